Context: an optimization exercise on an open-source flow, tuned for small area and few clock cycles per item. The choices shown serve that exercise and are no tape-out recipe.
In this exercise RTL edits were held to simulation tests only and were not proved equivalent to the original.
Order is by start time. A run may have started before the one above it ended, and the first run may already hold edits.
Not every run is shown, and edits may drop behaviour that the tests do not exercise.
Power and IR drop assume default switching activity.

## design/flow/run.sh

```bash
#!/bin/bash
# synth_recipe.tcl (not shown) runs the flow's synth.tcl, then flattens the netlist and writes it again
# the make line also repeats each setting of config.mk as NAME=value (left out here)
make -C /OpenROAD-flow-scripts/flow DESIGN_CONFIG=/design/flow/config.mk WORK_HOME=/design/flow/orfs CLKGATE_MAP_FILE= SYNTH_SCRIPT=/design/flow/synth_recipe.tcl finish
```

## design/flow/config.mk

```make
export PLATFORM = sky130hd
export DESIGN_NAME = SpiFlash
export DESIGN_NICKNAME = SpiFlash
export VERILOG_FILES = /design/flow/design.v
export SDC_FILE = /design/flow/constraint.sdc
export NUM_CORES = 4
export LEC_CHECK = 0
export CAP_MARGIN = 20
export CORE_MARGIN = 2
export CORE_UTILIZATION = 40
export SLEW_MARGIN = 20
```

## design/flow/constraint.sdc

```tcl
create_clock -name core_clock -period 10.0 [get_ports {iClk}]
set_input_delay 2.0000 -clock core_clock [delete_from_list [all_inputs] [get_ports {iClk}]]
set_output_delay 2.0000 -clock core_clock [all_outputs]
set_load 0.01 [all_outputs]
```

## design/flow/design.v

```verilog
module SpiMaster
	#(
	parameter CLK_DIV_COUNT = 10	 
	)
	( 						
		input iClk,
		input iRst,
		input iCpol,
		input iCpha,
		input	[7:0] iDin,
		input	iStart,
		output	[7:0] oDout,
		output	oReady,
		output	oSpiClk,
		output	oSpiMosi,
		input	iSpiMiso
	);					
	logic [$clog2(CLK_DIV_COUNT*2)-1:0] rClkCnt;
	logic [$clog2(CLK_DIV_COUNT*2)-1:0] wClkCnt;
	typedef	enum
	{			 
		S_IDLE,
		S_WAIT,
		S_PHASE0,
		S_PHASE1
	}SPI_M_STATE;
	SPI_M_STATE  rState;
	SPI_M_STATE wStateNext;
	logic [7:0] rDataMosi; 
	logic [7:0] rDataMiso;	 
	logic [7:0] wDataMosi;
	logic [7:0] wDataMiso;
	logic rSpiClk;
	logic [2:0] rBitCnt;
	logic rDone;
	logic wSpiClk;
	logic [2:0]	wBitCnt;
	logic wDone;
	wire wClk; 
	always_ff@(posedge iClk or posedge iRst)
	begin
		if(iRst) begin
			rState <= S_IDLE;
			rClkCnt <= 0; 
			rSpiClk <= 1'b1;  
			rBitCnt <= 3'h0;	
			rDone <= 1'b0;
			rDataMosi <= 8'h0;
			rDataMiso <= 8'h0;
		end						   
		else begin
			rState <= wStateNext;
			rClkCnt <= wClkCnt;
			rSpiClk <= wSpiClk;
			rBitCnt <= wBitCnt;
			rDone <= wDone;	
			rDataMosi <= wDataMosi;
			rDataMiso <= wDataMiso;
		end
	end
	always_comb
	begin
		wStateNext = rState;
		wClkCnt = rClkCnt;	
		wBitCnt = rBitCnt;	
		wDone = rDone;	 
		wDataMosi = rDataMosi;
		wDataMiso = rDataMiso;
		case (rState)
			S_IDLE:			
			begin		 
				wClkCnt = 0;
				wDone = 1'b0;
				if(iStart)
					begin	 
						wDataMosi = iDin;
						wBitCnt = 3'h0;	
						if(iCpha)  
							begin
								wStateNext = S_WAIT;
							end	
						else
							wStateNext = S_PHASE0;
					end
			end		 
			S_WAIT:
			begin	 
				if(rClkCnt == CLK_DIV_COUNT-1 ) begin
					wStateNext = S_PHASE0;
					wClkCnt = 0;
				end
				else begin
					wClkCnt = rClkCnt +1;
				end
			end
			S_PHASE0:
			begin				
				if(rClkCnt == CLK_DIV_COUNT-1) begin	 
					wDataMiso = {rDataMiso[6:0], iSpiMiso};
					wStateNext = S_PHASE1;
					wClkCnt = 0;
				end
				else begin		
					wClkCnt = rClkCnt + 1;
				end
			end
			S_PHASE1:
			begin					   
				if(rClkCnt == CLK_DIV_COUNT-1) begin
					wDataMosi = {rDataMosi[6:0], 1'b1};
					if(rBitCnt == 7) begin  
						wStateNext = S_IDLE;
						wDone = 1'b1;  
						wBitCnt = 0;	
					end	
					else begin
						wStateNext = S_PHASE0;  
						wBitCnt = rBitCnt + 1;
					end
					wClkCnt = 0;
				end
				else begin
					wClkCnt = rClkCnt + 1;
				end
			end
		endcase
	end	
	assign wClk = (rState==S_PHASE0 && iCpha) || (rState==S_PHASE1 && ~iCpha);  
	assign wSpiClk = (iCpol)?~wClk:wClk; 
	assign oDout  = (rDone)?rDataMiso:8'h0;
	assign oReady = rDone;
	assign oSpiClk = rSpiClk;
	assign oSpiMosi = rDataMosi[7];	
endmodule
module SpiFlash
	#(
	parameter CLK_COUNT_HALF_PERIOD = 4
	)						 
	(
		input logic			iClk,
		input logic			iRst,
		input logic			iWr,
		input logic 		iRd,
		input logic [31:0]	iAddr,  
		input logic [7:0] 	iDataIn,   
		output logic [7:0]	oDataOut,  
		output logic 		oDone,
		output	logic 		oSpiCs,
		output	logic		oSpiClk,
		output	logic		oSpiMosi,
		input	logic		iSpiMiso
	);
	localparam [7:0] 
		NOP			= 8'hFF,		 
		WR_EN		= 8'h06,		 
		WR_DI		= 8'h04,		 
		RD_SR		= 8'h05,		 
		WR_SR		= 8'h01,		 
		RD_CMD		= 8'h03,		 
		FAST_RD		= 8'h0B,		 
		PAGE_PRO	= 8'h02,		 
		SEC_ERASE 	= 8'hD8,		 
		BLOCK_ERASE	= 8'hC7,		 
		DEEP_DOWN 	= 8'hB9,		 
		READ_SIG 	= 8'hAB; 		 
	typedef	enum
	{			 
		S_IDLE,
		S_CMD,
		S_ADDR_3,
		S_ADDR_2,
		S_ADDR_1,
		S_ADDR_0,
		S_READ,
		S_WRITE,
		S_DONE
	}FLASH_STATE;
	FLASH_STATE	rState;
	FLASH_STATE	wStateNext;
	logic [31:0] rAddress, wAddress;
	logic [7:0] rWrData, wWrData;
	logic [7:0] rDataToFlash;
	logic [7:0] wDataToFlash;
	logic rIsRead;
	logic wIsRead;
	logic [7:0]	rRdData, wRdData;
	logic rSpiStart;
	logic wSpiStart;
	logic rSpiCs, wSpiCs;
	logic [7:0]	wDataFromFlash;
	logic wSpiDone;	 
	SpiMaster
	#(
	.CLK_DIV_COUNT(CLK_COUNT_HALF_PERIOD)
	)
	spi_minst
	( 
		.iClk(iClk),
		.iRst(iRst),
		.iCpol(1'b1),
		.iCpha(1'b1),
		.iDin(rDataToFlash),
		.iStart(rSpiStart),
		.oDout(wDataFromFlash),
		.oReady(wSpiDone),
		.oSpiClk(oSpiClk),
		.oSpiMosi(oSpiMosi),
		.iSpiMiso(iSpiMiso)
	);
	always_ff@(posedge iClk or posedge iRst)
	begin
		if(iRst) begin
			rState <= S_IDLE;		
			rAddress <= 0;
			rDataToFlash <= 8'h0;
			rIsRead <= 1'b0;	 
			rSpiStart <= 1'b0;
			rWrData <= 8'h0;  
			rRdData <= 8'h0;
			rSpiCs <= 1'b1;
		end
		else begin
			rState <= wStateNext;
			rAddress <= wAddress;
			rDataToFlash <= wDataToFlash;
			rIsRead <= wIsRead;
			rSpiStart <= wSpiStart;
			rWrData <= wWrData;	   
			rRdData <= wRdData;
			rSpiCs <= wSpiCs;
		end
	end
	always_comb
	begin		
		wStateNext = rState;	
		wAddress = rAddress;
		wDataToFlash = rDataToFlash;		 
		wIsRead = rIsRead;	  
		wSpiStart = rSpiStart;
		wWrData = rWrData;
		wRdData = rRdData;	
		wSpiCs = rSpiCs;
		case (rState)
			S_IDLE: begin 
				wSpiCs = 1'b1;  
				if(iWr || iRd) begin 
					wSpiCs = 1'b0;
					wStateNext = S_CMD;
					wAddress = iAddr;
					wSpiStart = 1'b1;	 
					if(iRd) begin
						wIsRead = 1'b1;
						wDataToFlash = RD_CMD;
					end	
					else begin
						wIsRead = 1'b0;
						wDataToFlash = PAGE_PRO;
						wWrData = iDataIn;
 					end	
				end
			end
			S_CMD: begin
				wSpiStart = 1'b0;
				if(wSpiDone) begin
					wSpiStart = 1'b1;  
					wStateNext = S_ADDR_2;
					wDataToFlash = rAddress[23:16];
				end
			end
			S_ADDR_3: begin
				wSpiStart = 1'b0;  
				if(wSpiDone) begin
					wStateNext = S_ADDR_2;
					wSpiStart = 1'b1;
					wDataToFlash = rAddress[23:16];
				end	
			end
			S_ADDR_2: begin		
				wSpiStart = 1'b0;  
				if(wSpiDone) begin
					wStateNext = S_ADDR_1;
					wSpiStart = 1'b1;
					wDataToFlash = rAddress[15:8];
				end	
			end
			S_ADDR_1: begin
				wSpiStart = 1'b0;  
				if(wSpiDone) begin
					wStateNext = S_ADDR_0;
					wSpiStart = 1'b1;
					wDataToFlash = rAddress[7:0];
				end	
			end
			S_ADDR_0: begin
				wSpiStart = 1'b0;  
				if(wSpiDone) begin  
					wSpiStart = 1'b1;   
					if(rIsRead) begin   
						wStateNext = S_READ;
					end	
					else begin
						wStateNext = S_WRITE;
						wDataToFlash = rWrData;  
					end	
				end	
			end
			S_READ: begin
				wSpiStart = 1'b0;  
				if(wSpiDone) begin
					wStateNext = S_DONE;
					wRdData = wDataFromFlash; 
				end	
			end
			S_WRITE: begin
				wSpiStart = 1'b0; 
				if(wSpiDone) begin 
					wStateNext = S_DONE;
				end	
			end
			S_DONE: begin
				wSpiStart = 1'b0;	   
				wSpiCs = 1'b1;  
				wStateNext = S_IDLE;
			end
		endcase
	end
	assign oDataOut = (rState==S_DONE)?rRdData:8'h0;  
	assign oDone = (rState==S_DONE)?1'b1:1'b0;
	assign oSpiCs = rSpiCs;
endmodule
```

==> out/metrics.cfg, run 1 <==
[power]
maximum_ir_drop_on_the_vdd_rail_mv=0.0782
power.density_cell_area_nw_per_um2=219
static-leakage-power_nw=1.98

[timing]
report.final.slew_viol_count=0
setup_tns_ps=0
max_freq_ghz=0.222
finalHoldViolations=0
worst_slew_margin_rel_pct=43.2
post-route-min-period_ps=4500
setup_repair_after_global_routing_missed_its_margin=no
final.setup_skew_ps=6.73
transition_time_at_the_pin_with_the_least_slew_margin_ps=853
timing.final.crit_share_pct=45.0
report.final.setup_viol=0
hold_ws_ps=456

[grt]
global_route.overflow_total=0
global_route_wire_length_before_repair_um=12700
first_global_vias=2536
antenna_found_initial=0
largest_net_degree_at_the_start_of_global_routing=82
groute.usage.overall_pct=15.7

[worst_setup_path]
regToRegEndpoint=rAddress[11]$_DFFE_PP0P_
crit_path_max_fanout=31
timing.critical_path.from_type=register
critical_path_required_ps=8000
worst-setup-path-type=reg -> out
endpoint_kind=output pin
rr_worst_depth=4
cp_data_arrival_time_ps=2500
setup.reg_to_reg.worst_slack_ps=7460
crit-reg2reg-launch=rState[1]$_DFFE_PP0P_

[synthesis]
asyncSetResetFlopFracSynth_pct=100
synth-seq-cells=81
postSynthCellCount=320
seq_area_frac_synth_pct=52.7
synth_ff_type=sky130_fd_sc_hd__dfrtp_1
synth.avg_cell_area_um2=12.0
ys.warnings.count=2
synth.cell_area_um2=3850
synth_enable_flop_cells=0
netlist-cell-type-count=43
syn-num-nets=372

[floorplan]
initial_util_pct=41.5
std_cell_rows=35
dieArea_um2=10400
core_area_um2=9280
die_width_um=102
pin_count=57
die-height_um=102

[clock_network]
cts_root_buf=sky130_fd_sc_hd__clkbuf_8
cts-resized-gates=0
clock_sinks=81
post_cts.repair.setup_buffers=0
cts_buffers=9
clk_pin_slew_ps=80
clock_tree.buffer_depth=2
post_cts_hold_buffer_count=0
clock_latency_ps=350
cts_htree_levels=3
clock_tree_from_tritoncts=yes

[cells_and_area]
flow.area_growth_from_synthesis_pct=20.4
multiInputGateArea_um2=1680
mostFrequentLayoutCell=sky130_fd_sc_hd__dfrtp_1
antenna-diode-count=0
layout.cells.most_common_list=79 x sky130_fd_sc_hd__dfrtp_1, 48 x sky130_fd_sc_hd__clkdlybuf4s50_1, 44 x sky130_fd_sc_hd__mux2_2, 18 x sky130_fd_sc_hd__nor2_1, 18 x sky130_fd_sc_hd__a21oi_1
stdcell_area_um2=4640
drive_above_1_share_pct=21.5
num-fill-cells=875
fin_nets=415
register_area_um2=2030

[routing]
first_iter_violations=155
num_vias=2534
drc_errors=0
wire_per_inst_um=14.6
final_antenna_net_count=0
overall_routed_net_length_um=7280
drtPass1Iterations=4
route.detailed.vias_per_inst=5.10

[worst_hold_path]
timing.hold.worst.class=reg -> reg
hold_path_startpoint=spi_minst.rClkCnt[0]$_DFFE_PP0P_
instance_count_along_the_most_critical_hold_path=1
worst_hold_path.endpoint=spi_minst.rClkCnt[0]$_DFFE_PP0P_

[placement]
buffer_ports.inserted=48
dp_hpwl_um=4930
placement.cell_area_um2=4420
gp_congestion=0.778

[job]
drv.max_cap_violation_count=0

[outcome]
outcome=finished clean

worst max-delay path by stage:
stage,start,end,depth (start not counted)
floorplan,iRst,rAddress[0]$_DFFE_PP0P_,1
global placement,rState[1]$_DFFE_PP0P_,oDataOut[6],3
detailed placement,rState[1]$_DFFE_PP0P_,oDataOut[5],3
CTS,rState[1]$_DFFE_PP0P_,oDataOut[5],3
global route,rState[1]$_DFFE_PP0P_,oDataOut[6],4
finish,rState[1]$_DFFE_PP0P_,oDataOut[4],4
through the flow:
step	setup slack, ps	util [%]	total power (W)	std cells
after floorplan	5920	-	0.000683	320
after global placement	5510	47.4	0.000748	479
after detailed placement	5520	47.6	0.000768	480
after CTS	5120	49.9	0.00103	496
after global routing	5340	50.0	0.00108	497
final	5500	50.0	0.00101	497
kinds of logic after synthesis:
kind of cell | count (synthesis) | share of synthesized area (%)
buf+inv | 30 | 3.99
compound gates | 57 | 10.0
fa+ha+maj | 7 | 2.27
simple gates | 81 | 11.9
mux | 64 | 19.2
flops | 81 | 52.7
Yosys cell counts, types with 2 or more instances:
| cell type | number | area [um^2] |
|---|---|---|
| sky130_fd_sc_hd__dfrtp_1 | 79 | 1980 |
| sky130_fd_sc_hd__mux2_2 | 44 | 495 |
| sky130_fd_sc_hd__a21oi_1 | 18 | 90.1 |
| sky130_fd_sc_hd__nor2_1 | 18 | 67.6 |
| sky130_fd_sc_hd__nand3b_1 | 15 | 113 |
| sky130_fd_sc_hd__nand2_1 | 14 | 52.6 |
| sky130_fd_sc_hd__clkbuf_1 | 10 | 37.5 |
| sky130_fd_sc_hd__inv_1 | 10 | 37.5 |
| sky130_fd_sc_hd__mux2i_1 | 10 | 100 |
| sky130_fd_sc_hd__o21ai_0 | 10 | 50.1 |
| sky130_fd_sc_hd__and3_1 | 8 | 50.1 |
| sky130_fd_sc_hd__mux2_4 | 8 | 120 |
| sky130_fd_sc_hd__ha_1 | 7 | 87.6 |
| sky130_fd_sc_hd__a221o_1 | 6 | 60.1 |
| sky130_fd_sc_hd__a21boi_0 | 5 | 37.5 |
| sky130_fd_sc_hd__buf_6 | 5 | 56.3 |
| sky130_fd_sc_hd__nand2b_1 | 5 | 31.3 |
| sky130_fd_sc_hd__nand3_1 | 5 | 25.0 |
| sky130_fd_sc_hd__nor3_1 | 4 | 20.0 |
| sky130_fd_sc_hd__nor3b_1 | 4 | 30.0 |
| sky130_fd_sc_hd__a211oi_1 | 3 | 22.5 |
| sky130_fd_sc_hd__buf_2 | 3 | 15.0 |
| sky130_fd_sc_hd__nor2b_1 | 3 | 18.8 |
| sky130_fd_sc_hd__dfstp_2 | 2 | 52.6 |
| sky130_fd_sc_hd__mux2_1 | 2 | 22.5 |
| sky130_fd_sc_hd__o21bai_1 | 2 | 15.0 |
| sky130_fd_sc_hd__o22ai_1 | 2 | 12.5 |
| sky130_fd_sc_hd__o311ai_0 | 2 | 17.5 |
| sky130_fd_sc_hd__o41ai_1 | 2 | 17.5 |
routing by layer:
layer,global-route usage (%),vias to the layer above,share of wire [%]
li1,-,1243,-
met1,22.6,1238,48
met2,22.6,42,46
met3,3.15,11,3.4
met4,8.00,0,2.3
met5,0,-,0
final cells by class:
type | instances | area share, %
Timing Repair Buffer | 51 | 11.0
Inverter | 11 | 0.917
Sequential cell | 81 | 43.8
Clock inverter | 6 | 1.78
Multi-Input combinational cell | 209 | 36.3
Clock buffer | 10 | 2.75
Tap cell | 129 | 3.48
power by group:
group	internal (W)	leakage, nW	switching, W
Combinational	0.000148	0.875	0.000128
Clock	0.000139	0.106	0.000116
Sequential	0.000426	1.00	0.0000569
worst max-delay path, stage by stage, from the launching register on:
cell	delay, ps
sky130_fd_sc_hd__dfrtp_1	700
sky130_fd_sc_hd__nor3_1	470
sky130_fd_sc_hd__buf_2	260
sky130_fd_sc_hd__and3_1	170
sky130_fd_sc_hd__clkdlybuf4s50_1	530
flip-flops by register name, summed over array words and instances, names as in the netlist, 3 cells and up:
name / flops
rRdData: 8
spi_minst.rDataMosi: 8
rAddress: 24
rState: 4
spi_minst.rDataMiso: 8
rWrData: 8
spi_minst.rClkCnt: 3
spi_minst.rBitCnt: 3
rDataToFlash: 8
Testbench counts, summed over its fixed seeds: cycles 168,948, items 480.
==> run 2, diff against run 1 <==
==> design/flow/design.v (replaced) <==
module SpiFlash
	(
		input logic			iClk,
		input logic			iRst,
		input logic			iWr,
		input logic 		iRd,
		input logic [31:0]	iAddr,
		input logic [7:0] 	iDataIn,
		output logic [7:0]	oDataOut,
		output logic 		oDone,
		output	logic 		oSpiCs,
		output	logic		oSpiClk,
		output	logic		oSpiMosi,
		input	logic		iSpiMiso
	);
	localparam logic [8:0] CNT_START = 9'd188;
	localparam int N = 33;
	logic [8:0]   rCnt;
	logic         rCs;       
	logic         rDone;
	logic         rMosi;
	logic [N-1:0] rRing;
	logic [N-1:0] wLoad;
	wire  [31:0]  wPay = {iAddr[23:0], iDataIn};
	always_comb begin
		wLoad = '0;
		wLoad[27] = iRd;
		for (int q = 0; q < 32; q++)
			wLoad[(8*q + 2) % N] = wPay[31-q];
	end
	wire wLatch = rCnt[2:0] == 3'd0;                
	wire wCapt  = rCnt[8] & (rCnt[2:0] == 3'd3);    
	wire wEnd   = &rCnt[8:2];                       
	always_ff @(posedge iClk or posedge iRst) begin
		if (iRst) begin
			rCs   <= 1'b1;
			rDone <= 1'b0;
		end else begin
			rCs   <= rCs ? ~(iRd | iWr) : wEnd;
			rDone <= ~rCs & wEnd;
		end
	end
	wire wCmdLow = ~rCnt[8] & ~(&rCnt[7:3]);        
	wire wCmd6   = ~rCnt[8] & (&rCnt[7:4]) & ~rCnt[3];
	always_ff @(posedge iClk) begin
		rCnt <= rCs ? CNT_START : rCnt + 9'd1;
		if (rCs)
			rRing <= wLoad;
		else begin
			rRing <= {rRing[0], rRing[N-1:1]};
			if (wCapt)
				rRing[29] <= iSpiMiso;
		end
		if (wLatch)
			rMosi <= wCmdLow ? wCmd6 : rRing[0];
	end
	assign oSpiMosi = rMosi;
	assign oSpiClk  = rCnt[2] | rCs;
	assign oSpiCs   = rCs;
	assign oDone    = rDone;
	assign oDataOut = {rRing[5], rRing[13], rRing[21], rRing[29],
	                   rRing[4], rRing[12], rRing[20], rRing[28]};
endmodule
==> run 2 against run 1 <==
Effect of this change:
- still clean on timing, DRC and antenna
- count of clock-buffer cells in the layout decreased by 4
- global-route usage shrank 2.5 points
- core utilization rose by 5.3 points
- critical path depth shrank 2
- clock power fell by 54%
- die area decreased by 55%
- clock skew decreased by 4.1 ps
- cell count down 54%
- largest cell class unchanged
- largest power group unchanged
==> out/metrics.cfg, run 2 <==
[outcome]
outcome=finished clean  ; unchanged

[routing]
first_iter_violations=22  ; was 155
overall_routed_net_length_um=2710  ; was 7280 um
route.detailed.vias_per_inst=4.67  ; was 5.10
num_vias=1064  ; was 2534
wire_per_inst_um=11.9  ; was 14.6 um
drtPass1Iterations=4  ; unchanged
final_antenna_net_count=0  ; unchanged
drc_errors=0  ; unchanged

[synthesis]
synth-seq-cells=45  ; was 81
ys.warnings.count=1  ; was 2
post-synth-top-area-cell=sky130_fd_sc_hd__dfxtp_1  ; was sky130_fd_sc_hd__dfrtp_1
syn-num-nets=184  ; was 372
synth_ff_type=sky130_fd_sc_hd__dfxtp_1  ; was sky130_fd_sc_hd__dfrtp_1
seq_area_frac_synth_pct=55.7  ; was 52.7%
netlist-cell-type-count=32  ; was 43
synth.top_cells.by_area=sky130_fd_sc_hd__dfxtp_1 51%, sky130_fd_sc_hd__mux2_2 22%, sky130_fd_sc_hd__buf_4 3.6%  ; was sky130_fd_sc_hd__dfrtp_1 51%, sky130_fd_sc_hd__mux2_2 13%, sky130_fd_sc_hd__mux2_4 3.1%
synth.cell_area_um2=1650  ; was 3850 um^2
synth_top_area_share_pct=50.8  ; was 51.3%
asyncSetResetFlopFracSynth_pct=4.44  ; was 100%
synth.most_common_cell=sky130_fd_sc_hd__dfxtp_1  ; was sky130_fd_sc_hd__dfrtp_1
yosys-top-cells-count=42 x sky130_fd_sc_hd__dfxtp_1, 32 x sky130_fd_sc_hd__mux2_2, 8 x sky130_fd_sc_hd__buf_4  ; was 79 x sky130_fd_sc_hd__dfrtp_1, 44 x sky130_fd_sc_hd__mux2_2, 18 x sky130_fd_sc_hd__a21oi_1, 18 x sky130_fd_sc_hd__nor2_1, 15 x sky130_fd_sc_hd__nand3b_1
postSynthCellCount=136  ; was 320
synth_enable_flop_cells=1  ; was 0
synth.avg_cell_area_um2=12.2  ; was 12.0 um^2

[floorplan]
die-height_um=68.3  ; was 102 um
die_width_um=68.3  ; was 102 um
pin_count=57  ; unchanged
core_area_um2=4000  ; was 9280 um^2
std_cell_rows=23  ; was 35
initial_util_pct=41.4  ; was 41.5%
dieArea_um2=4670  ; was 10400 um^2

[worst_hold_path]
timing.hold.worst.class=reg -> reg  ; unchanged

[timing]
finalHoldViolations=0  ; unchanged
final.setup_skew_ps=2.61  ; was 6.73 ps
report.final.slew_viol_count=0  ; unchanged
transition_time_at_the_pin_with_the_least_slew_margin_ps=895  ; was 853 ps
max_freq_ghz=0.239  ; was 0.222 GHz
setup_repair_after_global_routing_missed_its_margin=no  ; unchanged
post-route-min-period_ps=4180  ; was 4500 ps
timing.final.crit_share_pct=41.8  ; was 45.0%
setup_tns_ps=0  ; unchanged
worst_slew_margin_rel_pct=40.3  ; was 43.2%
report.final.setup_viol=0  ; unchanged

[worst_setup_path]
endpoint_kind=output pin  ; unchanged
timing.critical_path.from_type=register  ; unchanged
critical_path_required_ps=8000  ; about the same
crit_path_max_fanout=47  ; was 31
cp_data_arrival_time_ps=2180  ; was 2500 ps
worst-setup-path-type=reg -> out  ; unchanged

[cells_and_area]
num-fill-cells=362  ; was 875
finish.cell_count_without_fillers=228  ; was 497
drive_above_1_share_pct=25.8  ; was 21.5%
mostFrequentLayoutCell=sky130_fd_sc_hd__clkdlybuf4s50_1  ; was sky130_fd_sc_hd__dfrtp_1
fin_nets=226  ; was 415
flow.area_growth_from_synthesis_pct=33.7  ; was 20.4%
registers_with_the_highest_flip_flop_counts=rRing: 33 flops, rCnt: 9 flops
layout.cells.most_common_list=48 x sky130_fd_sc_hd__clkdlybuf4s50_1, 42 x sky130_fd_sc_hd__dfxtp_1, 32 x sky130_fd_sc_hd__mux2_2, 6 x sky130_fd_sc_hd__inv_1, 5 x sky130_fd_sc_hd__clkbuf_8  ; was 79 x sky130_fd_sc_hd__dfrtp_1, 48 x sky130_fd_sc_hd__clkdlybuf4s50_1, 44 x sky130_fd_sc_hd__mux2_2, 18 x sky130_fd_sc_hd__nor2_1, 18 x sky130_fd_sc_hd__a21oi_1
largest_reg_flops=33  ; was 24
antenna-diode-count=0  ; unchanged
max_flop_register=rRing  ; was rAddress

[placement]
buffer_ports.inserted=48  ; unchanged
gp_congestion=0.684  ; was 0.778
post-place-cells=221  ; was 480
dp_hpwl_um=1970  ; was 4930 um

[grt]
first_global_vias=1012  ; was 2536
groute.usage.overall_pct=13.2  ; was 15.7%
global_route.overflow_total=0  ; unchanged
antenna_found_initial=0  ; unchanged
global_route_wire_length_before_repair_um=4370  ; was 12700 um
largest_net_degree_at_the_start_of_global_routing=48  ; was 82

[clock_network]
cts_htree_levels=2  ; was 3
clock_sinks=45  ; was 81
cts_buffers=5  ; was 9
clock_tree_from_tritoncts=yes  ; unchanged
clock_tree.buffer_depth=2  ; unchanged
clk_pin_slew_ps=80  ; about the same
clock_latency_ps=290  ; was 350 ps
cts-resized-gates=0  ; unchanged
post_cts_hold_buffer_count=0  ; unchanged
post_cts.repair.setup_buffers=0  ; unchanged
cts_root_buf=sky130_fd_sc_hd__clkbuf_8  ; unchanged

[power]
report.power.total_w=0.000626  ; was 0.00101 W
static-leakage-power_nw=0.888  ; was 1.98 nW
maximum_ir_drop_on_the_vdd_rail_mv=0.121  ; was 0.0782 mV
power.density_cell_area_nw_per_um2=283  ; was 219 nW/um^2

[job]
drv.max_cap_violation_count=0  ; unchanged

-- run 2: cell types whose count changed after synthesis, moves of 6 or more --
cell	previous run	this run
sky130_fd_sc_hd__dfxtp_1	0	42
sky130_fd_sc_hd__mux2_4	8	0
sky130_fd_sc_hd__dfrtp_1	79	1
sky130_fd_sc_hd__a21oi_1	18	3
sky130_fd_sc_hd__buf_4	0	8
sky130_fd_sc_hd__nand2_1	14	4
sky130_fd_sc_hd__nor2_1	18	4
sky130_fd_sc_hd__o21ai_0	10	3
sky130_fd_sc_hd__nand3b_1	15	0
sky130_fd_sc_hd__and3_1	8	0
sky130_fd_sc_hd__a221o_1	6	0
sky130_fd_sc_hd__mux2_2	44	32
sky130_fd_sc_hd__mux2i_1	10	1
sky130_fd_sc_hd__clkbuf_1	10	1
-- run 2: area by class of cell --
| cell class | instances | area (um^2) | share of cell area (%) |
|---|---|---|---|
| flip-flops and latches | 45 | 922 | 41.7 |
| multi-input cells | 72 | 626 | 28.3 |
| repair buffers | 48 | 480 | 21.7 |
| clock buffers | 6 | 93.8 | 4.24 |
| well taps | 50 | 62.6 | 2.83 |
| inverters | 6 | 22.5 | 1.02 |
| clock inverters | 1 | 5.00 | 0.226 |
-- run 2: final timing paths --
check | startpoint | endpoint | slack [ps] | depth (start not counted)
worst min-delay path | rRing[10]$_DFF_P_ | rRing[9]$_DFF_P_ | 460 | 1
max in group asynchronous | iRst | rCs$_DFF_PP1_ | 7950 | 2
worst max-delay path | rCs$_DFF_PP1_ | oSpiClk | 5820 | 2
worst max register to register | rCs$_DFF_PP1_ | rRing[3]$_DFF_P_ | 8330 | 1
worst min register to register | rRing[10]$_DFF_P_ | rRing[9]$_DFF_P_ | 460 | 1
min in group asynchronous | iRst | rDone$_DFF_PP0_ | 1860 | 2
-- run 2: kinds of logic after synthesis --
| kind of cell | Yosys count | share of synthesized area [%] |
|---|---|---|
| AO/OA/AOI/OAI | 11 | 3.93 |
| flip-flops | 45 | 55.7 |
| adder cells (fa/ha/maj) | 3 | 2.27 |
| multiplexers | 33 | 22.4 |
| buffers and inverters | 19 | 6.43 |
| AND/OR/NAND/NOR | 24 | 8.70 |
| XOR/XNOR | 1 | 0.530 |
-- run 2: where the power goes --
part | total, W | leakage (nW) | internal, W | switching [W]
logic | 0.000190 | 0.448 | 0.000127 | 0.0000630
clock network | 0.000118 | 0.0522 | 0.0000625 | 0.0000556
registers | 0.000318 | 0.388 | 0.000273 | 0.0000449
total | 0.000626 | 0.888 | 0.000462 | 0.000164
-- run 2: critical path: stages, from the launching register on --
cell	delay, ps
sky130_fd_sc_hd__dfstp_2	1130
sky130_fd_sc_hd__or2_2	230
sky130_fd_sc_hd__clkdlybuf4s50_1	520
-- run 2: metal layers --
layer / routed length (um) / track usage [%] / share of wire, % / up-vias
met2: 1300 / 21.2 / 48 / 38
met3: 311 / 8.22 / 11 / 5
met4: 57 / 6.75 / 2.1 / 0
met5: 0 / 0 / 0 / -
li1: - / - / - / 540
met1: 1040 / 13.3 / 38 / 481
-- run 2: per-stage QoR --
step | util [%] | area [um^2] | worst slack [ps] | hold WS [ps]
3_3_place_gp | 52.8 | 2110 | 6130 | 436
2_1_floorplan | - | 1650 | 6870 | 434
6_report | 55.3 | 2210 | 5820 | 458
5_1_grt | 55.3 | 2210 | 5690 | 472
3_5_place_dp | 52.8 | 2110 | 6090 | 442
4_1_cts | 55.3 | 2210 | 5760 | 462
Testbench counts for the RTL of run 2, summed over its fixed seeds: cycles 155,028, items 480.
==> run 3, diff against run 2 <==
--- a/design/flow/design.v
+++ b/design/flow/design.v
@@ -18,5 +18,5 @@
 	logic [8:0]   rCnt;
 	logic         rCs;       
-	logic         rDone;
+	logic         rBusy;     
 	logic         rMosi;
 	logic [N-1:0] rRing;
@@ -32,11 +32,12 @@
 	wire wCapt  = rCnt[8] & (rCnt[2:0] == 3'd3);    
 	wire wEnd   = &rCnt[8:2];                       
+	wire wStart = ~rBusy & (iRd | iWr);             
 	always_ff @(posedge iClk or posedge iRst) begin
 		if (iRst) begin
 			rCs   <= 1'b1;
-			rDone <= 1'b0;
+			rBusy <= 1'b0;
 		end else begin
-			rCs   <= rCs ? ~(iRd | iWr) : wEnd;
-			rDone <= ~rCs & wEnd;
+			rCs   <= rCs ? ~wStart : wEnd;
+			rBusy <= ~rCs | wStart;
 		end
 	end
@@ -45,18 +46,14 @@
 	always_ff @(posedge iClk) begin
 		rCnt <= rCs ? CNT_START : rCnt + 9'd1;
-		if (rCs)
-			rRing <= wLoad;
-		else begin
-			rRing <= {rRing[0], rRing[N-1:1]};
-			if (wCapt)
-				rRing[29] <= iSpiMiso;
-		end
+		rRing <= ~((wLoad | {N{rBusy}}) & ({rRing[0], rRing[N-1:1]} | {N{rCs}}));
+		if (rBusy & wCapt)
+			rRing[29] <= ~iSpiMiso;
 		if (wLatch)
-			rMosi <= wCmdLow ? wCmd6 : rRing[0];
+			rMosi <= wCmdLow ? wCmd6 : ~rRing[0];
 	end
 	assign oSpiMosi = rMosi;
 	assign oSpiClk  = rCnt[2] | rCs;
 	assign oSpiCs   = rCs;
-	assign oDone    = rDone;
+	assign oDone    = rCs & rBusy;
 	assign oDataOut = {rRing[5], rRing[13], rRing[21], rRing[29],
 	                   rRing[4], rRing[12], rRing[20], rRing[28]};
==> run 3 against run 2 <==
Effect of this change:
- still clean
- fmax rose by 1.6%
- count of clock-buffer cells in the layout is 1 higher
- sequential power up 9.1%
- combinational power grew 15%
- via count is 9.9% higher
- power increased by 11%
- clock skew rose by 5.8 ps
- core utilization rose by 1.5 points
- first-iteration DRC count grew to 4.3 times the previous value
- die area shrank 8.1%
- non-clock buffer count rose by 1
- synthesized cell count rose by 5.1%
- critical endpoint is now oDone
- largest power group unchanged
==> out/metrics.cfg, run 3 <==
[grt]
antenna_found_initial=0  ; unchanged
largest_net_degree_at_the_start_of_global_routing=49  ; was 48
first_global_vias=1167  ; was 1012
global_route.overflow_total=0  ; unchanged
global_route_wire_length_before_repair_um=5260  ; was 4370 um
groute.usage.overall_pct=16.3  ; was 13.2%

[timing]
finalHoldViolations=0  ; unchanged
transition_time_at_the_pin_with_the_least_slew_margin_ps=794  ; was 895 ps
post-route-min-period_ps=4110  ; was 4180 ps
setup_tns_ps=0  ; unchanged
worst_slew_margin_rel_pct=47.1  ; was 40.3%
report.final.slew_viol_count=0  ; unchanged
setup_repair_after_global_routing_missed_its_margin=no  ; unchanged
final.setup_skew_ps=8.40  ; was 2.61 ps
timing.final.crit_share_pct=41.1  ; was 41.8%
max_freq_ghz=0.243  ; was 0.239 GHz
hold_ws_ps=408  ; was 458 ps
report.final.setup_viol=0  ; unchanged

[floorplan]
std_cell_rows=22  ; was 23
dieArea_um2=4290  ; was 4670 um^2
initial_util_pct=41.3  ; was 41.4%
die_width_um=65.5  ; was 68.3 um
core_area_um2=3660  ; was 4000 um^2
die-height_um=65.5  ; was 68.3 um
pin_count=57  ; unchanged

[routing]
overall_routed_net_length_um=3070  ; was 2710 um
first_iter_violations=94  ; was 22
wire_per_inst_um=13.3  ; was 11.9 um
num_vias=1169  ; was 1064
drc_errors=0  ; unchanged
final_antenna_net_count=0  ; unchanged
drtPass1Iterations=5  ; was 4
route.detailed.vias_per_inst=5.06  ; was 4.67

[cells_and_area]
fin_nets=230  ; was 226
antenna-diode-count=0  ; unchanged
registers_with_the_highest_flip_flop_counts=rRing: 33 flops, rCnt: 9 flops  ; unchanged
max_flop_register=rRing  ; unchanged
layout.cells.most_common_list=48 x sky130_fd_sc_hd__clkdlybuf4s50_1, 42 x sky130_fd_sc_hd__dfxtp_1, 32 x sky130_fd_sc_hd__o22ai_1, 7 x sky130_fd_sc_hd__inv_1  ; was 48 x sky130_fd_sc_hd__clkdlybuf4s50_1, 42 x sky130_fd_sc_hd__dfxtp_1, 32 x sky130_fd_sc_hd__mux2_2, 6 x sky130_fd_sc_hd__inv_1, 5 x sky130_fd_sc_hd__clkbuf_8
drive_above_1_share_pct=7.10  ; was 25.8%
mostFrequentLayoutCell=sky130_fd_sc_hd__clkdlybuf4s50_1  ; unchanged
largest_reg_flops=33  ; unchanged
flow.area_growth_from_synthesis_pct=37.5  ; was 33.7%

[clock_network]
clock_tree_from_tritoncts=yes  ; unchanged
clock_latency_ps=290  ; about the same
clk_pin_slew_ps=80  ; about the same
cts_root_buf=sky130_fd_sc_hd__clkbuf_8  ; unchanged
cts_buffers=5  ; unchanged
post_cts_hold_buffer_count=0  ; unchanged
clock_tree.buffer_depth=2  ; unchanged
cts_htree_levels=2  ; unchanged
clock_sinks=45  ; unchanged
cts-resized-gates=0  ; unchanged
post_cts.repair.setup_buffers=0  ; unchanged

[worst_setup_path]
worst-setup-path-type=reg -> out  ; unchanged
critical_path_required_ps=8000  ; about the same
endpoint_kind=output pin  ; unchanged
cp_data_arrival_time_ps=2110  ; was 2180 ps
crit_path_max_fanout=48  ; was 47
timing.critical_path.from_type=register  ; unchanged

[job]
drv.max_cap_violation_count=0  ; unchanged

[synthesis]
netlist-cell-type-count=29  ; was 32
post-synth-top-area-cell=sky130_fd_sc_hd__dfxtp_1  ; unchanged
syn-num-nets=191  ; was 184
synth.top_cells.by_area=sky130_fd_sc_hd__dfxtp_1 56%, sky130_fd_sc_hd__o22ai_1 13%, sky130_fd_sc_hd__buf_4 4.0%  ; was sky130_fd_sc_hd__dfxtp_1 51%, sky130_fd_sc_hd__mux2_2 22%, sky130_fd_sc_hd__buf_4 3.6%
synth.avg_cell_area_um2=10.6  ; was 12.2 um^2
postSynthCellCount=143  ; was 136
yosys-top-cells-count=42 x sky130_fd_sc_hd__dfxtp_1, 32 x sky130_fd_sc_hd__o22ai_1, 8 x sky130_fd_sc_hd__buf_4  ; was 42 x sky130_fd_sc_hd__dfxtp_1, 32 x sky130_fd_sc_hd__mux2_2, 8 x sky130_fd_sc_hd__buf_4
synth_top_area_share_pct=55.6  ; was 50.8%
synth_ff_type=sky130_fd_sc_hd__dfxtp_1  ; unchanged
synth_enable_flop_cells=1  ; unchanged
asyncSetResetFlopFracSynth_pct=4.44  ; unchanged
seq_area_frac_synth_pct=61.0  ; was 55.7%
synth.most_common_cell=sky130_fd_sc_hd__dfxtp_1  ; unchanged
synth.cell_area_um2=1510  ; was 1650 um^2
synth-seq-cells=45  ; unchanged
ys.warnings.count=1  ; unchanged

[placement]
dp_hpwl_um=2110  ; was 1970 um
buffer_ports.inserted=48  ; unchanged
gp_congestion=0.723  ; was 0.684

[worst_hold_path]
timing.hold.worst.class=reg -> reg  ; unchanged

[power]
power.density_cell_area_nw_per_um2=335  ; was 283 nW/um^2
static-leakage-power_nw=0.811  ; was 0.888 nW
maximum_ir_drop_on_the_vdd_rail_mv=0.154  ; was 0.121 mV

[outcome]
outcome=finished clean  ; unchanged

==> run 3: worst max-delay path: stages (launching register included) <==
cell	delay [ps]
sky130_fd_sc_hd__dfstp_2	1060
sky130_fd_sc_hd__and2_1	220
sky130_fd_sc_hd__clkdlybuf4s50_1	530
==> run 3: final timing paths <==
path / start / to / slack [ps] / depth (start not counted)
worst max-delay path: rCs$_DFF_PP1_ / oDone / 5890 / 2
worst min-delay path: rRing[1]$_DFF_P_ / rRing[0]$_DFF_P_ / 410 / 1
worst max register to register: rCs$_DFF_PP1_ / rCs$_DFF_PP1_ / 8380 / 2
worst min register to register: rRing[1]$_DFF_P_ / rRing[0]$_DFF_P_ / 410 / 1
max in group asynchronous: iRst / rCs$_DFF_PP1_ / 7940 / 2
min in group asynchronous: iRst / rBusy$_DFF_PP0_ / 1860 / 2
==> run 3: where the power goes <==
part / leakage (nW) / internal (W) / switching (W) / total, W
clock network: 0.0556 / 0.0000712 / 0.0000592 / 0.000130
registers: 0.383 / 0.000281 / 0.0000658 / 0.000347
logic: 0.373 / 0.000129 / 0.0000907 / 0.000219
total: 0.811 / 0.000481 / 0.000216 / 0.000697
==> run 3: routing by layer <==
layer / up-vias / wire, um / GRT usage (%)
met4: 0 / 30 / 5.47
met2: 36 / 1480 / 25.1
met1: 545 / 1350 / 20.3
met3: 4 / 207 / 7.02
met5: - / 0 / 0
li1: 584 / - / -
==> run 3: area by class of cell <==
class / instances / area [um^2]
fill: 325 / 1580
multi-input combinational: 74 / 468
clock buffer: 7 / 108
timing repair buffer: 49 / 488
clock inverter: 1 / 7.51
inverter: 7 / 26.3
sequential: 45 / 922
tap: 48 / 60.1
==> run 3: cell families after synthesis <==
kind of cell	after synthesis	share of synthesized area, %
AOI/OAI and AO/OA	46	18.5
xor gates and xnor gates	2	1.16
adders and majority gates	3	2.48
buffers and inverters	24	8.11
DFF	45	61.0
and+or+nand+nor	23	8.77
==> run 3: through the flow <==
step	instance area (um^2)	cells	setup slack (ps)	util [%]	power [W]
after floorplan	1510	143	7020	-	0.000495
final	2080	231	5890	56.8	0.000697
after CTS	2080	231	5890	56.8	0.000705
after detailed placement	1960	223	6220	53.7	0.000572
after global routing	2080	231	5770	56.8	0.000751
after global placement	1960	223	6240	53.7	0.000560
Testbench counts for the RTL of run 3, summed over its fixed seeds: cycles 155,028, items 480.
==> run 4, diff against run 3 <==
==> design/flow/flow/run.sh (new file) <==
#!/bin/bash
# Standard synthesis, then the standard ORFS layout with two changes:
# the port buffers are the smallest buffer cell, and CTS adds no dummy loads.
set -euo pipefail
bash standard.sh synth > synth.log 2>&1
bash standard.sh \
  "BUFFER_PORTS_ARGS=-buffer_cell sky130_fd_sc_hd__buf_1" \
  "CTS_ARGS=-sink_clustering_enable -repair_clock_nets -dont_use_dummy_load" \
  finish > layout.log 2>&1
==> design/flow/standard.sh (new file) <==
#!/bin/bash
# synth_recipe.tcl (not shown) runs the flow's synth.tcl, then flattens the netlist and writes it again
# the make line also repeats each setting of config.mk as NAME=value (left out here)
make -C /OpenROAD-flow-scripts/flow DESIGN_CONFIG=/design/flow/config.mk WORK_HOME=/design/flow/orfs CLKGATE_MAP_FILE= SYNTH_SCRIPT=/design/flow/synth_recipe.tcl "${@:-finish}"
removed: design/flow/run.sh
==> run 4 against run 3 <==
Effect of this change:
- still clean
- die area unchanged
- core utilization down 9.5 points
- register-to-register slack better by 20 ps
- critical path type unchanged
==> out/metrics.cfg, run 4 <==
[worst_hold_path]
timing.hold.worst.class=reg -> reg  ; unchanged

[floorplan]
core_area_um2=3660  ; unchanged
std_cell_rows=22  ; unchanged
pin_count=57  ; unchanged
die-height_um=65.5  ; unchanged
initial_util_pct=41.3  ; unchanged
die_width_um=65.5  ; unchanged
dieArea_um2=4290  ; unchanged

[synthesis]
post-synth-top-area-cell=sky130_fd_sc_hd__dfxtp_1  ; unchanged
synth_enable_flop_cells=1  ; unchanged
ys.warnings.count=1  ; unchanged
synth.avg_cell_area_um2=10.6  ; unchanged
asyncSetResetFlopFracSynth_pct=4.44  ; unchanged
synth_top_area_share_pct=55.6  ; unchanged
synth.top_cells.by_area=sky130_fd_sc_hd__dfxtp_1 56%, sky130_fd_sc_hd__o22ai_1 13%, sky130_fd_sc_hd__buf_4 4.0%  ; unchanged
synth.most_common_cell=sky130_fd_sc_hd__dfxtp_1  ; unchanged
synth-seq-cells=45  ; unchanged
netlist-cell-type-count=29  ; unchanged
syn-num-nets=191  ; unchanged
yosys-top-cells-count=42 x sky130_fd_sc_hd__dfxtp_1, 32 x sky130_fd_sc_hd__o22ai_1, 8 x sky130_fd_sc_hd__buf_4  ; unchanged
seq_area_frac_synth_pct=61.0  ; unchanged
postSynthCellCount=143  ; unchanged
synth.cell_area_um2=1510  ; unchanged
synth_ff_type=sky130_fd_sc_hd__dfxtp_1  ; unchanged

[clock_network]
cts_root_buf=sky130_fd_sc_hd__clkbuf_8  ; unchanged
clock_sinks=45  ; unchanged
clock_latency_ps=290  ; about the same
post_cts_hold_buffer_count=0  ; unchanged
cts_buffers=5  ; unchanged
clock_tree.buffer_depth=2  ; unchanged
post_cts.repair.setup_buffers=0  ; unchanged
cts_htree_levels=2  ; unchanged
clk_pin_slew_ps=70  ; was 80 ps
clock_tree_from_tritoncts=yes  ; unchanged
cts-resized-gates=0  ; unchanged

[grt]
met1_usage_in_global_routing_pct=17.4  ; was 20.3%
largest_net_degree_at_the_start_of_global_routing=49  ; unchanged
grt_most_used_layer=met2  ; unchanged
antenna_found_initial=0  ; unchanged
global_route.overflow_total=0  ; unchanged
grtUsageMet2_pct=21.6  ; was 25.1%
global_route_wire_length_before_repair_um=4490  ; was 5260 um
first_global_vias=1033  ; was 1167
groute.usage.overall_pct=14.0  ; was 16.3%
use_met3_pct=5.82  ; was 7.02%

[placement]
buffer_ports.inserted=48  ; unchanged
dp_hpwl_um=1850  ; was 2110 um
post-place-cells=223  ; unchanged
gp_congestion=0.721  ; was 0.723

[routing]
overall_routed_net_length_um=2720  ; was 3070 um
first_iter_violations=32  ; was 94
route.detailed.vias_per_inst=4.96  ; was 5.06
num_vias=1132  ; was 1169
wire_per_inst_um=11.9  ; was 13.3 um
final_antenna_net_count=0  ; unchanged
drc_errors=0  ; unchanged
drtPass1Iterations=4  ; was 5

[power]
power_frac_clock_pct=15.4  ; was 18.7%
share_seq_of_total_power_pct=56.0  ; was 49.8%
power_switching_share_pct=32.8  ; was 30.9%
switching_power_w=0.000203  ; was 0.000216 W
internal-power_w=0.000417  ; was 0.000481 W
report.power.total_w=0.000620  ; was 0.000697 W
power.density_cell_area_nw_per_um2=358  ; was 335 nW/um^2
maximum_ir_drop_on_the_vdd_rail_mv=0.172  ; was 0.154 mV
p_comb_share_pct=28.7  ; was 31.5%
static-leakage-power_nw=0.661  ; was 0.811 nW

[cells_and_area]
antenna-diode-count=0  ; unchanged
registers_with_the_highest_flip_flop_counts=rRing: 33 flops, rCnt: 9 flops  ; unchanged
fin_nets=230  ; unchanged
flow.area_growth_from_synthesis_pct=14.6  ; was 37.5%
max_flop_register=rRing  ; unchanged
largest_reg_flops=33  ; unchanged
finish.cell_count_without_fillers=228  ; was 231
num-fill-cells=366  ; was 325
mostFrequentLayoutCell=sky130_fd_sc_hd__buf_1  ; was sky130_fd_sc_hd__clkdlybuf4s50_1
layout.cells.most_common_list=48 x sky130_fd_sc_hd__buf_1, 42 x sky130_fd_sc_hd__dfxtp_1, 32 x sky130_fd_sc_hd__o22ai_1, 7 x sky130_fd_sc_hd__inv_1, 6 x sky130_fd_sc_hd__o21ai_0  ; was 48 x sky130_fd_sc_hd__clkdlybuf4s50_1, 42 x sky130_fd_sc_hd__dfxtp_1, 32 x sky130_fd_sc_hd__o22ai_1, 7 x sky130_fd_sc_hd__inv_1
drive_above_1_share_pct=5.56  ; was 7.10%

[worst_setup_path]
worst_path_largest_cell_delay_ps=1040  ; was 1060 ps
timing.critical_path.from_type=register  ; unchanged
crit_path_max_fanout=48  ; unchanged
cp_data_arrival_time_ps=1690  ; was 2110 ps
critical_path_required_ps=8000  ; about the same
cp_slowest_cell=sky130_fd_sc_hd__dfstp_2  ; unchanged
worst-setup-path-type=reg -> out  ; unchanged
endpoint_kind=output pin  ; unchanged
timing.critical_path.cells=or2_2 > buf_1  ; was and2_1 > clkdlybuf4s50_1

[timing]
setup_repair_after_global_routing_missed_its_margin=no  ; unchanged
setup_tns_ps=0  ; unchanged
worst_slew_margin_rel_pct=48.4  ; was 47.1%
timing.final.crit_share_pct=36.9  ; was 41.1%
final.setup_skew_ps=12.5  ; was 8.40 ps
max_freq_ghz=0.271  ; was 0.243 GHz
finalHoldViolations=0  ; unchanged
report.final.slew_viol_count=0  ; unchanged
post-route-min-period_ps=3690  ; was 4110 ps
report.final.setup_viol=0  ; unchanged
transition_time_at_the_pin_with_the_least_slew_margin_ps=774  ; was 794 ps

[outcome]
outcome=finished clean  ; unchanged

[job]
drv.max_cap_violation_count=0  ; unchanged

[run 4: cell counts after synthesis]
Identical to the previous run, type by type.
[run 4: layer usage]
metal | part of all wire (%) | vias up
li1 | - | 577
met1 | 47 | 523
met2 | 46 | 27
met3 | 5.7 | 5
met4 | 1.5 | 0
met5 | 0 | -
[run 4: logic make-up (layout without fill, tap and decap cells)]
| group | Yosys count | count (layout) | synth area share, % |
|---|---|---|---|
| AO/OA/AOI/OAI | 46 | 46 | 18.5 |
| flip-flops | 45 | 45 | 61.0 |
| buffers and inverters | 24 | 61 | 8.11 |
| AND/OR/NAND/NOR | 23 | 23 | 8.77 |
| adder cells (fa/ha/maj) | 3 | 3 | 2.48 |
| XOR/XNOR | 2 | 2 | 1.16 |
[run 4: power groups by stage]
stage / sequential (W) / combinational (W) / clock [W]
6_report: 0.000347 / 0.000178 / 0.0000954
5_1_grt: 0.000361 / 0.000204 / 0.000107
4_1_cts: 0.000347 / 0.000181 / 0.0000993
3_5_place_dp: 0.000348 / 0.000182 / 0
3_3_place_gp: 0.000347 / 0.000172 / 0
2_1_floorplan: 0.000319 / 0.000176 / 0
[run 4: final timing paths]
path | startpoint | end | slack [ps] | cells past startpoint
worst min register to register | rRing[31]$_DFF_P_ | rRing[30]$_DFF_P_ | 420 | 1
max in group asynchronous | iRst | rCs$_DFF_PP1_ | 8280 | 2
worst max register to register | rCs$_DFF_PP1_ | rCs$_DFF_PP1_ | 8400 | 2
min in group asynchronous | iRst | rBusy$_DFF_PP0_ | 1530 | 2
worst max-delay path | rCs$_DFF_PP1_ | oSpiClk | 6310 | 2
worst min-delay path | rRing[31]$_DFF_P_ | rRing[30]$_DFF_P_ | 420 | 1
[run 4: critical path: cells and delay by family, from the launching register on]
family                 cells  cell delay, ps
and+or+nand+nor            1             220
DFF                        1            1040
buffers and inverters      1             140
[run 4: cell type report]
class	count	area, um^2	share of cell area (%)
clock buffers	5	68.8	3.97
flip-flops and latches	45	922	53.2
inverters	7	26.3	1.52
well taps	48	60.1	3.47
repair buffers	49	188	10.8
multi-input cells	74	468	27.0
[run 4: per-stage QoR]
stage | area (um^2) | utilization (%) | hold WS (ps) | setup slack, ps
final | 1730 | 47.3 | 415 | 6310
after CTS | 1730 | 47.3 | 417 | 6280
after floorplan | 1510 | - | 388 | 7020
after global routing | 1730 | 47.3 | 427 | 6180
after global placement | 1660 | 45.5 | 403 | 6620
after detailed placement | 1660 | 45.5 | 404 | 6590
==> run 5, diff against run 4 <==
==> design/flow/flow/run.sh (replaced) <==
#!/bin/bash
# Standard synthesis, then the standard ORFS layout with these changes:
# the port buffers are the smallest buffer cell, and CTS adds no dummy loads
# and builds the tree from small clock buffers.
set -euo pipefail
bash standard.sh synth > synth.log 2>&1
bash standard.sh \
  "BUFFER_PORTS_ARGS=-buffer_cell sky130_fd_sc_hd__buf_1" \
  "CTS_ARGS=-sink_clustering_enable -repair_clock_nets -dont_use_dummy_load -buf_list {sky130_fd_sc_hd__clkbuf_2 sky130_fd_sc_hd__clkbuf_4} -root_buf sky130_fd_sc_hd__clkbuf_4" \
  finish > layout.log 2>&1
==> run 5 against run 4 <==
Effect of this change:
- core utilization fell by 0.85 points
- largest cell class unchanged
- clock skew rose by 9.5 ps
- cell count did not move
- critical path depth did not move
- register-to-register slack barely moved
- critical path type unchanged
- fmax fell by 1.6%
- critical endpoint unchanged
- flip-flop and latch count did not move
==> out/metrics.cfg, run 5 <==
[synthesis]
synth.cell_area_um2=1510  ; unchanged
synth_top_area_share_pct=55.6  ; unchanged
post-synth-top-area-cell=sky130_fd_sc_hd__dfxtp_1  ; unchanged
netlist-cell-type-count=29  ; unchanged
synth-seq-cells=45  ; unchanged
postSynthCellCount=143  ; unchanged
ys.warnings.count=1  ; unchanged
synth.avg_cell_area_um2=10.6  ; unchanged
seq_area_frac_synth_pct=61.0  ; unchanged
synth_ff_type=sky130_fd_sc_hd__dfxtp_1  ; unchanged
synth.most_common_cell=sky130_fd_sc_hd__dfxtp_1  ; unchanged
syn-num-nets=191  ; unchanged
yosys-top-cells-count=42 x sky130_fd_sc_hd__dfxtp_1, 32 x sky130_fd_sc_hd__o22ai_1, 8 x sky130_fd_sc_hd__buf_4  ; unchanged
synth.top_cells.by_area=sky130_fd_sc_hd__dfxtp_1 56%, sky130_fd_sc_hd__o22ai_1 13%, sky130_fd_sc_hd__buf_4 4.0%  ; unchanged
asyncSetResetFlopFracSynth_pct=4.44  ; unchanged
synth_enable_flop_cells=1  ; unchanged

[power]
maximum_ir_drop_on_the_vdd_rail_mv=0.163  ; was 0.172 mV
power.density_cell_area_nw_per_um2=350  ; was 358 nW/um^2
static-leakage-power_nw=0.648  ; was 0.661 nW

[timing]
timing.final.crit_share_pct=37.5  ; was 36.9%
worst_slack_ps=6250  ; was 6310 ps
report.final.slew_viol_count=0  ; unchanged
post-route-min-period_ps=3750  ; was 3690 ps
setup_repair_after_global_routing_missed_its_margin=no  ; unchanged
report.final.setup_viol=0  ; unchanged
transition_time_at_the_pin_with_the_least_slew_margin_ps=772  ; was 774 ps
setup_tns_ps=0  ; unchanged
finalHoldViolations=0  ; unchanged
worst_slew_margin_rel_pct=48.6  ; was 48.4%
max_freq_ghz=0.266  ; was 0.271 GHz
final.setup_skew_ps=22.1  ; was 12.5 ps

[floorplan]
initial_util_pct=41.3  ; unchanged
std_cell_rows=22  ; unchanged
die_width_um=65.5  ; unchanged
core_area_um2=3660  ; unchanged
pin_count=57  ; unchanged
die-height_um=65.5  ; unchanged
dieArea_um2=4290  ; unchanged

[clock_network]
clock_sinks=45  ; unchanged
post_cts_hold_buffer_count=0  ; unchanged
post_cts.repair.setup_buffers=0  ; unchanged
clock_latency_ps=340  ; was 290 ps
clock_tree_from_tritoncts=yes  ; unchanged
clk_pin_slew_ps=110  ; was 70 ps
clock_tree.buffer_depth=2  ; unchanged
cts_root_buf=sky130_fd_sc_hd__clkbuf_4  ; was sky130_fd_sc_hd__clkbuf_8
cts_buffers=5  ; unchanged
cts_htree_levels=2  ; unchanged
cts-resized-gates=0  ; unchanged

[placement]
dp_hpwl_um=1850  ; unchanged
post-place-cells=223  ; unchanged
gp_congestion=0.721  ; unchanged
buffer_ports.inserted=48  ; unchanged
dp_worst_setup_slack_ps=6590  ; unchanged

[worst_setup_path]
crit_path_max_fanout=48  ; unchanged
critical_path_required_ps=8000  ; about the same
crit-reg2reg-launch=rCs$_DFF_PP1_  ; unchanged
cp_data_arrival_time_ps=1750  ; was 1690 ps
timing.critical_path.from_type=register  ; unchanged
endpoint_kind=output pin  ; unchanged
critPathLaunch=rCs$_DFF_PP1_  ; unchanged
worst-setup-path-type=reg -> out  ; unchanged

[routing]
num_vias=1130  ; was 1132
drtPass1Iterations=4  ; unchanged
first_iter_violations=36  ; was 32
overall_routed_net_length_um=2730  ; was 2720 um
drc_errors=0  ; unchanged
wire_per_inst_um=12.0  ; was 11.9 um
route.detailed.vias_per_inst=4.96  ; about the same
final_antenna_net_count=0  ; unchanged

[grt]
global_route.overflow_total=0  ; unchanged
global_route_wire_length_before_repair_um=4500  ; was 4490 um
largest_net_degree_at_the_start_of_global_routing=49  ; unchanged
antenna_found_initial=0  ; unchanged
grtUsageMet2_pct=21.6  ; unchanged
groute.usage.overall_pct=14.0  ; about the same
met1_usage_in_global_routing_pct=17.5  ; was 17.4%
first_global_vias=1033  ; unchanged
grt_most_used_layer=met2  ; unchanged
use_met3_pct=5.82  ; unchanged

[cells_and_area]
largest_reg_flops=33  ; unchanged
drive_above_1_share_pct=5.56  ; unchanged
layout.cells.most_common_list=48 x sky130_fd_sc_hd__buf_1, 42 x sky130_fd_sc_hd__dfxtp_1, 32 x sky130_fd_sc_hd__o22ai_1, 7 x sky130_fd_sc_hd__inv_1, 6 x sky130_fd_sc_hd__o21ai_0  ; unchanged
finish.cell_count_without_fillers=228  ; unchanged
num-fill-cells=373  ; was 366
mostFrequentLayoutCell=sky130_fd_sc_hd__buf_1  ; unchanged
flow.area_growth_from_synthesis_pct=12.5  ; was 14.6%
fin_nets=230  ; unchanged
max_flop_register=rRing  ; unchanged
registers_with_the_highest_flip_flop_counts=rRing: 33 flops, rCnt: 9 flops  ; unchanged
antenna-diode-count=0  ; unchanged

[job]
drv.max_cap_violation_count=0  ; unchanged

[outcome]
outcome=finished clean  ; unchanged

[worst_hold_path]
hold_path_startpoint=rRing[31]$_DFF_P_  ; unchanged
timing.hold.worst.class=reg -> reg  ; unchanged

-- run 5: cell counts after synthesis --
Identical to the previous run, type by type.
-- run 5: kinds of logic after synthesis --
kind of cell	count (synthesis)	synth area share [%]
and+or+nand+nor	23	8.77
adders and majority gates	3	2.48
buffers and inverters	24	8.11
DFF	45	61.0
xor gates and xnor gates	2	1.16
AOI/OAI and AO/OA	46	18.5
-- run 5: layer usage --
| metal | vias to the layer above | routed length (um) |
|---|---|---|
| li1 | 579 | - |
| met1 | 517 | 1260 |
| met2 | 29 | 1260 |
| met3 | 5 | 160 |
| met4 | 0 | 42 |
| met5 | - | 0 |
-- run 5: worst max-delay path: stages (launching register included) --
cell and delay [ps]:
sky130_fd_sc_hd__dfstp_2 1050, sky130_fd_sc_hd__or2_2 220, sky130_fd_sc_hd__buf_1 140
-- run 5: final timing paths --
path / depth (start not counted) / end / slack, ps
setup reg to reg: 2 / rCs$_DFF_PP1_ / 8400
hold / removal: 1 / rRing[30]$_DFF_P_ / 420
setup / recovery: 2 / oSpiClk / 6250
hold reg to reg: 1 / rRing[30]$_DFF_P_ / 420
min in group asynchronous: 2 / rBusy$_DFF_PP0_ / 1470
max in group asynchronous: 2 / rCs$_DFF_PP1_ / 8340
-- run 5: power breakdown --
part / internal, W / switching, W
Combinational: 0.0000904 / 0.0000869
Clock: 0.0000236 / 0.0000486
Sequential: 0.000281 / 0.0000658
-- run 5: through the flow --
step	hold slack [ps]	area [um^2]	total power (W)	utilization [%]
floorplan	388	1510	0.000495	-
global placement	403	1660	0.000519	45.5
detailed placement	404	1660	0.000530	45.5
CTS	416	1700	0.000604	46.5
global route	430	1700	0.000647	46.5
finish	421	1700	0.000596	46.5
-- run 5: area by class of cell --
class	count	area [um^2]	area share, %
multi-input combinational	74	468	27.5
timing repair buffer	49	188	11.0
clock buffer	5	37.5	2.21
tap	48	60.1	3.53
sequential	45	922	54.2
inverter	7	26.3	1.54
==> run 6, diff against run 5 <==
--- a/design/flow/config.mk
+++ b/design/flow/config.mk
@@ -8,4 +8,4 @@
 export CAP_MARGIN = 20
 export CORE_MARGIN = 2
-export CORE_UTILIZATION = 40
+export CORE_UTILIZATION = 70
 export SLEW_MARGIN = 20
==> run 6 against run 5 <==
Effect of this change:
- synthesized cell count did not move
- register-to-register slack improved by 30 ps
- final area fell by 2.0%
- worst hold slack got worse by 8.4 ps
- die area fell by 41%
- clock power fell by 2%
- area after synthesis did not move
==> out/metrics.cfg, run 6 <==
[outcome]
outcome=finished clean  ; unchanged

[placement]
dp_hpwl_um=1920  ; was 1850 um
gp_congestion=0.725  ; was 0.721
dp_worst_setup_slack_ps=6580  ; was 6590 ps
buffer_ports.inserted=48  ; unchanged
placement.cell_area_um2=1630  ; was 1660 um^2

[worst_hold_path]
timing.hold.worst.class=reg -> reg  ; unchanged

[routing]
route.detailed.vias_per_inst=5.72  ; was 4.96
final_antenna_net_count=0  ; unchanged
first_iter_violations=29  ; was 36
overall_routed_net_length_um=2890  ; was 2730 um
drc_errors=0  ; unchanged
wire_per_inst_um=14.0  ; was 12.0 um
num_vias=1179  ; was 1130
drtPass1Iterations=4  ; unchanged

[synthesis]
synth.most_common_cell=sky130_fd_sc_hd__dfxtp_1  ; unchanged
yosys-top-cells-count=42 x sky130_fd_sc_hd__dfxtp_1, 32 x sky130_fd_sc_hd__o22ai_1, 8 x sky130_fd_sc_hd__buf_4  ; unchanged
synth_adder_area_share_pct=2.48  ; unchanged
synth.cell_area_um2=1510  ; unchanged
synth_ff_type=sky130_fd_sc_hd__dfxtp_1  ; unchanged
synth-seq-cells=45  ; unchanged
synth.top_cells.by_area=sky130_fd_sc_hd__dfxtp_1 56%, sky130_fd_sc_hd__o22ai_1 13%, sky130_fd_sc_hd__buf_4 4.0%  ; unchanged
ys.warnings.count=1  ; unchanged
synth_top_area_share_pct=55.6  ; unchanged
post_synth_mux_area_share_pct=0  ; unchanged
asyncSetResetFlopFracSynth_pct=4.44  ; unchanged
seq_area_frac_synth_pct=61.0  ; unchanged
post-synth-top-area-cell=sky130_fd_sc_hd__dfxtp_1  ; unchanged
synth_xor_area_share_pct=1.16  ; unchanged
compound_cell_area_share_of_the_yosys_netlist_pct=18.5  ; unchanged
syn-num-nets=191  ; unchanged
dominant_combinational_cell_family_by_area_after_synthesis=compound AO/OA/AOI/OAI gates  ; unchanged
synth_enable_flop_cells=1  ; unchanged
synth.avg_cell_area_um2=10.6  ; unchanged
postSynthCellCount=143  ; unchanged
yosys.area_share.simple_pct=8.77  ; unchanged
netlist-cell-type-count=29  ; unchanged

[worst_setup_path]
endpoint_kind=output pin  ; unchanged
critical_path_required_ps=8000  ; about the same
worst-setup-path-type=reg -> out  ; unchanged
worst_path_largest_cell_delay_ps=1060  ; was 1050 ps
timing.critical_path.cells=and2_1 > buf_1  ; was or2_2 > buf_1
timing.critical_path.from_type=register  ; unchanged
cp_data_arrival_time_ps=1810  ; was 1750 ps
crit_path_max_fanout=36  ; was 48
cp_slowest_cell=sky130_fd_sc_hd__dfrtp_1  ; was sky130_fd_sc_hd__dfstp_2

[cells_and_area]
fin_nets=229  ; was 230
flow.area_growth_from_synthesis_pct=10.3  ; was 12.5%
antenna-diode-count=0  ; unchanged
registers_with_the_highest_flip_flop_counts=rRing: 33 flops, rCnt: 9 flops  ; unchanged
drive_above_1_share_pct=5.03  ; was 5.56%
layout.cells.most_common_list=48 x sky130_fd_sc_hd__buf_1, 42 x sky130_fd_sc_hd__dfxtp_1, 32 x sky130_fd_sc_hd__o22ai_1, 7 x sky130_fd_sc_hd__inv_1, 6 x sky130_fd_sc_hd__o21ai_0  ; unchanged
multiInputGateArea_um2=468  ; unchanged
register_area_um2=922  ; unchanged
largest_reg_flops=33  ; unchanged
mostFrequentLayoutCell=sky130_fd_sc_hd__buf_1  ; unchanged
max_flop_register=rRing  ; unchanged
stdcell_area_um2=1670  ; was 1700 um^2
num-fill-cells=129  ; was 373

[clock_network]
post_cts.repair.setup_buffers=0  ; unchanged
clock_tree_from_tritoncts=yes  ; unchanged
cts-resized-gates=0  ; unchanged
post_cts_hold_buffer_count=0  ; unchanged
cts_root_buf=sky130_fd_sc_hd__clkbuf_4  ; unchanged
clock_sinks=45  ; unchanged
clk_pin_slew_ps=120  ; was 110 ps
clock_latency_ps=330  ; was 340 ps
cts_buffers=5  ; unchanged
cts_htree_levels=2  ; unchanged
clock_tree.buffer_depth=2  ; unchanged

[floorplan]
die_width_um=50.5  ; was 65.5 um
die-height_um=50.5  ; was 65.5 um
initial_util_pct=75.6  ; was 41.3%
std_cell_rows=16  ; was 22
dieArea_um2=2550  ; was 4290 um^2
core_area_um2=2000  ; was 3660 um^2
pin_count=57  ; unchanged

[grt]
antenna_found_initial=0  ; unchanged
largest_net_degree_at_the_start_of_global_routing=49  ; unchanged
first_global_vias=1128  ; was 1033
groute.usage.overall_pct=24.8  ; was 14.0%
global_route_wire_length_before_repair_um=4730  ; was 4500 um
global_route.overflow_total=0  ; unchanged

[timing]
worst_slack_ps=6190  ; was 6250 ps
hold_ws_ps=413  ; was 421 ps
setup_repair_after_global_routing_missed_its_margin=no  ; unchanged
final.setup_skew_ps=16.5  ; was 22.1 ps
report.final.setup_viol=0  ; unchanged
setup_tns_ps=0  ; unchanged
report.final.slew_viol_count=0  ; unchanged
post-route-min-period_ps=3810  ; was 3750 ps
timing.final.crit_share_pct=38.1  ; was 37.5%
max_freq_ghz=0.263  ; was 0.266 GHz
finalHoldViolations=0  ; unchanged
worst_slew_margin_rel_pct=29.1  ; was 48.6%
transition_time_at_the_pin_with_the_least_slew_margin_ps=1060  ; was 772 ps

[job]
drv.max_cap_violation_count=0  ; unchanged

[power]
maximum_ir_drop_on_the_vdd_rail_mv=0.249  ; was 0.163 mV
report.power.total_w=0.000600  ; was 0.000596 W
power.density_cell_area_nw_per_um2=360  ; was 350 nW/um^2
static-leakage-power_nw=0.644  ; was 0.648 nW

## run 6: final cells by class
| type | count | area share (%) |
|---|---|---|
| well taps | 27 | 2.03 |
| clock buffers | 5 | 2.25 |
| multi-input cells | 74 | 28.1 |
| repair buffers | 48 | 10.8 |
| inverters | 7 | 1.58 |
| flip-flops and latches | 45 | 55.3 |
## run 6: worst paths after layout
check	startpoint	end	slack [ps]	cells after the start
setup / recovery	rBusy$_DFF_PP0_	oDone	6190	2
hold / removal	rRing[1]$_DFF_P_	rRing[0]$_DFF_P_	410	1
hold reg to reg	rRing[1]$_DFF_P_	rRing[0]$_DFF_P_	410	1
max in group asynchronous	iRst	rCs$_DFF_PP1_	8340	2
min in group asynchronous	iRst	rBusy$_DFF_PP0_	1460	2
setup reg to reg	rCs$_DFF_PP1_	rRing[29]$_DFF_P_	8430	3
## run 6: layer usage
metal	share of wire [%]	GRT usage (%)	vias up
met5	0	0	-
met4	1.1	6.76	0
met3	6.2	6.25	6
met2	50	45.2	42
met1	43	28.7	548
li1	-	-	583
## run 6: where the power goes
part / leakage (nW) / internal (W) / switching (W) / total [W]
logic: 0.238 / 0.0000890 / 0.0000779 / 0.000167
registers: 0.383 / 0.000281 / 0.0000815 / 0.000362
clock network: 0.0230 / 0.0000236 / 0.0000475 / 0.0000711
total: 0.644 / 0.000393 / 0.000207 / 0.000600
## run 6: logic make-up after synthesis
| kind of cell | count (synthesis) |
|---|---|
| XOR/XNOR | 2 |
| buffers and inverters | 24 |
| flip-flops | 45 |
| AO/OA/AOI/OAI | 46 |
| adder cells (fa/ha/maj) | 3 |
| AND/OR/NAND/NOR | 23 |
## run 6: through the flow
step / util (%) / std cells
finish: 83.3 / 206
CTS: 83.3 / 206
floorplan: - / 143
detailed placement: 81.4 / 201
global route: 83.3 / 206
global placement: 81.4 / 201
## run 6: worst max-delay path: cells and delay by family (launching register included)
family                 cells  cell delay, ps
DFF                        1            1060
and+or+nand+nor            1             250
buffers and inverters      1             150
==> run 7, diff against run 6 <==
==> design/flow/flow/run.sh (replaced) <==
#!/bin/bash
# Standard synthesis, then the standard ORFS layout with these changes:
# the port buffers are the smallest buffer cell, and CTS adds no dummy loads
# and clusters all sinks under few clock buffers.
set -euo pipefail
bash standard.sh synth > synth.log 2>&1
bash standard.sh \
  "BUFFER_PORTS_ARGS=-buffer_cell sky130_fd_sc_hd__buf_1" \
  "CTS_ARGS=-sink_clustering_enable -repair_clock_nets -dont_use_dummy_load -sink_clustering_size 50 -sink_clustering_max_diameter 300 -buf_list {sky130_fd_sc_hd__clkbuf_4 sky130_fd_sc_hd__clkbuf_8 sky130_fd_sc_hd__clkbuf_16} -root_buf sky130_fd_sc_hd__clkbuf_4" \
  finish > layout.log 2>&1
==> run 7 against run 6 <==
Effect of this change:
- still clean
- sequential share of layout area unchanged
- power unchanged
- cell count unchanged
- register-to-register slack about the same
- critical path depth unchanged
- critical path type unchanged
- critical endpoint unchanged
==> out/metrics.cfg, run 7 <==
[power]
power.density_cell_area_nw_per_um2=360  ; unchanged
maximum_ir_drop_on_the_vdd_rail_mv=0.249  ; unchanged
static-leakage-power_nw=0.644  ; unchanged
report.power.total_w=0.000600  ; unchanged

[routing]
num_vias=1179  ; unchanged
final_antenna_net_count=0  ; unchanged
first_iter_violations=29  ; unchanged
wire_per_inst_um=14.0  ; unchanged
drtPass1Iterations=4  ; unchanged
drc_errors=0  ; unchanged
route.detailed.vias_per_inst=5.72  ; unchanged
overall_routed_net_length_um=2890  ; unchanged

[grt]
first_global_vias=1128  ; unchanged
largest_net_degree_at_the_start_of_global_routing=49  ; unchanged
antenna_found_initial=0  ; unchanged
global_route.overflow_total=0  ; unchanged
groute.usage.overall_pct=24.8  ; unchanged
global_route_wire_length_before_repair_um=4730  ; unchanged

[clock_network]
post_cts.repair.setup_buffers=0  ; unchanged
clock_sinks=45  ; unchanged
cts_root_buf=sky130_fd_sc_hd__clkbuf_4  ; unchanged
post_cts_hold_buffer_count=0  ; unchanged
clock_latency_ps=330  ; about the same
cts-resized-gates=0  ; unchanged
cts_buffers=5  ; unchanged
clk_pin_slew_ps=120  ; about the same
clock_tree.buffer_depth=2  ; unchanged
cts_htree_levels=2  ; unchanged
clock_tree_from_tritoncts=yes  ; unchanged

[synthesis]
postSynthCellCount=143  ; unchanged
synth.top_cells.by_area=sky130_fd_sc_hd__dfxtp_1 56%, sky130_fd_sc_hd__o22ai_1 13%, sky130_fd_sc_hd__buf_4 4.0%  ; unchanged
syn-num-nets=191  ; unchanged
synth_top_area_share_pct=55.6  ; unchanged
ys.warnings.count=1  ; unchanged
netlist-cell-type-count=29  ; unchanged
asyncSetResetFlopFracSynth_pct=4.44  ; unchanged
synth_enable_flop_cells=1  ; unchanged
synth-seq-cells=45  ; unchanged
yosys-top-cells-count=42 x sky130_fd_sc_hd__dfxtp_1, 32 x sky130_fd_sc_hd__o22ai_1, 8 x sky130_fd_sc_hd__buf_4  ; unchanged
synth.cell_area_um2=1510  ; unchanged
post-synth-top-area-cell=sky130_fd_sc_hd__dfxtp_1  ; unchanged
synth.avg_cell_area_um2=10.6  ; unchanged
seq_area_frac_synth_pct=61.0  ; unchanged
synth.most_common_cell=sky130_fd_sc_hd__dfxtp_1  ; unchanged
synth_ff_type=sky130_fd_sc_hd__dfxtp_1  ; unchanged

[placement]
buffer_ports.inserted=48  ; unchanged
gp_congestion=0.725  ; unchanged
dp_hpwl_um=1920  ; unchanged

[cells_and_area]
fin_nets=229  ; unchanged
mostFrequentLayoutCell=sky130_fd_sc_hd__buf_1  ; unchanged
layout.cells.most_common_list=48 x sky130_fd_sc_hd__buf_1, 42 x sky130_fd_sc_hd__dfxtp_1, 32 x sky130_fd_sc_hd__o22ai_1, 7 x sky130_fd_sc_hd__inv_1, 6 x sky130_fd_sc_hd__o21ai_0  ; unchanged
max_flop_register=rRing  ; unchanged
flow.area_growth_from_synthesis_pct=10.3  ; unchanged
drive_above_1_share_pct=5.03  ; unchanged
largest_reg_flops=33  ; unchanged
antenna-diode-count=0  ; unchanged
num-fill-cells=129  ; unchanged
registers_with_the_highest_flip_flop_counts=rRing: 33 flops, rCnt: 9 flops  ; unchanged

[worst_setup_path]
path_buf_inv=1  ; unchanged
cp_slowest_cell=sky130_fd_sc_hd__dfrtp_1  ; unchanged
timing.critical_path.cells=and2_1 > buf_1  ; unchanged
crit_path_max_fanout=36  ; unchanged
worst_path_largest_cell_delay_ps=1060  ; about the same
crit-reg2reg-launch=rCs$_DFF_PP1_  ; unchanged
endpoint_kind=output pin  ; unchanged
setup.reg_to_reg.worst_slack_ps=8430  ; about the same
worst-setup-path-type=reg -> out  ; unchanged
cp_data_arrival_time_ps=1810  ; about the same
rr_worst_depth=3  ; unchanged
timing.critical_path.from_type=register  ; unchanged
worst_path_dominant_cell_family=flip-flops  ; unchanged
critical_path_depth=2  ; unchanged
regToRegEndpoint=rRing[29]$_DFF_P_  ; unchanged
critical_path_required_ps=8000  ; about the same

[floorplan]
initial_util_pct=75.6  ; unchanged
std_cell_rows=16  ; unchanged
die_width_um=50.5  ; unchanged
dieArea_um2=2550  ; unchanged
pin_count=57  ; unchanged
core_area_um2=2000  ; unchanged
die-height_um=50.5  ; unchanged

[timing]
report.final.slew_viol_count=0  ; unchanged
max_freq_ghz=0.263  ; unchanged
transition_time_at_the_pin_with_the_least_slew_margin_ps=1060  ; unchanged
setup_tns_ps=0  ; unchanged
timing.final.crit_share_pct=38.1  ; unchanged
report.final.setup_viol=0  ; unchanged
post-route-min-period_ps=3810  ; unchanged
setup_repair_after_global_routing_missed_its_margin=no  ; unchanged
finalHoldViolations=0  ; unchanged
final.setup_skew_ps=16.5  ; unchanged
worst_slew_margin_rel_pct=29.1  ; unchanged
hold_ws_ps=413  ; unchanged

[outcome]
outcome=finished clean  ; unchanged

[worst_hold_path]
hold_path_startpoint=rRing[1]$_DFF_P_  ; unchanged
instance_count_along_the_most_critical_hold_path=1  ; unchanged
worst_hold_path.endpoint=rRing[0]$_DFF_P_  ; unchanged
timing.hold.worst.class=reg -> reg  ; unchanged

[job]
drv.max_cap_violation_count=0  ; unchanged

[run 7: cell counts after synthesis]
Identical to the previous run, type by type.
[run 7: metrics by stage]
step           setup slack (ps)  cells  area [um^2]  utilization (%)
2_1_floorplan              7020    143         1510                -
3_3_place_gp               6650    201         1630             81.4
3_5_place_dp               6580    201         1630             81.4
4_1_cts                    6210    206         1670             83.3
5_1_grt                    6050    206         1670             83.3
6_report                   6190    206         1670             83.3
[run 7: cell families (layout without fill, tap and decap cells)]
group | after synthesis | in the layout | synth area share [%]
compound gates | 46 | 46 | 18.5
flops | 45 | 45 | 61.0
buf+inv | 24 | 60 | 8.11
simple gates | 23 | 23 | 8.77
fa+ha+maj | 3 | 3 | 2.48
xor+xnor | 2 | 2 | 1.16
[run 7: layer usage]
| metal | vias to the layer above | share of wire [%] | wire length [um] | track usage (%) |
|---|---|---|---|---|
| met5 | - | 0 | 0 | 0 |
| met4 | 0 | 1.1 | 32 | 6.76 |
| met1 | 548 | 43 | 1230 | 28.7 |
| met3 | 6 | 6.2 | 180 | 6.25 |
| li1 | 583 | - | - | - |
| met2 | 42 | 50 | 1450 | 45.2 |
[run 7: layout make-up]
type	count	area [um^2]	share of cell area [%]
clock buffers	5	37.5	2.25
multi-input cells	74	468	28.1
repair buffers	48	180	10.8
inverters	7	26.3	1.58
well taps	27	33.8	2.03
flip-flops and latches	45	922	55.3
[run 7: where the power goes]
| group | total, W | switching, W | internal (W) |
|---|---|---|---|
| Clock | 0.0000711 | 0.0000475 | 0.0000236 |
| Combinational | 0.000167 | 0.0000779 | 0.0000890 |
| Sequential | 0.000362 | 0.0000815 | 0.000281 |
| Total | 0.000600 | 0.000207 | 0.000393 |
[run 7: how the worst max path moves through the flow]
| stage | startpoint | end |
|---|---|---|
| finish | rBusy$_DFF_PP0_ | oDone |
| global route | rBusy$_DFF_PP0_ | oDone |
| CTS | rBusy$_DFF_PP0_ | oDone |
| detailed placement | rBusy$_DFF_PP0_ | oDone |
| global placement | rCs$_DFF_PP1_ | oDone |
| floorplan | rCs$_DFF_PP1_ | oDone |
[run 7: worst register-to-register path, delay by kind of cell, from the launching register on]
family / cells / cell delay, ps
AOI/OAI and AO/OA: 3 / 390
DFF: 1 / 1050
==> run 8, diff against run 7 <==
==> design/flow/flow/run.sh (replaced) <==
#!/bin/bash
# Standard synthesis, then the standard ORFS layout with these changes:
# the port buffers are the smallest buffer cell, and CTS adds no dummy loads
# and builds a small clock tree.
set -euo pipefail
bash standard.sh synth > synth.log 2>&1
bash standard.sh \
  "BUFFER_PORTS_ARGS=-buffer_cell sky130_fd_sc_hd__buf_1" \
  "CTS_ARGS=-repair_clock_nets -dont_use_dummy_load -sink_clustering_enable -sink_clustering_size 50 -sink_clustering_max_diameter 500 -buf_list {sky130_fd_sc_hd__clkbuf_16} -root_buf sky130_fd_sc_hd__clkbuf_16" \
  finish > layout.log 2>&1
==> run 8 against run 7 <==
Effect of this change:
- still clean on timing, DRC and antenna
- via count up 2.5%
- power rose by 14%
- critical path depth is the same
- first-iteration DRC count is 6.9% lower
- combinational power increased by 4%
- core utilization is 4.4 points higher
- count of clock-buffer cells in the layout is the same
- synthesized cell count unchanged
- area after synthesis unchanged
- worst hold slack got worse by 0.91 ps
- worst setup slack improved by 84 ps
- non-clock buffer count is the same
- critical path type unchanged
==> out/metrics.cfg, run 8 <==
[worst_setup_path]
worst_path_dominant_cell_family=flip-flops  ; unchanged
endpoint_kind=output pin  ; unchanged
regToRegEndpoint=rCs$_DFF_PP1_  ; was rRing[29]$_DFF_P_
setup.reg_to_reg.worst_slack_ps=8420  ; was 8430 ps
critical_path_required_ps=8000  ; about the same
path_buf_inv=1  ; unchanged
crit_path_max_fanout=36  ; unchanged
timing.critical_path.from_type=register  ; unchanged
cp_slowest_cell=sky130_fd_sc_hd__dfrtp_1  ; unchanged
worst_path_largest_cell_delay_ps=1040  ; was 1060 ps
cp_data_arrival_time_ps=1720  ; was 1810 ps
rr_worst_depth=2  ; was 3
timing.critical_path.cells=and2_1 > buf_1  ; unchanged
worst-setup-path-type=reg -> out  ; unchanged
crit-reg2reg-launch=rBusy$_DFF_PP0_  ; was rCs$_DFF_PP1_

[timing]
report.final.slew_viol_count=0  ; unchanged
timing.final.crit_share_pct=37.2  ; was 38.1%
final.setup_skew_ps=6.58  ; was 16.5 ps
finalHoldViolations=0  ; unchanged
post-route-min-period_ps=3720  ; was 3810 ps
transition_time_at_the_pin_with_the_least_slew_margin_ps=1060  ; about the same
setup_tns_ps=0  ; unchanged
report.final.setup_viol=0  ; unchanged
worst_slew_margin_rel_pct=29.5  ; was 29.1%
max_freq_ghz=0.269  ; was 0.263 GHz
setup_repair_after_global_routing_missed_its_margin=no  ; unchanged

[synthesis]
netlist-cell-type-count=29  ; unchanged
synth_top_area_share_pct=55.6  ; unchanged
post-synth-top-area-cell=sky130_fd_sc_hd__dfxtp_1  ; unchanged
synth-seq-cells=45  ; unchanged
synth_ff_type=sky130_fd_sc_hd__dfxtp_1  ; unchanged
postSynthCellCount=143  ; unchanged
synth_enable_flop_cells=1  ; unchanged
synth.top_cells.by_area=sky130_fd_sc_hd__dfxtp_1 56%, sky130_fd_sc_hd__o22ai_1 13%, sky130_fd_sc_hd__buf_4 4.0%  ; unchanged
seq_area_frac_synth_pct=61.0  ; unchanged
synth.cell_area_um2=1510  ; unchanged
ys.warnings.count=1  ; unchanged
syn-num-nets=191  ; unchanged
asyncSetResetFlopFracSynth_pct=4.44  ; unchanged
synth.most_common_cell=sky130_fd_sc_hd__dfxtp_1  ; unchanged
synth.avg_cell_area_um2=10.6  ; unchanged
yosys-top-cells-count=42 x sky130_fd_sc_hd__dfxtp_1, 32 x sky130_fd_sc_hd__o22ai_1, 8 x sky130_fd_sc_hd__buf_4  ; unchanged

[grt]
global_route_wire_length_before_repair_um=5400  ; was 4730 um
antenna_found_initial=0  ; unchanged
global_route.overflow_total=0  ; unchanged
first_global_vias=1167  ; was 1128
largest_net_degree_at_the_start_of_global_routing=49  ; unchanged
groute.usage.overall_pct=30.3  ; was 24.8%

[clock_network]
post_cts.repair.setup_buffers=0  ; unchanged
cts_buffers=5  ; unchanged
cts_root_buf=sky130_fd_sc_hd__clkbuf_16  ; was sky130_fd_sc_hd__clkbuf_4
clock_latency_ps=280  ; was 330 ps
post_cts_hold_buffer_count=0  ; unchanged
clock_tree.buffer_depth=2  ; unchanged
cts-resized-gates=0  ; unchanged
clock_tree_from_tritoncts=yes  ; unchanged
clk_pin_slew_ps=60  ; was 120 ps
cts_htree_levels=2  ; unchanged
clock_sinks=45  ; unchanged

[routing]
overall_routed_net_length_um=3300  ; was 2890 um
final_antenna_net_count=0  ; unchanged
num_vias=1209  ; was 1179
drtPass1Iterations=4  ; unchanged
first_iter_violations=27  ; was 29
drc_errors=0  ; unchanged
wire_per_inst_um=16.0  ; was 14.0 um
route.detailed.vias_per_inst=5.87  ; was 5.72

[power]
maximum_ir_drop_on_the_vdd_rail_mv=0.292  ; was 0.249 mV
power.density_cell_area_nw_per_um2=390  ; was 360 nW/um^2
static-leakage-power_nw=0.683  ; was 0.644 nW

[cells_and_area]
drive_above_1_share_pct=5.03  ; unchanged
fin_nets=229  ; unchanged
antenna-diode-count=0  ; unchanged
max_flop_register=rRing  ; unchanged
largest_reg_flops=33  ; unchanged
flow.area_growth_from_synthesis_pct=16.0  ; was 10.3%
layout.cells.most_common_list=48 x sky130_fd_sc_hd__buf_1, 42 x sky130_fd_sc_hd__dfxtp_1, 32 x sky130_fd_sc_hd__o22ai_1, 7 x sky130_fd_sc_hd__inv_1, 6 x sky130_fd_sc_hd__o21ai_0  ; unchanged
share_of_the_core_filled_with_cells_pct=87.7  ; was 83.3%
registers_with_the_highest_flip_flop_counts=rRing: 33 flops, rCnt: 9 flops  ; unchanged
mostFrequentLayoutCell=sky130_fd_sc_hd__buf_1  ; unchanged

[floorplan]
initial_util_pct=75.6  ; unchanged
std_cell_rows=16  ; unchanged
dieArea_um2=2550  ; unchanged
pin_count=57  ; unchanged
die_width_um=50.5  ; unchanged
die-height_um=50.5  ; unchanged
core_area_um2=2000  ; unchanged

[worst_hold_path]
timing.hold.worst.class=reg -> reg  ; unchanged
hold_path_startpoint=rRing[32]$_DFF_P_  ; was rRing[1]$_DFF_P_
instance_count_along_the_most_critical_hold_path=1  ; unchanged
worst_hold_path.endpoint=rRing[31]$_DFF_P_  ; was rRing[0]$_DFF_P_

[outcome]
outcome=finished clean  ; unchanged

[placement]
buffer_ports.inserted=48  ; unchanged
gp_congestion=0.725  ; unchanged
dp_hpwl_um=1920  ; unchanged

[job]
drv.max_cap_violation_count=0  ; unchanged

## run 8: worst max path at each step
stage | to | slack (ps) | from | cells after the start
finish | oDone | 6280 | rBusy$_DFF_PP0_ | 2
global route | oDone | 6140 | rBusy$_DFF_PP0_ | 2
CTS | oDone | 6290 | rBusy$_DFF_PP0_ | 2
detailed placement | oDone | 6580 | rBusy$_DFF_PP0_ | 2
global placement | oDone | 6650 | rCs$_DFF_PP1_ | 2
floorplan | oDone | 7020 | rCs$_DFF_PP1_ | 2
## run 8: worst reg2reg max path: stages, from the launching register on
cell and delay, ps:
sky130_fd_sc_hd__dfrtp_1 1040, sky130_fd_sc_hd__o21ai_0 310, sky130_fd_sc_hd__o41ai_1 130
## run 8: through the flow
stage	area (um^2)	power (W)	std cells	worst slack [ps]	hold slack (ps)
global route	1760	0.000729	206	6140	420
finish	1760	0.000685	206	6280	412
floorplan	1510	0.000495	143	7020	388
CTS	1760	0.000684	206	6290	415
global placement	1630	0.000511	201	6650	393
detailed placement	1630	0.000530	201	6580	404
## run 8: layer usage
layer	up-vias	track usage, %	routed length [um]
met3	10	11.3	260
li1	582	-	-
met1	558	33.7	1310
met5	-	0	0
met2	59	49.6	1620
met4	0	17.6	111
## run 8: final cells by class
type / instances / area [um^2]
tap: 27 / 33.8
clock buffer: 5 / 125
multi-input combinational: 74 / 468
fill: 104 / 246
inverter: 7 / 26.3
sequential: 45 / 922
timing repair buffer: 48 / 180
## run 8: kinds of logic after synthesis
logic type	Yosys count	synth area share [%]
compound gates	46	18.5
xor+xnor	2	1.16
fa+ha+maj	3	2.48
buf+inv	24	8.11
flops	45	61.0
simple gates	23	8.77
## run 8: power by group
part	switching (W)	total (W)	internal, W
Sequential	0.0000854	0.000367	0.000282
Combinational	0.0000839	0.000173	0.0000890
Clock	0.0000573	0.000145	0.0000880
Total	0.000227	0.000685	0.000459
==> run 9, diff against run 8 <==
--- a/design/flow/design.v
+++ b/design/flow/design.v
@@ -14,7 +14,7 @@
 		input	logic		iSpiMiso
 	);
-	localparam logic [8:0] CNT_START = 9'd188;
 	localparam int N = 33;
-	logic [8:0]   rCnt;
+	logic [3:0]   rPh;
+	logic [5:0]   rBit;
 	logic         rCs;       
 	logic         rBusy;     
@@ -29,7 +29,8 @@
 			wLoad[(8*q + 2) % N] = wPay[31-q];
 	end
-	wire wLatch = rCnt[2:0] == 3'd0;                
-	wire wCapt  = rCnt[8] & (rCnt[2:0] == 3'd3);    
-	wire wEnd   = &rCnt[8:2];                       
+	wire wFall  = rPh[3] & ~rPh[2];                 
+	wire wLatch = ~rPh[3] & ~rPh[0];                
+	wire wCapt  = rBit[5] & ~rPh[3] & rPh[2];       
+	wire wEnd   = (&rBit) & rPh[3] & rPh[0];        
 	wire wStart = ~rBusy & (iRd | iWr);             
 	always_ff @(posedge iClk or posedge iRst) begin
@@ -42,8 +43,9 @@
 		end
 	end
-	wire wCmdLow = ~rCnt[8] & ~(&rCnt[7:3]);        
-	wire wCmd6   = ~rCnt[8] & (&rCnt[7:4]) & ~rCnt[3];
+	wire wCmdLow = ~rBit[5] & ~(&rBit[4:0]);        
+	wire wCmd6   = ~rBit[5] & (&rBit[4:1]) & ~rBit[0];
 	always_ff @(posedge iClk) begin
-		rCnt <= rCs ? CNT_START : rCnt + 9'd1;
+		rPh  <= rCs ? 4'b1111 : {rPh[2:0], ~rPh[3]};
+		rBit <= rCs ? 6'd23 : rBit + {5'd0, wFall};
 		rRing <= ~((wLoad | {N{rBusy}}) & ({rRing[0], rRing[N-1:1]} | {N{rCs}}));
 		if (rBusy & wCapt)
@@ -53,5 +55,5 @@
 	end
 	assign oSpiMosi = rMosi;
-	assign oSpiClk  = rCnt[2] | rCs;
+	assign oSpiClk  = rPh[3] | rCs;
 	assign oSpiCs   = rCs;
 	assign oDone    = rCs & rBusy;
==> design/flow/flow/run.sh (replaced) <==
#!/bin/bash
# Standard synthesis, then the standard ORFS layout with two changes:
# the port buffers are the smallest buffer cell, and CTS adds no dummy loads.
set -euo pipefail
bash standard.sh synth > synth.log 2>&1
bash standard.sh \
  "BUFFER_PORTS_ARGS=-buffer_cell sky130_fd_sc_hd__buf_1" \
  "CTS_ARGS=-sink_clustering_enable -repair_clock_nets -dont_use_dummy_load" \
  finish > layout.log 2>&1
--- a/design/flow/config.mk
+++ b/design/flow/config.mk
@@ -7,5 +7,5 @@
 export LEC_CHECK = 0
 export CAP_MARGIN = 20
-export CORE_MARGIN = 2
-export CORE_UTILIZATION = 70
+export CORE_AREA = 2.2 2.2 57.8 57.8
+export DIE_AREA = 0 0 60 60
 export SLEW_MARGIN = 20
==> run 9 against run 8 <==
Effect of this change:
- global-route usage is 14 points lower
- fmax is 0.80% lower
- clock skew is 11 ps higher
- die area is 41% higher
- register-to-register slack hardly changed
- critical path depth stayed put
- non-clock buffer count is 1 higher
- sequential power is 7.9% lower
- core utilization is 33 points lower
- routed wire length is 21% lower
- critical path type unchanged
- highest routed layer unchanged
==> out/metrics.cfg, run 9 <==
[worst_setup_path]
crit_path_max_fanout=49  ; was 36
timing.critical_path.from_type=register  ; unchanged
path_buf_inv=1  ; unchanged
timing.critical_path.cells=or2_2 > buf_1  ; was and2_1 > buf_1
rr_worst_depth=3  ; was 2
endpoint_kind=output pin  ; unchanged
setup.reg_to_reg.worst_slack_ps=8430  ; was 8420 ps
crit-reg2reg-launch=rCs$_DFF_PP1_  ; was rBusy$_DFF_PP0_
critical_path_required_ps=8000  ; about the same
worst_path_dominant_cell_family=flip-flops  ; unchanged
regToRegEndpoint=rBit[5]$_SDFF_PP0_  ; was rCs$_DFF_PP1_
cp_data_arrival_time_ps=1750  ; was 1720 ps
cp_slowest_cell=sky130_fd_sc_hd__dfstp_2  ; was sky130_fd_sc_hd__dfrtp_1
worst_path_largest_cell_delay_ps=1050  ; was 1040 ps
worst-setup-path-type=reg -> out  ; unchanged

[cells_and_area]
largest_reg_flops=33  ; unchanged
flow.area_growth_from_synthesis_pct=10.8  ; was 16.0%
finish.cell_count_without_fillers=202  ; was 206
antenna-diode-count=0  ; unchanged
drive_above_1_share_pct=8.28  ; was 5.03%
max_flop_register=rRing  ; unchanged
registers_with_the_highest_flip_flop_counts=rRing: 33 flops, rBit: 6 flops, rPh: 4 flops  ; was rRing: 33 flops, rCnt: 9 flops
num-fill-cells=298  ; was 104
fin_nets=218  ; was 229
multiInputGateArea_um2=438  ; was 468 um^2
register_area_um2=942  ; was 922 um^2
layout.cells.most_common_list=48 x sky130_fd_sc_hd__buf_1, 43 x sky130_fd_sc_hd__dfxtp_1, 33 x sky130_fd_sc_hd__o22ai_1, 6 x sky130_fd_sc_hd__or2_2  ; was 48 x sky130_fd_sc_hd__buf_1, 42 x sky130_fd_sc_hd__dfxtp_1, 32 x sky130_fd_sc_hd__o22ai_1, 7 x sky130_fd_sc_hd__inv_1, 6 x sky130_fd_sc_hd__o21ai_0
mostFrequentLayoutCell=sky130_fd_sc_hd__buf_1  ; unchanged

[timing]
max_freq_ghz=0.267  ; was 0.269 GHz
setup_repair_after_global_routing_missed_its_margin=no  ; unchanged
report.final.slew_viol_count=0  ; unchanged
report.final.setup_viol=0  ; unchanged
finalHoldViolations=0  ; unchanged
worst_slew_margin_rel_pct=48.9  ; was 29.5%
transition_time_at_the_pin_with_the_least_slew_margin_ps=767  ; was 1060 ps
post-route-min-period_ps=3750  ; was 3720 ps
timing.final.crit_share_pct=37.5  ; was 37.2%
setup_tns_ps=0  ; unchanged
final.setup_skew_ps=18.0  ; was 6.58 ps

[worst_hold_path]
instance_count_along_the_most_critical_hold_path=1  ; unchanged
worst_hold_path.endpoint=rRing[8]$_DFF_P_  ; was rRing[31]$_DFF_P_
timing.hold.worst.class=reg -> reg  ; unchanged
hold_path_startpoint=rRing[9]$_DFF_P_  ; was rRing[32]$_DFF_P_

[clock_network]
clock_tree.buffer_depth=2  ; unchanged
post_cts.repair.setup_buffers=0  ; unchanged
cts-resized-gates=0  ; unchanged
clock_sinks=46  ; was 45
clock_latency_ps=340  ; was 280 ps
clock_tree_from_tritoncts=yes  ; unchanged
clk_pin_slew_ps=120  ; was 60 ps
cts_buffers=5  ; unchanged
post_cts_hold_buffer_count=0  ; unchanged
cts_root_buf=sky130_fd_sc_hd__clkbuf_4  ; was sky130_fd_sc_hd__clkbuf_16
cts_htree_levels=2  ; unchanged

[routing]
drtPass1Iterations=4  ; unchanged
wire_per_inst_um=12.9  ; was 16.0 um
overall_routed_net_length_um=2610  ; was 3300 um
final_antenna_net_count=0  ; unchanged
drc_errors=0  ; unchanged
route.detailed.vias_per_inst=5.27  ; was 5.87
num_vias=1065  ; was 1209
first_iter_violations=23  ; was 27

[grt]
antenna_found_initial=0  ; unchanged
largest_net_degree_at_the_start_of_global_routing=50  ; was 49
global_route_wire_length_before_repair_um=4420  ; was 5400 um
global_route.overflow_total=0  ; unchanged
groute.usage.overall_pct=16.7  ; was 30.3%
first_global_vias=1059  ; was 1167

[synthesis]
synth_ff_type=sky130_fd_sc_hd__dfxtp_1  ; unchanged
synth_top_area_share_pct=57.8  ; was 55.6%
synth-seq-cells=46  ; was 45
netlist-cell-type-count=25  ; was 29
syn-num-nets=179  ; was 191
synth.most_common_cell=sky130_fd_sc_hd__dfxtp_1  ; unchanged
post-synth-top-area-cell=sky130_fd_sc_hd__dfxtp_1  ; unchanged
yosys-top-cells-count=43 x sky130_fd_sc_hd__dfxtp_1, 33 x sky130_fd_sc_hd__o22ai_1, 8 x sky130_fd_sc_hd__buf_2, 8 x sky130_fd_sc_hd__buf_4, 6 x sky130_fd_sc_hd__or2_2  ; was 42 x sky130_fd_sc_hd__dfxtp_1, 32 x sky130_fd_sc_hd__o22ai_1, 8 x sky130_fd_sc_hd__buf_4
synth.avg_cell_area_um2=11.3  ; was 10.6 um^2
synth.cell_area_um2=1490  ; was 1510 um^2
ys.warnings.count=1  ; unchanged
synth_enable_flop_cells=1  ; unchanged
post_synth_mux_area_share_pct=0  ; unchanged
synth.top_cells.by_area=sky130_fd_sc_hd__dfxtp_1 58%, sky130_fd_sc_hd__o22ai_1 14%, sky130_fd_sc_hd__buf_4 4.0%  ; was sky130_fd_sc_hd__dfxtp_1 56%, sky130_fd_sc_hd__o22ai_1 13%, sky130_fd_sc_hd__buf_4 4.0%
yosys.area_share.simple_pct=9.66  ; was 8.77%
compound_cell_area_share_of_the_yosys_netlist_pct=16.3  ; was 18.5%
seq_area_frac_synth_pct=63.3  ; was 61.0%
postSynthCellCount=132  ; was 143
dominant_combinational_cell_family_by_area_after_synthesis=compound AO/OA/AOI/OAI gates  ; unchanged
synth_xor_area_share_pct=1.76  ; was 1.16%
synth_adder_area_share_pct=1.68  ; was 2.48%
asyncSetResetFlopFracSynth_pct=4.35  ; was 4.44%

[outcome]
outcome=finished clean  ; unchanged

[floorplan]
std_cell_rows=20  ; was 16
pin_count=57  ; unchanged
dieArea_um2=3600  ; was 2550 um^2
core_area_um2=3000  ; was 2000 um^2
die_width_um=60  ; was 50.5 um
die-height_um=60  ; was 50.5 um
initial_util_pct=49.6  ; was 75.6%

[power]
static-leakage-power_nw=0.638  ; was 0.683 nW
maximum_ir_drop_on_the_vdd_rail_mv=0.133  ; was 0.292 mV
power.density_cell_area_nw_per_um2=342  ; was 390 nW/um^2

[job]
drv.max_cap_violation_count=0  ; unchanged

[placement]
post-place-cells=197  ; was 201
buffer_ports.inserted=48  ; unchanged
gp_congestion=0.722  ; was 0.725
dp_hpwl_um=1700  ; was 1920 um

[run 9: through the flow]
stage          power [W]  util [%]  cell area (um^2)  hold WS (ps)  setup slack, ps
2_1_floorplan   0.000471         -              1490           389             7110
3_3_place_gp    0.000487      53.7              1610           395             6620
3_5_place_dp    0.000497      53.7              1610           393             6590
4_1_cts         0.000573      55.0              1650           427             6220
5_1_grt         0.000613      55.0              1650           440             6090
6_report        0.000565      55.0              1650           424             6250
[run 9: metal layers]
metal,GRT usage [%],up-vias,wire [um]
met1,19.8,495,1130
li1,-,538,-
met3,4.98,4,138
met2,27.2,28,1300
met4,8.25,0,38
met5,0,-,0
[run 9: logic make-up (layout without fill, tap and decap cells)]
family | after synthesis | in the layout
flops | 46 | 46
compound gates | 39 | 39
simple gates | 24 | 24
buf+inv | 18 | 55
xor+xnor | 3 | 3
fa+ha+maj | 2 | 2
[run 9: how the worst max path moves through the flow]
stage / startpoint / to / slack, ps / cells after the start
floorplan: rCs$_DFF_PP1_ / oDone / 7110 / 2
global placement: rCs$_DFF_PP1_ / oSpiClk / 6620 / 2
detailed placement: rCs$_DFF_PP1_ / oSpiClk / 6590 / 2
CTS: rCs$_DFF_PP1_ / oSpiClk / 6220 / 2
global route: rCs$_DFF_PP1_ / oSpiClk / 6090 / 2
finish: rCs$_DFF_PP1_ / oSpiClk / 6250 / 2
[run 9: layout make-up]
| class | instances | share of cell area (%) |
|---|---|---|
| clock buffers | 5 | 2.27 |
| multi-input cells | 68 | 26.5 |
| repair buffers | 49 | 11.4 |
| flip-flops and latches | 46 | 57.1 |
| well taps | 33 | 2.50 |
| inverters | 1 | 0.227 |
[run 9: worst register-to-register path: stages (launching register included)]
cell                       delay, ps
sky130_fd_sc_hd__dfstp_2        1050
sky130_fd_sc_hd__nand2b_1        200
sky130_fd_sc_hd__a21oi_1          40
sky130_fd_sc_hd__a31o_1          180
[run 9: power by group]
| group | total, W | internal, W | switching (W) |
|---|---|---|---|
| registers | 0.000338 | 0.000285 | 0.0000535 |
| clock network | 0.0000735 | 0.0000236 | 0.0000499 |
| logic | 0.000153 | 0.0000821 | 0.0000713 |
| total | 0.000565 | 0.000390 | 0.000175 |
Testbench counts for the RTL of run 9, summed over its fixed seeds: cycles 155,028, items 480.
==> run 10, diff against run 9 <==
--- a/design/flow/config.mk
+++ b/design/flow/config.mk
@@ -7,5 +7,5 @@
 export LEC_CHECK = 0
 export CAP_MARGIN = 20
-export CORE_AREA = 2.2 2.2 57.8 57.8
-export DIE_AREA = 0 0 60 60
+export CORE_AREA = 2.5 2.5 59.5 59.5
+export DIE_AREA = 0 0 62 62
 export SLEW_MARGIN = 20
==> run 10 against run 9 <==
Effect of this change:
- area after synthesis unchanged
- combinational power about the same
- worst hold slack worse by 9.5 ps
- global-route usage down 1.0 points
- first-iteration DRC count down 30%
- count of clock-buffer cells in the layout unchanged
- final area up 0.83%
- core utilization down 0.89 points
- flip-flop and latch count unchanged
- fmax down 0.10%
- via count down 0.85%
- clock power down 1%
- critical path type unchanged
- highest routed layer unchanged
==> out/metrics.cfg, run 10 <==
[worst_hold_path]
instance_count_along_the_most_critical_hold_path=1  ; unchanged
timing.hold.worst.class=reg -> reg  ; unchanged

[synthesis]
synth-seq-cells=46  ; unchanged
syn-num-nets=179  ; unchanged
post-synth-top-area-cell=sky130_fd_sc_hd__dfxtp_1  ; unchanged
ys.warnings.count=1  ; unchanged
synth.avg_cell_area_um2=11.3  ; unchanged
synth_top_area_share_pct=57.8  ; unchanged
seq_area_frac_synth_pct=63.3  ; unchanged
synth.cell_area_um2=1490  ; unchanged
synth.top_cells.by_area=sky130_fd_sc_hd__dfxtp_1 58%, sky130_fd_sc_hd__o22ai_1 14%, sky130_fd_sc_hd__buf_4 4.0%  ; unchanged
postSynthCellCount=132  ; unchanged
netlist-cell-type-count=25  ; unchanged
synth_enable_flop_cells=1  ; unchanged
synth.most_common_cell=sky130_fd_sc_hd__dfxtp_1  ; unchanged
asyncSetResetFlopFracSynth_pct=4.35  ; unchanged
yosys-top-cells-count=43 x sky130_fd_sc_hd__dfxtp_1, 33 x sky130_fd_sc_hd__o22ai_1, 8 x sky130_fd_sc_hd__buf_2, 8 x sky130_fd_sc_hd__buf_4, 6 x sky130_fd_sc_hd__or2_2  ; unchanged
synth_ff_type=sky130_fd_sc_hd__dfxtp_1  ; unchanged

[timing]
transition_time_at_the_pin_with_the_least_slew_margin_ps=765  ; was 767 ps
report.final.setup_viol=0  ; unchanged
setup_repair_after_global_routing_missed_its_margin=no  ; unchanged
finalHoldViolations=0  ; unchanged
final.setup_skew_ps=19.8  ; was 18.0 ps
report.final.slew_viol_count=0  ; unchanged
post-route-min-period_ps=3760  ; was 3750 ps
setup_tns_ps=0  ; unchanged
timing.final.crit_share_pct=37.6  ; was 37.5%
max_freq_ghz=0.266  ; was 0.267 GHz
worst_slew_margin_rel_pct=49.0  ; was 48.9%

[routing]
route.detailed.vias_per_inst=4.96  ; was 5.27
wire_per_inst_um=12.4  ; was 12.9 um
first_iter_violations=16  ; was 23
overall_routed_net_length_um=2630  ; was 2610 um
num_vias=1056  ; was 1065
drtPass1Iterations=4  ; unchanged
drc_errors=0  ; unchanged
final_antenna_net_count=0  ; unchanged

[power]
power_frac_clock_pct=12.9  ; was 13.0%
internal-power_w=0.000391  ; was 0.000390 W
share_seq_of_total_power_pct=59.8  ; about the same
maximum_ir_drop_on_the_vdd_rail_mv=0.186  ; was 0.133 mV
power.density_cell_area_nw_per_um2=340  ; was 342 nW/um^2
power_switching_share_pct=31.0  ; was 30.9%
report.power.total_w=0.000566  ; was 0.000565 W
switching_power_w=0.000176  ; was 0.000175 W
static-leakage-power_nw=0.638  ; unchanged
p_comb_share_pct=27.3  ; was 27.2%

[grt]
antenna_found_initial=0  ; unchanged
first_global_vias=943  ; was 1059
groute.usage.overall_pct=15.7  ; was 16.7%
global_route_wire_length_before_repair_um=4180  ; was 4420 um
largest_net_degree_at_the_start_of_global_routing=50  ; unchanged
global_route.overflow_total=0  ; unchanged

[worst_setup_path]
timing.critical_path.from_type=register  ; unchanged
endpoint_kind=output pin  ; unchanged
crit_path_max_fanout=49  ; unchanged
cp_data_arrival_time_ps=1760  ; was 1750 ps
rr_worst_depth=3  ; unchanged
critical_path_required_ps=8000  ; about the same
worst-setup-path-type=reg -> out  ; unchanged

[clock_network]
clock_sinks=46  ; unchanged
post_cts_hold_buffer_count=0  ; unchanged
cts_root_buf=sky130_fd_sc_hd__clkbuf_4  ; unchanged
cts-resized-gates=0  ; unchanged
clk_pin_slew_ps=120  ; about the same
clock_tree_from_tritoncts=yes  ; unchanged
post_cts.repair.setup_buffers=0  ; unchanged
clock_latency_ps=340  ; about the same
clock_tree.buffer_depth=2  ; unchanged
cts_buffers=5  ; unchanged
cts_htree_levels=2  ; unchanged

[job]
drv.max_cap_violation_count=0  ; unchanged

[cells_and_area]
mostFrequentLayoutCell=sky130_fd_sc_hd__buf_1  ; unchanged
flow.area_growth_from_synthesis_pct=11.8  ; was 10.8%
fin_nets=218  ; unchanged
drive_above_1_share_pct=8.28  ; unchanged
registers_with_the_highest_flip_flop_counts=rRing: 33 flops, rBit: 6 flops, rPh: 4 flops  ; unchanged
max_flop_register=rRing  ; unchanged
largest_reg_flops=33  ; unchanged
layout.cells.most_common_list=48 x sky130_fd_sc_hd__buf_1, 43 x sky130_fd_sc_hd__dfxtp_1, 33 x sky130_fd_sc_hd__o22ai_1, 6 x sky130_fd_sc_hd__or2_2  ; unchanged
antenna-diode-count=0  ; unchanged

[placement]
dp_hpwl_um=1740  ; was 1700 um
buffer_ports.inserted=48  ; unchanged
gp_congestion=0.688  ; was 0.722

[floorplan]
die_width_um=62  ; was 60 um
dieArea_um2=3840  ; was 3600 um^2
initial_util_pct=48.4  ; was 49.6%
pin_count=57  ; unchanged
std_cell_rows=20  ; unchanged
die-height_um=62  ; was 60 um
core_area_um2=3080  ; was 3000 um^2

[outcome]
outcome=finished clean  ; unchanged

==> run 10: worst paths after layout <==
kind                                      end  slack, ps              start
max                                     oDone       6240      rCs$_DFF_PP1_
min                         rRing[17]$_DFF_P_        410  rRing[18]$_DFF_P_
max reg2reg                rBit[5]$_SDFF_PP0_       8440      rCs$_DFF_PP1_
min reg2reg                 rRing[17]$_DFF_P_        410  rRing[18]$_DFF_P_
max in group asynchronous       rCs$_DFF_PP1_       8330               iRst
min in group asynchronous     rBusy$_DFF_PP0_       1470               iRst
==> run 10: per-stage QoR <==
step	hold WS (ps)	setup WS (ps)	instances	util (%)	cell area, um^2
finish	414	6240	213	54.1	1660
global route	435	6080	213	54.1	1660
CTS	420	6210	213	54.1	1660
detailed placement	397	6590	208	52.8	1630
global placement	399	6620	208	52.8	1630
floorplan	389	7110	132	-	1490
==> run 10: per-layer routing <==
layer | track usage [%] | vias to the layer above | wire length (um)
li1 | - | 542 | -
met1 | 17.9 | 481 | 1150
met2 | 25.7 | 27 | 1270
met3 | 6.63 | 6 | 170
met4 | 6.38 | 0 | 41
met5 | 0 | - | 0
==> run 10: final cells by class <==
type                    instances  area (um^2)
inverters                       1         3.75
well taps                      44         55.1
clock buffers                   5         37.5
flip-flops and latches         46          942
multi-input cells              68          438
fillers                       299         1410
repair buffers                 49          188
==> run 10: worst max-delay path, cell delays in order (launching register included) <==
cell and delay [ps]:
sky130_fd_sc_hd__dfstp_2 1040, sky130_fd_sc_hd__and2_1 220, sky130_fd_sc_hd__buf_1 160
==> run 10: kinds of logic (layout without fill, tap and decap cells) <==
kind of cell    Yosys count  after routing  share of synthesized area (%)
buf+inv                  18             55                           7.31
xor+xnor                  3              3                           1.77
flops                    46             46                           63.3
fa+ha+maj                 2              2                           1.68
compound gates           39             39                           16.3
simple gates             24             24                           9.66
==> run 10: power by group through the flow <==
stage	Clock [W]	Combinational, W	Sequential, W
after global routing	0.0000842	0.000179	0.000352
after global placement	0	0.000150	0.000340
after detailed placement	0	0.000157	0.000342
after floorplan	0	0.000151	0.000320
after CTS	0.0000756	0.000158	0.000340
final	0.0000728	0.000155	0.000339
==> run 11, diff against run 10 <==
--- a/design/flow/config.mk
+++ b/design/flow/config.mk
@@ -6,6 +6,7 @@
 export NUM_CORES = 4
 export LEC_CHECK = 0
-export CAP_MARGIN = 20
+export CAP_MARGIN = 5
 export CORE_AREA = 2.5 2.5 59.5 59.5
 export DIE_AREA = 0 0 62 62
-export SLEW_MARGIN = 20
+export GPL_TIMING_DRIVEN = 0
+export SLEW_MARGIN = 5
==> run 11 against run 10 <==
Effect of this change:
- still clean on timing, DRC and antenna
- fmax grew 11%
- flip-flop and latch count is the same
- worst setup slack gained 360 ps
- final area grew 5.9%
- via count grew 5.3%
- sequential power shrank 3%
- first-iteration DRC count grew 110%
- synthesized cell count is the same
- sequential share of layout area shrank 3.1 points
- clock skew shrank 10 ps
- core utilization grew 3.2 points
- critical path type unchanged
- highest routed layer unchanged
==> out/metrics.cfg, run 11 <==
[grt]
global_route.overflow_total=0  ; unchanged
antenna_found_initial=0  ; unchanged
first_global_vias=1126  ; was 943
groute.usage.overall_pct=17.8  ; was 15.7%
global_route_wire_length_before_repair_um=4840  ; was 4180 um
largest_net_degree_at_the_start_of_global_routing=14  ; was 50

[worst_setup_path]
setup.reg_to_reg.worst_slack_ps=8540  ; was 8440 ps
cp_data_arrival_time_ps=1400  ; was 1760 ps
rr_worst_depth=4  ; was 3
timing.critical_path.cells=clkbuf_2 > and2_1 > buf_1  ; was and2_1 > buf_1
crit_path_max_fanout=10  ; was 49
worst-setup-path-type=reg -> out  ; unchanged
critical_path_required_ps=8000  ; about the same
timing.critical_path.from_type=register  ; unchanged
crit-reg2reg-launch=rPh[3]$_SDFF_PP1_  ; was rCs$_DFF_PP1_
path_buf_inv=2  ; was 1
worst_path_dominant_cell_family=flip-flops  ; unchanged
endpoint_kind=output pin  ; unchanged
cp_slowest_cell=sky130_fd_sc_hd__dfstp_2  ; unchanged
regToRegEndpoint=rBit[1]$_SDFF_PP1_  ; was rBit[5]$_SDFF_PP0_
worst_path_largest_cell_delay_ps=560  ; was 1040 ps

[timing]
worst_slack_ps=6600  ; was 6240 ps
final.setup_skew_ps=9.81  ; was 19.8 ps
max_freq_ghz=0.294  ; was 0.266 GHz
hold_ws_ps=424  ; was 414 ps
finalHoldViolations=0  ; unchanged
transition_time_at_the_pin_with_the_least_slew_margin_ps=201  ; was 765 ps
post-route-min-period_ps=3400  ; was 3760 ps
setup_repair_after_global_routing_missed_its_margin=no  ; unchanged
worst_slew_margin_rel_pct=86.5  ; was 49.0%
report.final.slew_viol_count=0  ; unchanged
report.final.setup_viol=0  ; unchanged
timing.final.crit_share_pct=34.0  ; was 37.6%
setup_tns_ps=0  ; unchanged

[routing]
num_vias=1112  ; was 1056
final_antenna_net_count=0  ; unchanged
drtPass1Iterations=3  ; was 4
route.detailed.vias_per_inst=4.86  ; was 4.96
overall_routed_net_length_um=2950  ; was 2630 um
wire_per_inst_um=12.9  ; was 12.4 um
drc_errors=0  ; unchanged
first_iter_violations=33  ; was 16

[synthesis]
netlist-cell-type-count=25  ; unchanged
yosys-top-cells-count=43 x sky130_fd_sc_hd__dfxtp_1, 33 x sky130_fd_sc_hd__o22ai_1, 8 x sky130_fd_sc_hd__buf_2, 8 x sky130_fd_sc_hd__buf_4, 6 x sky130_fd_sc_hd__or2_2  ; unchanged
synth.top_cells.by_area=sky130_fd_sc_hd__dfxtp_1 58%, sky130_fd_sc_hd__o22ai_1 14%, sky130_fd_sc_hd__buf_4 4.0%  ; unchanged
asyncSetResetFlopFracSynth_pct=4.35  ; unchanged
synth_enable_flop_cells=1  ; unchanged
synth.most_common_cell=sky130_fd_sc_hd__dfxtp_1  ; unchanged
synth_top_area_share_pct=57.8  ; unchanged
syn-num-nets=179  ; unchanged
synth.avg_cell_area_um2=11.3  ; unchanged
synth-seq-cells=46  ; unchanged
seq_area_frac_synth_pct=63.3  ; unchanged
postSynthCellCount=132  ; unchanged
synth_ff_type=sky130_fd_sc_hd__dfxtp_1  ; unchanged
ys.warnings.count=1  ; unchanged
synth.cell_area_um2=1490  ; unchanged
post-synth-top-area-cell=sky130_fd_sc_hd__dfxtp_1  ; unchanged

[placement]
dp_worst_setup_slack_ps=6960  ; was 6590 ps
gp_congestion=0.727  ; was 0.688
buffer_ports.inserted=48  ; unchanged
dp_hpwl_um=2150  ; was 1740 um

[clock_network]
cts-resized-gates=0  ; unchanged
post_cts.repair.setup_buffers=0  ; unchanged
clock_tree.buffer_depth=2  ; unchanged
cts_root_buf=sky130_fd_sc_hd__clkbuf_4  ; unchanged
cts_htree_levels=2  ; unchanged
clk_pin_slew_ps=110  ; was 120 ps
clock_sinks=46  ; unchanged
post_cts_hold_buffer_count=0  ; unchanged
clock_latency_ps=350  ; was 340 ps
clock_tree_from_tritoncts=yes  ; unchanged
cts_buffers=5  ; unchanged

[cells_and_area]
share_of_the_core_filled_with_cells_pct=57.2  ; was 54.1%
num-fill-cells=312  ; was 299
largest_reg_flops=33  ; unchanged
max_flop_register=rRing  ; unchanged
mostFrequentLayoutCell=sky130_fd_sc_hd__buf_1  ; unchanged
flow.area_growth_from_synthesis_pct=18.3  ; was 11.8%
antenna-diode-count=0  ; unchanged
registers_with_the_highest_flip_flop_counts=rRing: 33 flops, rBit: 6 flops, rPh: 4 flops  ; unchanged
layout.cells.most_common_list=48 x sky130_fd_sc_hd__buf_1, 43 x sky130_fd_sc_hd__dfxtp_1, 33 x sky130_fd_sc_hd__o22ai_1, 8 x sky130_fd_sc_hd__buf_2, 8 x sky130_fd_sc_hd__buf_4  ; was 48 x sky130_fd_sc_hd__buf_1, 43 x sky130_fd_sc_hd__dfxtp_1, 33 x sky130_fd_sc_hd__o22ai_1, 6 x sky130_fd_sc_hd__or2_2
drive_above_1_share_pct=16.2  ; was 8.28%
fin_nets=234  ; was 218

[floorplan]
pin_count=57  ; unchanged
die-height_um=62  ; unchanged
initial_util_pct=48.4  ; unchanged
dieArea_um2=3840  ; unchanged
die_width_um=62  ; unchanged
core_area_um2=3080  ; unchanged
std_cell_rows=20  ; unchanged

[worst_hold_path]
worst_hold_path.endpoint=rRing[24]$_DFF_P_  ; was rRing[17]$_DFF_P_
timing.hold.worst.class=reg -> reg  ; unchanged
hold_path_startpoint=rRing[25]$_DFF_P_  ; was rRing[18]$_DFF_P_
instance_count_along_the_most_critical_hold_path=1  ; unchanged

[power]
static-leakage-power_nw=0.709  ; was 0.638 nW
power.density_cell_area_nw_per_um2=340  ; about the same
maximum_ir_drop_on_the_vdd_rail_mv=0.158  ; was 0.186 mV

[job]
drv.max_cap_violation_count=0  ; unchanged

[outcome]
outcome=finished clean  ; unchanged

==> run 11: layer usage <==
layer	track usage, %	up-vias	share of wire, %
li1	-	576	-
met1	20.1	503	42
met2	30.2	27	50
met3	7.45	6	6.1
met4	6.38	0	1.6
met5	0	-	0
==> run 11: layout make-up <==
type | instances | area [um^2] | area share, %
Multi-Input combinational cell | 68 | 438 | 24.9
Inverter | 1 | 3.75 | 0.213
Tap cell | 44 | 55.1 | 3.12
Buffer | 17 | 105 | 5.97
Timing Repair Buffer | 48 | 180 | 10.2
Sequential cell | 46 | 942 | 53.5
Clock buffer | 5 | 37.5 | 2.13
==> run 11: logic make-up (layout without fill, tap and decap cells) <==
group,count (synthesis),after routing,synth area share (%)
adders and majority gates,2,2,1.68
DFF,46,46,63.3
and+or+nand+nor,24,24,9.66
AOI/OAI and AO/OA,39,39,16.3
buffers and inverters,18,71,7.31
xor gates and xnor gates,3,3,1.77
==> run 11: power by group <==
part           internal, W  switching [W]  total [W]
Sequential        0.000284      0.0000445   0.000329
Combinational     0.000106      0.0000897   0.000195
Clock            0.0000236      0.0000507  0.0000742
Total             0.000414       0.000185   0.000598
==> run 11: how the worst max path moves through the flow <==
stage / startpoint / to / cells past startpoint
finish: rCs$_DFF_PP1_ / oDone / 3
global route: rCs$_DFF_PP1_ / oDone / 3
CTS: rCs$_DFF_PP1_ / oDone / 3
detailed placement: rCs$_DFF_PP1_ / oDone / 3
global placement: rCs$_DFF_PP1_ / oDone / 3
floorplan: rCs$_DFF_PP1_ / oDone / 2
==> run 11: metrics by stage <==
| stage | total power (W) | instance area, um^2 | instances |
|---|---|---|---|
| after floorplan | 0.000471 | 1490 | 132 |
| after global placement | 0.000520 | 1720 | 224 |
| after detailed placement | 0.000531 | 1720 | 224 |
| after CTS | 0.000607 | 1760 | 229 |
| after global routing | 0.000648 | 1760 | 229 |
| final | 0.000598 | 1760 | 229 |
==> run 12, diff against run 11 <==
--- a/design/flow/config.mk
+++ b/design/flow/config.mk
@@ -6,7 +6,7 @@
 export NUM_CORES = 4
 export LEC_CHECK = 0
-export CAP_MARGIN = 5
+export CAP_MARGIN = 20
 export CORE_AREA = 2.5 2.5 59.5 59.5
 export DIE_AREA = 0 0 62 62
 export GPL_TIMING_DRIVEN = 0
-export SLEW_MARGIN = 5
+export SLEW_MARGIN = 20
==> run 12 against run 11 <==
Effect of this change:
- worst hold slack unchanged
- largest power group unchanged
- area after synthesis unchanged
- fmax did not move
- flip-flop and latch count did not move
- non-clock buffer count did not move
- power stayed put
- largest cell class unchanged
==> out/metrics.cfg, run 12 <==
[synthesis]
synth_top_area_share_pct=57.8  ; unchanged
synth.most_common_cell=sky130_fd_sc_hd__dfxtp_1  ; unchanged
netlist-cell-type-count=25  ; unchanged
synth_adder_area_share_pct=1.68  ; unchanged
post_synth_mux_area_share_pct=0  ; unchanged
synth_xor_area_share_pct=1.76  ; unchanged
asyncSetResetFlopFracSynth_pct=4.35  ; unchanged
compound_cell_area_share_of_the_yosys_netlist_pct=16.3  ; unchanged
synth-seq-cells=46  ; unchanged
ys.warnings.count=1  ; unchanged
synth_ff_type=sky130_fd_sc_hd__dfxtp_1  ; unchanged
yosys.area_share.simple_pct=9.66  ; unchanged
synth.cell_area_um2=1490  ; unchanged
synth.top_cells.by_area=sky130_fd_sc_hd__dfxtp_1 58%, sky130_fd_sc_hd__o22ai_1 14%, sky130_fd_sc_hd__buf_4 4.0%  ; unchanged
syn-num-nets=179  ; unchanged
seq_area_frac_synth_pct=63.3  ; unchanged
dominant_combinational_cell_family_by_area_after_synthesis=compound AO/OA/AOI/OAI gates  ; unchanged
synth.avg_cell_area_um2=11.3  ; unchanged
synth_enable_flop_cells=1  ; unchanged
post-synth-top-area-cell=sky130_fd_sc_hd__dfxtp_1  ; unchanged
yosys-top-cells-count=43 x sky130_fd_sc_hd__dfxtp_1, 33 x sky130_fd_sc_hd__o22ai_1, 8 x sky130_fd_sc_hd__buf_2, 8 x sky130_fd_sc_hd__buf_4, 6 x sky130_fd_sc_hd__or2_2  ; unchanged
postSynthCellCount=132  ; unchanged

[timing]
worst_slew_margin_rel_pct=86.5  ; unchanged
worst_slack_ps=6600  ; unchanged
setup_tns_ps=0  ; unchanged
transition_time_at_the_pin_with_the_least_slew_margin_ps=201  ; unchanged
post-route-min-period_ps=3400  ; unchanged
report.final.setup_viol=0  ; unchanged
timing.final.crit_share_pct=34.0  ; unchanged
setup_repair_after_global_routing_missed_its_margin=no  ; unchanged
report.final.slew_viol_count=0  ; unchanged
finalHoldViolations=0  ; unchanged
max_freq_ghz=0.294  ; unchanged
final.setup_skew_ps=9.81  ; unchanged

[clock_network]
cts-resized-gates=0  ; unchanged
clk_pin_slew_ps=110  ; about the same
post_cts.repair.setup_buffers=0  ; unchanged
post_cts_hold_buffer_count=0  ; unchanged
clock_tree_from_tritoncts=yes  ; unchanged
cts_htree_levels=2  ; unchanged
clock_latency_ps=350  ; about the same
cts_root_buf=sky130_fd_sc_hd__clkbuf_4  ; unchanged
clock_sinks=46  ; unchanged
clock_tree.buffer_depth=2  ; unchanged
cts_buffers=5  ; unchanged

[routing]
final_antenna_net_count=0  ; unchanged
drtPass1Iterations=3  ; unchanged
wire_per_inst_um=12.9  ; unchanged
first_iter_violations=33  ; unchanged
route.detailed.vias_per_inst=4.86  ; unchanged
overall_routed_net_length_um=2950  ; unchanged
drc_errors=0  ; unchanged
num_vias=1112  ; unchanged

[worst_hold_path]
timing.hold.worst.class=reg -> reg  ; unchanged

[floorplan]
std_cell_rows=20  ; unchanged
pin_count=57  ; unchanged
dieArea_um2=3840  ; unchanged
die_width_um=62  ; unchanged
initial_util_pct=48.4  ; unchanged
die-height_um=62  ; unchanged
core_area_um2=3080  ; unchanged

[grt]
antenna_found_initial=0  ; unchanged
first_global_vias=1126  ; unchanged
largest_net_degree_at_the_start_of_global_routing=14  ; unchanged
use_met3_pct=7.45  ; unchanged
met1_usage_in_global_routing_pct=20.1  ; unchanged
groute.usage.overall_pct=17.8  ; unchanged
global_route_wire_length_before_repair_um=4840  ; unchanged
grtUsageMet2_pct=30.2  ; unchanged
grt_most_used_layer=met2  ; unchanged
global_route.overflow_total=0  ; unchanged

[cells_and_area]
flow.area_growth_from_synthesis_pct=18.3  ; unchanged
antenna-diode-count=0  ; unchanged
finish.cell_count_without_fillers=229  ; unchanged
num-fill-cells=312  ; unchanged
mostFrequentLayoutCell=sky130_fd_sc_hd__buf_1  ; unchanged
registers_with_the_highest_flip_flop_counts=rRing: 33 flops, rBit: 6 flops, rPh: 4 flops  ; unchanged
drive_above_1_share_pct=16.2  ; unchanged
max_flop_register=rRing  ; unchanged
stdcell_area_um2=1760  ; unchanged
largest_reg_flops=33  ; unchanged
layout.cells.most_common_list=48 x sky130_fd_sc_hd__buf_1, 43 x sky130_fd_sc_hd__dfxtp_1, 33 x sky130_fd_sc_hd__o22ai_1, 8 x sky130_fd_sc_hd__buf_2, 8 x sky130_fd_sc_hd__buf_4  ; unchanged
fin_nets=234  ; unchanged

[placement]
buffer_ports.inserted=48  ; unchanged
dp_worst_setup_slack_ps=6960  ; unchanged
post-place-cells=224  ; unchanged
placement.cell_area_um2=1720  ; unchanged
dp_hpwl_um=2150  ; unchanged
gp_congestion=0.727  ; unchanged

[worst_setup_path]
timing.critical_path.from_type=register  ; unchanged
worst-setup-path-type=reg -> out  ; unchanged
critical_path_required_ps=8000  ; about the same
endpoint_kind=output pin  ; unchanged
cp_data_arrival_time_ps=1400  ; about the same
crit_path_max_fanout=10  ; unchanged

[job]
drv.max_cap_violation_count=0  ; unchanged

[outcome]
outcome=finished clean  ; unchanged

[power]
power.density_cell_area_nw_per_um2=340  ; unchanged
static-leakage-power_nw=0.709  ; unchanged
maximum_ir_drop_on_the_vdd_rail_mv=0.158  ; unchanged
report.power.total_w=0.000598  ; unchanged

run 12: cell counts after synthesis:
Identical to the previous run, type by type.
run 12: kinds of logic (layout without fill, tap and decap cells):
family / count (synthesis) / count (layout)
simple gates: 24 / 24
fa+ha+maj: 2 / 2
xor+xnor: 3 / 3
compound gates: 39 / 39
buf+inv: 18 / 71
flops: 46 / 46
run 12: worst paths after layout:
kind / from / endpoint / slack, ps / cells past startpoint
min in group asynchronous: iRst / rBusy$_DFF_PP0_ / 1460 / 2
min: rRing[25]$_DFF_P_ / rRing[24]$_DFF_P_ / 420 / 1
max reg2reg: rPh[3]$_SDFF_PP1_ / rBit[1]$_SDFF_PP1_ / 8540 / 4
max: rCs$_DFF_PP1_ / oDone / 6600 / 3
min reg2reg: rRing[25]$_DFF_P_ / rRing[24]$_DFF_P_ / 420 / 1
max in group asynchronous: iRst / rCs$_DFF_PP1_ / 8350 / 2
run 12: per-layer routing:
metal  routed length, um  vias up  share of wire (%)
met5                   0        -                  0
met4                  48        0                1.6
met3                 181        6                6.1
met2                1470       27                 50
met1                1250      503                 42
li1                    -      576                  -
run 12: critical path, stage by stage (launching register included):
cell,delay [ps]
sky130_fd_sc_hd__dfstp_2,560
sky130_fd_sc_hd__clkbuf_2,200
sky130_fd_sc_hd__and2_1,150
sky130_fd_sc_hd__buf_1,150
run 12: where the power goes:
group	switching, W	internal [W]	leakage [nW]	total, W
Sequential	0.0000445	0.000284	0.391	0.000329
Combinational	0.0000897	0.000106	0.294	0.000195
Clock	0.0000507	0.0000236	0.0230	0.0000742
run 12: per-stage QoR:
stage	utilization [%]	hold WS, ps
global route	57.2	440
CTS	57.2	427
global placement	56.0	397
floorplan	-	389
detailed placement	56.0	403
finish	57.2	424
run 12: cell type report:
| class | count | area [um^2] | area share (%) |
|---|---|---|---|
| sequential | 46 | 942 | 53.5 |
| buffer | 17 | 105 | 5.97 |
| inverter | 1 | 3.75 | 0.213 |
| tap | 44 | 55.1 | 3.12 |
| multi-input combinational | 68 | 438 | 24.9 |
| timing repair buffer | 48 | 180 | 10.2 |
| clock buffer | 5 | 37.5 | 2.13 |
==> run 13, diff against run 12 <==
--- a/design/flow/config.mk
+++ b/design/flow/config.mk
@@ -6,7 +6,6 @@
 export NUM_CORES = 4
 export LEC_CHECK = 0
-export CAP_MARGIN = 20
+export CAP_MARGIN = 10
 export CORE_AREA = 2.5 2.5 59.5 59.5
 export DIE_AREA = 0 0 62 62
-export GPL_TIMING_DRIVEN = 0
-export SLEW_MARGIN = 20
+export SLEW_MARGIN = 10
==> run 13 against run 12 <==
Effect of this change:
- clock power down 2%
- clock skew up 10 ps
- routed wire length down 11%
- global-route usage down 2.2 points
- core utilization down 3.2 points
- final area down 5.5%
- first-iteration DRC count down 52%
- largest cell class unchanged
- non-clock buffer count down 16
- still clean
- critical endpoint unchanged
- power down 5.4%
- synthesized cell count unchanged
- flip-flop and latch count unchanged
- critical path depth down 1
==> out/metrics.cfg, run 13 <==
[floorplan]
core_area_um2=3080  ; unchanged
initial_util_pct=48.4  ; unchanged
pin_count=57  ; unchanged
dieArea_um2=3840  ; unchanged
std_cell_rows=20  ; unchanged
die_width_um=62  ; unchanged
die-height_um=62  ; unchanged

[cells_and_area]
multiInputGateArea_um2=438  ; unchanged
drive_above_1_share_pct=8.28  ; was 16.2%
fin_nets=218  ; was 234
flow.area_growth_from_synthesis_pct=11.8  ; was 18.3%
num-fill-cells=299  ; was 312
registers_with_the_highest_flip_flop_counts=rRing: 33 flops, rBit: 6 flops, rPh: 4 flops  ; unchanged
antenna-diode-count=0  ; unchanged
largest_reg_flops=33  ; unchanged
register_area_um2=942  ; unchanged
stdcell_area_um2=1660  ; was 1760 um^2
max_flop_register=rRing  ; unchanged
share_of_the_core_filled_with_cells_pct=54.1  ; was 57.2%
mostFrequentLayoutCell=sky130_fd_sc_hd__buf_1  ; unchanged
layout.cells.most_common_list=48 x sky130_fd_sc_hd__buf_1, 43 x sky130_fd_sc_hd__dfxtp_1, 33 x sky130_fd_sc_hd__o22ai_1, 6 x sky130_fd_sc_hd__or2_2  ; was 48 x sky130_fd_sc_hd__buf_1, 43 x sky130_fd_sc_hd__dfxtp_1, 33 x sky130_fd_sc_hd__o22ai_1, 8 x sky130_fd_sc_hd__buf_2, 8 x sky130_fd_sc_hd__buf_4

[synthesis]
yosys-top-cells-count=43 x sky130_fd_sc_hd__dfxtp_1, 33 x sky130_fd_sc_hd__o22ai_1, 8 x sky130_fd_sc_hd__buf_2, 8 x sky130_fd_sc_hd__buf_4, 6 x sky130_fd_sc_hd__or2_2  ; unchanged
synth.most_common_cell=sky130_fd_sc_hd__dfxtp_1  ; unchanged
postSynthCellCount=132  ; unchanged
synth.avg_cell_area_um2=11.3  ; unchanged
synth_xor_area_share_pct=1.76  ; unchanged
syn-num-nets=179  ; unchanged
synth-seq-cells=46  ; unchanged
dominant_combinational_cell_family_by_area_after_synthesis=compound AO/OA/AOI/OAI gates  ; unchanged
ys.warnings.count=1  ; unchanged
synth_adder_area_share_pct=1.68  ; unchanged
asyncSetResetFlopFracSynth_pct=4.35  ; unchanged
netlist-cell-type-count=25  ; unchanged
synth_enable_flop_cells=1  ; unchanged
synth_top_area_share_pct=57.8  ; unchanged
post_synth_mux_area_share_pct=0  ; unchanged
seq_area_frac_synth_pct=63.3  ; unchanged
compound_cell_area_share_of_the_yosys_netlist_pct=16.3  ; unchanged
post-synth-top-area-cell=sky130_fd_sc_hd__dfxtp_1  ; unchanged
yosys.area_share.simple_pct=9.66  ; unchanged
synth_ff_type=sky130_fd_sc_hd__dfxtp_1  ; unchanged
synth.top_cells.by_area=sky130_fd_sc_hd__dfxtp_1 58%, sky130_fd_sc_hd__o22ai_1 14%, sky130_fd_sc_hd__buf_4 4.0%  ; unchanged
synth.cell_area_um2=1490  ; unchanged

[timing]
setup_repair_after_global_routing_missed_its_margin=no  ; unchanged
transition_time_at_the_pin_with_the_least_slew_margin_ps=765  ; was 201 ps
finalHoldViolations=0  ; unchanged
timing.final.crit_share_pct=37.6  ; was 34.0%
report.final.setup_viol=0  ; unchanged
final.setup_skew_ps=19.8  ; was 9.81 ps
post-route-min-period_ps=3760  ; was 3400 ps
report.final.slew_viol_count=0  ; unchanged
max_freq_ghz=0.266  ; was 0.294 GHz
worst_slew_margin_rel_pct=49.0  ; was 86.5%
setup_tns_ps=0  ; unchanged

[clock_network]
clock_sinks=46  ; unchanged
post_cts.repair.setup_buffers=0  ; unchanged
clock_latency_ps=340  ; was 350 ps
clk_pin_slew_ps=120  ; was 110 ps
post_cts_hold_buffer_count=0  ; unchanged
clock_tree.buffer_depth=2  ; unchanged
clock_tree_from_tritoncts=yes  ; unchanged
cts-resized-gates=0  ; unchanged
cts_htree_levels=2  ; unchanged
cts_root_buf=sky130_fd_sc_hd__clkbuf_4  ; unchanged
cts_buffers=5  ; unchanged

[grt]
largest_net_degree_at_the_start_of_global_routing=50  ; was 14
groute.usage.overall_pct=15.7  ; was 17.8%
first_global_vias=943  ; was 1126
global_route.overflow_total=0  ; unchanged
global_route_wire_length_before_repair_um=4180  ; was 4840 um
antenna_found_initial=0  ; unchanged

[routing]
overall_routed_net_length_um=2630  ; was 2950 um
route.detailed.vias_per_inst=4.96  ; was 4.86
first_iter_violations=16  ; was 33
drc_errors=0  ; unchanged
num_vias=1056  ; was 1112
final_antenna_net_count=0  ; unchanged
drtPass1Iterations=4  ; was 3
wire_per_inst_um=12.4  ; was 12.9 um

[worst_setup_path]
crit-reg2reg-launch=rCs$_DFF_PP1_  ; was rPh[3]$_SDFF_PP1_
timing.critical_path.from_type=register  ; unchanged
rr_worst_depth=3  ; was 4
cp_data_arrival_time_ps=1760  ; was 1400 ps
endpoint_kind=output pin  ; unchanged
crit_path_max_fanout=49  ; was 10
regToRegEndpoint=rBit[5]$_SDFF_PP0_  ; was rBit[1]$_SDFF_PP1_
setup.reg_to_reg.worst_slack_ps=8440  ; was 8540 ps
worst-setup-path-type=reg -> out  ; unchanged
critical_path_required_ps=8000  ; about the same

[placement]
dp_hpwl_um=1740  ; was 2150 um
buffer_ports.inserted=48  ; unchanged
gp_congestion=0.688  ; was 0.727
placement.cell_area_um2=1630  ; was 1720 um^2

[job]
drv.max_cap_violation_count=0  ; unchanged

[power]
maximum_ir_drop_on_the_vdd_rail_mv=0.186  ; was 0.158 mV
static-leakage-power_nw=0.638  ; was 0.709 nW
power.density_cell_area_nw_per_um2=340  ; about the same

[worst_hold_path]
worst_hold_path.endpoint=rRing[17]$_DFF_P_  ; was rRing[24]$_DFF_P_
timing.hold.worst.class=reg -> reg  ; unchanged
instance_count_along_the_most_critical_hold_path=1  ; unchanged
hold_path_startpoint=rRing[18]$_DFF_P_  ; was rRing[25]$_DFF_P_

[outcome]
outcome=finished clean  ; unchanged

run 13: final cells by class:
type	count	area share, %
Timing Repair Buffer	49	11.3
Inverter	1	0.226
Multi-Input combinational cell	68	26.3
Sequential cell	46	56.6
Tap cell	44	3.31
Clock buffer	5	2.26
run 13: stage by stage:
| stage | setup WS, ps | cells | power (W) | hold WS, ps |
|---|---|---|---|---|
| floorplan | 7110 | 132 | 0.000471 | 389 |
| global placement | 6620 | 208 | 0.000490 | 399 |
| detailed placement | 6590 | 208 | 0.000499 | 397 |
| CTS | 6210 | 213 | 0.000573 | 420 |
| global route | 6080 | 213 | 0.000615 | 435 |
| finish | 6240 | 213 | 0.000566 | 414 |
run 13: how the worst max path moves through the flow:
| stage | startpoint | endpoint | slack [ps] |
|---|---|---|---|
| floorplan | rCs$_DFF_PP1_ | oDone | 7110 |
| global placement | rCs$_DFF_PP1_ | oSpiClk | 6620 |
| detailed placement | rCs$_DFF_PP1_ | oDone | 6590 |
| CTS | rCs$_DFF_PP1_ | oDone | 6210 |
| global route | rCs$_DFF_PP1_ | oSpiClk | 6080 |
| finish | rCs$_DFF_PP1_ | oDone | 6240 |
run 13: kinds of logic (layout without fill, tap and decap cells):
group / after synthesis / after routing
flops: 46 / 46
xor+xnor: 3 / 3
compound gates: 39 / 39
fa+ha+maj: 2 / 2
simple gates: 24 / 24
buf+inv: 18 / 55
run 13: critical path, stage by stage, from the launching register on:
cell and delay [ps]:
sky130_fd_sc_hd__dfstp_2 1040, sky130_fd_sc_hd__and2_1 220, sky130_fd_sc_hd__buf_1 160
run 13: routing by layer:
| layer | up-vias | GRT usage (%) | part of all wire (%) |
|---|---|---|---|
| met5 | - | 0 | 0 |
| met4 | 0 | 6.38 | 1.6 |
| met3 | 6 | 6.63 | 6.5 |
| met2 | 27 | 25.7 | 48 |
| met1 | 481 | 17.9 | 44 |
| li1 | 542 | - | - |
run 13: where the power goes:
| part | switching (W) | internal (W) | leakage, nW |
|---|---|---|---|
| logic | 0.0000723 | 0.0000824 | 0.224 |
| clock network | 0.0000493 | 0.0000236 | 0.0230 |
| registers | 0.0000541 | 0.000285 | 0.391 |
==> run 14, diff against run 13 <==
==> design/flow/config.mk (replaced) <==
export PLATFORM = sky130hd
export DESIGN_NAME = SpiFlash
export DESIGN_NICKNAME = SpiFlash
export VERILOG_FILES = /design/flow/design.v
export SDC_FILE = /design/flow/constraint.sdc
export NUM_CORES = 4
export LEC_CHECK = 0
export CAP_MARGIN = 20
export CORE_AREA = 2.5 2.5 65.5 65.5
export DIE_AREA = 0 0 68 68
export SLEW_MARGIN = 20
==> run 14 against run 13 <==
Effect of this change:
- non-clock buffer count did not move
- die area increased by 20%
- largest power group unchanged
- clock skew shrank 7.0 ps
- largest cell class unchanged
==> out/metrics.cfg, run 14 <==
[outcome]
outcome=finished clean  ; unchanged

[synthesis]
asyncSetResetFlopFracSynth_pct=4.35  ; unchanged
synth.avg_cell_area_um2=11.3  ; unchanged
synth.top_cells.by_area=sky130_fd_sc_hd__dfxtp_1 58%, sky130_fd_sc_hd__o22ai_1 14%, sky130_fd_sc_hd__buf_4 4.0%  ; unchanged
synth.cell_area_um2=1490  ; unchanged
seq_area_frac_synth_pct=63.3  ; unchanged
synth_top_area_share_pct=57.8  ; unchanged
postSynthCellCount=132  ; unchanged
syn-num-nets=179  ; unchanged
synth_ff_type=sky130_fd_sc_hd__dfxtp_1  ; unchanged
ys.warnings.count=1  ; unchanged
synth.most_common_cell=sky130_fd_sc_hd__dfxtp_1  ; unchanged
synth-seq-cells=46  ; unchanged
netlist-cell-type-count=25  ; unchanged
yosys-top-cells-count=43 x sky130_fd_sc_hd__dfxtp_1, 33 x sky130_fd_sc_hd__o22ai_1, 8 x sky130_fd_sc_hd__buf_2, 8 x sky130_fd_sc_hd__buf_4, 6 x sky130_fd_sc_hd__or2_2  ; unchanged
post-synth-top-area-cell=sky130_fd_sc_hd__dfxtp_1  ; unchanged
synth_enable_flop_cells=1  ; unchanged

[timing]
final.setup_skew_ps=12.8  ; was 19.8 ps
post-route-min-period_ps=3730  ; was 3760 ps
report.final.slew_viol_count=0  ; unchanged
max_freq_ghz=0.268  ; was 0.266 GHz
finalHoldViolations=0  ; unchanged
worst_slew_margin_rel_pct=47.2  ; was 49.0%
setup_repair_after_global_routing_missed_its_margin=no  ; unchanged
setup_tns_ps=0  ; unchanged
transition_time_at_the_pin_with_the_least_slew_margin_ps=792  ; was 765 ps
report.final.setup_viol=0  ; unchanged
worst_slack_ps=6270  ; was 6240 ps
timing.final.crit_share_pct=37.3  ; was 37.6%

[routing]
drc_errors=0  ; unchanged
final_antenna_net_count=0  ; unchanged
num_vias=1077  ; was 1056
first_iter_violations=40  ; was 16
drtPass1Iterations=4  ; unchanged
overall_routed_net_length_um=2790  ; was 2630 um
route.detailed.vias_per_inst=4.92  ; was 4.96
wire_per_inst_um=12.7  ; was 12.4 um

[clock_network]
clock_sinks=46  ; unchanged
clock_tree.buffer_depth=2  ; unchanged
clock_latency_ps=280  ; was 340 ps
cts_root_buf=sky130_fd_sc_hd__clkbuf_8  ; was sky130_fd_sc_hd__clkbuf_4
cts-resized-gates=0  ; unchanged
cts_htree_levels=2  ; unchanged
cts_buffers=5  ; unchanged
clk_pin_slew_ps=80  ; was 120 ps
post_cts.repair.setup_buffers=0  ; unchanged
post_cts_hold_buffer_count=0  ; unchanged
clock_tree_from_tritoncts=yes  ; unchanged

[grt]
antenna_found_initial=0  ; unchanged
largest_net_degree_at_the_start_of_global_routing=50  ; unchanged
global_route_wire_length_before_repair_um=4570  ; was 4180 um
groute.usage.overall_pct=13.4  ; was 15.7%
global_route.overflow_total=0  ; unchanged
first_global_vias=1040  ; was 943

[floorplan]
pin_count=57  ; unchanged
die-height_um=68  ; was 62 um
initial_util_pct=38.0  ; was 48.4%
dieArea_um2=4620  ; was 3840 um^2
die_width_um=68  ; was 62 um
std_cell_rows=23  ; was 20
core_area_um2=3910  ; was 3080 um^2

[placement]
dp_hpwl_um=1840  ; was 1740 um
gp_congestion=0.677  ; was 0.688
buffer_ports.inserted=48  ; unchanged
placement.cell_area_um2=1630  ; about the same
dp_worst_setup_slack_ps=6560  ; was 6590 ps

[cells_and_area]
max_flop_register=rRing  ; unchanged
drive_above_1_share_pct=8.28  ; unchanged
flow.area_growth_from_synthesis_pct=14.4  ; was 11.8%
mostFrequentLayoutCell=sky130_fd_sc_hd__buf_1  ; unchanged
largest_reg_flops=33  ; unchanged
num-fill-cells=397  ; was 299
register_area_um2=942  ; unchanged
layout.cells.most_common_list=48 x sky130_fd_sc_hd__buf_1, 43 x sky130_fd_sc_hd__dfxtp_1, 33 x sky130_fd_sc_hd__o22ai_1, 6 x sky130_fd_sc_hd__or2_2  ; unchanged
multiInputGateArea_um2=438  ; unchanged
registers_with_the_highest_flip_flop_counts=rRing: 33 flops, rBit: 6 flops, rPh: 4 flops  ; unchanged
stdcell_area_um2=1700  ; was 1660 um^2
fin_nets=218  ; unchanged
antenna-diode-count=0  ; unchanged

[worst_setup_path]
timing.critical_path.from_type=register  ; unchanged
critPathLaunch=rCs$_DFF_PP1_  ; unchanged
crit_path_max_fanout=49  ; unchanged
regToRegEndpoint=rBit[5]$_SDFF_PP0_  ; unchanged
cp_data_arrival_time_ps=1730  ; was 1760 ps
cp-endpoint=oDone  ; unchanged
rr_worst_depth=3  ; unchanged
endpoint_kind=output pin  ; unchanged
setup.reg_to_reg.worst_slack_ps=8400  ; was 8440 ps
crit-reg2reg-launch=rCs$_DFF_PP1_  ; unchanged
critical_path_required_ps=8000  ; about the same
worst-setup-path-type=reg -> out  ; unchanged

[worst_hold_path]
timing.hold.worst.class=reg -> reg  ; unchanged

[power]
maximum_ir_drop_on_the_vdd_rail_mv=0.145  ; was 0.186 mV
static-leakage-power_nw=0.651  ; was 0.638 nW
power.density_cell_area_nw_per_um2=346  ; was 340 nW/um^2

[job]
drv.max_cap_violation_count=0  ; unchanged

-- run 14: changes by cell type in the layout (fill, tap and decap cells not counted) --
cell / previous run / this run
sky130_fd_sc_hd__clkbuf_8: 0 / 5
sky130_fd_sc_hd__clkbuf_4: 5 / 0
-- run 14: layer usage --
layer	vias to the layer above	track usage [%]	part of all wire, %	wire (um)
met2	30	21.0	48	1350
met4	0	5.75	0.65	18
met1	506	16.2	44	1240
met5	-	0	0	0
li1	539	-	-	-
met3	2	5.26	6.5	180
-- run 14: worst min-delay path by stage --
stage | from | endpoint | slack, ps | depth (start not counted)
2_1_floorplan | rPh[1]$_SDFF_PP1_ | rPh[2]$_SDFF_PP1_ | 390 | 1
3_5_place_dp | rPh[1]$_SDFF_PP1_ | rPh[2]$_SDFF_PP1_ | 400 | 1
3_3_place_gp | rPh[1]$_SDFF_PP1_ | rPh[2]$_SDFF_PP1_ | 390 | 1
4_1_cts | rPh[1]$_SDFF_PP1_ | rPh[2]$_SDFF_PP1_ | 410 | 1
5_1_grt | rPh[1]$_SDFF_PP1_ | rPh[2]$_SDFF_PP1_ | 430 | 1
6_report | rPh[1]$_SDFF_PP1_ | rPh[2]$_SDFF_PP1_ | 410 | 1
-- run 14: stage by stage --
step	power [W]	hold slack, ps	util [%]	instances
CTS	0.000597	412	43.5	219
global placement	0.000488	395	41.8	214
floorplan	0.000471	389	-	132
finish	0.000588	409	43.5	219
global route	0.000636	425	43.5	219
detailed placement	0.000498	396	41.8	214
-- run 14: worst max-delay path, cell delays in order (launching register included) --
cell and delay, ps:
sky130_fd_sc_hd__dfstp_2 1040, sky130_fd_sc_hd__and2_1 220, sky130_fd_sc_hd__buf_1 150
-- run 14: logic make-up after synthesis --
| family | Yosys count | share of synthesized area, % |
|---|---|---|
| flops | 46 | 63.3 |
| compound gates | 39 | 16.3 |
| simple gates | 24 | 9.66 |
| buf+inv | 18 | 7.31 |
| xor+xnor | 3 | 1.77 |
| fa+ha+maj | 2 | 1.68 |
-- run 14: cell type report --
| class | count | share of cell area (%) |
|---|---|---|
| Sequential cell | 46 | 55.3 |
| Multi-Input combinational cell | 68 | 25.7 |
| Timing Repair Buffer | 49 | 11.0 |
| Clock buffer | 5 | 4.04 |
| Tap cell | 50 | 3.67 |
| Inverter | 1 | 0.220 |
-- run 14: report_power, final --
part,switching [W],internal [W]
logic,0.0000723,0.0000819
clock network,0.0000503,0.0000450
registers,0.0000537,0.000285

[re-timing with driven ports]
How much do the figures lean on ideal ports? The routed layouts below were timed once more, with nothing changed but the port constraints.
Step 1, drivers: a clkbuf_16 drives iClk and a buf_2 each remaining input, both assumed.
Step 2 adds t to the input delays and takes it off the output delays; t is the mean of the earliest and latest rising clock arrival at the registers after step 1. Input paths then give back, and output paths get back, about the clock's delay inside the block.
Three values: ideal, step 1, step 2; two values: the first two.
| run | t (ns) | slack for setup (ns) | latest minus earliest clock arrival (ns) | worst data-port slew with drivers (ns) | pins driven straight from the clock port |
|---|---|---|---|---|---|
| run 1 | 0.383 | 5.505 / 5.471 / 5.854 | 0.007 / 0.007 | 0.04 | 1 |
| run 2 | 0.312 | 5.824 / 5.798 / 6.110 | 0.003 / 0.004 | 0.05 | 1 |
| run 3 | 0.311 | 5.889 / 5.864 / 6.176 | 0.013 / 0.013 | 0.04 | 1 |
| run 4 | 0.306 | 6.307 / 6.283 / 6.590 | 0.014 / 0.013 | 0.04 | 1 |
| run 5 | 0.357 | 6.247 / 6.224 / 6.582 | 0.023 / 0.023 | 0.04 | 1 |
| run 6 | 0.345 | 6.195 / 6.175 / 6.520 | 0.017 / 0.018 | 0.05 | 1 |
| run 7 | 0.345 | 6.195 / 6.175 / 6.520 | 0.017 / 0.018 | 0.05 | 1 |
| run 8 | 0.309 | 6.279 / 6.246 / 6.556 | 0.008 / 0.007 | 0.05 | 1 |
| run 9 | 0.354 | 6.249 / 6.227 / 6.581 | 0.019 / 0.018 | 0.03 | 1 |
| run 10 | 0.355 | 6.245 / 6.223 / 6.578 | 0.020 / 0.020 | 0.04 | 1 |
| run 11 | 0.366 | 6.604 / 6.582 / 6.948 | 0.011 / 0.010 | 0.04 | 1 |
| run 12 | 0.366 | 6.604 / 6.582 / 6.948 | 0.011 / 0.010 | 0.04 | 1 |
| run 13 | 0.355 | 6.245 / 6.223 / 6.578 | 0.020 / 0.020 | 0.04 | 1 |
| run 14 | 0.302 | 6.269 / 6.245 / 6.548 | 0.013 / 0.013 | 0.04 | 1 |
After both steps setup and hold are still met in every run listed.
